Background: an optimization exercise with open tools, aiming at small area, a short achievable clock period and few clock cycles per item. Do not read the settings as production practice.
Where RTL was checked, it was by simulation tests only, not by an equivalence proof against the original.
Order is by start time. A run may have started before the one above it ended, and the first run may already hold edits.
Some runs may be left out. An edit can pass the tests and still lose a function that they never use.
Function not checked in runs 5, 6, 9 and 12: the RTL went through the layout flow alone.
Power figures rest on the tool's default switching activity, not on a simulated workload.

[flow/design.v]
module mmc_s(  
    input ld, clk,
    input [31:0] i_a, i_b,
    output [31:0] res,  
    output done);  
    wire [31:0] a, b, a_i_a, b_i_b;
    wire en_a, en_b;
    assign a_i_a = a + i_a;
    assign b_i_b = b + i_b;
    assign en_a = a < b;
    assign en_b = b < a;
    reg32 ra(ld, clk, en_a, i_a, a_i_a, a);
    reg32 rb(ld, clk, en_b, i_b, b_i_b, b);
    assign res = a;
    assign done = (a == b);
endmodule
module reg32(  
    input ld, clk, en,
    input [31:0] data_l, data_i,
    output reg [31:0] data_o);
    always @(posedge clk)
    if (ld) 
        data_o <= data_l;
    else if (en) 
        data_o <= data_i;
endmodule
[flow/constraint.sdc]
create_clock -name core_clock -period 5.5 [get_ports {clk}]
set_input_delay 1.1000 -clock core_clock [delete_from_list [all_inputs] [get_ports {clk}]]
set_output_delay 1.1000 -clock core_clock [all_outputs]
set_load 0.01 [all_outputs]
[flow/run.sh]
#!/bin/bash
# synth_recipe.tcl (not shown) runs the flow's synth.tcl, then flattens the netlist and writes it again
# the make line also repeats each setting of config.mk as NAME=value (left out here)
make -C /OpenROAD-flow-scripts/flow DESIGN_CONFIG=/design/flow/config.mk WORK_HOME=/design/flow/orfs CLKGATE_MAP_FILE= SYNTH_SCRIPT=/design/flow/synth_recipe.tcl finish
[flow/config.mk]
export PLATFORM = sky130hd
export DESIGN_NAME = mmc_s
export DESIGN_NICKNAME = mmc_s
export VERILOG_FILES = /design/flow/design.v
export SDC_FILE = /design/flow/constraint.sdc
export NUM_CORES = 4
export LEC_CHECK = 0
export CAP_MARGIN = 20
export CORE_MARGIN = 2
export CORE_UTILIZATION = 40
export SLEW_MARGIN = 20
==> results by group, run 1 <==
Place
  • Cells after DPL: 1,025
  • Port buffer count: 98
  • Post-DP HPWL: ~13 mm
  • Global placer's final weighted congestion: 0.904

Routing
  • Vias post-DR: around 5,600
  • Via density: between 5 and 6
  • DRT iter0 DRCs: about 290
  • Wire length per cell: approximately 16 um
  • DR pass1 iterations: 5
  • Drt drc: 0
  • DRT antenna net count: 0
  • Wirelength, routed: 16.3 mm

Timing
  • Worst Tran Pin Value: ~0.62 ns
  • Max Transition Viols Final: 0
  • Crit share post-route: 0.736
  • Final Hold Vio Count: 0
  • Setup TNS: 0 ns
  • Clock Skews: approximately 0.013 ns
  • Final setup fails: 0
  • RSZ-0062 raised after global routing: false
  • Max-slew headroom: 0.589
  • Post-layout min period: approximately 4.0 ns
  • Fmax: approximately 250 MHz

GRT
  • Gr usage total: 0.191
  • Largest net degree at the start of global routing: 69
  • Grt ovf: 0
  • Number of antenna violations at the first check in global routing: 0
  • First-pass GRT wire length: ~27 mm
  • Vias in the first global route: ~5,400

Layout
  • Layout area overhead: 21.6%
  • Sequential cell area: between 0.0015 and 0.002 mm2
  • Fillers: 1,507
  • Final nets: 982
  • Non-filler cells, final: around 1,000
  • Area of the multi-input gates: 0.00431 mm2
  • N_diodes: 0
  • Layout cells sized above 1: 0.0450

Clock network
  • Post-CTS Resized: 0
  • TritonCTS clock tree: yes
  • Clock Sinks: between 60 and 70
  • Clock buffer count from CTS: 9
  • Clock Path Buffers: 2
  • Clock-pin transition on the worst setup and hold timing paths: 0.05 ns
  • Root buffer cell: clkbuf_16
  • Postcts setup bufs: 0
  • CTS H-tree lvls: 3
  • # hold bufs at CTS: 0
  • Clock latency on the worst-skew pair: 0.34 ns

Yosys
  • Post-synth top area share: 0.296
  • Syn_nets: ~890
  • Post-synth top cells: ha_1 (94), nand2_1 (91), o21ai_0 (66), a21oi_1 (64), edfxtp_1 (64)
  • Sequential area share after synthesis: 0.296
  • YS warnings: 1
  • Syn Std Cell Area: roughly 0.0065 mm2
  • Area share of fa/ha/maj cells after synthesis: 0.187
  • Syn_area_per_cell: 8.89 um2
  • Largest cells by area after synthesis: edfxtp_1 (30%), ha_1 (18%), nand2_1 (5.3%)
  • Yosys top cell by area: edfxtp_1
  • Most common cell in the netlist: ha_1
  • Synth Flop Type: edfxtp_1
  • Largest family of logic cells by synthesized area: compound AO/OA/AOI/OAI gates
  • Synth Area in Simple Gates: 0.131
  • Distinct cells, synth: 62
  • EDFF count, synth: 64
  • Synth Area in XOR/XNOR: 0.0782
  • Post-Synthesis Cells: ~730
  • Flops & latches, synth: between 60 and 70
  • Asr flop ratio synth: 0
  • Post-synthesis compound-gate area fraction: 0.251
  • Multiplexer share of the synthesized area: 0.0152

Floorplanning
  • Die Span X: between 100 and 150 um
  • Initial core utilization: 0.409
  • Rows: 46
  • Die height: around 130 um
  • I/O Pins: 99
  • Core area: approximately 0.016 mm2
  • Die ar.: around 0.017 mm2

Setup path
  • Critical path peak fanout: 3
  • Worst r2r src: rb.data_o[0]
  • Crit path to: rb.data_o[30]
  • Crit-path slowest cell: fa_1
  • Crit end category: flop
  • Most frequent CP cell: a211o_1
  • RR Endpoint: rb.data_o[30]
  • Worst r2r path cells: 11
  • Worst R2R Setup Slack: between 2 and 2.5 ns
  • CP arrival: approximately 4.1 ns
  • Crit-path cells: clkdlybuf4s50_1 -> ha_1 -> fa_1 -> a211o_1 -> a211o_1 -> a22oi_2 -> o31ai_1 -> o2111a_1 -> and3_1 -> a31oi_1 -> xor2_1 -> o21ai_1
  • CP Data Required Time: about 5.6 ns
  • CP peak stage delay: around 0.44 ns
  • Worst setup path startpoint: i_b[0]
  • Crit Path Class: in -> reg
  • Worst setup SP type: input pin

Worst hold path
  • Tightest Hold Check Type: reg -> reg

Pwr
  • Power Density: 627 mW/mm2
  • Share of power burned in registers: 0.248
  • Clk pwr share: 0.100
  • Pint: around 2.7 mW
  • Net load switching power: around 2.2 mW
  • Max VDD drop: roughly 0.22 mV
  • Pleak: 3.43 nW
  • Combinational share of power: 0.651
  • Switching share of power: 0.448

Outcome
  • Outcome: finished clean

Run
  • Max cap viols: 0
[per-layer routing]
layer,share of wire,routed length [um],up-vias,GRT usage
met4,0.016,265,0,0.0616
met2,0.43,7010,112,0.292
met5,0,0,-,0
met1,0.52,8420,2611,0.277
li1,-,-,2908,-
met3,0.038,621,17,0.0278
[layout by cell type, fill, tap and decap left out, types with 5 or more instances in the layout]
cell type	count
nor2b_1	5
clkbuf_16	9
a21oi_1	64
o21ai_0	66
nand3_1	13
a211o_1	6
o21bai_1	10
a21o_1	39
edfxtp_1	64
xnor2_1	30
o211ai_1	5
xor2_1	28
nand2_1	91
nor2_1	24
and3_1	6
a31oi_1	9
ha_1	94
clkdlybuf4s50_1	97
nand4_1	14
nand2b_1	7
mux2_2	7
o21ai_1	16
inv_1	44
[worst min path at each step]
| stage | start | endpoint | slack (ns) | cells after the start |
|---|---|---|---|---|
| floorplan | rb.data_o[0] | rb.data_o[0] | 0.67 | 2 |
| global placement | rb.data_o[0] | rb.data_o[0] | 0.70 | 2 |
| detailed placement | rb.data_o[0] | rb.data_o[0] | 0.72 | 2 |
| CTS | rb.data_o[0] | rb.data_o[0] | 0.73 | 2 |
| global route | ra.data_o[0] | ra.data_o[0] | 0.76 | 2 |
| finish | rb.data_o[0] | rb.data_o[0] | 0.72 | 2 |
[stage by stage]
step           area [um2]  power (mW)  hold slack, ns  utilization  setup slack [ns]
3_3_place_gp         7670        4.39           0.701        0.483              1.15
4_1_cts              7910        4.98           0.733        0.498              1.47
2_1_floorplan        6500        3.53           0.674            -              1.84
3_5_place_dp         7670        4.46           0.716        0.483              1.13
6_report             7910        4.96           0.724        0.498              1.45
5_1_grt              7910        5.46           0.757        0.498              1.34
[layout make-up]
| cell class | count | share of cell area |
|---|---|---|
| sequential | 64 | 0.243 |
| multi-input combinational | 600 | 0.545 |
| clock buffer | 9 | 0.0285 |
| timing repair buffer | 101 | 0.127 |
| clock inverter | 4 | 0.00190 |
| tap | 216 | 0.0342 |
| inverter | 44 | 0.0209 |
[power groups by stage]
stage | clock network, mW | registers [mW] | logic [mW]
after global routing | 0.526 | 1.27 | 3.66
after floorplan | 0 | 1.17 | 2.36
after CTS | 0.508 | 1.23 | 3.24
after global placement | 0 | 1.24 | 3.15
final | 0.498 | 1.23 | 3.23
after detailed placement | 0 | 1.24 | 3.22
[state kept, by name, summed over array words and instances, names as in the netlist]
name / count
ra.data_o: 32
rb.data_o: 32
[kinds of logic after synthesis]
kind of cell / count (synthesis)
AO/OA/AOI/OAI: 254
AND/OR/NAND/NOR: 183
adder cells (fa/ha/maj): 96
buffers and inverters: 67
flip-flops: 64
XOR/XNOR: 58
multiplexers: 9
[critical path: cells and delay by family]
family                   cells  cell delay [ns]
AO/OA/AOI/OAI                7             1.51
XOR/XNOR                     1             0.18
adder cells (fa/ha/maj)      2             0.68
buffers and inverters        1             0.42
AND/OR/NAND/NOR              1             0.22
Testbench counts, summed over its fixed seeds: cycles 817,283, items 1,200.
==> inputs of run 2 (changes only) <==
==> flow/design.v (replaced) <==
module mmc_s(
    input ld, clk,
    input [31:0] i_a, i_b,
    output [31:0] res,
    output done);
    reg [31:0] x, y;
    reg [32:0] u, v;
    reg        dn;
    wire [32:0] dxy = {1'b0, x} - {1'b0, y};
    wire [31:0] dyx = y - x;
    wire        lt  = dxy[32];
    wire        eq  = (x == y);
    wire [32:0] sum = u + v;
    wire xe = ~x[0];
    wire ye = ~y[0];
    wire subx = eq | (~xe & ~ye & ~lt);
    wire suby = ~eq & ~xe & ~ye & lt;
    always @(posedge clk) begin
        if (ld) begin
            x  <= i_a;
            y  <= i_b;
            u  <= {1'b0, i_b};
            v  <= {1'b0, i_a};
            dn <= 1'b0;
        end else begin
            if (subx)      x <= dxy[31:1];
            else if (xe)   x <= {1'b0, x[31:1]};
            if (suby)      y <= dyx[31:1];
            else if (ye & ~subx) y <= {1'b0, y[31:1]};
            if (suby)      u <= sum;
            else if (subx | (xe & ~ye)) u <= {u[31:0], 1'b0};
            if (subx)      v <= sum;
            else if (suby | (ye & ~xe)) v <= {v[31:0], 1'b0};
            if (eq)        dn <= 1'b1;
        end
    end
    assign res  = v[32:1];
    assign done = dn;
endmodule
==> run 2 against run 1 <==
  * Synthesized area grew 83%
  * Non-clock buffer count grew 12
  * Critical path depth is the same
  * Die area grew 80%
  * Synthesized cell count grew 97%
  * Maximum frequency shrank 7.1%
==> results by group, run 2 <==
Worst hold path
  • Tightest Hold Check Type: reg -> reg

GRT
  • Vias in the first global route: 10,300 (+91%)
  • First-pass GRT wire length: 59.9 mm (+120%)
  • Number of antenna violations at the first check in global routing: 0 (unchanged)
  • Gr usage total: 0.249 (+0.0585)
  • Grt ovf: 0 (unchanged)
  • Largest net degree at the start of global routing: 83 (+20%)

Clock network
  • Post-CTS Resized: 0 (unchanged)
  • Clock latency on the worst-skew pair: 0.43 ns (+0.09 ns)
  • Clock Path Buffers: 2 (unchanged)
  • Clock-pin transition on the worst setup and hold timing paths: 0.06 ns (about the same)
  • Clock buffer count from CTS: 17 (+8)
  • # hold bufs at CTS: 0 (unchanged)
  • Clock Sinks: 131 (+100%)
  • CTS H-tree lvls: 4 (+1)
  • Root buffer cell: clkbuf_16
  • Postcts setup bufs: 0 (unchanged)
  • TritonCTS clock tree: yes

Yosys
  • Largest cells by area after synthesis: edfxtp_1 (32%), ha_1 (10%), a21oi_1 (6.7%)
  • YS warnings: 1 (unchanged)
  • Yosys top cell by area: edfxtp_1
  • Syn_area_per_cell: 8.28 um2 (-6.9%)
  • Syn Std Cell Area: 0.0119 mm2 (+83%)
  • Synth Flop Type: edfxtp_1
  • Distinct cells, synth: 74 (+19%)
  • EDFF count, synth: 127 (+98%)
  • Asr flop ratio synth: 0 (unchanged)
  • Syn_nets: 1,604 (+80%)
  • Post-synth top area share: 0.321 (+0.0250)
  • Most common cell in the netlist: nand2_1
  • Post-Synthesis Cells: 1,437 (+97%)
  • Post-synth top cells: nand2_1 (172), a21oi_1 (160), nor2_1 (129), edfxtp_1 (127), ha_1 (98)
  • Sequential area share after synthesis: 0.327 (+0.0317)
  • Flops & latches, synth: 131 (+100%)

Setup path
  • Crit-path cells: ha_1 -> fa_1 -> nor2b_1 -> o2111ai_1 -> nand3_1 -> a31oi_1 -> o2bb2ai_2 -> nor3_4 -> buf_4 -> o21ai_0 -> a21oi_1 -> nor2_1
  • CP arrival: 4.53 ns (+0.42 ns)
  • Worst setup SP type: flop
  • Crit end category: flop
  • CP peak stage delay: 0.79 ns (+0.35 ns)
  • Critical path peak fanout: 35 (+32)
  • Crit-path leading delay family: compound AO/OA/AOI/OAI gates
  • Crit-path slowest cell: nor3_4
  • CP Data Required Time: 5.67 ns (+0.11 ns)
  • Crit Path Class: reg -> reg
  • WP buf/inv: 1 (unchanged)

Routing
  • Drt drc: 0 (unchanged)
  • Wirelength, routed: 39.0 mm (+140%)
  • Wire length per cell: 21.0 um (+34%)
  • Vias post-DR: 11,000 (+94%)
  • DRT iter0 DRCs: 1,216 (+320%)
  • DRT antenna net count: 0 (unchanged)
  • DR pass1 iterations: 5 (unchanged)
  • Via density: 5.91 (+8.5%)

Timing
  • Crit share post-route: 0.792 (+0.0566)
  • Final setup fails: 0 (unchanged)
  • Max Transition Viols Final: 0 (unchanged)
  • Fmax: 229 MHz (-7.1%)
  • Max-slew headroom: 0.371 (-0.217)
  • Post-layout min period: 4.36 ns (+0.311 ns)
  • Worst Tran Pin Value: 0.940 ns (+0.323 ns)
  • Clock Skews: 0.0151 ns (+0.00199 ns)
  • RSZ-0062 raised after global routing: false
  • Setup TNS: 0 ns (unchanged)
  • Final Hold Vio Count: 0 (unchanged)

Place
  • Global placer's final weighted congestion: 0.925 (+2.3%)
  • Post-DP HPWL: 29.2 mm (+130%)
  • Port buffer count: 98 (unchanged)

Floorplanning
  • Die Span X: 176 um (+34%)
  • Die ar.: 0.0311 mm2 (+80%)
  • I/O Pins: 99 (unchanged)
  • Rows: 63 (+37%)
  • Initial core utilization: 0.403 (-0.00578)
  • Core area: 0.0295 mm2 (+86%)
  • Die height: 176 um (+34%)

Layout
  • Commonest non-fill, non-tap cells in the layout: nand2_1 (172), a21oi_1 (160), nor2_1 (129)
  • Most common cell after layout, fill and taps aside: nand2_1
  • Fillers: 2,953 (+96%)
  • N_diodes: 0 (unchanged)
  • Layout cells sized above 1: 0.0525 (+0.00748)
  • Top flop regs: u (33), v (33)
  • Final nets: 1,621 (+65%)
  • Area of the multi-input gates: 0.00707 mm2 (+64%)
  • Sequential cell area: 0.00389 mm2 (+100%)
  • Layout area overhead: 13.3%

Run
  • Max cap viols: 0 (unchanged)

Outcome
  • Outcome: finished clean
[run 2: cell types whose count changed after synthesis, sizes merged, moves of 43 or more]
cell and delta:
nor2 +105, nand2 +81, edfxtp +63, a21oi +96, a31oi +55, inv +43
buf +56
[run 2: tightest hold or removal path: cells and delay by family (launching register included)]
kind	cells	cell delay, ns
AO/OA/AOI/OAI	2	0.21
flip-flops	1	0.33
[run 2: cells by family (layout without fill, tap and decap cells)]
| group | Yosys count | in the layout | share of synthesized area |
|---|---|---|---|
| muxes | 20 | 20 | 0.0180 |
| AOI/OAI and AO/OA | 466 | 466 | 0.244 |
| xor gates and xnor gates | 85 | 85 | 0.0626 |
| buffers and inverters | 202 | 232 | 0.0790 |
| adders and majority gates | 101 | 101 | 0.108 |
| and+or+nand+nor | 432 | 432 | 0.160 |
| DFF | 131 | 131 | 0.327 |
[run 2: area by class of cell]
class / instances / share of cell area
multi-input cells: 1104 / 0.525
well taps: 390 / 0.0362
clock inverters: 13 / 0.0101
clock buffers: 19 / 0.0321
repair buffers: 113 / 0.0832
flip-flops and latches: 131 / 0.289
inverters: 87 / 0.0244
[run 2: per-layer routing]
metal	routed length, um	GRT usage	share of wire
met1	19100	0.383	0.49
met2	16700	0.363	0.43
met3	2510	0.0349	0.064
met4	649	0.0647	0.017
met5	0	0	0
[run 2: path summary, 6_finish.rpt]
kind / start / endpoint / slack, ns / cells after the start
hold reg to reg: x[0] / x[0] / 0.58 / 2
setup / recovery: y[0] / y[19] / 1.14 / 12
hold / removal: x[0] / x[0] / 0.58 / 2
setup reg to reg: y[0] / y[19] / 1.14 / 12
[run 2: per-stage QoR]
step | instance area, um2 | setup WS (ns) | std cells | hold slack, ns | util
after floorplan | 11900 | 0.960 | 1437 | 0.505 | -
after global placement | 12900 | 1.27 | 1824 | 0.546 | 0.437
after detailed placement | 12900 | 1.23 | 1824 | 0.555 | 0.437
after CTS | 13400 | 1.22 | 1856 | 0.570 | 0.456
after global routing | 13500 | 1.04 | 1857 | 0.623 | 0.457
final | 13500 | 1.14 | 1857 | 0.577 | 0.457
Testbench counts for the RTL of run 2, summed over its fixed seeds: cycles 12,642, items 1,200.
Power of run 2 is not shown: the default activity estimate is doubtful for this run.
==> inputs of run 3 (changes only) <==
--- a/flow/config.mk
+++ b/flow/config.mk
@@ -6,6 +6,8 @@
 export NUM_CORES = 4
 export LEC_CHECK = 0
+export ABC_CLOCK_PERIOD_IN_PS = 2500
 export CAP_MARGIN = 20
 export CORE_MARGIN = 2
 export CORE_UTILIZATION = 40
+export SETUP_SLACK_MARGIN = 2.5
 export SLEW_MARGIN = 20
==> run 3 against run 2 <==
  * Still clean
  * Global-route usage up 5.4 points
  * Clock skew down 0.0078 ns
  * Hold slack better by 0.028 ns
  * Count of clock-buffer cells in the layout down 1
  * Maximum frequency up 34%
  * Utilization up 13 points
  * Critical path depth up 1
  * Critical endpoint is now x[9]
  * Highest routed layer unchanged
==> results by group, run 3 <==
Outcome
  • Outcome: finished clean

Yosys
  • YS warnings: 1 (unchanged)
  • Flops & latches, synth: 131 (unchanged)
  • Largest cells by area after synthesis: edfxtp_1 (32%), ha_1 (10%), a21oi_1 (6.7%)
  • Sequential area share after synthesis: 0.327 (unchanged)
  • Asr flop ratio synth: 0 (unchanged)
  • Post-synth top area share: 0.321 (unchanged)
  • Post-Synthesis Cells: 1,437 (unchanged)
  • Post-synth top cells: nand2_1 (172), a21oi_1 (160), nor2_1 (129), edfxtp_1 (127), ha_1 (98)
  • Synth Flop Type: edfxtp_1
  • Syn_nets: 1,604 (unchanged)
  • EDFF count, synth: 127 (unchanged)
  • Syn Std Cell Area: 0.0119 mm2 (unchanged)
  • Yosys top cell by area: edfxtp_1
  • Distinct cells, synth: 74 (unchanged)
  • Most common cell in the netlist: nand2_1
  • Syn_area_per_cell: 8.28 um2 (unchanged)

Timing
  • Crit share post-route: 0.591 (-0.201)
  • Final setup fails: 0 (unchanged)
  • Fmax: 307 MHz (+34%)
  • Clock Skews: 0.00730 ns (-0.00779 ns)
  • Post-layout min period: 3.25 ns (-1.11 ns)
  • Final Hold Vio Count: 0 (unchanged)
  • Setup TNS: 0 ns (unchanged)
  • RSZ-0062 raised after global routing: true
  • Setup ws final: 2.25 ns (+1.11 ns)
  • Worst Tran Pin Value: 0.891 ns (-0.0490 ns)
  • Max Transition Viols Final: 0 (unchanged)
  • Max-slew headroom: 0.406 (+0.0347)

Worst hold path
  • Hold_sp: dn
  • Worst hold endpoint: dn
  • Hold Path Depth: 2 (unchanged)
  • Tightest Hold Check Type: reg -> reg

Routing
  • Via density: 6.25 (+5.8%)
  • Drt drc: 0 (unchanged)
  • Wire length per cell: 25.0 um (+19%)
  • DRT antenna net count: 0 (unchanged)
  • Wirelength, routed: 50.9 mm (+31%)
  • DRT iter0 DRCs: 1,493 (+23%)
  • DR pass1 iterations: 6 (+1)
  • Vias post-DR: 12,800 (+16%)

Layout
  • N_diodes: 0 (unchanged)
  • Final nets: 1,805 (+11%)
  • Top flop regs: u (33), v (33)
  • Most common cell after layout, fill and taps aside: nand2_1
  • Layout cells sized above 1: 0.295 (+0.243)
  • Commonest non-fill, non-tap cells in the layout: nand2_1 (143), a21oi_1 (128), edfxtp_1 (127)
  • Layout area overhead: 45.9%
  • Finished Core Util: 0.589 (+0.132)
  • Fillers: 2,432 (-18%)

GRT
  • Largest net degree at the start of global routing: 74 (-11%)
  • Number of antenna violations at the first check in global routing: 0 (unchanged)
  • Gr usage total: 0.303 (+0.0542)
  • First-pass GRT wire length: 70.6 mm (+18%)
  • Grt ovf: 0 (unchanged)
  • Vias in the first global route: 11,800 (+14%)

Clock network
  • Clock latency on the worst-skew pair: 0.44 ns (about the same)
  • CTS H-tree lvls: 4 (unchanged)
  • Clock Sinks: 131 (unchanged)
  • Clock buffer count from CTS: 17 (unchanged)
  • Root buffer cell: clkbuf_16
  • TritonCTS clock tree: yes
  • Clock-pin transition on the worst setup and hold timing paths: 0.06 ns (about the same)
  • Clock Path Buffers: 2 (unchanged)

Setup path
  • Worst r2r src: y[0]
  • CP arrival: 3.43 ns (-1.10 ns)
  • Worst R2R Setup Slack: 2.25 ns (+1.11 ns)
  • Crit Path Class: reg -> reg
  • RR Endpoint: x[9]
  • Worst setup SP type: flop
  • Worst r2r path cells: 13 (+1)
  • Crit end category: flop
  • Critical path peak fanout: 6 (-83%)
  • CP Data Required Time: 5.68 ns (about the same)

Run
  • Max cap viols: 0 (unchanged)

Floorplanning
  • Die ar.: 0.0311 mm2 (unchanged)
  • Die Span X: 176 um (unchanged)
  • Die height: 176 um (unchanged)
  • Initial core utilization: 0.403 (unchanged)
  • Core area: 0.0295 mm2 (unchanged)
  • Rows: 63 (unchanged)
  • I/O Pins: 99 (unchanged)

Place
  • Post-DP HPWL: 29.4 mm (+0.86%)
  • Setup WS pre-CTS: 1.43 ns (+0.202 ns)
  • Global placer's final weighted congestion: 0.927 (+0.28%)
  • Port buffer count: 98 (unchanged)
run 3: cell types whose count changed in the layout (fill, tap and decap cells not counted), sizes merged:
cell,before,now
buf,16,187
clkbuf,19,26
clkinvlp,4,1
nand2,172,175
bufinv,2,4
clkinv,6,8
or3,4,6
inv,88,87
run 3: cells by family (layout without fill, tap and decap cells):
kind of cell | count (synthesis) | after routing | share of synthesized area
xor gates and xnor gates | 85 | 85 | 0.0626
DFF | 131 | 131 | 0.327
buffers and inverters | 202 | 410 | 0.0790
muxes | 20 | 20 | 0.0180
adders and majority gates | 101 | 101 | 0.108
and+or+nand+nor | 432 | 437 | 0.160
AOI/OAI and AO/OA | 466 | 466 | 0.244
run 3: timing repair:
item | 4_1_cts | 5_1_grt
pin swaps | 89 | 110
gates cloned | 17 | 11
buffers inserted | 101 | 58
hold endpoints to repair | 0 | 0
gates resized for setup | 248 | 169
hold buffers | 0 | 0
setup endpoints to repair | 255 | 255
run 3: layout make-up:
cell class | instances | area [um2] | share of cell area
Clock inverter | 13 | 166 | 0.00959
Tap cell | 390 | 488 | 0.0281
Clock buffer | 18 | 429 | 0.0247
Inverter | 87 | 329 | 0.0190
Timing Repair Buffer | 292 | 3280 | 0.189
Multi-Input combinational cell | 1109 | 8760 | 0.505
Sequential cell | 131 | 3900 | 0.225
run 3: worst max-delay path, stage by stage (launching register included):
cell       delay [ns]
edfxtp_1         0.49
ha_4             0.22
fa_2             0.40
nor2b_2          0.15
o2111ai_2        0.17
nand3_2          0.16
a31oi_4          0.11
o2bb2ai_4        0.27
o22ai_4          0.12
buf_12           0.16
buf_12           0.14
clkbuf_16        0.16
a311oi_2         0.34
nor2_1           0.07
run 3: metrics by stage:
stage	hold slack (ns)	instances	area, um2
floorplan	0.505	1437	12000
global placement	0.556	1822	13000
detailed placement	0.561	1822	13000
CTS	0.574	1971	16000
global route	0.618	2040	17400
finish	0.606	2040	17400
run 3: routing by layer:
metal,part of all wire,vias to the layer above,track usage
li1,-,5552,-
met1,0.40,6228,0.414
met2,0.44,795,0.466
met3,0.11,176,0.0715
met4,0.045,0,0.117
met5,0,-,0
run 3: worst max path at each step:
stage               start    end  slack, ns  cells after the start
floorplan           x[11]   y[0]       1.15                     13
global placement    x[27]  y[26]       1.46                     10
detailed placement  x[27]  y[25]       1.43                     10
CTS                 y[11]  u[29]       2.33                     15
global route         y[3]  y[28]       2.22                     12
finish               y[0]   x[9]       2.25                     13
Power of run 3 is not shown: the default activity estimate is doubtful for this run.
==> inputs of run 4 (changes only) <==
--- a/flow/config.mk
+++ b/flow/config.mk
@@ -10,4 +10,3 @@
 export CORE_MARGIN = 2
 export CORE_UTILIZATION = 40
-export SETUP_SLACK_MARGIN = 2.5
 export SLEW_MARGIN = 20
==> run 4 against run 3 <==
  * Still clean on timing, DRC and antenna
  * Clock skew is 0.0078 ns higher
  * Hold slack worse by 0.028 ns
  * Worst setup slack got worse by 1.1 ns
  * Utilization decreased by 13 points
==> results by group, run 4 <==
Routing
  • Wire length per cell: 21.0 um (-16%)
  • DRT iter0 DRCs: 1,216 (-19%)
  • Wirelength, routed: 39.0 mm (-23%)
  • DRT antenna net count: 0 (unchanged)
  • Vias post-DR: 11,000 (-14%)
  • Via density: 5.91 (-5.5%)
  • Drt drc: 0 (unchanged)
  • DR pass1 iterations: 5 (-1)

Timing
  • Final Hold Vio Count: 0 (unchanged)
  • Max-slew headroom: 0.371 (-0.0347)
  • Setup ws final: 1.14 ns (-1.11 ns)
  • Setup TNS: 0 ns (unchanged)
  • Fmax: 229 MHz (-25%)
  • Crit share post-route: 0.792 (+0.201)
  • Post-layout min period: 4.36 ns (+1.11 ns)
  • Final setup fails: 0 (unchanged)
  • Clock Skews: 0.0151 ns (+0.00779 ns)
  • Max Transition Viols Final: 0 (unchanged)
  • Worst Tran Pin Value: 0.940 ns (+0.0490 ns)
  • RSZ-0062 raised after global routing: false

Yosys
  • Post-synth top cells: nand2_1 (172), a21oi_1 (160), nor2_1 (129), edfxtp_1 (127), ha_1 (98)
  • Asr flop ratio synth: 0 (unchanged)
  • Largest cells by area after synthesis: edfxtp_1 (32%), ha_1 (10%), a21oi_1 (6.7%)
  • Syn_nets: 1,604 (unchanged)
  • Synth Flop Type: edfxtp_1
  • Post-synth top area share: 0.321 (unchanged)
  • Most common cell in the netlist: nand2_1
  • Distinct cells, synth: 74 (unchanged)
  • Syn_area_per_cell: 8.28 um2 (unchanged)
  • Flops & latches, synth: 131 (unchanged)
  • Sequential area share after synthesis: 0.327 (unchanged)
  • Post-Synthesis Cells: 1,437 (unchanged)
  • Syn Std Cell Area: 0.0119 mm2 (unchanged)
  • Yosys top cell by area: edfxtp_1
  • EDFF count, synth: 127 (unchanged)
  • YS warnings: 1 (unchanged)

Clock network
  • Clock Sinks: 131 (unchanged)
  • TritonCTS clock tree: yes
  • Clock Path Buffers: 2 (unchanged)
  • Clock-pin transition on the worst setup and hold timing paths: 0.06 ns (about the same)
  • Post-CTS Resized: 0 (-100%)
  • CTS H-tree lvls: 4 (unchanged)
  • Clock latency on the worst-skew pair: 0.43 ns (about the same)
  • Clock buffer count from CTS: 17 (unchanged)
  • # hold bufs at CTS: 0 (unchanged)
  • Root buffer cell: clkbuf_16
  • Postcts setup bufs: 0 (-100%)

Place
  • Port buffer count: 98 (unchanged)
  • Global placer's final weighted congestion: 0.925 (-0.28%)
  • Setup WS pre-CTS: 1.23 ns (-0.202 ns)
  • Post-DP HPWL: 29.2 mm (-0.86%)

Layout
  • Top flop regs: u (33), v (33)
  • Layout cells sized above 1: 0.0525 (-0.243)
  • Commonest non-fill, non-tap cells in the layout: nand2_1 (172), a21oi_1 (160), nor2_1 (129)
  • Layout area overhead: 13.3%
  • Fillers: 2,953 (+21%)
  • N_diodes: 0 (unchanged)
  • Most common cell after layout, fill and taps aside: nand2_1
  • Final nets: 1,621 (-10%)

Floorplanning
  • I/O Pins: 99 (unchanged)
  • Die height: 176 um (unchanged)
  • Die Span X: 176 um (unchanged)
  • Rows: 63 (unchanged)
  • Core area: 0.0295 mm2 (unchanged)
  • Initial core utilization: 0.403 (unchanged)
  • Die ar.: 0.0311 mm2 (unchanged)

Setup path
  • Critical path peak fanout: 35 (+29)
  • CP peak stage delay: 0.79 ns (+0.30 ns)
  • Crit-path cells: ha_1 -> fa_1 -> nor2b_1 -> o2111ai_1 -> nand3_1 -> a31oi_1 -> o2bb2ai_2 -> nor3_4 -> buf_4 -> o21ai_0 -> a21oi_1 -> nor2_1
  • CP Data Required Time: 5.67 ns (about the same)
  • Worst setup SP type: flop
  • Crit Path Class: reg -> reg
  • Crit-path leading delay family: compound AO/OA/AOI/OAI gates
  • Crit-path slowest cell: nor3_4
  • WP buf/inv: 1 (-2)
  • Crit end category: flop
  • CP arrival: 4.53 ns (+1.10 ns)

Outcome
  • Outcome: finished clean

GRT
  • First-pass GRT wire length: 59.9 mm (-15%)
  • Largest net degree at the start of global routing: 83 (+12%)
  • Vias in the first global route: 10,300 (-12%)
  • Number of antenna violations at the first check in global routing: 0 (unchanged)
  • Grt ovf: 0 (unchanged)
  • Gr usage total: 0.249 (-0.0542)

Worst hold path
  • Tightest Hold Check Type: reg -> reg

Run
  • Max cap viols: 0 (unchanged)
[run 4: path summary, 6_finish.rpt]
| kind | startpoint | end | slack (ns) | depth (start not counted) |
|---|---|---|---|---|
| min reg2reg | x[0] | x[0] | 0.58 | 2 |
| max | y[0] | y[19] | 1.14 | 12 |
| min | x[0] | x[0] | 0.58 | 2 |
| max reg2reg | y[0] | y[19] | 1.14 | 12 |
[run 4: kinds of logic (layout without fill, tap and decap cells)]
logic type | after synthesis | in the layout | synth area share
AO/OA/AOI/OAI | 466 | 466 | 0.244
XOR/XNOR | 85 | 85 | 0.0626
adder cells (fa/ha/maj) | 101 | 101 | 0.108
buffers and inverters | 202 | 232 | 0.0790
flip-flops | 131 | 131 | 0.327
multiplexers | 20 | 20 | 0.0180
AND/OR/NAND/NOR | 432 | 432 | 0.160
[run 4: worst register-to-register path: stages, from the launching register on]
cell and delay, ns:
edfxtp_1 0.60, ha_1 0.29, fa_1 0.25, nor2b_1 0.10, o2111ai_1 0.24, nand3_1 0.22, a31oi_1 0.45, o2bb2ai_2 0.19
nor3_4 0.79, buf_4 0.53, o21ai_0 0.16, a21oi_1 0.25, nor2_1 0.06
[run 4: cell type report]
type,instances,area (um2),area share
clock inverter,13,136,0.0101
clock buffer,19,433,0.0321
sequential,131,3890,0.289
timing repair buffer,113,1120,0.0832
inverter,87,329,0.0244
multi-input combinational,1104,7070,0.525
tap,390,488,0.0362
[run 4: per-stage QoR]
step	std cells	utilization	hold WS [ns]	instance area (um2)
2_1_floorplan	1437	-	0.505	11900
5_1_grt	1857	0.457	0.623	13500
6_report	1857	0.457	0.577	13500
3_3_place_gp	1824	0.437	0.546	12900
4_1_cts	1856	0.456	0.570	13400
3_5_place_dp	1824	0.437	0.555	12900
[run 4: metal layers]
metal  part of all wire  track usage  up-vias
li1                   -            -     5171
met5                  0            0        -
met1               0.49        0.383     5302
met4              0.017       0.0647        0
met3              0.064       0.0349       46
met2               0.43        0.363      449
Power of run 4 is not shown: the default activity estimate is doubtful for this run.
==> inputs of run 5 (changes only) <==
==> flow/design.v (replaced) <==
module mmc_s(
    input ld, clk,
    input [31:0] i_a, i_b,
    output [31:0] res,
    output done);
    reg [31:0] x, y, u, v;
    reg        fx, fy, dn;
    wire px = x[0] ^ fx;
    wire py = y[0] ^ fy;
    wire odd = px & py;
    wire        cin = fx | ~fy;
    wire        f   = fx & ~fy;
    wire [32:0] s   = {1'b0, x} + {1'b1, ~y} + {32'd0, cin};
    wire        neg = s[32];
    wire        fin = f ? &s : ~|s;
    wire [31:0] mh  = s[32:1] ^ {32{neg}};    
    wire        fm  = f ^ neg;
    wire [31:0] sum = u + v;
    always @(posedge clk) begin
        if (ld) begin
            x  <= i_a;  fx <= 1'b0;
            y  <= i_b;  fy <= 1'b0;
            u  <= i_b;
            v  <= 32'd0;
            dn <= 1'b0;
        end else if (!dn) begin
            if (odd) begin
                if (fin) begin
                    v  <= sum;
                    dn <= 1'b1;
                end else if (!neg) begin
                    x  <= mh;  fx <= fm;
                    u  <= {u[30:0], 1'b0};
                    v  <= sum;
                end else begin
                    y  <= mh;  fy <= fm;
                    v  <= {v[30:0], 1'b0};
                    u  <= sum;
                end
            end else begin
                if (!px) x <= {1'b0, x[31:1]};
                if (!py) y <= {1'b0, y[31:1]};
                if (!px & py) u <= {u[30:0], 1'b0};
                if (px & !py) v <= {v[30:0], 1'b0};
            end
        end
    end
    assign res  = v;
    assign done = dn;
endmodule
--- a/flow/config.mk
+++ b/flow/config.mk
@@ -6,7 +6,7 @@
 export NUM_CORES = 4
 export LEC_CHECK = 0
-export ABC_CLOCK_PERIOD_IN_PS = 2500
 export CAP_MARGIN = 20
 export CORE_MARGIN = 2
 export CORE_UTILIZATION = 40
+export SETUP_SLACK_MARGIN = 2.5
 export SLEW_MARGIN = 20
==> run 5 against run 4 <==
  * Utilization rose by 14 points
  * Highest routed layer unchanged
  * Hold slack worse by 0.050 ns
  * Via count is 0.28% higher
  * Largest cell class unchanged
  * Critical path type unchanged
  * Final cell count down 4.4%
  * Wire length up 3.6%
==> results by group, run 5 <==
Routing
  • Drt drc: 0 (unchanged)
  • Wirelength, routed: 40.4 mm (+3.6%)
  • Via density: 6.19 (+4.9%)
  • Vias post-DR: 11,000 (+0.28%)
  • DR pass1 iterations: 6 (+1)
  • DRT antenna net count: 0 (unchanged)
  • Wire length per cell: 22.8 um (+8.3%)
  • DRT iter0 DRCs: 1,218 (+0.16%)

Yosys
  • Syn_area_per_cell: 8.33 um2 (+0.62%)
  • YS warnings: 1 (unchanged)
  • Post-Synthesis Cells: 1,262 (-12%)
  • Synth Flop Type: edfxtp_1
  • Distinct cells, synth: 81 (+9.5%)
  • Most common cell in the netlist: nor2_1
  • Asr flop ratio synth: 0 (unchanged)
  • Post-synth top cells: nor2_1 (189), nand2_1 (116), edfxtp_1 (96), a21oi_1 (90), o21ai_0 (82)
  • Post-synth top area share: 0.274 (-0.0464)
  • Yosys top cell by area: edfxtp_1
  • Flops & latches, synth: 131 (unchanged)
  • Syn Std Cell Area: 0.0105 mm2 (-12%)
  • Syn_nets: 1,393 (-13%)
  • Sequential area share after synthesis: 0.341 (+0.0136)
  • EDFF count, synth: 96 (-24%)
  • Largest cells by area after synthesis: edfxtp_1 (27%), ha_1 (7.4%), nor2_1 (6.8%)

Clock network
  • TritonCTS clock tree: yes
  • Root buffer cell: clkbuf_16
  • Clock Sinks: 131 (unchanged)
  • Clock latency on the worst-skew pair: 0.43 ns (about the same)
  • Clock buffer count from CTS: 17 (unchanged)
  • Clock-pin transition on the worst setup and hold timing paths: 0.07 ns (about the same)
  • Clock Path Buffers: 2 (unchanged)
  • # hold bufs at CTS: 0 (unchanged)
  • CTS H-tree lvls: 4 (unchanged)

Timing
  • Post-layout min period: 4.44 ns (+0.0856 ns)
  • Crit share post-route: 0.808 (+0.0156)
  • Fmax: 225 MHz (-1.9%)
  • Clock Skews: 0.0106 ns (-0.00453 ns)
  • Final setup fails: 0 (unchanged)
  • Max Transition Viols Final: 0 (unchanged)
  • Setup TNS: 0 ns (unchanged)
  • Max-slew headroom: 0.264 (-0.108)
  • Worst Tran Pin Value: 1.10 ns (+0.165 ns)
  • RSZ-0062 raised after global routing: true
  • Final Hold Vio Count: 0 (unchanged)

Setup path
  • Crit-path slowest cell: o31ai_4
  • Critical path peak fanout: 8 (-77%)
  • Crit end category: flop
  • Crit Path Class: reg -> reg
  • CP arrival: 4.59 ns (+0.06 ns)
  • Crit-path leading delay family: compound AO/OA/AOI/OAI gates
  • Most frequent CP cell: fa_2
  • CP Data Required Time: 5.65 ns (-0.02 ns)
  • CP peak stage delay: 0.44 ns (-0.35 ns)
  • Worst setup SP type: flop
  • Crit-path cells: inv_2 -> fa_2 -> fa_2 -> nand2b_4 -> a21bo_4 -> a211oi_4 -> or4_4 -> a41oi_4 -> xnor2_2 -> nor4_1 -> nand4b_1 -> and4bb_2 -> o21a_4 -> buf_6 -> o31ai_4 -> clkbuf_16
  • WP buf/inv: 3 (+2)

Layout
  • Final nets: 1,558 (-3.9%)
  • Commonest non-fill, non-tap cells in the layout: nor2_1 (147), nand2_1 (113), clkdlybuf4s50_1 (97)
  • Most common cell after layout, fill and taps aside: nor2_1
  • Layout area overhead: 46.1%
  • Layout cells sized above 1: 0.266 (+0.213)

GRT
  • Largest net degree at the start of global routing: 82 (-1.2%)
  • Number of antenna violations at the first check in global routing: 1 (+1)
  • Vias in the first global route: 10,100 (-2.0%)
  • Grt ovf: 0 (unchanged)
  • Gr usage total: 0.267 (+0.0173)
  • First-pass GRT wire length: 57.9 mm (-3.3%)

Floorplanning
  • Die height: 166 um (-5.9%)
  • Die ar.: 0.0276 mm2 (-11%)
  • I/O Pins: 99 (unchanged)
  • Core area: 0.0259 mm2 (-12%)
  • Rows: 59 (-6.3%)
  • Initial core utilization: 0.406 (+0.00217)
  • Die Span X: 166 um (-5.9%)

Place
  • Post-DP HPWL: 25.2 mm (-14%)
  • Global placer's final weighted congestion: 0.933 (+0.85%)
  • Port buffer count: 98 (unchanged)

Run
  • Max cap viols: 0 (unchanged)

Worst hold path
  • Tightest Hold Check Type: reg -> reg

Outcome
  • Outcome: finished clean
==> run 5: kinds of logic (layout without fill, tap and decap cells) <==
kind of cell    after synthesis  after routing  share of synthesized area
fa+ha+maj                    65             65                     0.0795
xor+xnor                     76             76                     0.0641
buf+inv                     134            307                     0.0508
flops                       131            131                      0.341
mux                          13             13                     0.0126
compound gates              408            408                      0.266
simple gates                435            440                      0.185
other cells                   0              1                          0
==> run 5: final cells by class <==
| cell class | count | area, um2 |
|---|---|---|
| Multi-Input combinational cell | 1002 | 8050 |
| Clock inverter | 15 | 156 |
| Inverter | 65 | 244 |
| Timing Repair Buffer | 210 | 2460 |
| Sequential cell | 131 | 3590 |
| Antenna cell | 1 | 2.50 |
| Fill cell | 2089 | 10600 |
| Clock buffer | 17 | 425 |
| Tap cell | 335 | 419 |
==> run 5: path summary, 6_finish.rpt <==
path	slack [ns]	to	startpoint	depth (start not counted)
worst max-delay path	1.06	y[27]	x[0]	16
worst min-delay path	0.53	v[27]	v[26]	2
worst max register to register	1.06	y[27]	x[0]	16
worst min register to register	0.53	v[27]	v[26]	2
==> run 5: tightest hold or removal path: cells and delay by family (launching register included) <==
kind	cells	cell delay, ns
flops	1	0.35
simple gates	1	0.07
compound gates	1	0.07
==> run 5: metrics by stage <==
step	util	cells	hold slack, ns	worst slack (ns)	area [um2]
3_3_place_gp	0.459	1642	0.494	1.04	11900
5_1_grt	0.592	1775	0.534	0.917	15300
4_1_cts	0.546	1744	0.495	1.31	14200
2_1_floorplan	-	1262	0.477	1.25	10700
3_5_place_dp	0.459	1642	0.503	1.02	11900
6_report	0.592	1776	0.527	1.06	15400
==> run 5: repair_timing <==
item                                    CTS  global route
endpoints found under the setup margin  225           225
pin swaps                               110            74
setup buffers                            57            25
resized for setup                       214           160
cloned                                   13             6
==> run 5: routing by layer <==
metal | global-route usage | part of all wire | wire [um] | up-vias
met3 | 0.0634 | 0.091 | 3690 | 115
met5 | 0 | 0 | 0 | -
met1 | 0.375 | 0.43 | 17400 | 5327
met4 | 0.107 | 0.043 | 1720 | 0
li1 | - | - | - | 5013
met2 | 0.395 | 0.44 | 17600 | 544
Power of run 5 is left out: the tool's default activity adds up to more than one toggle a clock period on the data nets, which glitch-free logic cannot reach.
==> inputs of run 6 (changes only) <==
--- a/flow/config.mk
+++ b/flow/config.mk
@@ -9,4 +9,3 @@
 export CORE_MARGIN = 2
 export CORE_UTILIZATION = 40
-export SETUP_SLACK_MARGIN = 2.5
 export SLEW_MARGIN = 20
==> run 6 against run 5 <==
  * Via count shrank 10%
  * Design area is 19% lower
  * Critical path type unchanged
  * Die area stayed put
==> results by group, run 6 <==
Yosys
  • Post-Synthesis Cells: 1,262 (unchanged)
  • Multiplexer share of the synthesized area: 0.0126 (unchanged)
  • Syn Std Cell Area: 0.0105 mm2 (unchanged)
  • Area share of fa/ha/maj cells after synthesis: 0.0795 (unchanged)
  • Yosys top cell by area: edfxtp_1
  • YS warnings: 1 (unchanged)
  • Sequential area share after synthesis: 0.341 (unchanged)
  • Post-synth top cells: nor2_1 (189), nand2_1 (116), edfxtp_1 (96), a21oi_1 (90), o21ai_0 (82)
  • Synth Area in XOR/XNOR: 0.0641 (unchanged)
  • Largest cells by area after synthesis: edfxtp_1 (27%), ha_1 (7.4%), nor2_1 (6.8%)
  • Largest family of logic cells by synthesized area: compound AO/OA/AOI/OAI gates
  • Distinct cells, synth: 81 (unchanged)
  • Asr flop ratio synth: 0 (unchanged)
  • Flops & latches, synth: 131 (unchanged)
  • Post-synth top area share: 0.274 (unchanged)
  • Synth Area in Simple Gates: 0.185 (unchanged)
  • Syn_nets: 1,393 (unchanged)
  • EDFF count, synth: 96 (unchanged)
  • Post-synthesis compound-gate area fraction: 0.266 (unchanged)
  • Syn_area_per_cell: 8.33 um2 (unchanged)
  • Synth Flop Type: edfxtp_1
  • Most common cell in the netlist: nor2_1

Timing
  • Max-slew headroom: 0.361 (+0.0972)
  • Hold WS: 0.526 ns (-0.000764 ns)
  • Post-layout min period: 5.12 ns (+0.676 ns)
  • Fmax: 195 MHz (-13%)
  • Setup TNS: 0 ns (unchanged)
  • Max Transition Viols Final: 0 (unchanged)
  • RSZ-0062 raised after global routing: false
  • Setup ws final: 0.380 ns (-0.676 ns)
  • Clock Skews: 0.0127 ns (+0.00217 ns)
  • Final setup fails: 0 (unchanged)
  • Crit share post-route: 0.931 (+0.123)
  • Worst Tran Pin Value: 0.959 ns (-0.146 ns)
  • Final Hold Vio Count: 0 (unchanged)

Worst hold path
  • Tightest Hold Check Type: reg -> reg
  • Hold Path Depth: 1 (-1)

GRT
  • Vias in the first global route: 9,142 (-9.4%)
  • Gr usage total: 0.241 (-0.0258)
  • Grt ovf: 0 (unchanged)
  • First-pass GRT wire length: 52.4 mm (-9.5%)
  • Largest net degree at the start of global routing: 82 (unchanged)
  • Number of antenna violations at the first check in global routing: 3 (+2)

Layout
  • N_diodes: 0 (-1)
  • Sequential cell area: 0.00358 mm2 (-0.17%)
  • Commonest non-fill, non-tap cells in the layout: nor2_1 (187), nand2_1 (115), clkdlybuf4s50_1 (97)
  • Final nets: 1,458 (-6.4%)
  • Fin area: 0.0124 mm2 (-19%)
  • Fillers: 2,504 (+20%)
  • Layout area overhead: 18.2%
  • Layout cells sized above 1: 0.0590 (-0.207)
  • Area of the multi-input gates: 0.00647 mm2 (-20%)
  • Most common cell after layout, fill and taps aside: nor2_1

Routing
  • Vias post-DR: 9,897 (-10%)
  • Drt drc: 0 (unchanged)
  • Wirelength, routed: 33.8 mm (-16%)
  • DRT iter0 DRCs: 937 (-23%)
  • Via density: 5.91 (-4.6%)
  • DRT antenna net count: 0 (unchanged)
  • Wire length per cell: 20.2 um (-11%)
  • DR pass1 iterations: 6 (unchanged)

Floorplanning
  • I/O Pins: 99 (unchanged)
  • Rows: 59 (unchanged)
  • Initial core utilization: 0.406 (unchanged)
  • Core area: 0.0259 mm2 (unchanged)
  • Die height: 166 um (unchanged)
  • Die ar.: 0.0276 mm2 (unchanged)
  • Die Span X: 166 um (unchanged)

Setup path
  • WP buf/inv: 1 (-2)
  • CP arrival: 5.22 ns (+0.63 ns)
  • Crit-path slowest cell: o31ai_4
  • Critical path peak fanout: 17 (+9)
  • Crit-path cells: fa_1 -> fa_1 -> nand2b_1 -> a21boi_0 -> o211ai_1 -> a21oi_1 -> o21ai_1 -> a211o_1 -> o2111ai_1 -> and4bb_2 -> o21a_1 -> o31ai_4 -> buf_4
  • Crit Path Class: reg -> reg
  • CP peak stage delay: 0.83 ns (+0.39 ns)
  • Critical Path Stages: 13 (-3)
  • Crit-path leading delay family: compound AO/OA/AOI/OAI gates
  • Worst setup SP type: flop
  • CP Data Required Time: 5.60 ns (-0.05 ns)
  • Most frequent CP cell: fa_1
  • Crit end category: flop
  • Worst r2r path cells: 13 (-3)

Place
  • Post-DP HPWL: 25.1 mm (-0.31%)
  • Setup WS pre-CTS: 0.413 ns (-0.607 ns)
  • Global placer's final weighted congestion: 0.935 (+0.24%)
  • Dpl cell area: 0.0118 mm2 (-0.65%)
  • Port buffer count: 98 (unchanged)

Clock network
  • CTS H-tree lvls: 4 (unchanged)
  • # hold bufs at CTS: 0 (unchanged)
  • Clock Path Buffers: 2 (unchanged)
  • Clock-pin transition on the worst setup and hold timing paths: 0.06 ns (about the same)
  • Postcts setup bufs: 0 (-100%)
  • TritonCTS clock tree: yes
  • Clock Sinks: 131 (unchanged)
  • Root buffer cell: clkbuf_16
  • Clock latency on the worst-skew pair: 0.44 ns (about the same)
  • Post-CTS Resized: 0 (-100%)
  • Clock buffer count from CTS: 17 (unchanged)

Outcome
  • Outcome: finished clean

Run
  • Max cap viols: 0 (unchanged)
==> run 6: cell counts after synthesis <==
No cell type changed its count.
==> run 6: per-stage QoR <==
step / cells / utilization
floorplan: 1262 / -
global route: 1675 / 0.480
global placement: 1643 / 0.456
finish: 1675 / 0.480
CTS: 1675 / 0.480
detailed placement: 1643 / 0.456
==> run 6: final cells by class <==
| class | count | area share |
|---|---|---|
| clock buffers | 24 | 0.0439 |
| clock inverters | 8 | 0.00473 |
| inverters | 65 | 0.0196 |
| multi-input cells | 997 | 0.521 |
| flip-flops and latches | 131 | 0.288 |
| well taps | 335 | 0.0337 |
| repair buffers | 115 | 0.0890 |
==> run 6: kinds of logic (layout without fill, tap and decap cells) <==
group                    after synthesis  in the layout
AND/OR/NAND/NOR                      435            435
AO/OA/AOI/OAI                        408            408
buffers and inverters                134            212
flip-flops                           131            131
XOR/XNOR                              76             76
adder cells (fa/ha/maj)               65             65
multiplexers                          13             13
==> run 6: path summary, 6_finish.rpt <==
kind | to | slack [ns] | from
setup reg to reg | x[8] | 0.38 | y[0]
setup / recovery | x[8] | 0.38 | y[0]
hold / removal | fx | 0.53 | fx
hold reg to reg | fx | 0.53 | fx
==> run 6: worst reg2reg max path: cells and delay by family, from the launching register on <==
family	cells	cell delay, ns
simple gates	2	0.50
buf+inv	1	0.46
flops	1	0.44
fa+ha+maj	2	0.89
compound gates	8	2.50
==> run 6: per-layer routing <==
layer  GRT usage  vias up  routed length, um
met5           0        -                  0
met4      0.0692        0                761
met3      0.0422       45               2380
met2       0.355      377              14400
met1       0.360     4687              16200
li1            -     4788                  -
Power of run 6 is not shown: the default activity estimate is doubtful for this run.
==> inputs of run 7 (changes only) <==
==> flow/design.v (replaced) <==
module mmc_s(
    input ld, clk,
    input [31:0] i_a, i_b,
    output [31:0] res,
    output done);
    reg [31:0] x, y, u, v;
    reg        fy, dn;
    wire px = x[0];
    wire py = y[0] ^ fy;
    wire odd = px & py;
    wire [31:0] ny  = ~y;
    wire        cin = ~fy;
    wire [32:0] s   = {1'b0, x} + {1'b1, ny} + {32'd0, cin};
    wire        neg = s[32];
    wire        fin = &((x ^ ny) ~^ {x[30:0] | ny[30:0], cin});
    wire [31:0] m1  = s[32:1] ^ {32{neg}};    
    wire [31:0] m2  = {1'b0, m1[31:1]};
    wire [31:0] m3  = {2'b0, m1[31:2]};
    wire        e2  = ~s[1];
    wire        e4  = e2 & ~s[2];
    wire [31:0] sum = u + v;
    wire run  = ~ld & ~dn;
    wire sub  = run & odd;
    wire subx = sub & ~neg;             
    wire suby = sub & neg;              
    wire k1   = ~e2;
    wire k2   = e2 & ~e4;
    wire k3   = e4;
    wire hx   = run & ~px;              
    wire hy   = run & ~py;              
    wire du1 = (subx & k1) | (hx & py);
    wire dv1 = (suby & k1) | (hy & px);
    wire kx = ~(ld | subx | hx);
    wire ky = ~(ld | suby | hy);
    wire ku = ~(ld | suby | subx | du1);
    wire kv = ~(ld | subx | suby | dv1);
    always @(posedge clk) begin
        x  <= ({32{ld}} & i_a) | ({32{subx & k1}} & m1) | ({32{subx & k2}} & m2) | ({32{subx & k3}} & m3)
            | ({32{hx}} & {1'b0, x[31:1]}) | ({32{kx}} & x);
        y  <= ({32{ld}} & i_b) | ({32{suby & k1}} & m1) | ({32{suby & k2}} & m2) | ({32{suby & k3}} & m3)
            | ({32{hy}} & {1'b0, y[31:1]}) | ({32{ky}} & y);
        u  <= ({32{ld}} & i_b) | ({32{suby}} & sum) | ({32{du1}} & {u[30:0], 1'b0})
            | ({32{subx & k2}} & {u[29:0], 2'b0}) | ({32{subx & k3}} & {u[28:0], 3'b0}) | ({32{ku}} & u);
        v  <= ({32{subx}} & sum) | ({32{dv1}} & {v[30:0], 1'b0})
            | ({32{suby & k2}} & {v[29:0], 2'b0}) | ({32{suby & k3}} & {v[28:0], 3'b0}) | ({32{kv}} & v);
        fy <= suby | (~ld & fy);
        dn <= ~ld & (dn | (sub & fin));
    end
    assign res  = v;
    assign done = dn;
endmodule
--- a/flow/config.mk
+++ b/flow/config.mk
@@ -9,3 +9,4 @@
 export CORE_MARGIN = 2
 export CORE_UTILIZATION = 40
+export SETUP_SLACK_MARGIN = 3.2
 export SLEW_MARGIN = 20
==> run 7 against run 6 <==
  * Still clean on timing, DRC and antenna
  * Non-clock buffer count up 139
  * First-iteration DRC count rose by 77%
  * Die area up 2.3%
  * Maximum frequency is 38% higher
  * Utilization rose by 9.8 points
  * Clock skew shrank 0.00086 ns
  * Critical path depth rose by 4
  * Highest routed layer is now met5
==> results by group, run 7 <==
GRT
  • Gr usage total: 0.319 (+0.0781)
  • Vias in the first global route: 11,400 (+24%)
  • First-pass GRT wire length: 69.4 mm (+32%)
  • Number of antenna violations at the first check in global routing: 3 (unchanged)
  • Grt ovf: 0 (unchanged)
  • Largest net degree at the start of global routing: 62 (-24%)

Place
  • Post-DP HPWL: 29.9 mm (+19%)
  • Global placer's final weighted congestion: 0.950 (+1.6%)
  • Port buffer count: 98 (unchanged)

Setup path
  • Crit Path Class: reg -> reg
  • Crit path to: y[15]
  • Worst setup path startpoint: x[0]
  • Worst R2R Setup Slack: 1.79 ns (+1.41 ns)
  • Critical path peak fanout: 4 (-13)
  • Worst r2r src: x[0]
  • Worst setup SP type: flop
  • CP Data Required Time: 5.82 ns (+0.22 ns)
  • RR Endpoint: y[15]
  • Crit end category: flop
  • Worst r2r path cells: 17 (+4)
  • CP arrival: 4.03 ns (-1.19 ns)

Routing
  • Via density: 6.75 (+14%)
  • Drt drc: 0 (unchanged)
  • DRT antenna net count: 0 (unchanged)
  • Wirelength, routed: 50.0 mm (+48%)
  • DRT iter0 DRCs: 1,660 (+77%)
  • Wire length per cell: 26.6 um (+32%)
  • DR pass1 iterations: 8 (+2)
  • Vias post-DR: 12,700 (+28%)

Yosys
  • Post-Synthesis Cells: 1,333 (+5.6%)
  • Distinct cells, synth: 73 (-9.9%)
  • Syn Std Cell Area: 0.0108 mm2 (+2.3%)
  • Largest cells by area after synthesis: dfxtp_1 (24%), ha_1 (11%), a222oi_1 (7.9%)
  • Most common cell in the netlist: nand2_1
  • Asr flop ratio synth: 0 (unchanged)
  • Syn_area_per_cell: 8.07 um2 (-3.1%)
  • Flops & latches, synth: 130 (-0.76%)
  • Synth Flop Type: dfxtp_1
  • EDFF count, synth: 0 (-100%)
  • YS warnings: 1 (unchanged)
  • Sequential area share after synthesis: 0.242 (-0.0989)
  • Post-synth top cells: nand2_1 (164), dfxtp_1 (130), ha_1 (93), a222oi_1 (85), inv_1 (78)
  • Post-synth top area share: 0.242 (-0.0323)
  • Yosys top cell by area: dfxtp_1
  • Syn_nets: 1,495 (+7.3%)

Timing
  • Fmax: 270 MHz (+38%)
  • Crit share post-route: 0.674 (-0.257)
  • Post-layout min period: 3.71 ns (-1.41 ns)
  • Final setup fails: 0 (unchanged)
  • Final Hold Vio Count: 0 (unchanged)
  • Clock Skews: 0.0119 ns (-0.000861 ns)
  • RSZ-0062 raised after global routing: true
  • Max-slew headroom: 0.334 (-0.0272)
  • Setup TNS: 0 ns (unchanged)
  • Worst Tran Pin Value: 0.992 ns (+0.0337 ns)
  • Max Transition Viols Final: 0 (unchanged)

Layout
  • Fillers: 2,293 (-8.4%)
  • Layout area overhead: 43.2%
  • Commonest non-fill, non-tap cells in the layout: nand2_1 (154), dfxtp_1 (95), a222oi_1 (85)
  • Most common cell after layout, fill and taps aside: nand2_1
  • Layout cells sized above 1: 0.244 (+0.185)
  • Final nets: 1,684 (+16%)

Floorplanning
  • Core area: 0.0267 mm2 (+2.9%)
  • Rows: 60 (+1.7%)
  • I/O Pins: 99 (unchanged)
  • Initial core utilization: 0.403 (-0.00215)
  • Die height: 168 um (+1.1%)
  • Die ar.: 0.0282 mm2 (+2.3%)
  • Die Span X: 168 um (+1.1%)

Outcome
  • Outcome: finished clean

Worst hold path
  • Tightest Hold Check Type: reg -> reg

Clock network
  • Clock buffer count from CTS: 17 (unchanged)
  • Clock latency on the worst-skew pair: 0.45 ns (about the same)
  • TritonCTS clock tree: yes
  • CTS H-tree lvls: 4 (unchanged)
  • Clock-pin transition on the worst setup and hold timing paths: 0.07 ns (about the same)
  • Clock Path Buffers: 2 (unchanged)
  • Clock Sinks: 130 (-0.76%)
  • Root buffer cell: clkbuf_16

Run
  • Max cap viols: 0 (unchanged)
==> run 7: changes by cell type after synthesis, moves of 21 or more <==
cell | before | now
nand3_1 | 28 | 49
nor2_1 | 189 | 49
edfxtp_1 | 96 | 0
a21oi_1 | 90 | 57
o21ai_0 | 82 | 50
xor2_1 | 29 | 50
nand2_1 | 116 | 164
o31ai_1 | 55 | 2
a222oi_1 | 0 | 85
ha_1 | 62 | 93
dfxtp_1 | 35 | 130
a22oi_1 | 0 | 75
==> run 7: cells by family (layout without fill, tap and decap cells) <==
kind of cell / Yosys count / in the layout / share of synthesized area
AOI/OAI and AO/OA: 491 / 491 / 0.351
and+or+nand+nor: 351 / 353 / 0.150
DFF: 130 / 130 / 0.242
adders and majority gates: 96 / 96 / 0.114
muxes: 4 / 4 / 0.00396
buffers and inverters: 165 / 365 / 0.0609
other: 0 / 3 / 0
xor gates and xnor gates: 96 / 96 / 0.0782
==> run 7: critical path, stage by stage, from the launching register on <==
cell	delay [ns]
dfxtp_4	0.35
inv_4	0.05
fa_2	0.22
inv_2	0.06
fa_2	0.36
a211oi_2	0.22
o211ai_1	0.17
and3b_2	0.26
o21a_1	0.23
a221o_2	0.37
buf_6	0.14
nor2_4	0.21
buf_6	0.14
buf_8	0.11
xnor2_4	0.09
buf_12	0.16
a221oi_2	0.28
o21ai_1	0.12
==> run 7: area by class of cell <==
cell class | instances | area, um2 | share of cell area
Antenna cell | 3 | 7.51 | 0.000487
Clock buffer | 18 | 429 | 0.0279
Clock inverter | 14 | 145 | 0.00942
Inverter | 79 | 299 | 0.0194
Multi-Input combinational cell | 1040 | 8440 | 0.548
Sequential cell | 130 | 2650 | 0.172
Tap cell | 341 | 427 | 0.0277
Timing Repair Buffer | 254 | 3000 | 0.195
==> run 7: what timing repair did <==
item,in CTS,in global routing
buffers inserted,68,48
gates resized for setup,232,113
hold buffers,0,0
endpoints found under the setup margin,162,132
cloned,12,7
pin swaps,69,86
==> run 7: worst min-delay path by stage <==
stage	slack (ns)	from	cells past startpoint	to
after global routing	0.54	fy	2	fy
after CTS	0.49	fy	2	fy
after floorplan	0.46	fy	2	fy
after detailed placement	0.48	fy	2	fy
after global placement	0.48	fy	2	fy
final	0.50	fy	2	fy
==> run 7: per-layer routing <==
metal / GRT usage / vias to the layer above / wire length, um
li1: - / 5577 / -
met5: 0 / - / 13
met2: 0.485 / 810 / 21600
met4: 0.185 / 2 / 3910
met3: 0.0773 / 209 / 5270
met1: 0.412 / 6078 / 19200
==> run 7: metrics by stage <==
| stage | hold slack [ns] | setup slack (ns) | utilization | cell area [um2] | cells |
|---|---|---|---|---|---|
| 3_3_place_gp | 0.476 | 1.49 | 0.454 | 12100 | 1709 |
| 4_1_cts | 0.487 | 1.94 | 0.538 | 14300 | 1821 |
| 6_report | 0.504 | 1.79 | 0.578 | 15400 | 1879 |
| 5_1_grt | 0.538 | 1.70 | 0.578 | 15400 | 1877 |
| 3_5_place_dp | 0.479 | 1.46 | 0.454 | 12100 | 1709 |
| 2_1_floorplan | 0.463 | 2.26 | - | 10900 | 1333 |
Testbench counts for the RTL of run 7, summed over its fixed seeds: cycles 9,782, items 1,200.
Power of run 7 is not shown: the default activity estimate is doubtful for this run.
==> inputs of run 8 (changes only) <==
--- a/flow/config.mk
+++ b/flow/config.mk
@@ -9,4 +9,4 @@
 export CORE_MARGIN = 2
 export CORE_UTILIZATION = 40
-export SETUP_SLACK_MARGIN = 3.2
+export SETUP_SLACK_MARGIN = 2.5
 export SLEW_MARGIN = 20
==> run 8 against run 7 <==
  * Largest cell class unchanged
  * Synthesized area did not move
  * First-iteration DRC count rose by 16%
  * Die area did not move
  * Still clean on timing, DRC and antenna
  * Critical endpoint is now y[18]
==> results by group, run 8 <==
Outcome
  • Outcome: finished clean

Yosys
  • EDFF count, synth: 0 (unchanged)
  • Most common cell in the netlist: nand2_1
  • YS warnings: 1 (unchanged)
  • Syn Std Cell Area: 0.0108 mm2 (unchanged)
  • Flops & latches, synth: 130 (unchanged)
  • Largest cells by area after synthesis: dfxtp_1 (24%), ha_1 (11%), a222oi_1 (7.9%)
  • Post-synth top cells: nand2_1 (164), dfxtp_1 (130), ha_1 (93), a222oi_1 (85), inv_1 (78)
  • Sequential area share after synthesis: 0.242 (unchanged)
  • Yosys top cell by area: dfxtp_1
  • Syn_area_per_cell: 8.07 um2 (unchanged)
  • Post-Synthesis Cells: 1,333 (unchanged)
  • Syn_nets: 1,495 (unchanged)
  • Post-synth top area share: 0.242 (unchanged)
  • Synth Flop Type: dfxtp_1
  • Distinct cells, synth: 73 (unchanged)
  • Asr flop ratio synth: 0 (unchanged)

Routing
  • Drt drc: 0 (unchanged)
  • Met1 wire length: 18.7 mm (-2.9%)
  • Highest metal used: met4
  • Wirelength, routed: 49.1 mm (-2.0%)
  • Vias post-DR: 12,700 (+0.47%)
  • DR pass1 iterations: 10 (+2)
  • Met2 Wirelength: 21.5 mm (-0.67%)
  • DR WL met3: 5.32 mm (+0.95%)
  • Via density: 6.83 (+1.2%)
  • DRT iter0 DRCs: 1,919 (+16%)
  • Wire length per cell: 26.3 um (-1.2%)
  • DRT antenna net count: 0 (unchanged)

Worst hold path
  • Hold_sp: fy
  • Tightest Hold Check Type: reg -> reg

Timing
  • Crit share post-route: 0.647 (-0.0274)
  • Max-slew headroom: 0.231 (-0.103)
  • Worst Tran Pin Value: 1.14 ns (+0.152 ns)
  • Fmax: 281 MHz (+4.2%)
  • Post-layout min period: 3.56 ns (-0.151 ns)
  • Max Transition Viols Final: 0 (unchanged)
  • Clock Skews: 0.0113 ns (-0.000568 ns)
  • Final Hold Vio Count: 0 (unchanged)
  • Setup TNS: 0 ns (unchanged)
  • Final setup fails: 0 (unchanged)
  • Setup ws final: 1.94 ns (+0.151 ns)
  • RSZ-0062 raised after global routing: true

Setup path
  • Worst r2r src: y[0]
  • Crit-path cells: xor2_1 -> nand3_1 -> nor3_1 -> nand3_4 -> o21ai_0 -> a221oi_2 -> o21ai_1
  • CP Data Required Time: 5.86 ns (+0.04 ns)
  • RR Endpoint: y[18]
  • Critical Path Stages: 7 (-10)
  • Worst setup path startpoint: y[0]
  • Crit path to: y[18]
  • Crit-path leading delay family: simple AND/OR/NAND/NOR gates
  • Worst setup SP type: flop
  • Worst R2R Setup Slack: 1.94 ns (+0.15 ns)
  • Crit end category: flop
  • Critical path peak fanout: 9 (+5)
  • CP peak stage delay: 1.07 ns (+0.70 ns)
  • Worst r2r path cells: 7 (-10)
  • WP buf/inv: 0 (-6)
  • Crit Path Class: reg -> reg
  • Crit-path slowest cell: nor3_1
  • CP arrival: 3.92 ns (-0.11 ns)

Floorplanning
  • Core area: 0.0267 mm2 (unchanged)
  • I/O Pins: 99 (unchanged)
  • Rows: 60 (unchanged)
  • Die ar.: 0.0282 mm2 (unchanged)
  • Initial core utilization: 0.403 (unchanged)
  • Die height: 168 um (unchanged)
  • Die Span X: 168 um (unchanged)

Layout
  • Non-filler cells, final: 1,865 (-0.75%)
  • Layout area overhead: 42.5%
  • Layout cells sized above 1: 0.230 (-0.0140)
  • Final nets: 1,673 (-0.65%)
  • Most common cell after layout, fill and taps aside: nand2_1
  • Finished Core Util: 0.575 (-0.00315)
  • Commonest non-fill, non-tap cells in the layout: nand2_1 (139), dfxtp_1 (124), clkdlybuf4s50_1 (97)
  • N_diodes: 0 (-3)
  • Fillers: 2,219 (-3.2%)

Clock network
  • # hold bufs at CTS: 0 (unchanged)
  • Clock latency on the worst-skew pair: 0.44 ns (about the same)
  • CTS H-tree lvls: 4 (unchanged)
  • Clock Sinks: 130 (unchanged)
  • Clock-pin transition on the worst setup and hold timing paths: 0.06 ns (about the same)
  • Root buffer cell: clkbuf_16
  • TritonCTS clock tree: yes
  • Clock Path Buffers: 2 (unchanged)
  • Clock buffer count from CTS: 17 (unchanged)

GRT
  • Vias in the first global route: 11,400 (+0.19%)
  • Number of antenna violations at the first check in global routing: 0 (-3)
  • Largest net degree at the start of global routing: 69 (+11%)
  • First-pass GRT wire length: 69.8 mm (+0.55%)
  • Grt ovf: 0 (unchanged)
  • Gr usage total: 0.322 (+0.00270)

Place
  • Port buffer count: 98 (unchanged)
  • Setup WS pre-CTS: 1.57 ns (+0.114 ns)
  • Global placer's final weighted congestion: 0.996 (+4.9%)
  • Post-DP HPWL: 30.0 mm (+0.24%)
  • Cells after DPL: 1,704 (-0.29%)

Run
  • Max cap viols: 0 (unchanged)
[run 8: cell count changes in the layout (fill, tap and decap cells not counted), sizes merged, moves of 2 or more]
cell	delta
clkinvlp	+3
dlygate4sd2	-31
clkbuf	-4
buf	-9
clkdlybuf4s50	+33
nand3	+2
diode	-3
inv	-4
[run 8: worst register-to-register path: cells and delay by family, from the launching register on]
kind                      cells  cell delay [ns]
and+or+nand+nor               3             1.98
xor gates and xnor gates      1             0.62
AOI/OAI and AO/OA             3             0.51
DFF                           1             0.38
[run 8: metal layers]
metal,vias to the layer above,GRT usage
li1,5574,-
met1,6108,0.421
met2,852,0.487
met3,201,0.0588
met4,0,0.209
met5,-,0
[run 8: what timing repair did]
| action | CTS | global route |
|---|---|---|
| gates cloned | 21 | 3 |
| gates resized for setup | 162 | 133 |
| pin swaps | 57 | 76 |
| endpoints found under the setup margin | 129 | 129 |
| setup buffers | 68 | 37 |
[run 8: worst min path at each step]
stage	endpoint	slack, ns	cells after the start
after detailed placement	y[31]	0.49	1
after CTS	fy	0.48	2
final	fy	0.49	2
after global placement	fy	0.49	2
after floorplan	u[1]	0.46	2
after global routing	fy	0.51	2
[run 8: logic make-up (layout without fill, tap and decap cells)]
logic type	after synthesis	in the layout	share of synthesized area
AOI/OAI and AO/OA	491	491	0.351
xor gates and xnor gates	96	96	0.0782
adders and majority gates	96	96	0.114
buffers and inverters	165	352	0.0609
DFF	130	130	0.242
muxes	4	4	0.00396
and+or+nand+nor	351	355	0.150
[run 8: cell type report]
cell class	instances	area [um2]	share of cell area
Clock buffer	18	429	0.0280
Tap cell	341	427	0.0279
Clock inverter	14	155	0.0101
Multi-Input combinational cell	1042	8540	0.557
Inverter	79	299	0.0195
Sequential cell	130	2620	0.171
Timing Repair Buffer	241	2850	0.186
[run 8: per-stage QoR]
stage | cell area [um2] | hold WS [ns]
5_1_grt | 15300 | 0.512
2_1_floorplan | 10900 | 0.463
4_1_cts | 14400 | 0.483
3_5_place_dp | 12000 | 0.490
6_report | 15300 | 0.495
3_3_place_gp | 12000 | 0.488
Power of run 8 is not shown: the default activity estimate is doubtful for this run.
==> inputs of run 9 (changes only) <==
==> flow/design.v (replaced) <==
module mmc_s(
    input ld, clk,
    input [31:0] i_a, i_b,
    output [31:0] res,
    output done);
    function automatic cout32(input [31:0] a, input [31:0] b, input c);
        reg [31:0] g, p;
        integer l, i;
        begin
            g = a & b;
            p = a | b;
            for (l = 1; l < 32; l = l * 2)
                for (i = 0; i < 32; i = i + 2 * l) begin
                    g[i + 2*l - 1] = g[i + 2*l - 1] | (p[i + 2*l - 1] & g[i + l - 1]);
                    p[i + 2*l - 1] = p[i + 2*l - 1] & p[i + l - 1];
                end
            cout32 = g[31] | (p[31] & c);
        end
    endfunction
    function automatic [32:0] padd32(input [31:0] a, input [31:0] b, input c);
        reg [31:0] g, p, t;
        integer l, i;
        begin
            t = a ^ b;
            g = a & b;
            p = t;
            g[0] = g[0] | (p[0] & c);
            for (l = 1; l < 32; l = l * 2)
                for (i = 0; i < 32; i = i + 1)
                    if (i & l) begin
                        g[i] = g[i] | (p[i] & g[(i & ~(l - 1)) - 1]);
                        p[i] = p[i] & p[(i & ~(l - 1)) - 1];
                    end
            padd32 = {g[31], t ^ {g[30:0], c}};
        end
    endfunction
    reg [31:0] x, y, u, v;
    reg        fy;
    wire px = x[0];
    wire py = y[0] ^ fy;
    wire odd = px & py;
    wire [31:0] ny  = ~y;
    wire        cin = ~fy;
    wire [32:0] s;
    assign s[31:0] = padd32(x, ny, cin);
    assign s[32] = ~cout32(x, ny, cin);
    wire        neg = ~cout32(x, ny, cin);
    wire        fin = &((x ^ ny) ~^ {x[30:0] | ny[30:0], cin});
    wire [31:0] p1  = s[32:1];
    wire [31:0] p2  = {1'b0, s[32:2]};
    wire [31:0] p3  = {2'b0, s[32:3]};
    wire [31:0] n1  = {1'b0, ~s[31:1]};
    wire [31:0] n2  = {2'b0, ~s[31:2]};
    wire [31:0] n3  = {3'b0, ~s[31:3]};
    wire        e2  = ~s[1];
    wire        e4  = e2 & ~s[2];
    wire [31:0] sum = padd32(u, v, 1'b0);
    wire run  = ~ld & ~fin;           
    wire sub  = run & odd;
    wire subx = sub & ~neg;             
    wire suby = sub & neg;              
    wire k1   = ~e2;
    wire k2   = e2 & ~e4;
    wire k3   = e4;
    wire hx   = run & ~px;              
    wire hy   = run & ~py;              
    wire du1 = (subx & k1) | (hx & py);
    wire dv1 = (suby & k1) | (hy & px);
    wire kx = ~(ld | subx | hx);
    wire ky = ~(ld | suby | hy);
    wire ku = ~(ld | suby | subx | du1);
    wire kv = ~(ld | subx | suby | dv1);
    always @(posedge clk) begin
        x  <= ({32{ld}} & i_a) | ({32{subx & k1}} & p1) | ({32{subx & k2}} & p2) | ({32{subx & k3}} & p3)
            | ({32{hx}} & {1'b0, x[31:1]}) | ({32{kx}} & x);
        y  <= ({32{ld}} & i_b) | ({32{suby & k1}} & n1) | ({32{suby & k2}} & n2) | ({32{suby & k3}} & n3)
            | ({32{hy}} & {1'b0, y[31:1]}) | ({32{ky}} & y);
        u  <= ({32{ld}} & i_b) | ({32{suby}} & sum) | ({32{du1}} & {u[30:0], 1'b0})
            | ({32{subx & k2}} & {u[29:0], 2'b0}) | ({32{subx & k3}} & {u[28:0], 3'b0}) | ({32{ku}} & u);
        v  <= ({32{subx}} & sum) | ({32{dv1}} & {v[30:0], 1'b0})
            | ({32{suby & k2}} & {v[29:0], 2'b0}) | ({32{suby & k3}} & {v[28:0], 3'b0}) | ({32{kv}} & v);
        fy <= suby | (~ld & fy);
    end
    assign res  = sum;
    assign done = fin;
endmodule
==> run 9 against run 8 <==
  * Still clean on timing, DRC and antenna
  * Die area is 0.47% higher
  * Register-to-register slack worse by 0.18 ns
  * Design area is 20% higher
  * Critical path depth grew 5
  * Hold slack lost 0.00084 ns
  * Global-route usage grew 0.78 points
  * Critical endpoint is now res[16]
==> results by group, run 9 <==
Yosys
  • Syn Std Cell Area: 0.0108 mm2 (+0.48%)
  • Sequential area share after synthesis: 0.239 (-0.00300)
  • Distinct cells, synth: 72 (-1.4%)
  • EDFF count, synth: 0 (unchanged)
  • Asr flop ratio synth: 0 (unchanged)
  • Yosys top cell by area: dfxtp_1
  • YS warnings: 1 (unchanged)
  • Post-synth top cells: nand2_1 (140), dfxtp_1 (129), inv_1 (98), a222oi_1 (96), ha_1 (94)
  • Synth Flop Type: dfxtp_1
  • Post-Synthesis Cells: 1,294 (-2.9%)
  • Syn_nets: 1,465 (-2.0%)
  • Most common cell in the netlist: nand2_1
  • Syn_area_per_cell: 8.35 um2 (+3.5%)
  • Largest cells by area after synthesis: dfxtp_1 (24%), ha_1 (11%), a222oi_1 (8.9%)
  • Flops & latches, synth: 129 (-0.77%)
  • Post-synth top area share: 0.239 (-0.00300)

Clock network
  • # hold bufs at CTS: 0 (unchanged)
  • Clock-pin transition on the worst setup and hold timing paths: 0.07 ns (about the same)
  • Clock buffer count from CTS: 17 (unchanged)
  • Clock Sinks: 129 (-0.77%)
  • TritonCTS clock tree: yes
  • Root buffer cell: clkbuf_16
  • Clock latency on the worst-skew pair: 0.44 ns (about the same)
  • CTS H-tree lvls: 4 (unchanged)
  • Clock Path Buffers: 2 (unchanged)

Layout
  • Most common cell after layout, fill and taps aside: buf_4
  • Sequential cell area: 0.00274 mm2 (+4.6%)
  • Final nets: 1,836 (+9.7%)
  • Area of the multi-input gates: 0.00980 mm2 (+15%)
  • N_diodes: 0 (unchanged)
  • Layout cells sized above 1: 0.462 (+0.233)
  • Fillers: 1,779 (-20%)
  • Commonest non-fill, non-tap cells in the layout: buf_4 (203), nand2_1 (110), a222oi_1 (96)
  • Layout area overhead: 70.7%

Run
  • Max cap viols: 0 (unchanged)

Setup path
  • Crit end category: primary output
  • CP arrival: 3.43 ns (-0.49 ns)
  • Critical path peak fanout: 3 (-6)
  • Crit Path Class: reg -> out
  • CP peak stage delay: 0.47 ns (-0.60 ns)
  • CP Data Required Time: 4.40 ns (-1.46 ns)
  • Crit-path slowest cell: fa_2
  • Crit-path cells: ha_4 -> inv_2 -> fa_2 -> nand2b_4 -> a211o_1 -> a211o_1 -> buf_4 -> buf_6 -> o211ai_1 -> and2_4 -> fa_2 -> buf_6
  • Worst setup SP type: flop

Timing
  • Setup TNS: 0 ns (unchanged)
  • Crit share post-route: 0.824 (+0.177)
  • Max Transition Viols Final: 0 (unchanged)
  • Final Hold Vio Count: 0 (unchanged)
  • Fmax: 221 MHz (-22%)
  • Clock Skews: 0.0128 ns (+0.00150 ns)
  • Worst Tran Pin Value: 0.846 ns (-0.299 ns)
  • Final setup fails: 0 (unchanged)
  • Setup ws final: 0.969 ns (-0.975 ns)
  • RSZ-0062 raised after global routing: true
  • Max-slew headroom: 0.436 (+0.205)
  • Post-layout min period: 4.53 ns (+0.975 ns)

GRT
  • Number of antenna violations at the first check in global routing: 0 (unchanged)
  • Gr usage total: 0.329 (+0.00781)
  • First-pass GRT wire length: 72.8 mm (+4.4%)
  • Vias in the first global route: 12,700 (+12%)
  • Grt ovf: 0 (unchanged)
  • Largest net degree at the start of global routing: 70 (+1.4%)

Floorplanning
  • Die height: 168 um (+0.24%)
  • Rows: 60 (unchanged)
  • Initial core utilization: 0.404 (+0.000786)
  • Core area: 0.0267 mm2 (+0.28%)
  • Die ar.: 0.0283 mm2 (+0.47%)
  • Die Span X: 168 um (+0.24%)
  • I/O Pins: 99 (unchanged)

Routing
  • DR pass1 iterations: 10 (unchanged)
  • Wire length per cell: 27.6 um (+4.8%)
  • Via density: 6.84 (+0.22%)
  • DRT iter0 DRCs: 2,431 (+27%)
  • Vias post-DR: 13,800 (+8.5%)
  • DRT antenna net count: 0 (unchanged)
  • Wirelength, routed: 55.7 mm (+13%)
  • Drt drc: 0 (unchanged)

Outcome
  • Outcome: finished clean

Place
  • Post-DP HPWL: 27.0 mm (-9.9%)
  • Setup WS pre-CTS: 0.977 ns (-0.597 ns)
  • Port buffer count: 98 (unchanged)
  • Global placer's final weighted congestion: 0.994 (-0.22%)

Worst hold path
  • Tightest Hold Check Type: reg -> reg
-- run 9: kinds of logic after synthesis --
group / after synthesis / synth area share
AO/OA/AOI/OAI: 444 / 0.319
XOR/XNOR: 84 / 0.0695
adder cells (fa/ha/maj): 105 / 0.129
buffers and inverters: 182 / 0.0687
flip-flops: 129 / 0.239
multiplexers: 40 / 0.0376
AND/OR/NAND/NOR: 310 / 0.137
-- run 9: area by class of cell --
cell class,instances,share of cell area
Clock buffer,19,0.0240
Multi-Input combinational cell,987,0.531
Clock inverter,13,0.00957
Sequential cell,129,0.148
Inverter,98,0.0206
Timing Repair Buffer,432,0.243
Tap cell,341,0.0231
-- run 9: timing repair --
action / CTS / global route
gates resized for setup: 542 / 199
gates cloned: 17 / 10
buffers inserted: 192 / 97
endpoints found under the setup margin: 161 / 160
pin swaps: 145 / 169
-- run 9: per-layer routing --
| layer | wire length, um | vias to the layer above | global-route usage |
|---|---|---|---|
| li1 | - | 5731 | - |
| met1 | 19900 | 6627 | 0.420 |
| met2 | 25300 | 1153 | 0.527 |
| met3 | 6430 | 306 | 0.0559 |
| met4 | 4020 | 0 | 0.189 |
| met5 | 0 | - | 0 |
-- run 9: final timing paths --
check	start	end	slack (ns)	depth (start not counted)
worst max register to register	fy	y[22]	1.76	13
worst max-delay path	u[0]	res[16]	0.97	12
worst min register to register	x[9]	x[9]	0.49	2
worst min-delay path	x[9]	x[9]	0.49	2
-- run 9: per-stage QoR --
stage | cells | util | cell area, um2 | hold WS [ns]
after CTS | 1912 | 0.622 | 16600 | 0.488
after global routing | 2019 | 0.690 | 18400 | 0.507
after floorplan | 1294 | - | 11100 | 0.447
final | 2019 | 0.690 | 18400 | 0.494
after detailed placement | 1671 | 0.460 | 12300 | 0.486
after global placement | 1671 | 0.460 | 12300 | 0.485
-- run 9: worst max-delay path: cells and delay by family (launching register included) --
family,cells,cell delay (ns)
AOI/OAI and AO/OA,3,0.88
and+or+nand+nor,2,0.35
buffers and inverters,4,0.45
DFF,1,0.36
adders and majority gates,3,0.96
Power of run 9 is left out: the tool's default activity adds up to more than one toggle a clock period on the data nets, which glitch-free logic cannot reach.
==> inputs of run 10 (changes only) <==
--- a/flow/design.v
+++ b/flow/design.v
@@ -36,5 +36,5 @@
     endfunction
     reg [31:0] x, y, u, v;
-    reg        fy;
+    reg        fy, dn;
     wire px = x[0];
     wire py = y[0] ^ fy;
@@ -56,5 +56,5 @@
     wire        e4  = e2 & ~s[2];
     wire [31:0] sum = padd32(u, v, 1'b0);
-    wire run  = ~ld & ~fin;           
+    wire run  = ~ld & ~dn;
     wire sub  = run & odd;
     wire subx = sub & ~neg;             
@@ -81,6 +81,7 @@
             | ({32{suby & k2}} & {v[29:0], 2'b0}) | ({32{suby & k3}} & {v[28:0], 3'b0}) | ({32{kv}} & v);
         fy <= suby | (~ld & fy);
+        dn <= ~ld & (dn | (sub & fin));
     end
-    assign res  = sum;
-    assign done = fin;
+    assign res  = v;
+    assign done = dn;
 endmodule
==> run 10 against run 9 <==
  * Count of clock-buffer cells in the layout decreased by 1
  * Sequential cell count grew 1
  * Critical path depth up 2
  * Non-clock buffer count is 148 lower
  * Clock skew down 0.00086 ns
  * Wire length is 18% lower
  * Die area is 5.0% lower
  * Global-route usage is 2.8 points lower
  * Via count fell by 14%
  * Final cell count shrank 11%
  * Hold slack got worse by 0.0090 ns
  * Critical endpoint is now y[15]
==> results by group, run 10 <==
Clock network
  • # hold bufs at CTS: 0 (unchanged)
  • Clock buffer count from CTS: 17 (unchanged)
  • CTS H-tree lvls: 4 (unchanged)
  • Root buffer cell: clkbuf_16
  • Clock Path Buffers: 2 (unchanged)
  • Clock latency on the worst-skew pair: 0.44 ns (about the same)
  • TritonCTS clock tree: yes
  • Clock Sinks: 130 (+0.78%)
  • Clock-pin transition on the worst setup and hold timing paths: 0.06 ns (about the same)

Yosys
  • Post-synth top cells: dfxtp_1 (130), nand2_1 (112), inv_1 (102), a222oi_1 (96), ha_1 (94)
  • Sequential area share after synthesis: 0.254 (+0.0150)
  • Syn_nets: 1,385 (-5.5%)
  • Post-Synthesis Cells: 1,214 (-6.2%)
  • Yosys top cell by area: dfxtp_1
  • EDFF count, synth: 0 (unchanged)
  • Distinct cells, synth: 67 (-6.9%)
  • Syn_area_per_cell: 8.44 um2 (+1.1%)
  • Flops & latches, synth: 130 (+0.78%)
  • Synth Flop Type: dfxtp_1
  • YS warnings: 1 (unchanged)
  • Syn Std Cell Area: 0.0102 mm2 (-5.2%)
  • Most common cell in the netlist: dfxtp_1
  • Largest cells by area after synthesis: dfxtp_1 (25%), ha_1 (11%), a222oi_1 (9.4%)
  • Post-synth top area share: 0.254 (+0.0150)
  • Asr flop ratio synth: 0 (unchanged)

Layout
  • Layout area overhead: 50.3%
  • N_diodes: 0 (unchanged)
  • Commonest non-fill, non-tap cells in the layout: buf_4 (106), nand2_1 (101), dfxtp_1 (101)
  • Final nets: 1,622 (-12%)
  • Most common cell after layout, fill and taps aside: buf_4
  • Non-filler cells, final: 1,793 (-11%)
  • Fin area: 0.0154 mm2 (-16%)
  • Layout cells sized above 1: 0.303 (-0.159)
  • Fillers: 2,018 (+13%)

GRT
  • Number of antenna violations at the first check in global routing: 0 (unchanged)
  • Grt ovf: 0 (unchanged)
  • Largest net degree at the start of global routing: 57 (-19%)
  • Gr usage total: 0.301 (-0.0280)
  • Gr busiest metal: met2
  • Global Route met3 Usage: 0.0566 (+0.000618)
  • Global Route met1 Usage: 0.413 (-0.00765)
  • Vias in the first global route: 10,900 (-15%)
  • First-pass GRT wire length: 62.8 mm (-14%)
  • GR Util met2: 0.472 (-0.0552)

Setup path
  • CP peak stage delay: 0.45 ns (-0.02 ns)
  • Crit-path cells: inv_1 -> ha_2 -> and3_1 -> o2111ai_1 -> a211oi_2 -> a211oi_4 -> buf_4 -> fa_2 -> xnor2_4 -> buf_4 -> buf_12 -> o21ai_0 -> a221oi_1 -> o21ai_1
  • Worst R2R Setup Slack: 2.20 ns (+0.44 ns)
  • Crit-path slowest cell: dfxtp_1
  • CP arrival: 3.60 ns (+0.17 ns)
  • Most frequent CP cell: buf_4
  • Critical path peak fanout: 5 (+2)
  • Worst r2r path cells: 14 (+1)
  • CP Data Required Time: 5.80 ns (+1.40 ns)
  • Crit Path Class: reg -> reg
  • Worst setup SP type: flop
  • Crit end category: flop

Routing
  • Via density: 6.66 (-2.7%)
  • DRT iter0 DRCs: 2,293 (-5.7%)
  • Vias post-DR: 11,900 (-14%)
  • Drt drc: 0 (unchanged)
  • DRT antenna net count: 0 (unchanged)
  • Wirelength, routed: 45.5 mm (-18%)
  • Wire length per cell: 25.4 um (-7.9%)
  • DR pass1 iterations: 10 (unchanged)

Worst hold path
  • Tightest Hold Check Type: reg -> reg
  • Hold Path Depth: 2 (unchanged)

Place
  • Port buffer count: 98 (unchanged)
  • Post-DP HPWL: 26.5 mm (-2.2%)
  • Dpl cell area: 0.0116 mm2 (-6.0%)
  • Cells after DPL: 1,585 (-5.1%)
  • Global placer's final weighted congestion: 0.924 (-7.0%)

Timing
  • Crit share post-route: 0.600 (-0.224)
  • Max Transition Viols Final: 0 (unchanged)
  • Final Hold Vio Count: 0 (unchanged)
  • Setup TNS: 0 ns (unchanged)
  • Max-slew headroom: 0.484 (+0.0474)
  • Fmax: 303 MHz (+37%)
  • Clock Skews: 0.0119 ns (-0.000858 ns)
  • Final setup fails: 0 (unchanged)
  • Post-layout min period: 3.30 ns (-1.23 ns)
  • Worst Tran Pin Value: 0.769 ns (-0.0766 ns)
  • RSZ-0062 raised after global routing: true

Floorplanning
  • Rows: 58 (-3.3%)
  • Die ar.: 0.0269 mm2 (-5.0%)
  • Core area: 0.0252 mm2 (-5.8%)
  • Die height: 164 um (-2.6%)
  • Initial core utilization: 0.407 (+0.00262)
  • Die Span X: 164 um (-2.6%)
  • I/O Pins: 99 (unchanged)

Run
  • Max cap viols: 0 (unchanged)

Outcome
  • Outcome: finished clean
==> run 10: logic make-up after synthesis <==
family | Yosys count | share of synthesized area
AO/OA/AOI/OAI | 430 | 0.334
AND/OR/NAND/NOR | 281 | 0.131
buffers and inverters | 179 | 0.0678
flip-flops | 130 | 0.254
adder cells (fa/ha/maj) | 105 | 0.136
XOR/XNOR | 82 | 0.0701
multiplexers | 7 | 0.00757
==> run 10: worst paths after layout <==
| path | from | to |
|---|---|---|
| max | y[12] | y[15] |
| min | u[0] | u[0] |
| max reg2reg | y[12] | y[15] |
| min reg2reg | u[0] | u[0] |
==> run 10: cell type report <==
cell class,count,area (um2),area share
clock inverter,13,161,0.0105
inverter,102,385,0.0250
clock buffer,18,439,0.0285
tap,330,413,0.0268
multi-input combinational,916,8340,0.542
sequential,130,2680,0.174
timing repair buffer,284,2980,0.194
==> run 10: stage by stage <==
step / hold WS (ns) / util / setup slack, ns
6_report: 0.485 / 0.612 / 2.20
5_1_grt: 0.506 / 0.612 / 2.05
4_1_cts: 0.479 / 0.554 / 2.29
3_5_place_dp: 0.494 / 0.459 / 1.51
3_3_place_gp: 0.506 / 0.458 / 1.53
2_1_floorplan: 0.460 / - / 2.49
==> run 10: critical path: cells and delay by family, from the launching register on <==
family                   cells  cell delay, ns
AO/OA/AOI/OAI                6            1.02
XOR/XNOR                     1            0.20
adder cells (fa/ha/maj)      2            0.79
buffers and inverters        4            0.48
flip-flops                   1            0.45
AND/OR/NAND/NOR              1            0.22
==> run 10: routing by layer <==
metal  vias up  wire length [um]
li1       5224                 -
met4         0              2390
met3       177              5280
met5         -                 0
met1      5690             17700
met2       851             20200
==> run 10: repair_timing <==
action | CTS | global route
buffers inserted | 79 | 77
gates resized for setup | 226 | 164
cloned | 11 | 10
endpoints found under the setup margin | 126 | 121
pin swaps | 74 | 143
Testbench counts for the RTL of run 10, summed over its fixed seeds: cycles 9,782, items 1,200.
Power of run 10 is not shown: the default activity estimate is doubtful for this run.
==> inputs of run 11 (changes only) <==
==> flow/flow/run.sh (new file) <==
#!/bin/bash
# The standard layout (standard.sh, standard synthesis unchanged) with
# two ORFS options set:
#  - port buffers are buf_2 cells instead of the default delay-buffer
#    choice (every input and output port still gets its own buffer);
#  - ORFS's power recovery after global routing downsizes gates on paths
#    with slack to spare.
set -o pipefail
cat standard.sh > standard_sh.txt
export BUFFER_PORTS_ARGS="-buffer_cell sky130_fd_sc_hd__buf_2"
export RECOVER_POWER=100
bash standard.sh > standard.log 2>&1
==> flow/standard.sh (new file) <==
#!/bin/bash
# synth_recipe.tcl (not shown) runs the flow's synth.tcl, then flattens the netlist and writes it again
# the make line also repeats each setting of config.mk as NAME=value (left out here)
make -C /OpenROAD-flow-scripts/flow DESIGN_CONFIG=/design/flow/config.mk WORK_HOME=/design/flow/orfs CLKGATE_MAP_FILE= SYNTH_SCRIPT=/design/flow/synth_recipe.tcl "${@:-finish}"
removed: flow/run.sh
==> run 11 against run 10 <==
  * Wire length shrank 4.0%
  * Largest cell class unchanged
  * Maximum frequency shrank 25%
  * Synthesized area is the same
  * Critical endpoint is now x[27]
==> results by group, run 11 <==
Outcome
  • Outcome: finished clean

Layout
  • Commonest non-fill, non-tap cells in the layout: nand2_1 (107), dfxtp_1 (100), inv_1 (97)
  • Final nets: 1,586 (-2.2%)
  • Finished Core Util: 0.550 (-0.0615)
  • Fillers: 2,240 (+11%)
  • Most common cell after layout, fill and taps aside: nand2_1
  • Layout cells sized above 1: 0.272 (-0.0311)
  • N_diodes: 0 (unchanged)
  • Layout area overhead: 35.2%

Setup path
  • Crit Path Class: reg -> reg
  • Critical path peak fanout: 12 (+7)
  • CP Data Required Time: 5.88 ns (+0.08 ns)
  • Crit-path slowest cell: clkbuf_1
  • Worst setup SP type: flop
  • Worst r2r path cells: 10 (-4)
  • Crit-path cells: ha_1 -> nor4_4 -> nand4_1 -> a211oi_1 -> o211a_4 -> o31ai_1 -> nor3_1 -> clkbuf_1 -> clkbuf_1 -> a221o_1
  • Worst R2R Setup Slack: 1.12 ns (-1.08 ns)
  • WP buf/inv: 2 (-2)
  • Crit-path leading delay family: simple AND/OR/NAND/NOR gates
  • CP arrival: 4.76 ns (+1.16 ns)
  • Critical Path Stages: 10 (-4)
  • CP peak stage delay: 0.97 ns (+0.52 ns)
  • Most frequent CP cell: clkbuf_1
  • Crit end category: flop

GRT
  • Vias in the first global route: 10,500 (-3.2%)
  • GR Util met2: 0.458 (-0.0136)
  • Gr usage total: 0.293 (-0.00792)
  • Gr busiest metal: met2
  • Number of antenna violations at the first check in global routing: 0 (unchanged)
  • Grt ovf: 0 (unchanged)
  • Largest net degree at the start of global routing: 75 (+32%)
  • First-pass GRT wire length: 60.8 mm (-3.3%)
  • Global Route met1 Usage: 0.391 (-0.0216)
  • Global Route met3 Usage: 0.0646 (+0.00808)

Timing
  • Max Transition Viols Final: 0 (unchanged)
  • Crit share post-route: 0.797 (+0.197)
  • Final Hold Vio Count: 0 (unchanged)
  • Worst Tran Pin Value: 1.30 ns (+0.532 ns)
  • RSZ-0062 raised after global routing: true
  • Setup ws final: 1.12 ns (-1.08 ns)
  • Max-slew headroom: 0.132 (-0.351)
  • Fmax: 228 MHz (-25%)
  • Post-layout min period: 4.38 ns (+1.08 ns)
  • Setup TNS: 0 ns (unchanged)
  • Clock Skews: 0.0107 ns (-0.00121 ns)
  • Final setup fails: 0 (unchanged)

Clock network
  • Clock Path Buffers: 2 (unchanged)
  • Clock-pin transition on the worst setup and hold timing paths: 0.06 ns (about the same)
  • Clock latency on the worst-skew pair: 0.44 ns (about the same)
  • TritonCTS clock tree: yes
  • Clock Sinks: 130 (unchanged)
  • # hold bufs at CTS: 0 (unchanged)
  • Root buffer cell: clkbuf_16
  • Clock buffer count from CTS: 17 (unchanged)
  • CTS H-tree lvls: 4 (unchanged)

Yosys
  • Synth Flop Type: dfxtp_1
  • Post-Synthesis Cells: 1,214 (unchanged)
  • Syn Std Cell Area: 0.0102 mm2 (unchanged)
  • Post-synth top cells: dfxtp_1 (130), nand2_1 (112), inv_1 (102), a222oi_1 (96), ha_1 (94)
  • Yosys top cell by area: dfxtp_1
  • Largest cells by area after synthesis: dfxtp_1 (25%), ha_1 (11%), a222oi_1 (9.4%)
  • Sequential area share after synthesis: 0.254 (unchanged)
  • Most common cell in the netlist: dfxtp_1
  • YS warnings: 1 (unchanged)
  • Post-synth top area share: 0.254 (unchanged)
  • Asr flop ratio synth: 0 (unchanged)
  • EDFF count, synth: 0 (unchanged)
  • Syn_area_per_cell: 8.44 um2 (unchanged)
  • Flops & latches, synth: 130 (unchanged)
  • Distinct cells, synth: 67 (unchanged)
  • Syn_nets: 1,385 (unchanged)

Routing
  • DRT iter0 DRCs: 2,095 (-8.6%)
  • Wire length per cell: 24.8 um (-2.1%)
  • Via density: 6.73 (+1.0%)
  • DR pass1 iterations: 10 (unchanged)
  • DRT antenna net count: 0 (unchanged)
  • Wirelength, routed: 43.7 mm (-4.0%)
  • Drt drc: 0 (unchanged)
  • Vias post-DR: 11,800 (-0.95%)

Run
  • Max cap viols: 0 (unchanged)

Floorplanning
  • Rows: 58 (unchanged)
  • Die ar.: 0.0269 mm2 (unchanged)
  • I/O Pins: 99 (unchanged)
  • Initial core utilization: 0.407 (unchanged)
  • Core area: 0.0252 mm2 (unchanged)
  • Die Span X: 164 um (unchanged)
  • Die height: 164 um (unchanged)

Worst hold path
  • Tightest Hold Check Type: reg -> reg
  • Hold Path Depth: 1 (-1)

Place
  • Setup WS pre-CTS: 1.19 ns (-0.320 ns)
  • Port buffer count: 98 (unchanged)
  • Post-DP HPWL: 26.0 mm (-1.7%)
  • Global placer's final weighted congestion: 0.942 (+1.9%)
==> run 11: cell counts after synthesis <==
No cell type changed its count.
==> run 11: worst paths after layout <==
kind / startpoint / end
max: y[30] / x[27]
min: x[31] / x[31]
max reg2reg: y[30] / x[27]
min reg2reg: x[31] / x[31]
==> run 11: layer usage <==
metal,vias up,part of all wire
met1,5673,0.39
met2,819,0.45
li1,5160,-
met5,-,0
met3,177,0.12
met4,0,0.049
==> run 11: repair_timing <==
item / 4_1_cts / 5_1_grt
gates cloned: 8 / 12
endpoints found under the setup margin: 126 / 123
setup buffers: 58 / 65
resized for setup: 149 / 162
pin swaps: 53 / 87
hold endpoints to repair: 0 / 0
==> run 11: cell type report <==
class / count / area [um2] / share of cell area
Sequential cell: 130 / 2670 / 0.193
Tap cell: 330 / 413 / 0.0298
Inverter: 102 / 385 / 0.0278
Clock inverter: 10 / 156 / 0.0113
Clock buffer: 22 / 464 / 0.0335
Timing Repair Buffer: 253 / 1900 / 0.137
Multi-Input combinational cell: 911 / 7860 / 0.568
==> run 11: kinds of logic (layout without fill, tap and decap cells) <==
kind of cell | after synthesis | after routing | synth area share
AO/OA/AOI/OAI | 430 | 432 | 0.334
XOR/XNOR | 82 | 82 | 0.0701
adder cells (fa/ha/maj) | 105 | 105 | 0.136
buffers and inverters | 179 | 387 | 0.0678
flip-flops | 130 | 130 | 0.254
multiplexers | 7 | 7 | 0.00757
AND/OR/NAND/NOR | 281 | 285 | 0.131
==> run 11: through the flow <==
stage                     hold WS, ns  cell area, um2  std cells
after floorplan                 0.460           10300       1214
after global placement          0.492           11000       1583
after detailed placement        0.502           11000       1583
after CTS                       0.486           13000       1681
after global routing            0.531           13900       1758
final                           0.504           13900       1758
Power of run 11 is not shown: the default activity estimate is doubtful for this run.
==> inputs of run 12 (changes only) <==
==> flow/design.v (replaced) <==
module mmc_s(
    input ld, clk,
    input [31:0] i_a, i_b,
    output [31:0] res,
    output done);
    function automatic [32:0] padd32(input [31:0] a, input [31:0] b, input c);
        reg [31:0] t, g, p, g0, p0;
        integer l, i, m;
        begin
            t = a ^ b;
            g0 = a;
            p0 = t;
            g0[0] = t[0] ? c : a[0];
            p0[0] = 1'b0;
            g = g0;
            p = p0;
            for (i = 1; i < 32; i = i + 1) begin
                g[i] = p0[i] ? g0[i - 1] : g0[i];
                p[i] = p0[i] & p0[i - 1];
            end
            for (l = 2; l < 32; l = l * 2)
                for (i = 0; i < 32; i = i + 1)
                    if (i & l) begin
                        m = (i & ~(l - 1)) - 1;
                        g[i] = p[i] ? g[m] : g[i];
                        p[i] = p[i] & p[m];
                    end
            padd32 = {g[31], t ^ {g[30:0], c}};
        end
    endfunction
    reg [31:0] x, y, u, v;
    reg        fy, dn;
    wire px = x[0];
    wire py = y[0] ^ fy;
    wire odd = px & py;
    wire [31:0] ny  = ~y;
    wire        cin = ~fy;
    wire [32:0] sc  = padd32(x, ny, cin);
    wire [32:0] s   = {~sc[32], sc[31:0]};
    wire        neg = s[32];
    wire        fin = &((x ^ ny) ~^ {x[30:0] | ny[30:0], cin});
    wire [31:0] p1  = s[32:1];
    wire [31:0] p2  = {1'b0, s[32:2]};
    wire [31:0] p3  = {2'b0, s[32:3]};
    wire [31:0] n1  = {1'b0, ~s[31:1]};
    wire [31:0] n2  = {2'b0, ~s[31:2]};
    wire [31:0] n3  = {3'b0, ~s[31:3]};
    wire [32:0] uv  = padd32(u, v, 1'b0);
    wire [31:0] sum = uv[31:0];
    function automatic [2:0] amt(input [2:1] l);
        amt = {~l[1] & ~l[2], ~l[1] & l[2], l[1]};
    endfunction
    wire [2:0] yl = y[2:0] ^ {3{fy}};   
    wire [2:0] kd = amt(s[2:1]);        
    wire [2:0] kx = amt(x[2:1]);
    wire [2:0] ky = amt(yl[2:1]);
    wire [2:0] kc = amt(x[2:1] | yl[2:1]);
    wire run  = ~ld & ~dn;
    wire sub  = run & odd;
    wire subx = sub & ~neg;             
    wire suby = sub & neg;              
    wire hb   = run & ~px & ~py;        
    wire hx   = run & ~px & py;         
    wire hy   = run & px & ~py;         
    wire [2:0] xd = {3{subx}} & kd;
    wire [2:0] yd = {3{suby}} & kd;
    wire [2:0] xh = ({3{hx}} & kx) | ({3{hb}} & kc);
    wire [2:0] yh = ({3{hy}} & ky) | ({3{hb}} & kc);
    wire [2:0] ud = xd | ({3{hx}} & kx);    
    wire [2:0] vd = yd | ({3{hy}} & ky);
    wire hold_x = ~(ld | subx | hx | hb);
    wire hold_y = ~(ld | suby | hy | hb);
    wire hold_u = ~(ld | suby | subx | hx);
    wire hold_v = ~(ld | subx | suby | hy);
    always @(posedge clk) begin
        x  <= ({32{ld}} & i_a)
            | ({32{xd[0]}} & p1) | ({32{xd[1]}} & p2) | ({32{xd[2]}} & p3)
            | ({32{xh[0]}} & {1'b0, x[31:1]}) | ({32{xh[1]}} & {2'b0, x[31:2]}) | ({32{xh[2]}} & {3'b0, x[31:3]})
            | ({32{hold_x}} & x);
        y  <= ({32{ld}} & i_b)
            | ({32{yd[0]}} & n1) | ({32{yd[1]}} & n2) | ({32{yd[2]}} & n3)
            | ({32{yh[0]}} & {1'b0, y[31:1]}) | ({32{yh[1]}} & {2'b0, y[31:2]}) | ({32{yh[2]}} & {3'b0, y[31:3]})
            | ({32{hold_y}} & y);
        u  <= ({32{ld}} & i_b) | ({32{suby}} & sum)
            | ({32{ud[0]}} & {u[30:0], 1'b0}) | ({32{ud[1]}} & {u[29:0], 2'b0}) | ({32{ud[2]}} & {u[28:0], 3'b0})
            | ({32{hold_u}} & u);
        v  <= ({32{subx}} & sum)
            | ({32{vd[0]}} & {v[30:0], 1'b0}) | ({32{vd[1]}} & {v[29:0], 2'b0}) | ({32{vd[2]}} & {v[28:0], 3'b0})
            | ({32{hold_v}} & v);
        fy <= suby | (~ld & fy);
        dn <= ~ld & (dn | (sub & fin));
    end
    assign res  = v;
    assign done = dn;
endmodule
==> flow/flow/run.sh (replaced) <==
#!/bin/bash
# The standard layout (standard.sh, standard synthesis unchanged), with
# the port buffers made buf_2 cells instead of ORFS's default choice (a
# delay buffer); every input and output port still gets its own buffer.
set -o pipefail
cat standard.sh > standard_sh.txt
export BUFFER_PORTS_ARGS="-buffer_cell sky130_fd_sc_hd__buf_2"
bash standard.sh > standard.log 2>&1
==> run 12 against run 11 <==
  * Non-clock buffer count up 83
  * Die area up 11%
  * Highest routed layer unchanged
  * Hold slack better by 0.0030 ns
  * Largest cell class unchanged
  * Maximum frequency up 33%
==> results by group, run 12 <==
GRT
  • Largest net degree at the start of global routing: 64 (-15%)
  • Number of antenna violations at the first check in global routing: 0 (unchanged)
  • First-pass GRT wire length: 70.8 mm (+16%)
  • Vias in the first global route: 12,100 (+15%)
  • Gr usage total: 0.295 (+0.00133)
  • Grt ovf: 0 (unchanged)

Clock network
  • Clock-pin transition on the worst setup and hold timing paths: 0.06 ns (about the same)
  • TritonCTS clock tree: yes
  • Clock Sinks: 130 (unchanged)
  • CTS H-tree lvls: 4 (unchanged)
  • Clock buffer count from CTS: 17 (unchanged)
  • Clock Path Buffers: 2 (unchanged)
  • Root buffer cell: clkbuf_16
  • Clock latency on the worst-skew pair: 0.45 ns (about the same)

Layout
  • Most common cell after layout, fill and taps aside: nand2_1
  • Commonest non-fill, non-tap cells in the layout: nand2_1 (171), buf_4 (157), a222oi_1 (98), buf_2 (98), xnor2_1 (57)
  • Fin area: 0.0168 mm2 (+21%)
  • N_diodes: 0 (unchanged)
  • Final nets: 1,751 (+10%)
  • Layout cells sized above 1: 0.422 (+0.150)
  • Layout area overhead: 47.3%

Floorplanning
  • Die height: 173 um (+5.4%)
  • Initial core utilization: 0.408 (+0.00125)
  • Die Span X: 173 um (+5.4%)
  • Rows: 61 (+5.2%)
  • Die ar.: 0.0299 mm2 (+11%)
  • I/O Pins: 99 (unchanged)
  • Core area: 0.0279 mm2 (+11%)

Routing
  • Wirelength, routed: 51.7 mm (+18%)
  • DRT iter0 DRCs: 2,172 (+3.7%)
  • Drt drc: 0 (unchanged)
  • Wire length per cell: 25.3 um (+1.8%)
  • Vias post-DR: 14,100 (+19%)
  • Via density: 6.88 (+2.3%)
  • DRT antenna net count: 0 (unchanged)
  • DR pass1 iterations: 11 (+1)

Outcome
  • Outcome: finished clean

Timing
  • Final Hold Vio Count: 0 (unchanged)
  • Fmax: 304 MHz (+33%)
  • Crit share post-route: 0.599 (-0.198)
  • RSZ-0062 raised after global routing: true
  • Setup TNS: 0 ns (unchanged)
  • Final setup fails: 0 (unchanged)
  • Setup ws final: 2.21 ns (+1.09 ns)
  • Post-layout min period: 3.29 ns (-1.09 ns)
  • Worst Tran Pin Value: 0.860 ns (-0.442 ns)
  • Max-slew headroom: 0.423 (+0.291)
  • Max Transition Viols Final: 0 (unchanged)
  • Clock Skews: 0.0131 ns (+0.00231 ns)

Yosys
  • Syn Std Cell Area: 0.0114 mm2 (+11%)
  • YS warnings: 1 (unchanged)
  • EDFF count, synth: 0 (unchanged)
  • Syn_nets: 1,544 (+11%)
  • Asr flop ratio synth: 0 (unchanged)
  • Yosys top cell by area: dfxtp_1
  • Flops & latches, synth: 130 (unchanged)
  • Syn_area_per_cell: 7.88 um2 (-6.6%)
  • Post-synth top cells: nand2_1 (188), dfxtp_1 (130), a222oi_1 (98), clkbuf_1 (97), xnor2_1 (71)
  • Distinct cells, synth: 81 (+21%)
  • Sequential area share after synthesis: 0.228 (-0.0257)
  • Most common cell in the netlist: nand2_1
  • Post-Synthesis Cells: 1,446 (+19%)
  • Post-synth top area share: 0.228 (-0.0257)
  • Largest cells by area after synthesis: dfxtp_1 (23%), a222oi_1 (8.6%), nand2_1 (6.2%)
  • Synth Flop Type: dfxtp_1

Place
  • Global placer's final weighted congestion: 0.929 (-1.4%)
  • Dpl cell area: 0.0120 mm2 (+8.9%)
  • Setup WS pre-CTS: 1.35 ns (+0.156 ns)
  • Port buffer count: 98 (unchanged)
  • Post-DP HPWL: 29.3 mm (+13%)

Setup path
  • Critical path peak fanout: 6 (-6)
  • Worst setup SP type: flop
  • Crit Path Class: reg -> reg
  • CP Data Required Time: 5.84 ns (-0.04 ns)
  • Crit end category: flop
  • CP arrival: 3.63 ns (-1.13 ns)

Worst hold path
  • Tightest Hold Check Type: reg -> reg

Run
  • Max cap viols: 0 (unchanged)
run 12: cell count changes after synthesis, moves of 25 or more:
cell / before / now
xor2_1: 36 / 62
a32oi_1: 30 / 2
inv_1: 102 / 62
a22oi_1: 28 / 62
nand2_1: 112 / 188
clkbuf_1: 58 / 97
ha_1: 94 / 32
xnor2_1: 46 / 71
run 12: cell type report:
class | count | area, um2
clock buffers | 20 | 467
inverters | 62 | 246
well taps | 378 | 473
multi-input cells | 1106 | 9760
flip-flops and latches | 130 | 2800
repair buffers | 336 | 2900
fillers | 2279 | 11100
clock inverters | 12 | 156
run 12: stage by stage:
| stage | hold WS (ns) | util | std cells |
|---|---|---|---|
| floorplan | 0.464 | - | 1446 |
| global placement | 0.521 | 0.431 | 1791 |
| detailed placement | 0.522 | 0.431 | 1791 |
| CTS | 0.505 | 0.522 | 1914 |
| global route | 0.524 | 0.601 | 2044 |
| finish | 0.507 | 0.601 | 2044 |
run 12: cells by family (layout without fill, tap and decap cells):
group	after synthesis	in the layout	share of synthesized area
AOI/OAI and AO/OA	543	546	0.378
and+or+nand+nor	362	366	0.144
buffers and inverters	217	430	0.0852
xor gates and xnor gates	134	134	0.105
DFF	130	130	0.228
adders and majority gates	47	47	0.0485
muxes	13	13	0.0117
run 12: critical path, stage by stage (launching register included):
cell	delay [ns]
dfxtp_4	0.37
inv_6	0.04
ha_4	0.21
or2_4	0.23
nand4_1	0.14
a31oi_4	0.13
a2111o_2	0.62
a211oi_4	0.39
o211ai_1	0.19
a31oi_2	0.30
xor2_2	0.11
buf_4	0.16
a221o_1	0.30
run 12: final timing paths:
path	startpoint	endpoint	slack (ns)	cells after the start
min	y[5]	y[5]	0.51	2
max reg2reg	x[0]	y[25]	2.21	12
max	x[0]	y[25]	2.21	12
min reg2reg	y[5]	y[5]	0.51	2
run 12: layer usage:
metal | track usage | routed length, um
met5 | 0 | 0
met1 | 0.403 | 20300
met2 | 0.442 | 23100
met3 | 0.0471 | 5320
met4 | 0.162 | 2990
run 12: repair_timing:
item / CTS / global route
pin swaps: 79 / 109
setup endpoints to repair: 129 / 125
cloned: 8 / 7
gates resized for setup: 270 / 235
buffers inserted: 83 / 123
hold buffers: 0 / 0
Power of run 12 is not shown: the default activity estimate is doubtful for this run.
==> inputs of run 13 (changes only) <==
==> flow/design.v (replaced) <==
module mmc_s(
    input ld, clk,
    input [31:0] i_a, i_b,
    output [31:0] res,
    output done);
    function automatic [32:0] padd32(input [31:0] a, input [31:0] b, input c);
        reg [31:0] t, g, p, g0, p0;
        integer l, i, m;
        begin
            t = a ^ b;
            g0 = a;
            p0 = t;
            g0[0] = t[0] ? c : a[0];
            p0[0] = 1'b0;
            g = g0;
            p = p0;
            for (i = 1; i < 32; i = i + 1) begin
                g[i] = p0[i] ? g0[i - 1] : g0[i];
                p[i] = p0[i] & p0[i - 1];
            end
            for (l = 2; l < 32; l = l * 2)
                for (i = 0; i < 32; i = i + 1)
                    if (i & l) begin
                        m = (i & ~(l - 1)) - 1;
                        g[i] = p[i] ? g[m] : g[i];
                        p[i] = p[i] & p[m];
                    end
            padd32 = {g[31], t ^ {g[30:0], c}};
        end
    endfunction
    reg [31:0] x, y, u, v;
    reg        fy, dn;
    wire px = x[0];
    wire py = y[0] ^ fy;
    wire odd = px & py;
    wire [31:0] ny  = ~y;
    wire        cin = ~fy;
    wire [32:0] sc  = padd32(x, ny, cin);
    wire [32:0] s   = {~sc[32], sc[31:0]};
    wire        neg = s[32];
    wire        fin = &((x ^ ny) ~^ {x[30:0] | ny[30:0], cin});
    wire [31:0] p1  = s[32:1];
    wire [31:0] p2  = {1'b0, s[32:2]};
    wire [31:0] p3  = {2'b0, s[32:3]};
    wire [31:0] n1  = {1'b0, ~s[31:1]};
    wire [31:0] n2  = {2'b0, ~s[31:2]};
    wire [31:0] n3  = {3'b0, ~s[31:3]};
    wire        e2  = ~s[1];
    wire        e4  = e2 & ~s[2];
    wire [32:0] uv  = padd32(u, v, 1'b0);
    wire [31:0] sum = uv[31:0];
    wire run  = ~ld & ~dn;
    wire sub  = run & odd;
    wire subx = sub & ~neg;             
    wire suby = sub & neg;              
    wire k1   = ~e2;
    wire k2   = e2 & ~e4;
    wire k3   = e4;
    wire hx   = run & ~px;              
    wire hy   = run & ~py;              
    wire du1 = (subx & k1) | (hx & py);
    wire dv1 = (suby & k1) | (hy & px);
    wire kx = ~(ld | subx | hx);
    wire ky = ~(ld | suby | hy);
    wire ku = ~(ld | suby | subx | du1);
    wire kv = ~(ld | subx | suby | dv1);
    always @(posedge clk) begin
        x  <= ({32{ld}} & i_a) | ({32{subx & k1}} & p1) | ({32{subx & k2}} & p2) | ({32{subx & k3}} & p3)
            | ({32{hx}} & {1'b0, x[31:1]}) | ({32{kx}} & x);
        y  <= ({32{ld}} & i_b) | ({32{suby & k1}} & n1) | ({32{suby & k2}} & n2) | ({32{suby & k3}} & n3)
            | ({32{hy}} & {1'b0, y[31:1]}) | ({32{ky}} & y);
        u  <= ({32{ld}} & i_b) | ({32{suby}} & sum) | ({32{du1}} & {u[30:0], 1'b0})
            | ({32{subx & k2}} & {u[29:0], 2'b0}) | ({32{subx & k3}} & {u[28:0], 3'b0}) | ({32{ku}} & u);
        v  <= ({32{subx}} & sum) | ({32{dv1}} & {v[30:0], 1'b0})
            | ({32{suby & k2}} & {v[29:0], 2'b0}) | ({32{suby & k3}} & {v[28:0], 3'b0}) | ({32{kv}} & v);
        fy <= suby | (~ld & fy);
        dn <= ~ld & (dn | (sub & fin));
    end
    assign res  = v;
    assign done = dn;
endmodule
==> run 13 against run 12 <==
  * Count of clock-buffer cells in the layout grew 2
  * Sequential cell count is the same
  * Wire length shrank 12%
  * Design area shrank 15%
  * Critical path depth grew 2
  * Synthesized cell count shrank 6.8%
  * First-iteration DRC count shrank 20%
  * Largest cell class unchanged
==> results by group, run 13 <==
Outcome
  • Outcome: finished clean

Setup path
  • Most frequent CP cell: nor3_4
  • CP peak stage delay: 0.35 ns (-0.27 ns)
  • WP buf/inv: 5 (+3)
  • Crit Path Class: reg -> reg
  • Crit-path leading delay family: simple AND/OR/NAND/NOR gates
  • Crit end category: flop
  • CP Data Required Time: 5.82 ns (-0.02 ns)
  • Worst setup SP type: flop
  • CP arrival: 3.48 ns (-0.15 ns)
  • Critical path peak fanout: 8 (+2)
  • Crit-path cells: inv_1 -> ha_4 -> nand3b_1 -> a311oi_1 -> a21oi_2 -> nand4b_4 -> and3_4 -> nor3_4 -> buf_8 -> nor3_4 -> buf_6 -> buf_12 -> buf_16 -> a221o_1
  • Crit-path slowest cell: dfxtp_2

Floorplanning
  • Die height: 168 um (-2.9%)
  • Initial core utilization: 0.410 (+0.00170)
  • Rows: 59 (-3.3%)
  • Die Span X: 168 um (-2.9%)
  • Die ar.: 0.0282 mm2 (-5.7%)
  • I/O Pins: 99 (unchanged)
  • Core area: 0.0262 mm2 (-6.2%)

Yosys
  • Most common cell in the netlist: nand2_1
  • Post-Synthesis Cells: 1,347 (-6.8%)
  • Post-synth top cells: nand2_1 (168), dfxtp_1 (130), a222oi_1 (97), xnor2_1 (93), clkbuf_1 (73)
  • Asr flop ratio synth: 0 (unchanged)
  • Syn_nets: 1,445 (-6.4%)
  • Sequential area share after synthesis: 0.242 (+0.0140)
  • Area share of fa/ha/maj cells after synthesis: 0.0492 (+0.000654)
  • Flops & latches, synth: 130 (unchanged)
  • Distinct cells, synth: 91 (+12%)
  • EDFF count, synth: 0 (unchanged)
  • Yosys top cell by area: dfxtp_1
  • Synth Flop Type: dfxtp_1
  • Multiplexer share of the synthesized area: 0.00280 (-0.00895)
  • Post-synth top area share: 0.242 (+0.0140)
  • Syn_area_per_cell: 7.97 um2 (+1.1%)
  • Synth Area in XOR/XNOR: 0.108 (+0.00306)
  • Syn Std Cell Area: 0.0107 mm2 (-5.8%)
  • Post-synthesis compound-gate area fraction: 0.340 (-0.0374)
  • Largest cells by area after synthesis: dfxtp_1 (24%), a222oi_1 (9.0%), xnor2_1 (7.6%)
  • YS warnings: 1 (unchanged)
  • Largest family of logic cells by synthesized area: compound AO/OA/AOI/OAI gates
  • Synth Area in Simple Gates: 0.169 (+0.0251)

Timing
  • Final Hold Vio Count: 0 (unchanged)
  • Setup TNS: 0 ns (unchanged)
  • Post-layout min period: 3.17 ns (-0.126 ns)
  • Fmax: 316 MHz (+4.0%)
  • Final setup fails: 0 (unchanged)
  • Crit share post-route: 0.576 (-0.0230)
  • Max-slew headroom: 0.592 (+0.169)
  • RSZ-0062 raised after global routing: true
  • Clock Skews: 0.0128 ns (-0.000288 ns)
  • Worst Tran Pin Value: 0.608 ns (-0.252 ns)
  • Max Transition Viols Final: 0 (unchanged)

Layout
  • N_diodes: 0 (unchanged)
  • Layout area overhead: 33.7%
  • Layout cells sized above 1: 0.324 (-0.0978)
  • Fillers: 2,303 (+1.1%)
  • Most common cell after layout, fill and taps aside: nand2_1
  • Commonest non-fill, non-tap cells in the layout: nand2_1 (163), buf_4 (100), dfxtp_1 (99)
  • Final nets: 1,572 (-10%)
  • Fin area: 0.0144 mm2 (-15%)

Clock network
  • Clock-pin transition on the worst setup and hold timing paths: 0.06 ns (about the same)
  • TritonCTS clock tree: yes
  • Root buffer cell: clkbuf_16
  • CTS H-tree lvls: 4 (unchanged)
  • Clock latency on the worst-skew pair: 0.43 ns (-0.02 ns)
  • Clock Path Buffers: 2 (unchanged)
  • Clock buffer count from CTS: 17 (unchanged)
  • Clock Sinks: 130 (unchanged)

GRT
  • Vias in the first global route: 11,100 (-8.7%)
  • Global Route met1 Usage: 0.381 (-0.0219)
  • GR Util met2: 0.455 (+0.0129)
  • Largest net degree at the start of global routing: 63 (-1.6%)
  • First-pass GRT wire length: 64.8 mm (-8.4%)
  • Number of antenna violations at the first check in global routing: 0 (unchanged)
  • Global Route met3 Usage: 0.0606 (+0.0136)
  • Grt ovf: 0 (unchanged)
  • Gr busiest metal: met2
  • Gr usage total: 0.294 (-0.000739)

Place
  • Dpl cell area: 0.0111 mm2 (-7.4%)
  • Post-DP HPWL: 26.6 mm (-8.9%)
  • Global placer's final weighted congestion: 0.975 (+5.0%)
  • Port buffer count: 98 (unchanged)

Routing
  • Vias post-DR: 12,300 (-12%)
  • DR pass1 iterations: 10 (-1)
  • Via density: 6.78 (-1.4%)
  • DRT iter0 DRCs: 1,732 (-20%)
  • Wirelength, routed: 45.7 mm (-12%)
  • Wire length per cell: 25.1 um (-0.64%)
  • Drt drc: 0 (unchanged)
  • DRT antenna net count: 0 (unchanged)

Run
  • Max cap viols: 0 (unchanged)

Worst hold path
  • Tightest Hold Check Type: reg -> reg
[run 13: changes by cell type after synthesis, sizes merged, moves of 11 or more]
cell    delta
o211ai    -28
a221o     -26
xor2      -23
nand3     +22
xnor2     +21
clkbuf    -19
nand2     -19
buf       +17
nor2      -15
a221oi    -13
inv       -11
[run 13: through the flow]
| stage | setup WS, ns | util | instances | hold WS, ns |
|---|---|---|---|---|
| CTS | 2.47 | 0.499 | 1754 | 0.499 |
| floorplan | 2.51 | - | 1347 | 0.440 |
| detailed placement | 1.65 | 0.425 | 1650 | 0.477 |
| global placement | 1.67 | 0.425 | 1650 | 0.466 |
| finish | 2.33 | 0.548 | 1819 | 0.502 |
| global route | 2.31 | 0.548 | 1819 | 0.523 |
[run 13: cells by family (layout without fill, tap and decap cells)]
kind of cell,count (synthesis),in the layout
DFF,130,130
xor gates and xnor gates,132,132
adders and majority gates,44,44
AOI/OAI and AO/OA,458,461
buffers and inverters,202,332
muxes,3,3
and+or+nand+nor,378,382
[run 13: worst paths after layout]
path	startpoint	end	slack [ns]	cells after the start
max	x[4]	y[7]	2.33	14
min	x[6]	x[6]	0.50	2
max reg2reg	x[4]	y[7]	2.33	14
min reg2reg	x[6]	x[6]	0.50	2
[run 13: cell type report]
cell class / instances / area (um2) / area share
multi-input cells: 1022 / 8360 / 0.582
inverters: 51 / 191 / 0.0133
well taps: 335 / 419 / 0.0292
clock buffers: 22 / 464 / 0.0323
clock inverters: 7 / 85.1 / 0.00593
repair buffers: 252 / 2180 / 0.152
flip-flops and latches: 130 / 2660 / 0.185
[run 13: tightest hold or removal path, stage by stage (launching register included)]
cell,delay (ns)
dfxtp_2,0.35
nand2_1,0.05
o2111ai_1,0.07
[run 13: timing repair]
action / in CTS / in global routing
endpoints found under the setup margin: 128 / 114
resized for setup: 151 / 163
hold buffers: 0 / 0
cloned: 9 / 7
pin swaps: 38 / 92
setup buffers: 66 / 58
[run 13: routing by layer]
layer / vias to the layer above / share of wire
li1: 5472 / -
met1: 5881 / 0.38
met2: 806 / 0.44
met3: 180 / 0.11
met4: 0 / 0.070
met5: - / 0
Testbench counts for the RTL of run 13, summed over its fixed seeds: cycles 9,782, items 1,200.
Power of run 13 is not shown: the default activity estimate is doubtful for this run.
==> inputs of run 14 (changes only) <==
--- a/flow/design.v
+++ b/flow/design.v
@@ -46,32 +46,48 @@
     wire [31:0] n2  = {2'b0, ~s[31:2]};
     wire [31:0] n3  = {3'b0, ~s[31:3]};
-    wire        e2  = ~s[1];
-    wire        e4  = e2 & ~s[2];
     wire [32:0] uv  = padd32(u, v, 1'b0);
     wire [31:0] sum = uv[31:0];
+    function automatic [2:0] amt(input [2:1] l);
+        amt = {~l[1] & ~l[2], ~l[1] & l[2], l[1]};
+    endfunction
+    wire [2:0] yl = y[2:0] ^ {3{fy}};   
+    wire [2:0] kd = amt(s[2:1]);        
+    wire [2:0] kx = amt(x[2:1]);
+    wire [2:0] ky = amt(yl[2:1]);
+    wire [2:0] kc = amt(x[2:1] | yl[2:1]);
     wire run  = ~ld & ~dn;
     wire sub  = run & odd;
     wire subx = sub & ~neg;             
     wire suby = sub & neg;              
-    wire k1   = ~e2;
-    wire k2   = e2 & ~e4;
-    wire k3   = e4;
-    wire hx   = run & ~px;              
-    wire hy   = run & ~py;              
-    wire du1 = (subx & k1) | (hx & py);
-    wire dv1 = (suby & k1) | (hy & px);
-    wire kx = ~(ld | subx | hx);
-    wire ky = ~(ld | suby | hy);
-    wire ku = ~(ld | suby | subx | du1);
-    wire kv = ~(ld | subx | suby | dv1);
+    wire hb   = run & ~px & ~py;        
+    wire hx   = run & ~px & py;         
+    wire hy   = run & px & ~py;         
+    wire [2:0] xd = {3{subx}} & kd;
+    wire [2:0] yd = {3{suby}} & kd;
+    wire [2:0] xh = ({3{hx}} & kx) | ({3{hb}} & kc);
+    wire [2:0] yh = ({3{hy}} & ky) | ({3{hb}} & kc);
+    wire [2:0] ud = xd | ({3{hx}} & kx);    
+    wire [2:0] vd = yd | ({3{hy}} & ky);
+    wire hold_x = ~(ld | subx | hx | hb);
+    wire hold_y = ~(ld | suby | hy | hb);
+    wire hold_u = ~(ld | suby | subx | hx);
+    wire hold_v = ~(ld | subx | suby | hy);
+    wire [34:0] bx = sub ? {2'b0, s[32:0]} : {3'b0, x};
+    wire [34:0] by = sub ? {2'b0, ~s[32], ~s[31:0]} : {3'b0, y};
+    wire [2:0]  sx = xd | xh;
+    wire [2:0]  sy = yd | yh;
     always @(posedge clk) begin
-        x  <= ({32{ld}} & i_a) | ({32{subx & k1}} & p1) | ({32{subx & k2}} & p2) | ({32{subx & k3}} & p3)
-            | ({32{hx}} & {1'b0, x[31:1]}) | ({32{kx}} & x);
-        y  <= ({32{ld}} & i_b) | ({32{suby & k1}} & n1) | ({32{suby & k2}} & n2) | ({32{suby & k3}} & n3)
-            | ({32{hy}} & {1'b0, y[31:1]}) | ({32{ky}} & y);
-        u  <= ({32{ld}} & i_b) | ({32{suby}} & sum) | ({32{du1}} & {u[30:0], 1'b0})
-            | ({32{subx & k2}} & {u[29:0], 2'b0}) | ({32{subx & k3}} & {u[28:0], 3'b0}) | ({32{ku}} & u);
-        v  <= ({32{subx}} & sum) | ({32{dv1}} & {v[30:0], 1'b0})
-            | ({32{suby & k2}} & {v[29:0], 2'b0}) | ({32{suby & k3}} & {v[28:0], 3'b0}) | ({32{kv}} & v);
+        x  <= ({32{ld}} & i_a)
+            | ({32{sx[0]}} & bx[32:1]) | ({32{sx[1]}} & bx[33:2]) | ({32{sx[2]}} & bx[34:3])
+            | ({32{hold_x}} & x);
+        y  <= ({32{ld}} & i_b)
+            | ({32{sy[0]}} & by[32:1]) | ({32{sy[1]}} & by[33:2]) | ({32{sy[2]}} & by[34:3])
+            | ({32{hold_y}} & y);
+        u  <= ({32{ld}} & i_b) | ({32{suby}} & sum)
+            | ({32{ud[0]}} & {u[30:0], 1'b0}) | ({32{ud[1]}} & {u[29:0], 2'b0}) | ({32{ud[2]}} & {u[28:0], 3'b0})
+            | ({32{hold_u}} & u);
+        v  <= ({32{subx}} & sum)
+            | ({32{vd[0]}} & {v[30:0], 1'b0}) | ({32{vd[1]}} & {v[29:0], 2'b0}) | ({32{vd[2]}} & {v[28:0], 3'b0})
+            | ({32{hold_v}} & v);
         fy <= suby | (~ld & fy);
         dn <= ~ld & (dn | (sub & fin));
==> run 14 against run 13 <==
  * Sequential share of layout area shrank 1.7 points
  * Via count is 10% higher
  * Non-clock buffer count rose by 73
  * Die area grew 0.48%
  * Synthesized area increased by 0.49%
  * Critical path depth fell by 3
  * Maximum frequency is 5.4% lower
  * First-iteration DRC count increased by 33%
  * Clock skew rose by 0.00069 ns
  * Critical path type unchanged
==> results by group, run 14 <==
Place
  • Post-DP HPWL: 28.7 mm (+7.6%)
  • Cells after DPL: 1,729 (+4.8%)
  • Global placer's final weighted congestion: 0.951 (-2.5%)
  • Port buffer count: 98 (unchanged)

Setup path
  • Worst setup path startpoint: v[0]
  • RR Endpoint: u[15]
  • CP arrival: 3.67 ns (+0.19 ns)
  • Crit end category: flop
  • Critical path peak fanout: 4 (-4)
  • Worst r2r path cells: 11 (-3)
  • Worst setup SP type: flop
  • CP Data Required Time: 5.82 ns (about the same)
  • Worst r2r src: v[0]
  • Crit path to: u[15]
  • Worst R2R Setup Slack: 2.15 ns (-0.18 ns)
  • Crit Path Class: reg -> reg

Timing
  • Final Hold Vio Count: 0 (unchanged)
  • Max Transition Viols Final: 0 (unchanged)
  • Worst Tran Pin Value: 1.16 ns (+0.555 ns)
  • Clock Skews: 0.0135 ns (+0.000695 ns)
  • Final setup fails: 0 (unchanged)
  • Max-slew headroom: 0.203 (-0.389)
  • Post-layout min period: 3.35 ns (+0.180 ns)
  • Setup TNS: 0 ns (unchanged)
  • RSZ-0062 raised after global routing: true
  • Crit share post-route: 0.608 (+0.0327)
  • Fmax: 299 MHz (-5.4%)

Yosys
  • Largest cells by area after synthesis: dfxtp_1 (24%), a222oi_1 (9.0%), xnor2_1 (5.9%)
  • Yosys top cell by area: dfxtp_1
  • Synth Area in XOR/XNOR: 0.0998 (-0.00783)
  • Post-synthesis compound-gate area fraction: 0.347 (+0.00715)
  • Sequential area share after synthesis: 0.241 (-0.00118)
  • Syn Std Cell Area: 0.0108 mm2 (+0.49%)
  • Most common cell in the netlist: nand2_1
  • EDFF count, synth: 0 (unchanged)
  • Flops & latches, synth: 130 (unchanged)
  • Post-Synthesis Cells: 1,417 (+5.2%)
  • Asr flop ratio synth: 0 (unchanged)
  • Multiplexer share of the synthesized area: 0.0204 (+0.0176)
  • Post-synth top area share: 0.241 (-0.00118)
  • Synth Flop Type: dfxtp_1
  • Distinct cells, synth: 72 (-21%)
  • Largest family of logic cells by synthesized area: compound AO/OA/AOI/OAI gates
  • YS warnings: 1 (unchanged)
  • Area share of fa/ha/maj cells after synthesis: 0.0577 (+0.00857)
  • Syn_nets: 1,515 (+4.8%)
  • Syn_area_per_cell: 7.62 um2 (-4.5%)
  • Synth Area in Simple Gates: 0.163 (-0.00581)
  • Post-synth top cells: nand2_1 (164), clkbuf_1 (141), dfxtp_1 (130), a222oi_1 (97), nor2_1 (85)

Layout
  • Most common cell after layout, fill and taps aside: nand2_1
  • Layout area overhead: 48.0%
  • Layout cells sized above 1: 0.401 (+0.0767)
  • Commonest non-fill, non-tap cells in the layout: nand2_1 (154), buf_4 (141), buf_2 (98)
  • Final nets: 1,724 (+9.7%)
  • Non-filler cells, final: 1,981 (+8.9%)

Clock network
  • Clock-pin transition on the worst setup and hold timing paths: 0.06 ns (about the same)
  • TritonCTS clock tree: yes
  • # hold bufs at CTS: 0 (unchanged)
  • Clock Sinks: 130 (unchanged)
  • Root buffer cell: clkbuf_16
  • Clock Path Buffers: 2 (unchanged)
  • CTS H-tree lvls: 4 (unchanged)
  • Clock latency on the worst-skew pair: 0.44 ns (about the same)
  • Clock buffer count from CTS: 17 (unchanged)

GRT
  • Grt ovf: 0 (unchanged)
  • Vias in the first global route: 11,600 (+4.7%)
  • First-pass GRT wire length: 68.7 mm (+6.0%)
  • Largest net degree at the start of global routing: 71 (+13%)
  • Gr usage total: 0.310 (+0.0163)
  • Number of antenna violations at the first check in global routing: 1 (+1)

Floorplanning
  • Die ar.: 0.0283 mm2 (+0.48%)
  • Die height: 168 um (+0.24%)
  • Die Span X: 168 um (+0.24%)
  • I/O Pins: 99 (unchanged)
  • Rows: 60 (+1.7%)
  • Initial core utilization: 0.404 (-0.00600)
  • Core area: 0.0267 mm2 (+2.0%)

Routing
  • Vias post-DR: 13,600 (+10%)
  • DRT iter0 DRCs: 2,301 (+33%)
  • Via density: 6.85 (+0.96%)
  • DRT antenna net count: 0 (unchanged)
  • Wire length per cell: 25.9 um (+3.2%)
  • Drt drc: 0 (unchanged)
  • DR pass1 iterations: 9 (-1)
  • Wirelength, routed: 51.3 mm (+12%)

Outcome
  • Outcome: finished clean

Worst hold path
  • Hold_sp: x[3]
  • Tightest Hold Check Type: reg -> reg

Run
  • Max cap viols: 0 (unchanged)
-- run 14: how the worst min path moves through the flow --
stage	end	slack, ns	depth (start not counted)
2_1_floorplan	x[3]	0.44	2
3_3_place_gp	x[3]	0.46	2
3_5_place_dp	x[3]	0.47	2
4_1_cts	x[3]	0.48	2
5_1_grt	x[4]	0.52	2
6_report	x[3]	0.48	2
-- run 14: kinds of logic (layout without fill, tap and decap cells) --
family | Yosys count | count (layout)
compound gates | 503 | 508
simple gates | 386 | 393
buf+inv | 201 | 411
fa+ha+maj | 53 | 53
xor+xnor | 123 | 123
other cells | 0 | 1
mux | 21 | 21
flops | 130 | 130
-- run 14: final cells by class --
class / count / area, um2
clock inverters: 9 / 126
inverters: 54 / 220
repair buffers: 325 / 2830
fillers: 2202 / 10800
diodes: 1 / 2.50
flip-flops and latches: 130 / 2690
clock buffers: 23 / 479
well taps: 341 / 427
multi-input cells: 1098 / 9190
-- run 14: repair_timing --
action	in CTS	in global routing
endpoints found under the setup margin	129	127
pin swaps	97	160
endpoints found under the hold margin	0	0
resized for setup	224	231
gates cloned	13	14
setup buffers	99	93
-- run 14: critical path: stages, from the launching register on --
cell and delay, ns:
dfxtp_4 0.35, ha_4 0.16, maj3_2 0.31, maj3_2 0.32, maj3_2 0.34, o221a_4 0.30, o21a_1 0.19, maj3_2 0.32
maj3_2 0.32, maj3_2 0.34, xor2_2 0.19, o21ai_1 0.09
-- run 14: per-layer routing --
| metal | up-vias | part of all wire | global-route usage |
|---|---|---|---|
| met5 | - | 0 | 0 |
| met4 | 0 | 0.073 | 0.150 |
| met3 | 286 | 0.11 | 0.0458 |
| met2 | 1011 | 0.45 | 0.490 |
| met1 | 6438 | 0.37 | 0.415 |
| li1 | 5832 | - | - |
-- run 14: per-stage QoR --
stage / instance area (um2) / utilization / setup slack (ns) / hold slack (ns)
global placement: 11600 / 0.433 / 1.35 / 0.457
floorplan: 11100 / - / 2.09 / 0.442
CTS: 14100 / 0.527 / 2.21 / 0.479
detailed placement: 11600 / 0.433 / 1.35 / 0.466
global route: 16000 / 0.598 / 2.09 / 0.522
finish: 16000 / 0.598 / 2.15 / 0.478
Testbench counts for the RTL of run 14, summed over its fixed seeds: cycles 8,802, items 1,200.
Power of run 14 is not shown: the default activity estimate is doubtful for this run.
==> inputs of run 15 (changes only) <==
==> flow/design.v: back to that of run 13 <==
--- a/flow/config.mk
+++ b/flow/config.mk
@@ -9,4 +9,6 @@
 export CORE_MARGIN = 2
 export CORE_UTILIZATION = 40
-export SETUP_SLACK_MARGIN = 2.5
+export CTS_BUF_LIST = sky130_fd_sc_hd__clkbuf_4 sky130_fd_sc_hd__clkbuf_8
+export CTS_CLUSTER_SIZE = 30
+export SETUP_SLACK_MARGIN = 2.0
 export SLEW_MARGIN = 20
==> run 15 against run 14 <==
  * Clock skew is 0.0041 ns higher
  * Wire length is 24% lower
  * Final cell count is 14% lower
  * Global-route usage is 3.9 points lower
  * Hold slack better by 0.023 ns
  * Maximum frequency is 2.4% lower
  * Synthesized cell count is 4.9% lower
  * Critical endpoint is now u[28]
  * Sequential cell count stayed put
  * Sequential share of layout area is 5.2 points higher
  * First-iteration DRC count is 32% lower
  * Worst setup slack worse by 0.081 ns
==> results by group, run 15 <==
Outcome
  • Outcome: finished clean

Floorplanning
  • Core area: 0.0262 mm2 (-1.9%)
  • Rows: 59 (-1.7%)
  • Initial core utilization: 0.410 (+0.00600)
  • Die height: 168 um (-0.24%)
  • I/O Pins: 99 (unchanged)
  • Die ar.: 0.0282 mm2 (-0.48%)
  • Die Span X: 168 um (-0.24%)

Setup path
  • Worst R2R Setup Slack: 2.07 ns (-0.08 ns)
  • Crit-path slowest cell: a21oi_2
  • CP arrival: 3.82 ns (+0.15 ns)
  • Crit Path Class: reg -> reg
  • CP Data Required Time: 5.89 ns (+0.07 ns)
  • Worst r2r src: x[19]
  • Crit end category: flop
  • WP buf/inv: 3 (+3)
  • Worst setup SP type: flop
  • RR Endpoint: u[28]
  • CP peak stage delay: 0.78 ns (+0.43 ns)
  • Critical path peak fanout: 14 (+10)
  • Crit-path cells: inv_1 -> ha_2 -> nand2_1 -> o211ai_1 -> a221oi_2 -> buf_4 -> a311oi_4 -> nand2_4 -> buf_4 -> a21oi_2 -> a222oi_1 -> o2111ai_1
  • Most frequent CP cell: buf_4
  • Worst r2r path cells: 12 (+1)
  • Crit-path leading delay family: compound AO/OA/AOI/OAI gates

Run
  • Max cap viols: 0 (unchanged)

Yosys
  • Syn_nets: 1,445 (-4.6%)
  • Distinct cells, synth: 91 (+26%)
  • Largest family of logic cells by synthesized area: compound AO/OA/AOI/OAI gates
  • Synth Area in XOR/XNOR: 0.108 (+0.00783)
  • Syn_area_per_cell: 7.97 um2 (+4.7%)
  • Synth Flop Type: dfxtp_1
  • YS warnings: 1 (unchanged)
  • Post-synthesis compound-gate area fraction: 0.340 (-0.00715)
  • Largest cells by area after synthesis: dfxtp_1 (24%), a222oi_1 (9.0%), xnor2_1 (7.6%)
  • Asr flop ratio synth: 0 (unchanged)
  • Synth Area in Simple Gates: 0.169 (+0.00581)
  • Yosys top cell by area: dfxtp_1
  • Multiplexer share of the synthesized area: 0.00280 (-0.0176)
  • Post-synth top area share: 0.242 (+0.00118)
  • Most common cell in the netlist: nand2_1
  • Syn Std Cell Area: 0.0107 mm2 (-0.49%)
  • Post-Synthesis Cells: 1,347 (-4.9%)
  • Post-synth top cells: nand2_1 (168), dfxtp_1 (130), a222oi_1 (97), xnor2_1 (93), clkbuf_1 (73)
  • Area share of fa/ha/maj cells after synthesis: 0.0492 (-0.00857)
  • EDFF count, synth: 0 (unchanged)
  • Sequential area share after synthesis: 0.242 (+0.00118)
  • Flops & latches, synth: 130 (unchanged)

Layout
  • Layout area overhead: 10.3%
  • Commonest non-fill, non-tap cells in the layout: nand2_1 (168), dfxtp_1 (126), a222oi_1 (97), buf_2 (97), xnor2_1 (93)
  • Non-filler cells, final: 1,706 (-14%)
  • Most common cell after layout, fill and taps aside: nand2_1
  • Final nets: 1,456 (-16%)
  • N_diodes: 0 (-1)
  • Layout cells sized above 1: 0.179 (-0.221)

Place
  • Global placer's final weighted congestion: 0.922 (-3.0%)
  • Post-DP HPWL: 26.6 mm (-7.1%)
  • Cells after DPL: 1,653 (-4.4%)
  • Port buffer count: 98 (unchanged)

Clock network
  • Root buffer cell: clkbuf_8
  • CTS H-tree lvls: 4 (unchanged)
  • Clock Sinks: 130 (unchanged)
  • TritonCTS clock tree: yes
  • Clock buffer count from CTS: 17 (unchanged)
  • Clock Path Buffers: 2 (unchanged)
  • Clock latency on the worst-skew pair: 0.47 ns (+0.03 ns)
  • Clock-pin transition on the worst setup and hold timing paths: 0.09 ns (+0.03 ns)

Timing
  • Worst Tran Pin Value: 0.989 ns (-0.173 ns)
  • Post-layout min period: 3.43 ns (+0.0807 ns)
  • Max Transition Viols Final: 0 (unchanged)
  • RSZ-0062 raised after global routing: true
  • Final Hold Vio Count: 0 (unchanged)
  • Max-slew headroom: 0.340 (+0.138)
  • Clock Skews: 0.0176 ns (+0.00409 ns)
  • Crit share post-route: 0.623 (+0.0147)
  • Setup TNS: 0 ns (unchanged)
  • Final setup fails: 0 (unchanged)
  • Fmax: 292 MHz (-2.4%)

Routing
  • Wire length per cell: 23.0 um (-11%)
  • DRT iter0 DRCs: 1,561 (-32%)
  • Wirelength, routed: 39.2 mm (-24%)
  • DR WL met3: 3.40 mm (-40%)
  • DR pass1 iterations: 9 (unchanged)
  • Drt drc: 0 (unchanged)
  • DRT antenna net count: 0 (unchanged)
  • Met2 Wirelength: 17.7 mm (-23%)
  • Via density: 6.63 (-3.3%)
  • Highest metal used: met4
  • Vias post-DR: 11,300 (-17%)
  • Met1 wire length: 16.4 mm (-14%)

GRT
  • First-pass GRT wire length: 60.2 mm (-12%)
  • Vias in the first global route: 10,300 (-11%)
  • Number of antenna violations at the first check in global routing: 0 (-1)
  • Gr usage total: 0.271 (-0.0393)
  • Largest net degree at the start of global routing: 61 (-14%)
  • Grt ovf: 0 (unchanged)

Worst hold path
  • Hold Path Depth: 2 (unchanged)
  • Worst hold endpoint: x[2]
  • Tightest Hold Check Type: reg -> reg
  • Hold_sp: x[2]
## run 15: cell types whose count changed in the layout (fill, tap and decap cells not counted), moves of 20 or more
cell,before,now
dfxtp_1,85,126
xnor2_1,62,93
nor2_1,71,46
o211ai_1,60,28
o2111ai_1,4,29
buf_4,141,39
clkbuf_16,23,0
a22oi_1,41,61
dfxtp_2,31,4
ha_4,26,2
buf_6,56,3
o21ai_1,36,2
## run 15: timing repair
item,CTS,global route
endpoints found under the setup margin,114,95
setup buffers,11,7
pin swaps,5,7
gates cloned,3,0
gates resized for setup,19,32
hold buffers,0,0
hold endpoints to repair,0,0
## run 15: worst max-delay path by stage
stage          startpoint  endpoint  slack (ns)  depth (start not counted)
2_1_floorplan       x[16]     v[27]        2.45                         13
3_3_place_gp         x[9]     x[22]        1.65                         11
3_5_place_dp        x[10]     x[22]        1.60                         10
4_1_cts             x[16]     x[24]        2.00                         13
5_1_grt              x[4]     y[30]        2.00                         12
6_report            x[19]     u[28]        2.07                         12
## run 15: final cells by class
| class | count | area, um2 |
|---|---|---|
| well taps | 335 | 419 |
| inverters | 51 | 191 |
| multi-input cells | 1018 | 7440 |
| fillers | 2595 | 14400 |
| repair buffers | 140 | 832 |
| clock buffers | 23 | 292 |
| flip-flops and latches | 130 | 2610 |
| clock inverters | 9 | 58.8 |
## run 15: cell families (layout without fill, tap and decap cells)
family | count (synthesis) | after routing
fa+ha+maj | 44 | 44
mux | 3 | 3
simple gates | 378 | 379
xor+xnor | 132 | 132
compound gates | 458 | 460
flops | 130 | 130
buf+inv | 202 | 223
## run 15: routing by layer
layer	up-vias	global-route usage
met3	78	0.0529
met1	5441	0.360
li1	5225	-
met5	-	0
met4	0	0.125
met2	559	0.425
## run 15: worst register-to-register path: cells and delay by family, from the launching register on
kind | cells | cell delay [ns]
buffers and inverters | 3 | 0.43
DFF | 1 | 0.42
AOI/OAI and AO/OA | 6 | 1.88
adders and majority gates | 1 | 0.40
and+or+nand+nor | 2 | 0.22
## run 15: through the flow
step | hold slack (ns) | cell area [um2] | setup slack (ns) | utilization
after floorplan | 0.440 | 10700 | 2.45 | -
after global placement | 0.461 | 11100 | 1.65 | 0.425
after detailed placement | 0.475 | 11100 | 1.60 | 0.425
after CTS | 0.490 | 11700 | 2.00 | 0.445
after global routing | 0.522 | 11800 | 2.00 | 0.452
final | 0.502 | 11800 | 2.07 | 0.452
Testbench counts for the RTL of run 15, summed over its fixed seeds: cycles 9,782, items 1,200.
Power of run 15 is not shown: the default activity estimate is doubtful for this run.
==> inputs of run 16 (changes only) <==
==> flow/design.v: back to that of run 14 <==
==> run 16 against run 15 <==
  * Critical path depth is 1 lower
  * Largest cell class unchanged
  * Final cell count is 4.7% higher
  * Still clean
  * First-iteration DRC count is 11% higher
  * Non-clock buffer count is 2 higher
==> results by group, run 16 <==
Routing
  • DRT antenna net count: 0 (unchanged)
  • Wire length per cell: 21.4 um (-6.9%)
  • Drt drc: 0 (unchanged)
  • DRT iter0 DRCs: 1,738 (+11%)
  • Vias post-DR: 11,600 (+2.4%)
  • Wirelength, routed: 38.2 mm (-2.5%)
  • DR pass1 iterations: 11 (+2)
  • Via density: 6.48 (-2.2%)

Worst hold path
  • Tightest Hold Check Type: reg -> reg

Yosys
  • EDFF count, synth: 0 (unchanged)
  • Asr flop ratio synth: 0 (unchanged)
  • Post-synth top area share: 0.241 (-0.00118)
  • Yosys top cell by area: dfxtp_1
  • Post-Synthesis Cells: 1,417 (+5.2%)
  • Flops & latches, synth: 130 (unchanged)
  • Syn Std Cell Area: 0.0108 mm2 (+0.49%)
  • Largest cells by area after synthesis: dfxtp_1 (24%), a222oi_1 (9.0%), xnor2_1 (5.9%)
  • Most common cell in the netlist: nand2_1
  • Syn_area_per_cell: 7.62 um2 (-4.5%)
  • Syn_nets: 1,515 (+4.8%)
  • Synth Flop Type: dfxtp_1
  • YS warnings: 1 (unchanged)
  • Post-synth top cells: nand2_1 (164), clkbuf_1 (141), dfxtp_1 (130), a222oi_1 (97), nor2_1 (85)
  • Sequential area share after synthesis: 0.241 (-0.00118)
  • Distinct cells, synth: 72 (-21%)

Timing
  • Worst Tran Pin Value: 0.876 ns (-0.113 ns)
  • Final Hold Vio Count: 0 (unchanged)
  • Max-slew headroom: 0.410 (+0.0691)
  • Fmax: 295 MHz (+1.0%)
  • Setup TNS: 0 ns (unchanged)
  • Crit share post-route: 0.617 (-0.00640)
  • Final setup fails: 0 (unchanged)
  • Max Transition Viols Final: 0 (unchanged)
  • Clock Skews: 0.0201 ns (+0.00253 ns)
  • Post-layout min period: 3.39 ns (-0.0352 ns)
  • RSZ-0062 raised after global routing: true

Layout
  • Commonest non-fill, non-tap cells in the layout: nand2_1 (161), dfxtp_1 (116), buf_2 (98)
  • Layout area overhead: 14.3%
  • Sequential cell area: 0.00263 mm2 (+0.67%)
  • Final nets: 1,530 (+5.1%)
  • Layout cells sized above 1: 0.187 (+0.00742)
  • Fillers: 2,705 (+4.2%)
  • N_diodes: 0 (unchanged)
  • Area of the multi-input gates: 0.00784 mm2 (+5.3%)
  • Most common cell after layout, fill and taps aside: nand2_1

Floorplanning
  • Core area: 0.0267 mm2 (+2.0%)
  • Die height: 168 um (+0.24%)
  • I/O Pins: 99 (unchanged)
  • Rows: 60 (+1.7%)
  • Die Span X: 168 um (+0.24%)
  • Die ar.: 0.0283 mm2 (+0.48%)
  • Initial core utilization: 0.404 (-0.00600)

Clock network
  • CTS H-tree lvls: 4 (unchanged)
  • Clock latency on the worst-skew pair: 0.48 ns (about the same)
  • Clock Sinks: 130 (unchanged)
  • Clock Path Buffers: 2 (unchanged)
  • Clock-pin transition on the worst setup and hold timing paths: 0.08 ns (about the same)
  • TritonCTS clock tree: yes
  • Root buffer cell: clkbuf_8
  • # hold bufs at CTS: 0 (unchanged)
  • Clock buffer count from CTS: 17 (unchanged)

Place
  • Post-DP HPWL: 26.6 mm (-0.17%)
  • Port buffer count: 98 (unchanged)
  • Global placer's final weighted congestion: 0.921 (-0.16%)

GRT
  • Grt ovf: 0 (unchanged)
  • Gr usage total: 0.258 (-0.0129)
  • First-pass GRT wire length: 58.5 mm (-2.8%)
  • Vias in the first global route: 10,500 (+1.3%)
  • Number of antenna violations at the first check in global routing: 0 (unchanged)
  • Largest net degree at the start of global routing: 71 (+16%)

Setup path
  • Most frequent CP cell: maj3_2
  • Crit end category: flop
  • Crit Path Class: reg -> reg
  • CP peak stage delay: 0.37 ns (-0.41 ns)
  • Crit-path cells: ha_4 -> maj3_2 -> maj3_2 -> maj3_2 -> o221a_4 -> o21a_1 -> maj3_2 -> maj3_2 -> maj3_2 -> xor2_2 -> o21ai_1
  • CP Data Required Time: 5.90 ns (about the same)
  • Crit-path slowest cell: dfxtp_4
  • Critical path peak fanout: 5 (-9)
  • CP arrival: 3.79 ns (-0.03 ns)
  • Worst setup SP type: flop

Outcome
  • Outcome: finished clean

Run
  • Max cap viols: 0 (unchanged)
[run 16: cell types whose count changed after synthesis, sizes merged, moves of 9 or more]
cell / delta
a21o: +10
a21oi: +24
buf: -66
clkbuf: +62
maj3: +9
mux2i: +10
nand3: -17
nor2: +39
o2111ai: -22
o211ai: +32
o21ai: +33
o31ai: -11
xnor2: -20
xor2: +11
[run 16: logic make-up after synthesis]
logic type	after synthesis	synth area share
flip-flops	130	0.241
XOR/XNOR	123	0.0998
adder cells (fa/ha/maj)	53	0.0577
AND/OR/NAND/NOR	386	0.163
buffers and inverters	201	0.0701
AO/OA/AOI/OAI	503	0.347
multiplexers	21	0.0204
[run 16: per-stage QoR]
stage	setup slack, ns	cells	hold WS [ns]	instance area (um2)	utilization
floorplan	2.01	1417	0.442	10800	-
global placement	1.35	1734	0.462	11400	0.427
detailed placement	1.27	1734	0.466	11400	0.427
CTS	2.00	1777	0.485	12000	0.450
global route	1.99	1786	0.523	12300	0.462
finish	2.11	1786	0.491	12300	0.462
[run 16: final timing paths]
kind,start,slack (ns),endpoint,cells after the start
setup / recovery,v[0],2.11,v[15],11
hold / removal,x[3],0.49,x[3],2
setup reg to reg,v[0],2.11,v[15],11
hold reg to reg,x[3],0.49,x[3],2
[run 16: layer usage]
metal / GRT usage / share of wire
met3: 0.0418 / 0.087
met5: 0 / 0
met4: 0.0791 / 0.023
met2: 0.401 / 0.44
met1: 0.366 / 0.45
[run 16: final cells by class]
| cell class | instances | area share |
|---|---|---|
| inverters | 54 | 0.0164 |
| clock buffers | 19 | 0.0207 |
| well taps | 341 | 0.0346 |
| multi-input cells | 1087 | 0.635 |
| repair buffers | 142 | 0.0712 |
| clock inverters | 13 | 0.00913 |
| flip-flops and latches | 130 | 0.213 |
[run 16: critical path, delay by kind of cell (launching register included)]
family	cells	cell delay, ns
adders and majority gates	7	2.12
AOI/OAI and AO/OA	3	0.66
DFF	1	0.37
xor gates and xnor gates	1	0.16
[run 16: what timing repair did]
action / 4_1_cts / 5_1_grt
buffers inserted: 11 / 6
pin swaps: 10 / 18
gates cloned: 0 / 3
gates resized for setup: 35 / 63
setup endpoints to repair: 128 / 101
Testbench counts for the RTL of run 16, summed over its fixed seeds: cycles 8,802, items 1,200.
Power of run 16 is not shown: the default activity estimate is doubtful for this run.
==> inputs of run 17 (changes only) <==
--- a/flow/config.mk
+++ b/flow/config.mk
@@ -11,4 +11,4 @@
 export CTS_BUF_LIST = sky130_fd_sc_hd__clkbuf_4 sky130_fd_sc_hd__clkbuf_8
 export CTS_CLUSTER_SIZE = 30
-export SETUP_SLACK_MARGIN = 2.0
+export SETUP_SLACK_MARGIN = 2.2
 export SLEW_MARGIN = 20
==> run 17 against run 16 <==
  * Synthesized area unchanged
  * Worst setup slack improved by 0.0041 ns
  * Via count increased by 4.1%
  * Wire length increased by 6.8%
  * First-iteration DRC count increased by 3.4%
  * Register-to-register slack about the same
  * Critical endpoint unchanged
  * Global-route usage increased by 0.13 points
  * Sequential cell count unchanged
  * Count of clock-buffer cells in the layout decreased by 1
  * Synthesized cell count unchanged
  * Non-clock buffer count increased by 73
==> results by group, run 17 <==
Yosys
  • Syn_nets: 1,515 (unchanged)
  • Largest cells by area after synthesis: dfxtp_1 (24%), a222oi_1 (9.0%), xnor2_1 (5.9%)
  • Post-synth top area share: 0.241 (unchanged)
  • EDFF count, synth: 0 (unchanged)
  • Most common cell in the netlist: nand2_1
  • Post-Synthesis Cells: 1,417 (unchanged)
  • Flops & latches, synth: 130 (unchanged)
  • Asr flop ratio synth: 0 (unchanged)
  • Syn Std Cell Area: 0.0108 mm2 (unchanged)
  • Syn_area_per_cell: 7.62 um2 (unchanged)
  • Yosys top cell by area: dfxtp_1
  • Synth Flop Type: dfxtp_1
  • YS warnings: 1 (unchanged)
  • Sequential area share after synthesis: 0.241 (unchanged)
  • Distinct cells, synth: 72 (unchanged)
  • Post-synth top cells: nand2_1 (164), clkbuf_1 (141), dfxtp_1 (130), a222oi_1 (97), nor2_1 (85)

Setup path
  • Worst setup SP type: flop
  • RR Endpoint: v[15]
  • CP arrival: 3.73 ns (-0.06 ns)
  • Crit Path Class: reg -> reg
  • Worst r2r path cells: 16 (+5)
  • CP Data Required Time: 5.84 ns (-0.06 ns)
  • Worst R2R Setup Slack: 2.11 ns (about the same)
  • Critical path peak fanout: 7 (+2)
  • Worst r2r src: x[0]
  • Crit end category: flop

Clock network
  • CTS H-tree lvls: 4 (unchanged)
  • Clock-pin transition on the worst setup and hold timing paths: 0.09 ns (about the same)
  • Root buffer cell: clkbuf_8
  • Clock buffer count from CTS: 17 (unchanged)
  • Clock Sinks: 130 (unchanged)
  • Clock Path Buffers: 2 (unchanged)
  • Clock latency on the worst-skew pair: 0.45 ns (-0.03 ns)
  • TritonCTS clock tree: yes

Timing
  • Max-slew headroom: 0.342 (-0.0674)
  • Final setup fails: 0 (unchanged)
  • RSZ-0062 raised after global routing: true
  • Post-layout min period: 3.39 ns (-0.00413 ns)
  • Max Transition Viols Final: 0 (unchanged)
  • Clock Skews: 0.0201 ns (+0.0000116 ns)
  • Fmax: 295 MHz (+0.12%)
  • Worst Tran Pin Value: 0.981 ns (+0.104 ns)
  • Setup TNS: 0 ns (unchanged)
  • Crit share post-route: 0.616 (-0.000751)
  • Final Hold Vio Count: 0 (unchanged)

Floorplanning
  • Die Span X: 168 um (unchanged)
  • Die ar.: 0.0283 mm2 (unchanged)
  • I/O Pins: 99 (unchanged)
  • Rows: 60 (unchanged)
  • Die height: 168 um (unchanged)
  • Core area: 0.0267 mm2 (unchanged)
  • Initial core utilization: 0.404 (unchanged)

GRT
  • Largest net degree at the start of global routing: 81 (+14%)
  • Number of antenna violations at the first check in global routing: 0 (unchanged)
  • First-pass GRT wire length: 59.1 mm (+0.93%)
  • Grt ovf: 0 (unchanged)
  • Gr usage total: 0.259 (+0.00133)
  • Vias in the first global route: 10,600 (+1.4%)

Layout
  • Most common cell after layout, fill and taps aside: nand2_1
  • Commonest non-fill, non-tap cells in the layout: nand2_1 (161), dfxtp_1 (104), buf_2 (98)
  • Area of the multi-input gates: 0.00829 mm2 (+5.8%)
  • Final nets: 1,604 (+4.8%)
  • N_diodes: 0 (unchanged)
  • Sequential cell area: 0.00266 mm2 (+1.3%)
  • Layout area overhead: 25.6%
  • Fillers: 2,519 (-6.9%)
  • Layout cells sized above 1: 0.268 (+0.0816)

Routing
  • DR pass1 iterations: 9 (-2)
  • DRT iter0 DRCs: 1,797 (+3.4%)
  • Via density: 6.49 (+0.17%)
  • Drt drc: 0 (unchanged)
  • Wire length per cell: 22.0 um (+2.7%)
  • Wirelength, routed: 40.8 mm (+6.8%)
  • Vias post-DR: 12,100 (+4.1%)
  • DRT antenna net count: 0 (unchanged)

Worst hold path
  • Tightest Hold Check Type: reg -> reg
  • Hold_sp: x[3]
  • Worst hold endpoint: x[3]
  • Hold Path Depth: 2 (unchanged)

Outcome
  • Outcome: finished clean

Place
  • Port buffer count: 98 (unchanged)
  • Global placer's final weighted congestion: 0.923 (+0.26%)
  • Post-DP HPWL: 26.2 mm (-1.6%)

Run
  • Max cap viols: 0 (unchanged)
run 17: cell count changes in the layout (fill, tap and decap cells not counted), moves of 5 or more:
cell | previous run | this run
buf_12 | 2 | 7
buf_4 | 33 | 88
buf_6 | 7 | 17
dfxtp_1 | 116 | 104
dfxtp_4 | 2 | 10
ha_1 | 20 | 6
ha_4 | 6 | 18
maj3_1 | 11 | 5
maj3_2 | 10 | 16
o21ai_0 | 49 | 44
run 17: metrics by stage:
stage | worst slack, ns | area [um2] | hold WS (ns) | utilization | std cells
final | 2.11 | 13600 | 0.499 | 0.507 | 1857
after global placement | 1.49 | 11500 | 0.459 | 0.429 | 1734
after global routing | 2.02 | 13600 | 0.502 | 0.507 | 1857
after detailed placement | 1.37 | 11500 | 0.463 | 0.429 | 1734
after floorplan | 2.09 | 10900 | 0.442 | - | 1417
after CTS | 2.17 | 12300 | 0.482 | 0.462 | 1792
run 17: worst max path at each step:
stage,startpoint,endpoint,slack (ns),depth (start not counted)
after CTS,v[0],v[15],2.17,11
after global placement,x[1],v[9],1.49,12
final,x[0],v[15],2.11,16
after detailed placement,y[0],u[1],1.37,12
after global routing,x[0],v[18],2.02,16
after floorplan,v[0],v[15],2.09,11
run 17: layout make-up:
cell class	count	area share
timing repair buffer	215	0.118
tap	341	0.0315
clock buffer	18	0.0183
multi-input combinational	1088	0.612
sequential	130	0.196
inverter	54	0.0155
clock inverter	11	0.00858
run 17: critical path, stage by stage, from the launching register on:
cell	delay [ns]
dfxtp_4	0.39
inv_6	0.05
ha_4	0.22
and2_4	0.16
o311ai_4	0.33
a31oi_4	0.16
o2111ai_4	0.32
nand4_1	0.24
buf_4	0.20
buf_6	0.11
nand3_4	0.14
buf_12	0.13
o22ai_4	0.11
buf_12	0.19
a22o_1	0.22
a221oi_1	0.21
o21ai_1	0.10
run 17: routing by layer:
| layer | wire length (um) | share of wire | vias to the layer above | GRT usage |
|---|---|---|---|---|
| met5 | 0 | 0 | - | 0 |
| met3 | 3830 | 0.094 | 80 | 0.0480 |
| met4 | 1200 | 0.029 | 0 | 0.0885 |
| met2 | 18300 | 0.45 | 632 | 0.398 |
| met1 | 17500 | 0.43 | 5759 | 0.365 |
| li1 | - | - | 5583 | - |
run 17: timing repair:
action	CTS	global route
gates cloned	2	7
endpoints found under the setup margin	128	118
hold buffers	0	0
pin swaps	21	60
setup buffers	27	58
gates resized for setup	60	158
run 17: cells by family (layout without fill, tap and decap cells):
group	Yosys count	after routing	synth area share
buf+inv	201	298	0.0701
xor+xnor	123	123	0.0998
fa+ha+maj	53	53	0.0577
mux	21	21	0.0204
compound gates	503	503	0.347
flops	130	130	0.241
simple gates	386	388	0.163
Power of run 17 is not shown: the default activity estimate is doubtful for this run.
==> inputs of run 18 (changes only) <==
--- a/flow/config.mk
+++ b/flow/config.mk
@@ -11,4 +11,4 @@
 export CTS_BUF_LIST = sky130_fd_sc_hd__clkbuf_4 sky130_fd_sc_hd__clkbuf_8
 export CTS_CLUSTER_SIZE = 30
-export SETUP_SLACK_MARGIN = 2.2
+export SETUP_SLACK_MARGIN = 1.8
 export SLEW_MARGIN = 20
==> run 18 against run 17 <==
  * Still clean
  * Wire length down 7.8%
  * Hold slack worse by 0.0025 ns
  * Non-clock buffer count is 79 lower
  * Synthesized cell count stayed put
  * Sequential cell count stayed put
  * Critical path depth is 5 lower
  * Clock skew shrank 0.0029 ns
  * Synthesized area stayed put
  * First-iteration DRC count up 2.5%
==> results by group, run 18 <==
Timing
  • Crit share post-route: 0.655 (+0.0392)
  • Worst Tran Pin Value: 1.14 ns (+0.163 ns)
  • Fmax: 278 MHz (-6.0%)
  • Clock Skews: 0.0172 ns (-0.00285 ns)
  • Post-layout min period: 3.60 ns (+0.216 ns)
  • Final setup fails: 0 (unchanged)
  • Setup TNS: 0 ns (unchanged)
  • RSZ-0062 raised after global routing: true
  • Setup ws final: 1.90 ns (-0.216 ns)
  • Max-slew headroom: 0.232 (-0.110)
  • Final Hold Vio Count: 0 (unchanged)
  • Max Transition Viols Final: 0 (unchanged)

Layout
  • Commonest non-fill, non-tap cells in the layout: nand2_1 (162), dfxtp_1 (123), a222oi_1 (97), buf_2 (97), nor2_1 (81)
  • Final nets: 1,524 (-5.0%)
  • Finished Core Util: 0.453 (-0.0537)
  • Layout cells sized above 1: 0.169 (-0.0996)
  • Fillers: 2,716 (+7.8%)
  • N_diodes: 0 (unchanged)
  • Layout area overhead: 12.3%
  • Most common cell after layout, fill and taps aside: nand2_1

Setup path
  • CP Data Required Time: 5.86 ns (+0.02 ns)
  • Critical Path Stages: 11 (-5)
  • Crit-path cells: ha_2 -> maj3_2 -> maj3_2 -> maj3_2 -> o221a_4 -> o21a_4 -> maj3_2 -> maj3_2 -> maj3_2 -> xor2_2 -> o21ai_1
  • CP peak stage delay: 0.38 ns (about the same)
  • Crit end category: flop
  • Critical path peak fanout: 6 (-1)
  • Worst r2r path cells: 11 (-5)
  • Worst setup SP type: flop
  • Crit-path slowest cell: maj3_2
  • Crit Path Class: reg -> reg
  • CP arrival: 3.97 ns (+0.24 ns)
  • Most frequent CP cell: maj3_2
  • WP buf/inv: 0 (-5)
  • Crit-path leading delay family: adder cells

Yosys
  • Flops & latches, synth: 130 (unchanged)
  • Synth Flop Type: dfxtp_1
  • Post-Synthesis Cells: 1,417 (unchanged)
  • Syn Std Cell Area: 0.0108 mm2 (unchanged)
  • Post-synth top area share: 0.241 (unchanged)
  • Most common cell in the netlist: nand2_1
  • Post-synth top cells: nand2_1 (164), clkbuf_1 (141), dfxtp_1 (130), a222oi_1 (97), nor2_1 (85)
  • Syn_nets: 1,515 (unchanged)
  • Sequential area share after synthesis: 0.241 (unchanged)
  • Yosys top cell by area: dfxtp_1
  • Syn_area_per_cell: 7.62 um2 (unchanged)
  • Distinct cells, synth: 72 (unchanged)
  • Largest cells by area after synthesis: dfxtp_1 (24%), a222oi_1 (9.0%), xnor2_1 (5.9%)
  • Asr flop ratio synth: 0 (unchanged)
  • YS warnings: 1 (unchanged)
  • EDFF count, synth: 0 (unchanged)

Routing
  • Via density: 6.39 (-1.6%)
  • DRT iter0 DRCs: 1,842 (+2.5%)
  • DRT antenna net count: 0 (unchanged)
  • Drt drc: 0 (unchanged)
  • Wirelength, routed: 37.6 mm (-7.8%)
  • Vias post-DR: 11,400 (-5.6%)
  • DR pass1 iterations: 9 (unchanged)
  • Wire length per cell: 21.1 um (-3.8%)

GRT
  • Vias in the first global route: 10,400 (-1.6%)
  • First-pass GRT wire length: 57.9 mm (-2.0%)
  • Number of antenna violations at the first check in global routing: 0 (unchanged)
  • Grt ovf: 0 (unchanged)
  • Largest net degree at the start of global routing: 69 (-15%)
  • Gr usage total: 0.256 (-0.00344)

Floorplanning
  • Rows: 60 (unchanged)
  • Die ar.: 0.0283 mm2 (unchanged)
  • Core area: 0.0267 mm2 (unchanged)
  • Die Span X: 168 um (unchanged)
  • Initial core utilization: 0.404 (unchanged)
  • Die height: 168 um (unchanged)
  • I/O Pins: 99 (unchanged)

Place
  • Setup WS pre-CTS: 1.01 ns (-0.364 ns)
  • Global placer's final weighted congestion: 0.905 (-1.9%)
  • Post-DP HPWL: 26.6 mm (+1.8%)
  • Port buffer count: 98 (unchanged)

Clock network
  • Root buffer cell: clkbuf_8
  • Clock-pin transition on the worst setup and hold timing paths: 0.09 ns (about the same)
  • Clock buffer count from CTS: 17 (unchanged)
  • TritonCTS clock tree: yes
  • Clock Sinks: 130 (unchanged)
  • CTS H-tree lvls: 4 (unchanged)
  • # hold bufs at CTS: 0 (unchanged)
  • Clock latency on the worst-skew pair: 0.48 ns (+0.03 ns)
  • Clock Path Buffers: 2 (unchanged)

Outcome
  • Outcome: finished clean

Worst hold path
  • Tightest Hold Check Type: reg -> reg
  • Hold Path Depth: 2 (unchanged)

Run
  • Max cap viols: 0 (unchanged)
## run 18: cell counts after synthesis
Identical to the previous run, type by type.
## run 18: cell type report
cell class / instances / area, um2 / area share
clock buffers: 20 / 275 / 0.0227
clock inverters: 12 / 131 / 0.0108
inverters: 54 / 203 / 0.0167
multi-input cells: 1087 / 7690 / 0.634
flip-flops and latches: 130 / 2610 / 0.215
well taps: 341 / 427 / 0.0352
repair buffers: 136 / 782 / 0.0645
## run 18: per-layer routing
metal,vias to the layer above,global-route usage,wire [um]
met3,61,0.0409,2900
met5,-,0,0
met2,510,0.390,16200
li1,5397,-,-
met1,5405,0.366,17400
met4,0,0.0892,1040
## run 18: timing repair
action                                 4_1_cts  5_1_grt
setup buffers                                3        7
resized for setup                           20       30
cloned                                       0        1
setup endpoints to repair                  128       85
pin swaps                                    3        5
endpoints found under the hold margin        0        0
## run 18: path summary, 6_finish.rpt
check / start / end / slack [ns]
min: x[3] / x[3] / 0.50
max: v[0] / u[15] / 1.90
max reg2reg: v[0] / u[15] / 1.90
min reg2reg: x[3] / x[3] / 0.50
## run 18: logic make-up after synthesis
group                      synth area share
adders and majority gates            0.0577
xor gates and xnor gates             0.0998
muxes                                0.0204
AOI/OAI and AO/OA                     0.347
and+or+nand+nor                       0.163
DFF                                   0.241
buffers and inverters                0.0701
## run 18: worst reg2reg max path, cell delays in order (launching register included)
cell and delay [ns]:
dfxtp_2 0.37, ha_2 0.22, maj3_2 0.35, maj3_2 0.36, maj3_2 0.38, o221a_4 0.33, o21a_4 0.23, maj3_2 0.33
maj3_2 0.33, maj3_2 0.33, xor2_2 0.18, o21ai_1 0.09
## run 18: stage by stage
stage,hold WS (ns),cells,area [um2]
detailed placement,0.476,1737,11400
finish,0.497,1780,12100
global route,0.540,1780,12100
CTS,0.497,1772,11900
floorplan,0.442,1417,10800
global placement,0.460,1737,11400
Power of run 18 is not shown: the default activity estimate is doubtful for this run.

## re-timing with driven ports
No port has a modelled driver above. Below, the same layouts with a new extraction and two added sets of constraints. Step 1 (the two cells are an assumption about what drives the block):
set clk [get_ports {clk}]
set_driving_cell -lib_cell sky130_fd_sc_hd__clkbuf_16 $clk
set_driving_cell -lib_cell sky130_fd_sc_hd__buf_2 [delete_from_list [all_inputs] $clk]
Step 2 also shifts input and output timing later by t, the mid clock arrival at the registers, as if the neighbouring blocks saw the same clock. a / b / c = ideal ports / drivers / drivers and shift; a / b = the first two.
run	t (ns)	setup WS [ns]	worst setup path at the end
run 1	0.371	1.453 / 1.471 / 1.100	input to register
run 2	0.472	1.142 / 1.142 / 1.142	register to register
run 3	0.483	2.248 / 2.248 / 2.248	register to register
run 4	0.472	1.142 / 1.142 / 1.142	register to register
run 5	0.475	1.056 / 1.056 / 1.056	register to register
run 6	0.477	0.380 / 0.380 / 0.380	register to register
run 7	0.493	1.792 / 1.792 / 1.650	input to register
run 8	0.488	1.943 / 1.943 / 1.519	input to register
run 9	0.481	0.969 / 0.921 / 1.403	register to output
run 10	0.488	2.201 / 2.201 / 1.801	input to register
run 11	0.481	1.117 / 1.117 / 0.984	input to register
run 12	0.496	2.207 / 2.207 / 1.928	input to register
run 13	0.473	2.334 / 2.334 / 1.973	input to register
run 14	0.482	2.154 / 2.154 / 1.976	input to register
run 15	0.503	2.073 / 2.073 / 2.073	register to register
run 16	0.511	2.109 / 2.109 / 1.632	input to register
run 17	0.485	2.113 / 2.113 / 1.822	input to register
run 18	0.510	1.897 / 1.897 / 1.515	input to register
After both steps every run listed still meets setup and hold. For run 16, which loses most, drivers alone change the setup slack by 0.000 ns; drivers and shift together by -0.477 ns.
